Context: an optimization exercise on an open-source flow, tuned for small area. The choices shown serve that exercise and are no tape-out recipe.
In this exercise RTL edits were held to simulation tests only and were not proved equivalent to the original.
The runs stand in the order in which they began. Some may have run side by side, so a run need not build on the results above it, and the first need not be the original design.
Not every run is shown, and edits may drop behaviour that the tests do not exercise.
Power is estimated from default activity; no workload was simulated.

--- run.sh ---
#!/bin/bash
# synth_recipe.tcl (not shown) runs the flow's synth.tcl, then flattens the netlist and writes it again
# the make line also repeats each setting of config.mk as NAME=value (left out here)
make -C /OpenROAD-flow-scripts/flow DESIGN_CONFIG=/design/flow/config.mk WORK_HOME=/design/flow/orfs CLKGATE_MAP_FILE= SYNTH_SCRIPT=/design/flow/synth_recipe.tcl finish
--- config.mk ---
export PLATFORM = sky130hd
export DESIGN_NAME = rifl_link
export DESIGN_NICKNAME = rifl_link
export VERILOG_FILES = /design/flow/design.v
export SDC_FILE = /design/flow/constraint.sdc
export NUM_CORES = 8
export LEC_CHECK = 0
export CAP_MARGIN = 20
export CORE_MARGIN = 2
export CORE_UTILIZATION = 45
export SLEW_MARGIN = 20
export SYNTH_MEMORY_MAX_BITS = 16384
--- constraint.sdc ---
create_clock -name core_clock -period 8.0 [get_ports {clk}]
set_input_delay 1.6000 -clock core_clock [delete_from_list [all_inputs] [get_ports {clk}]]
set_output_delay 1.6000 -clock core_clock [all_outputs]
set_load 0.01 [all_outputs]
--- design.v ---
`timescale 1ns/1ps
module graycntr #
(
    parameter int SIZE = 4
)
(
    input logic rst,
    input logic clk,
    input logic inc,
    output logic [SIZE-1:0] gray
);
    logic [SIZE-1:0] bin;
    logic [SIZE-1:0] bin_reg;
    always_ff @(posedge clk) begin
        if (rst) begin
            bin_reg <= {SIZE{1'b0}};
            gray <= {SIZE{1'b0}};
        end
        else begin
            bin_reg <= bin;
            gray <= (bin>>1) ^ bin;
        end
    end
    assign bin = bin_reg + inc;
endmodule
module gray2bin #
(
    parameter int SIZE = 4
)
(
    input logic [SIZE-1:0] gray,
    output logic [SIZE-1:0] bin
);
    genvar i;
    for (i=0; i<SIZE; i=i+1) begin
        assign bin[i] = ^(gray>>i);
    end
endmodule
`timescale 1ns/1ps
module simple_dp_ram #
(
    parameter int DWIDTH = 64,
    parameter int DEPTH = 16
)
(
    input logic wr_clk,
    input logic [DWIDTH-1:0] wr_data,
    input logic [$clog2(DEPTH)-1:0] wr_addr,
    input logic wr_en,
    input logic [$clog2(DEPTH)-1:0] rd_addr,
    output logic [DWIDTH-1:0] rd_data
);
    logic [DWIDTH-1:0] mem_int[DEPTH-1:0];
    always_ff @(posedge wr_clk) begin
        if (wr_en) mem_int[wr_addr] <= wr_data;
    end
    assign rd_data = mem_int[rd_addr];
endmodule
`timescale 1ns/1ps
module sync_signle_bit #
(
    parameter int SIZE = 1,
    parameter int N_STAGE = 2,
    parameter int INPUT_REG = 0
)
(
    input logic clk_in,
    input logic clk_out,
    input logic rst,
    input logic [SIZE-1:0] din,
    output logic [SIZE-1:0] dout
);
    logic [SIZE-1:0] dint;
    (* ASYNC_REG = "TRUE" *) logic [SIZE*N_STAGE-1:0] d_meta;
    if (INPUT_REG) begin
        always_ff @(posedge clk_in) begin
            if (rst)
                dint <= {SIZE{1'b0}};
            else
                dint <= din;
        end
    end
    else begin
        assign dint = din;
    end
    always_ff @(posedge clk_out) begin
        if (rst)
            d_meta[SIZE-1:0] <= {SIZE{1'b0}};
        else
            d_meta[SIZE-1:0] <= dint;
    end
    if (N_STAGE > 1) begin
        always_ff @(posedge clk_out) begin
            if (rst)
                d_meta[SIZE*N_STAGE-1:SIZE] <= {(SIZE*(N_STAGE-1)){1'b0}};
            else
                d_meta[SIZE*N_STAGE-1:SIZE] <= d_meta[SIZE*(N_STAGE-1)-1:0];
        end
    end
    assign dout = d_meta[SIZE*N_STAGE-1-:SIZE];
endmodule
`timescale 1ns/1ps
module sync_reset # (
	parameter int N_STAGE = 4
)(
	input logic clk,
	input logic rst_in,
	output logic rst_out
);
	(* ASYNC_REG = "TRUE" *) logic [N_STAGE-1:0] rst_meta;
	always_ff @(posedge clk) begin
		if (rst_in)
			rst_meta <= {N_STAGE{1'b1}};
		else
			rst_meta <= {rst_meta[N_STAGE-2:0],1'b0};
	end
	assign rst_out = rst_meta[N_STAGE-1];
endmodule
`timescale 1ns/1ps
module async_rd_ctrl #
(
    parameter int DEPTH = 4
)
(
    input logic rst,
    input logic rd_clk,
    input logic rd_en,
    input logic [$clog2(DEPTH):0] wr_ptr_rsync,
    output logic [$clog2(DEPTH)-1:0] rd_addr,
    output logic [$clog2(DEPTH):0] rd_ptr,
    output logic rd_empty,
	output logic [$clog2(DEPTH):0] fifo_cnt_rd_synced
);
    localparam AWIDTH = $clog2(DEPTH);
    logic [AWIDTH:0] rd_ptr_bin;
    logic [AWIDTH:0] wr_ptr_rsync_bin;
    graycntr #(
        .SIZE (AWIDTH+1)
    ) u_graycntr (
    	.rst  (rst),
        .clk  (rd_clk),
        .inc  (rd_en&~rd_empty),
        .gray (rd_ptr)
    );
    gray2bin #(
        .SIZE (AWIDTH+1)
    ) u_gray2bin1 (
    	.gray (wr_ptr_rsync),
        .bin  (wr_ptr_rsync_bin)
    );
    gray2bin #(
        .SIZE (AWIDTH+1)
    ) u_gray2bin2 (
    	.gray (rd_ptr),
        .bin  (rd_ptr_bin)
    );
	always_ff @(posedge rd_clk) begin
		if (rst)
			fifo_cnt_rd_synced <= {($clog2(DEPTH)+1){1'b0}};
		else
			fifo_cnt_rd_synced <= wr_ptr_rsync_bin - rd_ptr_bin;
	end
    assign rd_empty = rd_ptr_bin == wr_ptr_rsync_bin;
    assign rd_addr = rd_ptr_bin[AWIDTH-1:0];
endmodule
`timescale 1ns/1ps
module async_wr_ctrl #
(
    parameter int DEPTH = 4
)
(
    input logic rst,
    input logic wr_clk,
    input logic wr_en,
    input logic [$clog2(DEPTH):0] rd_ptr_wsync,
    output logic [$clog2(DEPTH)-1:0] wr_addr,
    output logic [$clog2(DEPTH):0] wr_ptr,
    output logic wr_full,
	output logic [$clog2(DEPTH):0] fifo_cnt_wr_synced
);
    localparam AWIDTH = $clog2(DEPTH);
    logic [AWIDTH:0] wr_ptr_bin;
    logic [AWIDTH:0] rd_ptr_wsync_bin;
    graycntr #(
        .SIZE (AWIDTH+1)
    ) u_graycntr (
    	.rst  (rst),
        .clk  (wr_clk),
        .inc  (wr_en&~wr_full),
        .gray (wr_ptr)
    );
    gray2bin #(
        .SIZE (AWIDTH+1)
    ) u_gray2bin1 (
    	.gray (rd_ptr_wsync),
        .bin  (rd_ptr_wsync_bin)
    );
    gray2bin #(
        .SIZE (AWIDTH+1)
    ) u_gray2bin2 (
    	.gray (wr_ptr),
        .bin  (wr_ptr_bin)
    );
	always_ff @(posedge wr_clk) begin
		if (rst)
			fifo_cnt_wr_synced <= {($clog2(DEPTH)+1){1'b0}};
		else
			fifo_cnt_wr_synced <= wr_ptr_bin - rd_ptr_wsync_bin;
	end
    always_ff @(posedge wr_clk) begin
        if (rst) begin
            wr_full <= 1'b0;
        end
        else begin
            wr_full <= (wr_ptr_bin+(wr_en&~wr_full)) == {~rd_ptr_wsync_bin[AWIDTH],rd_ptr_wsync_bin[AWIDTH-1:0]};
        end
    end
    assign wr_addr = wr_ptr_bin[AWIDTH-1:0];
endmodule
`timescale 1ns/1ps
module async_fifo #
(
    parameter int DWIDTH = 64,
    parameter int DEPTH = 16
)
(
    input logic rst,
    input logic wr_rst,
    input logic rd_rst,
    input logic wr_clk,
    input logic rd_clk,
    input logic wr_en,
    input logic rd_en,
    input logic [DWIDTH-1:0] wr_data,
    output logic wr_full,
    output logic [DWIDTH-1:0] rd_data,
    output logic rd_empty,
	output logic [$clog2(DEPTH):0] fifo_cnt_wr_synced,
	output logic [$clog2(DEPTH):0] fifo_cnt_rd_synced
);
    logic [$clog2(DEPTH)-1:0] wr_addr, rd_addr;
    logic [$clog2(DEPTH):0] wr_ptr, rd_ptr, wr_ptr_rsync, rd_ptr_wsync;
    sync_signle_bit #(
        .SIZE      ($clog2(DEPTH)+1),
        .N_STAGE   (2),
        .INPUT_REG (0)
    ) u_sync_signle_bit1 (
    	.clk_in  (wr_clk),
        .clk_out (rd_clk),
        .rst     (rst),
        .din     (wr_ptr),
        .dout    (wr_ptr_rsync)
    );
    sync_signle_bit #(
        .SIZE      ($clog2(DEPTH)+1),
        .N_STAGE   (2),
        .INPUT_REG (0)
    ) u_sync_signle_bit2 (
    	.clk_in  (rd_clk),
        .clk_out (wr_clk),
        .rst     (rst),
        .din     (rd_ptr),
        .dout    (rd_ptr_wsync)
    );
    simple_dp_ram #(
        .DWIDTH (DWIDTH),
        .DEPTH  (DEPTH)
    ) u_simple_dp_ram (
        .*,
        .wr_en(wr_en&~wr_full)
    );
    async_rd_ctrl #(
        .DEPTH  (DEPTH)
    ) u_async_rd_ctrl (
        .*,
        .rst(rd_rst)
    );
    async_wr_ctrl #(
        .DEPTH  (DEPTH)
    ) u_async_wr_ctrl(
        .*,
        .rst(wr_rst)
    );
endmodule
`timescale 1ns/1ps
module rst_cntrl (
    input logic rst,
    input logic wr_clk,
    input logic rd_clk,
    output logic wr_rst,
    output logic rd_rst
);
    logic wr_rst_request, rd_rst_request;
    logic wr_rst_rd_synced, rd_rst_wr_synced;
    sync_reset # (
        .N_STAGE(4)
    ) u_sync_reset_wr (
    	.clk        (wr_clk),
        .rst_in     (rst),
        .rst_out    (wr_rst_request)
    );
    sync_reset # (
        .N_STAGE(4)
    ) u_sync_reset_rd (
    	.clk        (rd_clk),
        .rst_in     (rst),
        .rst_out    (rd_rst_request)
    );
    sync_reset # (
        .N_STAGE(6)
    ) u_sync_reset_rd2wr (
    	.clk        (wr_clk),
        .rst_in     (rd_rst),
        .rst_out    (rd_rst_wr_synced)
    );
    sync_reset # (
        .N_STAGE(6)
    ) u_sync_reset_wr2rd (
    	.clk        (rd_clk),
        .rst_in     (wr_rst),
        .rst_out    (wr_rst_rd_synced)
    );
    always_ff @(posedge wr_clk) begin
        if (wr_rst_request)
            wr_rst <= 1'b1;
        else if (rd_rst_wr_synced)
            wr_rst <= 1'b0;
    end
    always_ff @(posedge rd_clk) begin
        if (rd_rst_request)
            rd_rst <= 1'b1;
        else if (wr_rst_rd_synced)
            rd_rst <= 1'b0;
    end
endmodule
`timescale 1ns/1ps
module rifl_axis_async_fifo #
(
    parameter int DWIDTH = 32,
    parameter int DEPTH = 16
)
(
    input logic rst,
    input logic s_axis_aclk,
    input logic m_axis_aclk,
    input logic [DWIDTH-1:0] s_axis_tdata,
    input logic s_axis_tvalid,
    output logic s_axis_tready,
    output logic [DWIDTH-1:0] m_axis_tdata,
    output logic m_axis_tvalid,
    input logic m_axis_tready
);
    logic wr_rst, rd_rst;
    logic wr_clk, rd_clk;
    logic [DWIDTH-1:0] wr_data_int, rd_data_int;
    logic wr_en_int, rd_en_int;
    logic wr_full_int, rd_empty_int;
    logic [DWIDTH-1:0] rd_data_async;
    logic wr_full_async, rd_empty_async;
    assign wr_clk = s_axis_aclk;
    assign rd_clk = m_axis_aclk;
    assign wr_data_int = s_axis_tdata;
    assign wr_en_int = s_axis_tvalid;
    assign s_axis_tready = ~wr_full_int & ~wr_rst;
    assign m_axis_tdata = rd_data_int;
    assign m_axis_tvalid = ~rd_empty_int & ~rd_rst;
    assign rd_en_int = m_axis_tready;
    async_fifo #(
        .DWIDTH (DWIDTH),
        .DEPTH  (DEPTH)
    ) u_async_fifo (
        .*,
        .wr_en    (wr_en_int),
        .rd_en    (rd_en_int),
        .wr_data  (wr_data_int),
        .wr_full  (wr_full_int),
        .rd_data  (rd_data_int),
        .rd_empty (rd_empty_int),
        .fifo_cnt_wr_synced(),
        .fifo_cnt_rd_synced()
    );
    rst_cntrl u_rst_cntrl(.*);
endmodule
`timescale 1ns/1ps
module rifl_sync_fifo #
(
    parameter int DWIDTH = 32,
    parameter int DEPTH = 512
)
(
    input logic clk,
    input logic rst,
    input logic [DWIDTH-1:0] wr_data,
    input logic wr_en,
    input logic rd_en,
    output logic [DWIDTH-1:0] rd_data,
    output logic wr_full,
    output logic rd_empty,
    output logic [$clog2(DEPTH):0] fifo_cnt
);
    localparam int LUT_DEPTH = DEPTH < 16 ? DEPTH : 16;
    localparam int BRAM_DEPTH = 1 << $clog2(DEPTH-LUT_DEPTH);
    localparam RAM_STYLE = BRAM_DEPTH > 32 ? "block" : "distributed";
    logic [DWIDTH-1:0] fifo_lutram[LUT_DEPTH-1:0];
    logic [$clog2(LUT_DEPTH)-1:0] lutram_rd_addr;
    logic [$clog2(LUT_DEPTH)-1:0] lutram_wr_addr;
    logic [$clog2(LUT_DEPTH):0] lutram_rd_ptr;
    logic [$clog2(LUT_DEPTH):0] lutram_wr_ptr;
    logic [DWIDTH-1:0] data_from_fifo;
    logic lutram_empty;
    logic lutram_full;
    logic input_to_output;
    logic input_to_lutram;
    logic [$clog2(LUT_DEPTH):0] lutram_cnt;
    if (DEPTH > 16) begin
        (* ram_style = RAM_STYLE *) logic [DWIDTH-1:0] fifo_bram[BRAM_DEPTH-1:0];
        logic [$clog2(BRAM_DEPTH)-1:0] bram_rd_addr;
        logic [$clog2(BRAM_DEPTH)-1:0] bram_wr_addr;
        logic [$clog2(BRAM_DEPTH):0] bram_rd_ptr;
        logic [$clog2(BRAM_DEPTH):0] bram_wr_ptr;
        logic [DWIDTH-1:0] bram_reg_1, bram_reg_2;
        logic bram_valid_1, bram_valid_2;
        logic bram_to_lutram, bram_to_lutram_1, bram_to_lutram_2;
        logic input_to_bram;
        logic bram_full;
        logic bram_empty;
        logic [$clog2(BRAM_DEPTH):0] bram_cnt;
        always_ff @(posedge clk) begin
            bram_reg_1 <= fifo_bram[bram_rd_addr];
            bram_reg_2 <= bram_reg_1;
        end
        always_ff @(posedge clk) begin
            if (rst) begin
                lutram_rd_ptr <= {{$clog2(LUT_DEPTH)+1}{1'b0}};
                lutram_wr_ptr <= {{$clog2(LUT_DEPTH)+1}{1'b0}};
                bram_rd_ptr <= {{$clog2(BRAM_DEPTH)+1}{1'b0}};
                bram_wr_ptr <= {{$clog2(BRAM_DEPTH)+1}{1'b0}};
                bram_valid_1 <= 1'b0;
                bram_valid_2 <= 1'b0;
                bram_to_lutram <= 1'b0;
                bram_to_lutram_1 <= 1'b0;
                bram_to_lutram_2 <= 1'b0;
                fifo_cnt <= {($clog2(DEPTH)+1){1'b0}};
            end
            else begin
                fifo_cnt <= bram_cnt+lutram_cnt;
                if (~bram_full & input_to_bram) begin
                    fifo_bram[bram_wr_addr] <= wr_data;
                    bram_wr_ptr <= bram_wr_ptr + 1'b1;
                end
                if (input_to_lutram)
                    fifo_lutram[lutram_wr_addr] <= wr_data;
                else if (bram_to_lutram_2 & bram_valid_2)
                    fifo_lutram[lutram_wr_addr] <= bram_reg_2;
                if (input_to_lutram | (bram_to_lutram_2 & bram_valid_2))
                    lutram_wr_ptr <= lutram_wr_ptr + 1'b1;
                if (bram_rd_ptr != bram_wr_ptr && bram_to_lutram)
                    bram_rd_ptr <= bram_rd_ptr + 1'b1;
                bram_valid_1 <= bram_rd_ptr != bram_wr_ptr;
                bram_valid_2 <= bram_valid_1;
                bram_to_lutram_1 <= bram_to_lutram;
                bram_to_lutram_2 <= bram_to_lutram_1;
                if (lutram_wr_ptr-lutram_rd_ptr <= 5'd8)
                    bram_to_lutram <= 1'b1;
                else
                    bram_to_lutram <= 1'b0;
                if (rd_en && lutram_rd_ptr != lutram_wr_ptr)
                    lutram_rd_ptr <= lutram_rd_ptr + 1'b1;
            end
        end
        assign wr_full = bram_full;
        assign bram_full = bram_rd_ptr == {~bram_wr_ptr[$clog2(BRAM_DEPTH)], bram_wr_addr};
        assign bram_empty = bram_rd_ptr == bram_wr_ptr && ~bram_valid_1 && ~bram_valid_2;
        assign bram_wr_addr = bram_wr_ptr[$clog2(BRAM_DEPTH)-1:0];
        assign bram_rd_addr = bram_rd_ptr[$clog2(BRAM_DEPTH)-1:0];
        assign input_to_output = lutram_empty & bram_empty & rd_en;
        assign input_to_bram = wr_en && (~bram_empty || lutram_full);
        assign input_to_lutram = (~lutram_empty | ~rd_en) & bram_empty & wr_en & ~lutram_full;
        assign bram_cnt = bram_wr_ptr-bram_rd_ptr;
        assign rd_data = (lutram_empty & bram_empty) ? wr_data : data_from_fifo;
        assign rd_empty = lutram_empty & (~wr_en | ~bram_empty);
    end
    else begin
        always_ff @(posedge clk) begin
            if (rst) begin
                lutram_rd_ptr <= {($clog2(LUT_DEPTH)+1){1'b0}};
                lutram_wr_ptr <= {($clog2(LUT_DEPTH)+1){1'b0}};
                fifo_cnt <= {($clog2(DEPTH)+1){1'b0}};
            end
            else begin
                fifo_cnt <= lutram_cnt;
                if (input_to_lutram) begin
                    fifo_lutram[lutram_wr_addr] <= wr_data;
                    lutram_wr_ptr <= lutram_wr_ptr + 1'b1;
                end
                if (rd_en && lutram_rd_ptr != lutram_wr_ptr)
                    lutram_rd_ptr <= lutram_rd_ptr + 1'b1;
            end
        end
        assign wr_full = lutram_full;
        assign input_to_output = lutram_empty & rd_en;
        assign input_to_lutram = ~input_to_output & wr_en & ~lutram_full;
        assign rd_data = lutram_empty ? wr_data : data_from_fifo;
        assign rd_empty = lutram_empty & ~wr_en;
    end
    assign lutram_wr_addr = lutram_wr_ptr[$clog2(LUT_DEPTH)-1:0];
    assign lutram_rd_addr = lutram_rd_ptr[$clog2(LUT_DEPTH)-1:0];
    assign lutram_full = lutram_rd_ptr == {~lutram_wr_ptr[$clog2(LUT_DEPTH)],lutram_wr_addr};
    assign lutram_empty = lutram_rd_ptr == lutram_wr_ptr;
    assign data_from_fifo = fifo_lutram[lutram_rd_addr];
    assign lutram_cnt = lutram_wr_ptr - lutram_rd_ptr;
endmodule
`timescale 1ns/1ps
module rifl_axis_sync_fifo #
(
    parameter int DWIDTH = 32,
    parameter int DEPTH = 1,
    parameter bit OUTPUT_REG = 0
)
(
    input logic rst,
    input logic clk,
    input logic [DWIDTH-1:0] s_axis_tdata,
    input logic [DWIDTH/8-1:0] s_axis_tkeep,
    input logic s_axis_tlast,
    input logic s_axis_tvalid,
    output logic s_axis_tready,
    output logic [DWIDTH-1:0] m_axis_tdata,
    output logic [DWIDTH/8-1:0] m_axis_tkeep,
    output logic m_axis_tlast,
    output logic m_axis_tvalid,
    input logic m_axis_tready,
	output logic [$clog2(DEPTH):0] fifo_cnt
);
    logic [DWIDTH*9/8:0] wr_data_int, rd_data_int;
    logic wr_en_int, rd_en_int;
    logic wr_full_int, rd_empty_int;
    rifl_sync_fifo #(
        .DWIDTH   (DWIDTH*9/8+1),
        .DEPTH    (DEPTH)
    ) u_sync_fifo (
    	.clk      (clk),
        .rst      (rst),
        .wr_data  (wr_data_int),
        .wr_en    (wr_en_int),
        .rd_en    (rd_en_int),
        .rd_data  (rd_data_int),
        .wr_full  (wr_full_int),
        .rd_empty (rd_empty_int),
		.fifo_cnt (fifo_cnt)
    );
    if (OUTPUT_REG) begin
        always_ff @(posedge clk) begin
            if (rst) begin
                m_axis_tdata <= {DWIDTH{1'b0}};
                m_axis_tkeep <= {DWIDTH/8{1'b0}};
                m_axis_tlast <= 1'b0;
                m_axis_tvalid <= 1'b0;
            end
            else if (rd_en_int) begin
                m_axis_tdata <= rd_data_int[DWIDTH-1:0];
                m_axis_tkeep <= rd_data_int[DWIDTH*9/8-1-:DWIDTH/8];
                m_axis_tlast <= rd_data_int[DWIDTH*9/8];
                m_axis_tvalid <= ~rd_empty_int;            
            end
        end
        assign rd_en_int = m_axis_tready | ~m_axis_tvalid;
    end
    else begin
        assign m_axis_tdata = rd_data_int[DWIDTH-1:0];
        assign m_axis_tkeep = rd_data_int[DWIDTH*9/8-1-:DWIDTH/8];
        assign m_axis_tlast = rd_data_int[DWIDTH*9/8];
        assign m_axis_tvalid = ~rd_empty_int;
        assign rd_en_int = m_axis_tready;        
    end
    assign wr_data_int = {s_axis_tlast,s_axis_tkeep,s_axis_tdata};
    assign wr_en_int = s_axis_tvalid;
    assign s_axis_tready = ~wr_full_int;
endmodule
module scrambler # (
    parameter int DWIDTH = 64,
    parameter int N1 = 13,
    parameter int N2 = 33,
    parameter bit DIRECTION = 1'b0
)
(
    input logic [N2-1:0] scrambler_in,
    input logic [DWIDTH-1:0] data_in,
    output logic [DWIDTH-1:0] data_out,
    output logic [N2-1:0] scrambler_out
);
    logic [DWIDTH+N2-1:0] scrambler_wire;
    logic [DWIDTH-1:0] data_out_wire;
    assign scrambler_out = scrambler_wire[N2-1:0];
    assign data_out = data_in ^ scrambler_wire[DWIDTH-1+N2:N2] ^ scrambler_wire[DWIDTH-1+N1:N1];
    if (DIRECTION == 0)
        assign scrambler_wire = {scrambler_in,data_out};
    else
        assign scrambler_wire = {scrambler_in,data_in};
endmodule
module rifl_scramble_cntrl #
(
    parameter int FRAME_WIDTH = 256,
    parameter int DWIDTH = 64,
    parameter int CRC_WIDTH = 12,
    parameter bit DIRECTION = 1'b0,
    parameter int N1 = 13,
    parameter int N2 = 33
)
(
    input logic clk,
    input logic rst,
    input logic sof,
    input logic [DWIDTH-1:0] data_in,
    output logic sof_out,
    output logic [DWIDTH-1:0] data_out
);
    localparam PIP_CYCLES = FRAME_WIDTH/DWIDTH;
    localparam CNT_WIDTH = PIP_CYCLES > 1 ? $clog2(PIP_CYCLES) : 1;
    logic [N2-1:0] scrambler_in;
    logic [N2-1:0] scrambler_out_head, scrambler_out_tail, scrambler_out_body;
    logic [DWIDTH-3-CRC_WIDTH:0] data_out_head_narrow;
    logic [DWIDTH-3:0] data_out_head;
    logic [DWIDTH-CRC_WIDTH-1:0] data_out_tail;
    logic [DWIDTH-1:0] data_out_body;
    logic [CNT_WIDTH-1:0] cnt;
    always_ff @(posedge clk) begin
        sof_out <= sof;
    end
    if (PIP_CYCLES != 1) begin
        always_ff @(posedge clk) begin
            if (sof)
                cnt <= 'b1;
            else if (cnt != 'b0)
                cnt <= cnt + 1'b1;
        end
    end
    else
        assign cnt = 1'b0;
    if (PIP_CYCLES == 1) begin
        always_ff @(posedge clk) begin
            if (rst)
                scrambler_in <= {N2{1'b0}};
            else
                scrambler_in <= scrambler_out_head;
        end
        always_ff @(posedge clk) begin
            data_out <= {data_in[DWIDTH-1:DWIDTH-2],data_out_head_narrow,{CRC_WIDTH{1'b0}}};
        end
    end
    else if (PIP_CYCLES == 2) begin
        always_ff @(posedge clk) begin
            if (rst)
                scrambler_in <= {N2{1'b0}};
            else if (cnt == 'b0)
                scrambler_in <= scrambler_out_head;
            else
                scrambler_in <= scrambler_out_tail;
        end
        always_ff @(posedge clk) begin
            if (cnt == 'b0)
                data_out <= {data_in[DWIDTH-1:DWIDTH-2],data_out_head};
            else
                data_out <= {data_out_tail,{CRC_WIDTH{1'b0}}};
        end
    end
    else begin
        always_ff @(posedge clk) begin
            if (rst)
                scrambler_in <= {N2{1'b0}};
            else if (cnt == 'b0)
                scrambler_in <= scrambler_out_head;
            else if (cnt == PIP_CYCLES-1)
                scrambler_in <= scrambler_out_tail;
            else
                scrambler_in <= scrambler_out_body;
        end
        always_ff @(posedge clk) begin
            if (cnt == 'b0)
                data_out <= {data_in[DWIDTH-1:DWIDTH-2],data_out_head};
            else if (cnt == PIP_CYCLES-1)
                data_out <= {data_out_tail,{CRC_WIDTH{1'b0}}};
            else
                data_out <= data_out_body;
        end
    end
    if (PIP_CYCLES == 1) begin
        scrambler #(
            .DWIDTH(DWIDTH-2-CRC_WIDTH),
            .DIRECTION(DIRECTION),
            .N1(N1),
            .N2(N2)
        ) u_scrambler_head (
            .*,
            .data_in       (data_in[DWIDTH-3:CRC_WIDTH]),
            .data_out      (data_out_head_narrow),
            .scrambler_out (scrambler_out_head)
        );
    end
    else begin
        scrambler #(
            .DWIDTH(DWIDTH-2),
            .DIRECTION(DIRECTION),
            .N1(N1),
            .N2(N2)
        ) u_scrambler_head (
            .*,
            .data_in       (data_in[DWIDTH-3:0]),
            .data_out      (data_out_head),
            .scrambler_out (scrambler_out_head)
        );
    end
    if (PIP_CYCLES >= 2) begin
        scrambler #(
            .DWIDTH(DWIDTH-CRC_WIDTH),
            .DIRECTION(DIRECTION),
            .N1(N1),
            .N2(N2)
        ) u_scrambler_tail (
            .*,
            .data_in       (data_in[DWIDTH-1:CRC_WIDTH]),
            .data_out      (data_out_tail),
            .scrambler_out (scrambler_out_tail)
        );
    end
    if (PIP_CYCLES > 2) begin
        scrambler #(
            .DWIDTH(DWIDTH),
            .DIRECTION(DIRECTION),
            .N1(N1),
            .N2(N2)
        ) u_scrambler_body (
            .*,
            .data_in       (data_in),
            .data_out      (data_out_body),
            .scrambler_out (scrambler_out_body)
        );
    end
endmodule
`timescale 1ns/1ps
module rifl_encode #(
    parameter int PAYLOAD_WIDTH = 240
)
(
    input logic [PAYLOAD_WIDTH-1:0] tx_lane_tdata,
    input logic [PAYLOAD_WIDTH/8-1:0] tx_lane_tkeep,
    input logic tx_lane_tlast,
    input logic tx_lane_tvalid,
    output logic tx_lane_tready,
    output logic [PAYLOAD_WIDTH+1:0] rifl_tx_payload,
    input logic rifl_tx_ready
);
    logic [1:0] rifl_tx_meta;
    logic [7:0] tx_lane_byte_cnt;
    assign rifl_tx_meta[0] = tx_lane_tkeep[0] & tx_lane_tvalid;
    assign rifl_tx_meta[1] = tx_lane_tlast & tx_lane_tvalid;
    always_comb begin
        tx_lane_byte_cnt = 8'b0;
        for (int i = 0; i < PAYLOAD_WIDTH/8; i++)
            tx_lane_byte_cnt = tx_lane_byte_cnt + tx_lane_tkeep[i];
    end
    always_comb begin
        if (~tx_lane_tvalid)
            rifl_tx_payload = {{PAYLOAD_WIDTH+2}{1'b0}};
        else if (tx_lane_tkeep[0])
            rifl_tx_payload = {rifl_tx_meta,tx_lane_tdata};
        else
            rifl_tx_payload = {rifl_tx_meta,tx_lane_tdata[PAYLOAD_WIDTH-1:8],tx_lane_byte_cnt};
    end
    assign tx_lane_tready = rifl_tx_ready;
endmodule
`timescale 1ns/1ps
module tx_controller # (
    parameter int FRAME_WIDTH = 256,
    parameter int PAYLOAD_WIDTH = 240,
    parameter int CRC_WIDTH = 12,
    parameter int FRAME_ID_WIDTH = 8
)
(
    input logic clk,
    input logic rst,
    input logic rx_up,
    input logic rx_error,
    input logic pause_req,
    input logic retrans_req,
    input logic compensate,
    input logic local_fc,
    input logic remote_fc,
    input logic [PAYLOAD_WIDTH+1:0] rifl_tx_payload,
    output logic rifl_tx_ready,
    output logic [FRAME_WIDTH-1:0] rifl_tx_data,
    output logic [2:0] state
);
    localparam bit [15:0] IDLE_KEY = 16'h0001;
    localparam bit [15:0] PAUSE_KEY = 16'h0010;
    localparam bit [15:0] RETRANS_KEY = 16'h1000;
    localparam bit [PAYLOAD_WIDTH+3:0] IDLE_CODE = {2'b10,IDLE_KEY,{(PAYLOAD_WIDTH-14){1'b0}}};
    localparam bit [PAYLOAD_WIDTH+3:0] PAUSE_CODE = {2'b10,PAUSE_KEY,{(PAYLOAD_WIDTH-14){1'b0}}};
    localparam bit [PAYLOAD_WIDTH+3:0] RETRANS_CODE = {2'b10,RETRANS_KEY,{(PAYLOAD_WIDTH-14){1'b0}}};
    localparam bit [7:0] FC_ON_KEY = 8'h01;
    localparam bit [7:0] FC_OFF_KEY = 8'h02;
    localparam bit [PAYLOAD_WIDTH+3:0] FC_ON_CODE = {4'b0100,{{(PAYLOAD_WIDTH-8){1'b0}},FC_ON_KEY}};
    localparam bit [PAYLOAD_WIDTH+3:0] FC_OFF_CODE = {4'b0100,{{(PAYLOAD_WIDTH-8){1'b0}},FC_OFF_KEY}};
    localparam bit [2:0] INIT = 3'd0;
    localparam bit [2:0] SEND_PAUSE = 3'd1;
    localparam bit [2:0] PAUSE = 3'd2;
    localparam bit [2:0] RETRANS = 3'd3;
    localparam bit [2:0] SEND_RESTRANS = 3'd4;
    localparam bit [2:0] NORMAL = 3'd5;
    logic shiftreg_ready;
    logic retrans_data_in_vld;
    logic [PAYLOAD_WIDTH+1:0] retrans_data_in;
    logic [PAYLOAD_WIDTH+1:0] retrans_data_out;
    logic [FRAME_ID_WIDTH+1:0] retrans_counter;
    logic [FRAME_ID_WIDTH:0] rollback_counter;
    logic [FRAME_ID_WIDTH:0] resume_counter;
    logic local_fc_on;
    logic [PAYLOAD_WIDTH+3:0] rifl_tx_data_reg;
    rifl_shiftreg #(
        .PAYLOAD_WIDTH  (PAYLOAD_WIDTH),
        .FRAME_ID_WIDTH (FRAME_ID_WIDTH)
    ) u_rifl_shiftreg(
        .*,
        .enable         (retrans_data_in_vld),
        .data_in        (retrans_data_in),
        .data_out       (retrans_data_out),
        .shiftreg_ready (shiftreg_ready)
    );
    always_comb begin
        if (~shiftreg_ready)
            state = INIT;
        else if (~rx_up)
            state = SEND_PAUSE;
        else if (pause_req)
            state = PAUSE;
        else if (retrans_req | (|retrans_counter))
            state = RETRANS;
        else if (rx_error)
            state = SEND_RESTRANS;
        else
            state = NORMAL;
    end
    always_ff @(posedge clk) begin
        if (rst)
            rollback_counter <= {(FRAME_ID_WIDTH+1){1'b0}};
        else if (state == NORMAL && ~rollback_counter[FRAME_ID_WIDTH] && ~compensate && ~remote_fc && ~(local_fc ^ local_fc_on))
            rollback_counter <= rollback_counter + 1'b1;
    end
    always @(posedge clk) begin
        if (rst)
            retrans_counter <= {(FRAME_ID_WIDTH+2){1'b0}};
        else if (state == RETRANS) begin
            if (retrans_counter[FRAME_ID_WIDTH+1-:3] != 3'b101)
                retrans_counter <= retrans_counter + 1'd1;
            else
                retrans_counter <= {(FRAME_ID_WIDTH+2){1'b0}};
        end
    end
    always_comb begin
        if (state == RETRANS && ~retrans_counter[FRAME_ID_WIDTH+1] && ~retrans_counter[0]) begin
            retrans_data_in = retrans_data_out;
            retrans_data_in_vld = 1'b1;
        end
        else if (state == NORMAL && ~compensate) begin
            if (~local_fc_on & local_fc) begin
                retrans_data_in = FC_ON_CODE[PAYLOAD_WIDTH+1:0];
                retrans_data_in_vld = 1'b1;
            end
            else if (local_fc_on & ~local_fc) begin
                retrans_data_in = FC_OFF_CODE[PAYLOAD_WIDTH+1:0];
                retrans_data_in_vld = 1'b1;
            end
            else if (~remote_fc & resume_counter[FRAME_ID_WIDTH]) begin
                retrans_data_in = rifl_tx_payload;
                retrans_data_in_vld = 1'b1;
            end
            else begin
                retrans_data_in = {(PAYLOAD_WIDTH+2){1'b0}};
                retrans_data_in_vld = 1'b0;
            end
        end
        else begin
            retrans_data_in = {(PAYLOAD_WIDTH+2){1'b0}};
            retrans_data_in_vld = 1'b0;
        end
    end
    always_ff @(posedge clk) begin
        if (rst)
            resume_counter <= {1'b1,{FRAME_ID_WIDTH{1'b0}}};
        else if (rx_error)
            resume_counter <= {(FRAME_ID_WIDTH+1){1'b0}};
        else if (state == NORMAL && ~resume_counter[FRAME_ID_WIDTH])
            resume_counter <= resume_counter + 1'b1;
    end
    always_ff @(posedge clk) begin
        if (rst) begin
            rifl_tx_data_reg <= PAUSE_CODE;
            local_fc_on <= 1'b0;
        end
        else begin
            if (state == INIT)
                rifl_tx_data_reg <= PAUSE_CODE;
            else if (state == SEND_PAUSE)
                rifl_tx_data_reg <= PAUSE_CODE;
            else if (state == PAUSE)
                rifl_tx_data_reg <= IDLE_CODE;
            else if (state == RETRANS) begin
                if (retrans_counter[FRAME_ID_WIDTH+1])
                    rifl_tx_data_reg <= rx_error ? RETRANS_CODE : IDLE_CODE;
                else if (~retrans_counter[0])
                    rifl_tx_data_reg <= {2'b01,retrans_data_out};
                else
                    rifl_tx_data_reg <= rx_error ? RETRANS_CODE : IDLE_CODE;
            end
            else if (state == SEND_RESTRANS)
                rifl_tx_data_reg <= RETRANS_CODE;
            else if (state == NORMAL) begin
                if (compensate)
                    rifl_tx_data_reg <= IDLE_CODE;
                else if (~local_fc_on & local_fc) begin
                    rifl_tx_data_reg <= FC_ON_CODE;
                    local_fc_on <= 1'b1;
                end
                else if (local_fc_on & ~local_fc) begin
                    rifl_tx_data_reg <= FC_OFF_CODE;
                    local_fc_on <= 1'b0;
                end
                else if (remote_fc | ~resume_counter[FRAME_ID_WIDTH])
                    rifl_tx_data_reg <= IDLE_CODE;
                else
                    rifl_tx_data_reg <= {2'b01,rifl_tx_payload};
            end
            else
                rifl_tx_data_reg <= IDLE_CODE;
        end
    end
    assign rifl_tx_data = {rifl_tx_data_reg,{CRC_WIDTH{1'b0}}};
    assign rifl_tx_ready = state == NORMAL && 
                            ~(local_fc ^ local_fc_on) &&
                           rollback_counter[FRAME_ID_WIDTH] &&
                            ~compensate && ~remote_fc && resume_counter[FRAME_ID_WIDTH];
endmodule
module rifl_shiftreg #(
    parameter int PAYLOAD_WIDTH = 240,
    parameter int FRAME_ID_WIDTH = 8
)
(
    input logic clk,
    input logic rst,
    input logic enable,
    input logic [PAYLOAD_WIDTH+1:0] data_in,
    output logic [PAYLOAD_WIDTH+1:0] data_out,
    output logic shiftreg_ready
);
    localparam int DEPTH = 1 << FRAME_ID_WIDTH;
    logic [FRAME_ID_WIDTH:0] rdy_cnt;
    logic [PAYLOAD_WIDTH+1:0] shiftreg[DEPTH-1:0];
    always_ff @(posedge clk) begin
        if (rst)
            rdy_cnt <= {(FRAME_ID_WIDTH+1){1'b0}};
        else if (~shiftreg_ready)
            rdy_cnt <= rdy_cnt + 1'b1;
    end
    always_ff @(posedge clk) begin
        if (~shiftreg_ready)
            shiftreg[0] <= {2'b01,{(PAYLOAD_WIDTH+2){1'b0}}};
        else if (enable)
            shiftreg[0] <= data_in;
        if (~shiftreg_ready | enable)
            for (int i = 0; i < DEPTH-1; i++)
                shiftreg[i+1] <= shiftreg[i];
    end
    assign data_out = shiftreg[DEPTH-1];
    assign shiftreg_ready = rdy_cnt[FRAME_ID_WIDTH];
endmodule
`timescale 1ns / 1ps
module tx_dwidth_conv # (
   parameter int DWIDTH_IN = 256,
   parameter int DWIDTH_OUT = 64,
   parameter int CNT_WIDTH = 2
)
(
   input logic clk,
   input logic [CNT_WIDTH-1:0] clk_cnt,
   input logic [DWIDTH_IN-1:0] din,
   output logic [DWIDTH_OUT-1:0] dout,
   output logic sof_out
);
    if (DWIDTH_IN > DWIDTH_OUT) begin
        localparam int RATIO = DWIDTH_IN / DWIDTH_OUT;
        logic [DWIDTH_IN-1:0] din_reg;
        always_ff @(posedge clk) begin
            if (clk_cnt == 'b0) begin
                din_reg <= din;
                sof_out <= 1'b1;
            end
            else begin
                din_reg <= din_reg << DWIDTH_OUT;
                sof_out <= 1'b0;
            end
        end
        assign dout = din_reg[DWIDTH_IN-1-:DWIDTH_OUT];
    end
    else begin
        assign dout = din;
        always_comb begin
            sof_out = 1'b1;
        end
    end
endmodule
`timescale 1ns/1ps
module vcode_gen #
(
    parameter int FRAME_WIDTH = 256,
    parameter int DWIDTH = 64,
    parameter int CRC_WIDTH = 12,
    parameter int CRC_POLY = 12'h02f,
    parameter int FRAME_ID_WIDTH = 8
)
(
    input logic clk,
    input logic rst,
    input logic sof,
    input logic [DWIDTH-1:0] data_in,
    output logic [DWIDTH-1:0] data_out
);
    (* keep = "true" *) logic [FRAME_ID_WIDTH-1:0] frame_id;
    logic [CRC_WIDTH-1:0] crc_int_in, crc_int_out;
    (* keep = "true" *) logic [CRC_WIDTH-1:0] crc_previous;
    always_comb begin
        crc_int_in = crc_previous;
        for (int i = 0; i < DWIDTH; i++) begin
            crc_int_out[0] = crc_int_in[CRC_WIDTH-1] ^ data_in[DWIDTH-1-i];
            for (int j = 1; j < CRC_WIDTH; j++) begin
                crc_int_out[j] = crc_int_in[j-1];
                if (CRC_POLY[j])
                    crc_int_out[j] = crc_int_out[j] ^ crc_int_out[0];
            end
            crc_int_in = crc_int_out;
        end
    end
    if (FRAME_WIDTH == DWIDTH) begin
        assign crc_previous = {CRC_WIDTH{1'b0}};
        always_ff @(posedge clk) begin
            if (rst)
                frame_id <= {FRAME_ID_WIDTH{1'b0}};
            else if (sof && data_in[DWIDTH-1-:2] == 2'b01)
                frame_id <= frame_id + 1'b1;
        end
        always_ff @(posedge clk) begin
            data_out <= {data_in[DWIDTH-1:CRC_WIDTH],crc_int_out ^ frame_id};
        end
    end
    else begin
        localparam int CNT_WIDTH = $clog2(FRAME_WIDTH/DWIDTH) == 0 ? 1 : $clog2(FRAME_WIDTH/DWIDTH);
        localparam bit [CNT_WIDTH-1:0] TAIL_CNT = (1 << $clog2(FRAME_WIDTH/DWIDTH)) - 1;
        (* keep = "true" *) logic [CNT_WIDTH-1:0] cnt;
        logic isdata;
        always_ff @(posedge clk) begin
            if (sof)
                cnt <= 'b1;
            else if (cnt != 'b0)
                cnt <= cnt + 1'b1;
        end
        always_ff @(posedge clk) begin
            if (cnt == TAIL_CNT)
                isdata <= 1'b0;
            else if (sof)
                isdata <= data_in[DWIDTH-1-:2] == 2'b01 ? 1'b1 : 1'b0;
        end
        always_ff @(posedge clk) begin
            if (rst)
                frame_id <= {FRAME_ID_WIDTH{1'b0}};
            else if (cnt == TAIL_CNT && isdata)
                frame_id <= frame_id + 1'b1;
        end
        always_ff @(posedge clk) begin
            if (cnt == TAIL_CNT)
                crc_previous <= {CRC_WIDTH{1'b0}};
            else
                crc_previous <= crc_int_out;
        end
        always_ff @(posedge clk) begin
            if (cnt == TAIL_CNT)
                data_out <= {data_in[DWIDTH-1:CRC_WIDTH],crc_int_out ^ frame_id};
            else
                data_out <= data_in;
        end
    end
endmodule
`timescale 1ns / 1ps
module rifl_tx #
(
    parameter int FRAME_WIDTH = 256,
    parameter int PAYLOAD_WIDTH = 240,
    parameter int GT_WIDTH = 64,
    parameter int CNT_WIDTH = 2,
    parameter int CRC_WIDTH = 12,
    parameter int CRC_POLY = 12'h02f,
    parameter int FRAME_ID_WIDTH = 8,
    parameter int SCRAMBLER_N1 = 13,
    parameter int SCRAMBLER_N2 = 33
)
(
    input logic tx_frame_clk,
    input logic tx_gt_clk,
    input logic rst,
    input logic tx_frame_rst,
    output logic [GT_WIDTH-1:0] gt_tx_data,
    input logic [PAYLOAD_WIDTH-1:0] tx_lane_tdata,
    input logic [PAYLOAD_WIDTH/8-1:0] tx_lane_tkeep,
    input logic tx_lane_tlast,
    input logic tx_lane_tvalid,
    output logic tx_lane_tready,
    input logic [CNT_WIDTH-1:0] clk_cnt,
    input logic rx_up,
    input logic rx_error,
    input logic pause_req,
    input logic retrans_req,
    input logic compensate,
    input logic local_fc,
    input logic remote_fc,
    output logic [2:0] tx_state
);
    logic [PAYLOAD_WIDTH+1:0] rifl_tx_payload;
    logic rifl_tx_ready;
    logic [FRAME_WIDTH-1:0] rifl_tx_data;
    logic sof_dwith_conv;
    logic [GT_WIDTH-1:0] dwidth_conv_data;
    logic [GT_WIDTH-1:0] scrambled_data;
    logic sof_scrambler;
    rifl_encode #(
        .PAYLOAD_WIDTH (PAYLOAD_WIDTH )
    ) u_rifl_encode(
        .tx_lane_tdata   (tx_lane_tdata   ),
        .tx_lane_tkeep   (tx_lane_tkeep   ),
        .tx_lane_tlast   (tx_lane_tlast   ),
        .tx_lane_tvalid  (tx_lane_tvalid  ),
        .tx_lane_tready  (tx_lane_tready  ),
        .rifl_tx_payload (rifl_tx_payload ),
        .rifl_tx_ready   (rifl_tx_ready   )
    );
    tx_controller #(
        .FRAME_WIDTH    (FRAME_WIDTH),
        .PAYLOAD_WIDTH  (PAYLOAD_WIDTH),
        .CRC_WIDTH      (CRC_WIDTH),
        .FRAME_ID_WIDTH (FRAME_ID_WIDTH)
    ) u_tx_controller(
        .*,
        .clk(tx_frame_clk),
        .rst(tx_frame_rst),
        .state(tx_state)
    );
    tx_dwidth_conv #(
        .DWIDTH_IN  (FRAME_WIDTH),
        .DWIDTH_OUT (GT_WIDTH),
        .CNT_WIDTH  (CNT_WIDTH)
    ) u_tx_dwidth_conv(
        .clk      (tx_gt_clk),
        .clk_cnt  (clk_cnt),
        .din      (rifl_tx_data),
        .dout     (dwidth_conv_data),
        .sof_out  (sof_dwith_conv)
    );
    rifl_scramble_cntrl #(
        .FRAME_WIDTH (FRAME_WIDTH),
        .DWIDTH      (GT_WIDTH),
        .CRC_WIDTH   (CRC_WIDTH),
        .DIRECTION   (1'b0),
        .N1          (SCRAMBLER_N1),
        .N2          (SCRAMBLER_N2)
    ) u_rifl_scramble_cntrl(
        .clk      (tx_gt_clk),
        .rst      (rst),
        .sof      (sof_dwith_conv),
        .data_in  (dwidth_conv_data),
        .sof_out  (sof_scrambler),
        .data_out (scrambled_data)
    );
    vcode_gen #(
        .FRAME_WIDTH    (FRAME_WIDTH    ),
        .DWIDTH         (GT_WIDTH       ),
        .CRC_WIDTH      (CRC_WIDTH      ),
        .CRC_POLY       (CRC_POLY       ),
        .FRAME_ID_WIDTH (FRAME_ID_WIDTH )
    ) u_vcode_gen(
    	.clk      (tx_gt_clk),
        .rst      (tx_frame_rst),
        .sof      (sof_scrambler),
        .data_in  (scrambled_data),
        .data_out (gt_tx_data)
    );
endmodule
`timescale 1ns / 1ps
module rx_aligner # (
	parameter int DWIDTH = 64,
	parameter int FRAME_WIDTH = 256,
	parameter bit LITTLE_ENDIAN = 1
)
(
    input logic rst,
	input logic clk,
	input logic [DWIDTH-1:0] rxdata_unaligned_in,
	output logic [DWIDTH-1:0] rxdata_aligned_out,
	output logic sof,
	output logic rx_aligned,
	output logic rx_up
);
	localparam N_FRAME_CYCLE = FRAME_WIDTH / DWIDTH;
	localparam N_INPUT1 = 1 << ($clog2(DWIDTH)/2);
	localparam DWIDTH_IN1 = 2*DWIDTH-1; 
	localparam DWIDTH_OUT1 = 2*DWIDTH-N_INPUT1;
	localparam N_INPUT2 = 1 << ($clog2(DWIDTH) - $clog2(DWIDTH)/2);
	logic [DWIDTH-2:0] rxdata_unaligned_reg;
	logic [DWIDTH_IN1-1:0] rxdata_combined;
	logic [DWIDTH_OUT1-1:0] p1_out;
	logic p1_slide;
	logic p2_slide;
	logic [$clog2(N_INPUT1)-1:0] p1_selector;
	logic [$clog2(N_INPUT2)-1:0] p2_selector;
	rx_aligner_mux #(
		.N_INPUT    (N_INPUT1),
		.DWIDTH_IN  (DWIDTH_IN1),
		.DWIDTH_OUT (DWIDTH_OUT1)
	) phase1_selector (
		.rst      (rst),
		.clk      (clk),
		.data_in  (rxdata_combined),
		.slide_in (p1_slide),
		.data_out (p1_out),
		.selector_out (p1_selector)
	);
	rx_aligner_mux #(
		.N_INPUT    (N_INPUT2),
		.DWIDTH_IN  (DWIDTH_OUT1),
		.DWIDTH_OUT (DWIDTH)
	) phase2_selector (
		.rst      (rst),
		.clk      (clk),
		.data_in  (p1_out),
		.slide_in (p2_slide),
		.data_out (rxdata_aligned_out),
		.selector_out (p2_selector)
	);
	rx_align_detector #(
		.N_FRAME_CYCLE (N_FRAME_CYCLE),
		.DWIDTH     (DWIDTH),
		.P1_SEL_WIDTH  ($clog2(N_INPUT1)),
		.P2_SEL_WIDTH  ($clog2(N_INPUT2))
	) rx_align_detector_inst (
		.rst(rst),
		.clk(clk),
		.rxdata_aligned(rxdata_aligned_out),
		.p1_selector(p1_selector),
		.p2_selector(p2_selector),
		.p1_slide(p1_slide),
		.p2_slide(p2_slide),
		.sof(sof),
		.rx_aligned(rx_aligned)
	);
	rx_up_detector rx_up_detector_inst (
		.rst        (rst        ),
		.clk        (clk        ),
		.rx_aligned (rx_aligned ),
		.rx_up      (rx_up      )
	);
	genvar i;
	if (LITTLE_ENDIAN) begin
		always_ff @(posedge clk) begin
			rxdata_unaligned_reg <= rxdata_unaligned_in[DWIDTH-1:1];
			rxdata_combined <= {rxdata_unaligned_in,rxdata_unaligned_reg};
		end
	end
	else begin
		always_ff @(posedge clk) begin
			rxdata_unaligned_reg <= rxdata_unaligned_in[DWIDTH-2:0];
			rxdata_combined <= {rxdata_unaligned_reg,rxdata_unaligned_in};
		end
	end
endmodule
module rx_aligner_mux #
(
    parameter int N_INPUT = 8,
    parameter int DWIDTH_IN = 127,
    parameter int DWIDTH_OUT= 120
)
(
	input logic rst,
	input logic clk,
	input logic [DWIDTH_IN-1:0] data_in,
	input logic slide_in,
	output logic [DWIDTH_OUT-1:0] data_out,
	output logic [$clog2(N_INPUT)-1:0] selector_out
);
	localparam N_STRIDE = (DWIDTH_IN - DWIDTH_OUT)/(N_INPUT-1);
	logic [$clog2(N_INPUT)-1:0] selector;
	logic [DWIDTH_IN-1:0] data_tmp_w;
	always_ff @(posedge clk) begin
		if (rst)
			selector <= {$clog2(N_INPUT){1'b0}};
		else if (slide_in)
			selector <= selector + 1'b1;
	end
	always_ff @(posedge clk) begin
		data_out <= data_tmp_w[DWIDTH_IN-1:DWIDTH_IN-DWIDTH_OUT];
	end
	assign data_tmp_w = data_in << N_STRIDE*selector;
	assign selector_out = selector;
endmodule
module rx_up_detector (
	input logic rst,
	input logic clk,
	input logic rx_aligned,
	output logic rx_up
);
	logic [20:0] rx_up_counter;
		always_ff @(posedge clk) begin
			if (rst) begin
				rx_up_counter <= 21'd0;
				rx_up <= 1'b0;
			end
			else begin
				rx_up <= rx_up_counter[12];
				if (~rx_aligned) begin
					if (rx_up_counter != 0)
						rx_up_counter <= rx_up_counter - 21'd1;
					else
						rx_up_counter <= 21'd0;
				end
				else if (~rx_up_counter[12])
					rx_up_counter <= rx_up_counter + 21'd1;
			end
		end
endmodule
module rx_align_detector #
(
	parameter int N_FRAME_CYCLE = 1,
	parameter int DWIDTH = 64,
	parameter int P1_SEL_WIDTH = 1,
	parameter int P2_SEL_WIDTH = 1
)
(
	input logic rst,
	input logic clk,
	input logic [DWIDTH-1:0] rxdata_aligned,
	input logic [P1_SEL_WIDTH-1:0] p1_selector,
	input logic [P2_SEL_WIDTH-1:0] p2_selector,
	output logic p1_slide,
	output logic p2_slide,
	output logic sof,
	output logic rx_aligned
);
	localparam WIDTH_ALIGN_CHECK = $clog2(N_FRAME_CYCLE) == 0 ? 1 : $clog2(N_FRAME_CYCLE);
	logic [4:0] slide_cnt;
	logic [1:0] header_invalid_cnt;
	logic [4:0] header_valid_cnt;
	logic p1_slide_int;
	logic cycle_slide;
	logic [WIDTH_ALIGN_CHECK-1:0] do_align_check_cnt;
	logic do_align_check;
	logic [1:0] pause_align_check_cnt;
	always_ff @(posedge clk) begin
		if (rst)
			pause_align_check_cnt <= 2'b0;
		else if (p1_slide_int)
			pause_align_check_cnt <= 2'd2;
		else if (|pause_align_check_cnt)
			pause_align_check_cnt <= pause_align_check_cnt - 1'b1;
	end
	if (N_FRAME_CYCLE > 1) begin
		always_ff @(posedge clk) begin
			if (rst)
				do_align_check_cnt <= {WIDTH_ALIGN_CHECK{1'b0}};
			else if (~cycle_slide) begin
				do_align_check_cnt <= do_align_check_cnt + 1'b1;
			end
		end
		assign do_align_check = (do_align_check_cnt == {WIDTH_ALIGN_CHECK{1'b0}} && ~|pause_align_check_cnt) ? 1'b1 : 1'b0;
	end
	else begin
		assign do_align_check_cnt = {WIDTH_ALIGN_CHECK{1'b0}};
		assign do_align_check = ~|pause_align_check_cnt;
	end
	always_ff @(posedge clk) begin
		if (rst) begin
			slide_cnt <= 5'b0;
			header_invalid_cnt <= 2'b0;
			header_valid_cnt <= 5'b0;
			p1_slide_int <= 1'b0;
			rx_aligned <= 1'b0;
		end
		else if(do_align_check) begin
			if (slide_cnt[4]) begin
				slide_cnt <= 5'b0;
			end
			else begin
				slide_cnt <= slide_cnt + 1'b1;
			end
			if (slide_cnt[4] | header_invalid_cnt[1]) begin
				header_invalid_cnt <= 2'd0;
				header_valid_cnt <= 5'd0;
			end
			else if (rxdata_aligned[DWIDTH-1] ^ rxdata_aligned[DWIDTH-2]) begin
				header_valid_cnt <= header_valid_cnt + 1'b1;
			end
			else begin
				header_invalid_cnt <= header_invalid_cnt + 1'b1;
			end
			p1_slide_int <= header_invalid_cnt[1];
			if (header_invalid_cnt[1])
				rx_aligned <= 1'b0;
			else if (header_valid_cnt[4])
				rx_aligned <= 1'b1;
		end
		else begin
			p1_slide_int <= 1'b0;
		end
	end
	assign p1_slide = p1_slide_int;
	assign p2_slide = p1_slide_int && p1_selector == {P1_SEL_WIDTH{1'b0}};
	assign sof = do_align_check_cnt == {WIDTH_ALIGN_CHECK{1'b0}} ? 1'b1 : 1'b0;
	if (N_FRAME_CYCLE > 1)
		assign cycle_slide = p1_slide_int && p1_selector == {P1_SEL_WIDTH{1'b0}} && p2_selector == {P2_SEL_WIDTH{1'b0}};
	else
		assign cycle_slide = 1'b0;
endmodule
`timescale 1ns/1ps
module vcode_val #
(
    parameter int FRAME_WIDTH = 256,
    parameter int DWIDTH = 64,
    parameter int CRC_WIDTH = 12,
    parameter int CRC_POLY = 12'h02f,
    parameter int FRAME_ID_WIDTH = 8
)
(
    input logic clk,
    input logic rst,
    input logic sof,
    input logic rx_up,
    input logic [DWIDTH-1:0] data_in,
    (* keep = "true" *) output logic crc_good_out,
    (* keep = "true" *) output logic rx_error,
    (* keep = "true" *) output logic isdata
);
    localparam bit [FRAME_ID_WIDTH-1:0] ROLLBACK_CYCLES = 'd16;
    logic [DWIDTH-1:0] data_int;
    logic [CRC_WIDTH-1:0] crc_golden;
    (* keep = "true" *) logic [FRAME_ID_WIDTH-1:0] frame_id;
    (* keep = "true" *) logic [FRAME_ID_WIDTH-1:0] frame_id_threshold;
    logic [CRC_WIDTH-1:0] crc_int_in, crc_int_out;
    (* keep = "true" *) logic [CRC_WIDTH-1:0] crc_previous;
    logic crc_good;
    always_comb begin
        crc_int_in = crc_previous;
        for (int i = 0; i < DWIDTH; i++) begin
            crc_int_out[0] = crc_int_in[CRC_WIDTH-1] ^ data_int[DWIDTH-1-i];
            for (int j = 1; j < CRC_WIDTH; j++) begin
                crc_int_out[j] = crc_int_in[j-1];
                if (CRC_POLY[j])
                    crc_int_out[j] = crc_int_out[j] ^ crc_int_out[0];
            end
            crc_int_in = crc_int_out;
        end
    end
    if (FRAME_WIDTH == DWIDTH) begin
        always_ff @(posedge clk) begin
            if (rst) begin
                frame_id <= {FRAME_ID_WIDTH{1'b0}};
                frame_id_threshold <= ROLLBACK_CYCLES;
                rx_error <= 1'b0;
            end
            else if (rx_up) begin
                if (crc_good && data_in[DWIDTH-1-:2] == 2'b01)
                    frame_id <= frame_id + 1'b1;
                else if (~crc_good)
                    frame_id <= frame_id_threshold - ROLLBACK_CYCLES;
                if (~crc_good)
                    rx_error <= 1'b1;
                else if (frame_id_threshold === (frame_id + 1'b1) && crc_good)
                    rx_error <= 1'b0;
                if (frame_id_threshold == frame_id && crc_good && data_in[DWIDTH-1-:2] == 2'b01)
                    frame_id_threshold <= frame_id_threshold + 1'b1;
            end
        end
        always_ff @(posedge clk) begin
            if (rst)
                crc_good_out <= 1'b0;
            else
                crc_good_out <= frame_id_threshold == frame_id && crc_good && data_in[DWIDTH-1-:2] == 2'b01;
        end
        always_ff @(posedge clk) begin
            if (rst)
                isdata <= 1'b0;
            else if (~rx_up)
                isdata <= 1'b0;
            else
                isdata <= data_in[DWIDTH-1-:2] == 2'b01 ? 1'b1 : 1'b0;
        end
        assign crc_previous = {CRC_WIDTH{1'b0}};
        assign data_int = {data_in[DWIDTH-1:CRC_WIDTH],{CRC_WIDTH{1'b0}}};
        assign crc_good = ~(|(crc_golden ^ crc_int_out ^ frame_id));
        assign crc_golden = data_in[CRC_WIDTH-1:0];
    end
    else begin
        localparam int CNT_WIDTH = $clog2(FRAME_WIDTH/DWIDTH) == 0 ? 1 : $clog2(FRAME_WIDTH/DWIDTH);
        localparam bit [CNT_WIDTH-1:0] TAIL_CNT = (1 << $clog2(FRAME_WIDTH/DWIDTH)) - 1;
        (* keep = "true" *) logic [CNT_WIDTH-1:0] cnt;
        always_ff @(posedge clk) begin
            if (rst)
                cnt <= 'b0;
            else if (sof & rx_up)
                cnt <= 'b1;
            else if (|cnt)
                cnt <= cnt + 1'b1;
        end
        always_ff @(posedge clk) begin
            if (rst)
                isdata <= 1'b0;
            else if (sof & rx_up)
                isdata <= data_in[DWIDTH-1-:2] == 2'b01 ? 1'b1 : 1'b0;
            else if (cnt == 'b0)
                isdata <= 1'b0;
        end
        always_ff @(posedge clk) begin
            if (rst)
                crc_previous <= {CRC_WIDTH{1'b0}};
            else if (cnt == TAIL_CNT)
                crc_previous <= {CRC_WIDTH{1'b0}};
            else if ((|cnt) || (sof & rx_up))
                crc_previous <= crc_int_out;
        end
        always_ff @(posedge clk) begin
            if (rst) begin
                frame_id <= {FRAME_ID_WIDTH{1'b0}};
                frame_id_threshold <= ROLLBACK_CYCLES;
                rx_error <= 1'b0;
            end
            else if (cnt == TAIL_CNT) begin
                if (crc_good & isdata)
                    frame_id <= frame_id + 1'b1;
                else if (~crc_good)
                    frame_id <= frame_id_threshold - ROLLBACK_CYCLES;
                if (~crc_good)
                    rx_error <= 1'b1;
                else if ((frame_id_threshold == frame_id + 1'b1) && crc_good)
                    rx_error <= 1'b0;
                if (frame_id_threshold == frame_id && crc_good && isdata)
                    frame_id_threshold <= frame_id_threshold + 1'b1;
            end
        end
        always_ff @(posedge clk) begin
            if (rst)
                crc_good_out <= 1'b0;
            else if (cnt == TAIL_CNT)
                crc_good_out <= frame_id_threshold == frame_id && crc_good;
            else
                crc_good_out <= 1'b0;
        end
        assign data_int = (cnt == TAIL_CNT) ? {data_in[DWIDTH-1:CRC_WIDTH],{CRC_WIDTH{1'b0}}} : data_in;
        assign crc_golden = data_in[CRC_WIDTH-1:0];
        assign crc_good = ~(|(crc_golden ^ crc_int_out ^ frame_id));
    end
endmodule
`timescale 1ns/1ps
module rx_controller (
    input logic clk,
    input logic rst,
    input logic sof,
    input logic rx_aligned,
    input logic [17:0] code,
    output logic pause_req,
    output logic retrans_req
);
    localparam bit [15:0] IDLE_KEY = 16'h001;
    localparam bit [15:0] PAUSE_KEY = 16'h0010;
    localparam bit [15:0] RETRANS_KEY = 16'h1000;
    logic [3:0] pause_cnt;
    logic [3:0] retrans_cnt;
    logic [4:0] regular_cnt;
    always_ff @(posedge clk) begin
        if (rst) begin
            pause_cnt <= 4'b0;
            retrans_cnt <= 4'b0;
            regular_cnt <= 5'b0;
        end
        else if (~rx_aligned) begin
            pause_cnt <= 4'b0;
            retrans_cnt <= 4'b0;
            regular_cnt <= 5'b0;
        end
        else if (sof) begin
            if (code[17:16] == 2'b10) begin
                if (code[15:0] != PAUSE_KEY)
                    pause_cnt <= 4'b0;
                else if (~pause_cnt[3])
                    pause_cnt <= pause_cnt + 1'b1;
                if (code[15:0] != RETRANS_KEY)
                    retrans_cnt <= 4'b0;
                else if (~retrans_cnt[3])
                    retrans_cnt <= retrans_cnt + 1'b1;
            end
            else if (regular_cnt[4]) begin
                pause_cnt <= 4'b0;
                retrans_cnt <= 4'b0;
            end
            if (code[15:0] != IDLE_KEY && code[17:16] != 2'b01)
                regular_cnt <= 5'b0;
            else if (~regular_cnt[4])
                regular_cnt <= regular_cnt + 1'b1;
        end        
    end
    assign retrans_req = retrans_cnt[3];
    assign pause_req = pause_cnt[3];
endmodule
module rx_cdc (
    input logic tx_frame_clk,
    input logic rst,
    input logic pause_req_rx,
    input logic retrans_req_rx,
    input logic rx_aligned_rx,
    input logic rx_up_rx,
    input logic rx_error_rx,
    output logic pause_req_tx,
    output logic retrans_req_tx,
    output logic rx_aligned_tx,
    output logic rx_up_tx,
    output logic rx_error_tx   
);
    sync_signle_bit sync_pause(
        .clk_in  (1'b0),
    	.clk_out (tx_frame_clk),
        .rst     (rst),
        .din     (pause_req_rx),
        .dout    (pause_req_tx)
    );
    sync_signle_bit sync_retrans(
        .clk_in  (1'b0),
    	.clk_out (tx_frame_clk),
        .rst     (rst),
        .din     (retrans_req_rx),
        .dout    (retrans_req_tx)
    );
    sync_signle_bit sync_rx_up(
        .clk_in  (1'b0),
    	.clk_out (tx_frame_clk),
        .rst     (rst),
        .din     (rx_up_rx),
        .dout    (rx_up_tx)
    );
    sync_signle_bit sync_rx_aligned(
        .clk_in  (1'b0),
    	.clk_out (tx_frame_clk),
        .rst     (rst),
        .din     (rx_aligned_rx),
        .dout    (rx_aligned_tx)
    );
    sync_signle_bit sync_rx_error(
        .clk_in  (1'b0),
    	.clk_out (tx_frame_clk),
        .rst     (rst),
        .din     (rx_error_rx),
        .dout    (rx_error_tx)
    );    
endmodule
`timescale 1ns / 1ps
module remote_fc_detector # 
(
   parameter int DWIDTH = 64,
   parameter int FRAME_WIDTH = 256,
   parameter int CRC_WIDTH = 12
)
(
    input logic tx_gt_clk,
    input logic tx_frame_clk,
    input logic rst,
    input logic [DWIDTH-1:0] din,
    input logic data_sof,
    input logic crc_good,
    input logic din_valid,
    output logic remote_fc
);
    localparam bit [7:0] FC_ON_KEY = 8'h01;
    localparam bit [7:0] FC_OFF_KEY = 8'h02;
    if (DWIDTH == FRAME_WIDTH) begin
        logic [1:0] rifl_rx_meta;
        always_ff @(posedge tx_gt_clk) begin
            if (rst)
                remote_fc <= 1'b0;
            else if (din_valid && rifl_rx_meta == 2'b00 && crc_good && din[CRC_WIDTH+7-:8] == FC_ON_KEY)
                remote_fc <= 1'b1;
            else if (din_valid && rifl_rx_meta == 2'b00 && crc_good && din[CRC_WIDTH+7-:8] == FC_OFF_KEY)
                remote_fc <= 1'b0;
        end
        assign rifl_rx_meta = din[DWIDTH-3-:2];
    end
    else begin
        localparam int RATIO = FRAME_WIDTH / DWIDTH;
        localparam bit [$clog2(RATIO)-1:0] EOF_CNT = RATIO-1;
        logic [1:0] rifl_rx_meta;
        logic remote_fc_int;
        logic [$clog2(RATIO)-1:0] cnt;
        always_ff @(posedge tx_gt_clk) begin
            if (din_valid) begin
                if (data_sof)
                    cnt <= {{($clog2(RATIO)-1){1'b0}},1'b1};
                else
                    cnt <= cnt + 1'b1;
            end
        end
        always_ff @(posedge tx_gt_clk) begin
            if (rst)
                remote_fc_int <= 1'b0;
            else if (din_valid) begin
                if (data_sof)
                    rifl_rx_meta <= din[DWIDTH-3-:2];
                if (cnt == EOF_CNT) begin
                    if (rifl_rx_meta == 2'b00 && crc_good && din[CRC_WIDTH+7-:8] == FC_ON_KEY)
                        remote_fc_int <= 1'b1;
                    else if (rifl_rx_meta == 2'b00 && crc_good && din[CRC_WIDTH+7-:8] == FC_OFF_KEY)
                        remote_fc_int <= 1'b0;
                end
            end
        end
        always_ff @(posedge tx_frame_clk) begin
            remote_fc <= remote_fc_int;
        end
    end
endmodule
`timescale 1ns / 1ps
module rx_dwidth_conv # 
(
   parameter int DWIDTH = 64,
   parameter int FRAME_WIDTH = 256,
   parameter int PAYLOAD_WIDTH = 240,
   parameter int CNT_WIDTH = 1
)
(
    input logic clk,
    input logic rst,
    input logic [CNT_WIDTH-1:0] clk_cnt,
    input logic [DWIDTH-1:0] din,
    input logic data_sof,
    input logic crc_good,
    input logic din_valid,
    output logic [PAYLOAD_WIDTH-1:0] dwidth_conv_out_tdata,
    output logic [PAYLOAD_WIDTH/8-1:0] dwidth_conv_out_tkeep,
    output logic dwidth_conv_out_tlast,
    output logic dwidth_conv_out_tvalid
);
    logic [1:0] rifl_rx_meta;
    if (DWIDTH == FRAME_WIDTH) begin
        genvar i;
        assign dwidth_conv_out_tdata = din[DWIDTH-5-:PAYLOAD_WIDTH];
        for (i = 0; i < PAYLOAD_WIDTH/8; i++)
            assign dwidth_conv_out_tkeep[PAYLOAD_WIDTH/8-1-i] = (din[DWIDTH+3-PAYLOAD_WIDTH-:8] > i && |rifl_rx_meta) || rifl_rx_meta[0];
        assign dwidth_conv_out_tlast = rifl_rx_meta[1];
        always_comb begin
            rifl_rx_meta = din[DWIDTH-3-:2];
            dwidth_conv_out_tvalid = (|rifl_rx_meta) & crc_good & din_valid;
        end
    end
    else begin
        localparam int RATIO = FRAME_WIDTH / DWIDTH;
        localparam bit [$clog2(RATIO)-1:0] EOF_CNT = RATIO-1;
        localparam int DWIDTH_INT = FRAME_WIDTH - DWIDTH;
        localparam bit [CNT_WIDTH-1:0] SAMPLE_EDGE_IDX = (1 << CNT_WIDTH) - 1;
        logic [PAYLOAD_WIDTH-1:0] int_tdata;
        logic [PAYLOAD_WIDTH/8-1:0] int_tkeep;
        logic int_tlast;
        logic int_tvalid;
        logic [$clog2(RATIO)-1:0] cnt;
        logic [DWIDTH_INT-1:0] int_reg;
        logic buffer_wr_flag;
        logic buffer_rd_flag;
        if (2*DWIDTH == FRAME_WIDTH) begin
            always_ff @(posedge clk) begin
                if (din_valid) begin
                    if (data_sof)
                        cnt <= 1'b1;
                    else
                        cnt <= ~cnt;
                end
            end
            always_ff @(posedge clk) begin
                if (rst) begin
                    buffer_wr_flag <= 1'b0;
                end
                else if (din_valid) begin
                    if (data_sof) begin
                        int_reg <= din;
                        rifl_rx_meta <= din[DWIDTH-3-:2];
                    end
                    if (cnt & ~clk_cnt) begin
                        int_tdata <= {int_reg[DWIDTH-5:0],din[DWIDTH-1:FRAME_WIDTH-4-PAYLOAD_WIDTH]};
                        for (int i = 0; i < PAYLOAD_WIDTH/8; i++)
                            int_tkeep[PAYLOAD_WIDTH/8-1-i] <= rifl_rx_meta[0] || (din[FRAME_WIDTH+3-PAYLOAD_WIDTH-:8] > i && |rifl_rx_meta);
                        int_tlast <= rifl_rx_meta[1];
                        int_tvalid <= (|rifl_rx_meta) & crc_good;
                        buffer_wr_flag <= ~buffer_wr_flag;
                    end
                end
            end
        end
        else begin
            always_ff @(posedge clk) begin
                if (din_valid) begin
                    if (data_sof)
                        cnt <= {{($clog2(RATIO)-1){1'b0}},1'b1};
                    else
                        cnt <= cnt + 1'b1;
                end
            end
            always_ff @(posedge clk) begin
                if (rst) begin
                    buffer_wr_flag <= 1'b0;
                end
                else if (din_valid) begin
                    if (data_sof) begin
                        int_reg <= {{(DWIDTH_INT-DWIDTH){1'b0}},din};
                        rifl_rx_meta <= din[DWIDTH-3-:2];
                    end
                    else
                        int_reg <= {int_reg[DWIDTH_INT-DWIDTH-1:0],din};
                    if (cnt == EOF_CNT && clk_cnt != SAMPLE_EDGE_IDX) begin
                        int_tdata <= {int_reg[DWIDTH_INT-5:0],din[DWIDTH-1:FRAME_WIDTH-4-PAYLOAD_WIDTH]};
                        for (int i = 0; i < PAYLOAD_WIDTH/8; i++)
                            int_tkeep[PAYLOAD_WIDTH/8-1-i] <= rifl_rx_meta[0] || (din[FRAME_WIDTH+3-PAYLOAD_WIDTH-:8] > i && |rifl_rx_meta);
                        int_tlast <= rifl_rx_meta[1];
                        int_tvalid <= (|rifl_rx_meta) && crc_good;
                        buffer_wr_flag <= ~buffer_wr_flag;
                    end
                end
            end
        end
        always_ff @(posedge clk) begin
            if (rst) begin
                buffer_rd_flag <= 1'b0;
                dwidth_conv_out_tvalid <= 1'b0;
            end
            else if (clk_cnt == SAMPLE_EDGE_IDX) begin
                if (buffer_wr_flag ^ buffer_rd_flag) begin
                    dwidth_conv_out_tdata <= int_tdata;
                    dwidth_conv_out_tkeep <= int_tkeep;
                    dwidth_conv_out_tlast <= int_tlast;
                    dwidth_conv_out_tvalid <= int_tvalid;
                    buffer_rd_flag <= ~buffer_rd_flag;
                end
                else if (cnt == EOF_CNT) begin
                    dwidth_conv_out_tdata <= {int_reg[DWIDTH_INT-5:0],din[DWIDTH-1:FRAME_WIDTH-4-PAYLOAD_WIDTH]};
                    for (int i = 0; i < PAYLOAD_WIDTH/8; i++)
                        dwidth_conv_out_tkeep[PAYLOAD_WIDTH/8-1-i] <= rifl_rx_meta[0] || (din[FRAME_WIDTH+3-PAYLOAD_WIDTH-:8] > i && |rifl_rx_meta);
                    dwidth_conv_out_tlast <= rifl_rx_meta[1];
                    dwidth_conv_out_tvalid <= (|rifl_rx_meta) && crc_good && din_valid;
                end
                else begin
                    dwidth_conv_out_tvalid <= 1'b0;
                end
            end
        end        
    end
endmodule
`timescale 1ns/1ps
module rifl_rx # 
(
    parameter int FRAME_WIDTH = 256,
    parameter int PAYLOAD_WIDTH = 240,
    parameter int GT_WIDTH = 64,
    parameter int CNT_WIDTH = 2,
    parameter int CRC_WIDTH = 12,
    parameter int CRC_POLY = 12'h02f,
    parameter int FRAME_ID_WIDTH = 8,
    parameter int SCRAMBLER_N1 = 13,
    parameter int SCRAMBLER_N2 = 33,
    parameter int FRAME_FREQ = 100
)
(
    input logic tx_frame_clk,
    input logic tx_gt_clk,
    input logic rx_gt_clk,
    input logic rst,
    input logic tx_frame_rst,
    input logic rx_frame_rst,
    input logic [CNT_WIDTH-1:0] clk_cnt,
    input logic [GT_WIDTH-1:0] gt_rx_data,
    output logic [PAYLOAD_WIDTH-1:0] rx_lane_tdata,
    output logic [PAYLOAD_WIDTH/8-1:0] rx_lane_tkeep,
    output logic rx_lane_tlast,
    output logic rx_lane_tvalid,
    input logic rx_lane_tready,
    output logic rx_aligned_tx,
    output logic rx_aligned_rx,
    output logic rx_up,
    output logic rx_error,
    output logic pause_req,
    output logic retrans_req,
    output logic local_fc,
    output logic remote_fc
);
    localparam int BUFFER_DEPTH = 1 << (FRAME_ID_WIDTH+1);
    localparam int PAUSE_ON_VAL = 2*BUFFER_DEPTH/3;
    localparam int PAUSE_OFF_VAL = BUFFER_DEPTH/3;
    localparam bit RX_BUFFER_REG = FRAME_FREQ >= 200 ? 1'b1 : 1'b0;
    logic rx_up_rx, rx_up_tx;
    logic rx_error_tx, rx_error_rx;
    logic pause_req_tx, pause_req_rx;
    logic retrans_req_tx, retrans_req_rx;
    logic [GT_WIDTH-1:0] gt_rx_data_aligned;
    logic sof_aligner;
    logic crc_good, isdata;
    logic sof_descrambler;
    logic [GT_WIDTH-1:0] descrambled_data;
    logic [GT_WIDTH+1:0] dwidth_conv_in;
    logic dwidth_conv_in_vld;
    logic [PAYLOAD_WIDTH-1:0] dwidth_conv_out_tdata;
    logic [PAYLOAD_WIDTH/8-1:0] dwidth_conv_out_tkeep;
    logic dwidth_conv_out_tlast;
    logic dwidth_conv_out_tvalid;
    logic [$clog2(BUFFER_DEPTH):0] rxbuffer_cnt;
    logic s_ready;
    rx_aligner #(
        .DWIDTH        (GT_WIDTH),
        .FRAME_WIDTH   (FRAME_WIDTH)
    ) u_rx_aligner(
        .rst                 (rx_frame_rst),
        .clk                 (rx_gt_clk),
        .rxdata_unaligned_in (gt_rx_data),
        .rxdata_aligned_out  (gt_rx_data_aligned),
        .sof                 (sof_aligner),
	    .rx_up               (rx_up_rx),
        .rx_aligned          (rx_aligned_rx)
    );
    vcode_val #(
        .FRAME_WIDTH     (FRAME_WIDTH),
        .DWIDTH          (GT_WIDTH),
        .CRC_WIDTH       (CRC_WIDTH),
        .CRC_POLY        (CRC_POLY),
        .FRAME_ID_WIDTH  (FRAME_ID_WIDTH)
    ) u_vcode_val(
        .clk          (rx_gt_clk),
        .rst          (rx_frame_rst),
        .sof          (sof_aligner),
        .rx_up        (rx_up_rx),
        .data_in      (gt_rx_data_aligned),
        .crc_good_out (crc_good),
        .rx_error     (rx_error_rx),
        .isdata       (isdata)
    );
    rifl_scramble_cntrl #(
        .FRAME_WIDTH (FRAME_WIDTH),
        .DWIDTH      (GT_WIDTH),
        .CRC_WIDTH   (CRC_WIDTH),
        .DIRECTION   (1'b1),
        .N1          (SCRAMBLER_N1),
        .N2          (SCRAMBLER_N2)
    ) u_rifl_scramble_cntrl(
        .clk      (rx_gt_clk),
        .rst      (rst),
        .sof      (sof_aligner),
        .data_in  (gt_rx_data_aligned),
        .sof_out  (sof_descrambler),
        .data_out (descrambled_data)
    );
    rx_controller u_rx_controller(
        .clk         (rx_gt_clk),
        .rst         (rx_frame_rst),
        .sof         (sof_descrambler),
        .rx_aligned  (rx_aligned_rx),
        .code        (descrambled_data[GT_WIDTH-1-:18]),
        .pause_req   (pause_req_rx),
        .retrans_req (retrans_req_rx)
    );
    rifl_axis_async_fifo #(
        .DWIDTH (GT_WIDTH+2),
        .DEPTH  (32)
    ) u_rifl_axis_async_fifo(
        .rst           (rst),
        .s_axis_aclk   (rx_gt_clk),
        .m_axis_aclk   (tx_gt_clk),
        .s_axis_tdata  ({crc_good,sof_descrambler,descrambled_data}),
        .s_axis_tvalid (isdata),
        .s_axis_tready (),
        .m_axis_tdata  (dwidth_conv_in),
        .m_axis_tvalid (dwidth_conv_in_vld),
        .m_axis_tready (1'b1)
    );
    remote_fc_detector #(
        .DWIDTH      (GT_WIDTH),
        .FRAME_WIDTH (FRAME_WIDTH),
        .CRC_WIDTH   (CRC_WIDTH)
    ) u_remote_fc_detector(
    	.tx_gt_clk    (tx_gt_clk),
        .tx_frame_clk (tx_frame_clk),
        .rst          (tx_frame_rst),
        .din          (dwidth_conv_in[GT_WIDTH-1:0]),
        .data_sof     (dwidth_conv_in[GT_WIDTH]),
        .crc_good     (dwidth_conv_in[GT_WIDTH+1]),
        .din_valid    (dwidth_conv_in_vld),
        .remote_fc    (remote_fc)
    );
    rx_dwidth_conv #(
        .DWIDTH (GT_WIDTH),
        .FRAME_WIDTH (FRAME_WIDTH),
        .PAYLOAD_WIDTH (PAYLOAD_WIDTH),
        .CNT_WIDTH(CNT_WIDTH)
    ) u_rx_dwidth_conv(
        .*,
        .clk      (tx_gt_clk),
        .rst      (tx_frame_rst),
        .din      (dwidth_conv_in[GT_WIDTH-1:0]),
        .data_sof (dwidth_conv_in[GT_WIDTH]),
        .crc_good (dwidth_conv_in[GT_WIDTH+1]),
        .din_valid(dwidth_conv_in_vld)
    );
    rifl_axis_sync_fifo #(
        .DWIDTH (PAYLOAD_WIDTH),
        .DEPTH  (BUFFER_DEPTH),
        .OUTPUT_REG (RX_BUFFER_REG)
    ) u_rifl_axis_sync_fifo(
    	.rst           (tx_frame_rst),
        .clk           (tx_frame_clk),
        .s_axis_tdata  (dwidth_conv_out_tdata),
        .s_axis_tkeep  (dwidth_conv_out_tkeep),
        .s_axis_tlast  (dwidth_conv_out_tlast),
        .s_axis_tvalid (dwidth_conv_out_tvalid),
        .s_axis_tready (s_ready),
        .m_axis_tdata  (rx_lane_tdata),
        .m_axis_tkeep  (rx_lane_tkeep),
        .m_axis_tlast  (rx_lane_tlast),
        .m_axis_tvalid (rx_lane_tvalid),
        .m_axis_tready (rx_lane_tready),
        .fifo_cnt      (rxbuffer_cnt)
    );
    rx_cdc u_rx_cdc(.*);
    always_ff @(posedge tx_frame_clk) begin
        if (tx_frame_rst)
            local_fc <= 1'b0;
        else if (rxbuffer_cnt > PAUSE_ON_VAL)
            local_fc <= 1'b1;
        else if (rxbuffer_cnt < PAUSE_OFF_VAL)
            local_fc <= 1'b0;
    end
    assign rx_up = rx_up_tx;
    assign rx_error = rx_error_tx;
    assign pause_req = pause_req_tx;
    assign retrans_req = retrans_req_tx;
endmodule
`timescale 1ns/1ps
module tx_spatial_cb #
(
    parameter int DWIDTH_IN = 240,
    parameter int DWIDTH_OUT = 240,
    parameter int N_CHANNEL = 1
)
(
    input logic clk,
    input logic rst,
    input logic [DWIDTH_IN-1:0] s_axis_tdata,
    input logic [DWIDTH_IN/8-1:0] s_axis_tkeep,
    input logic s_axis_tlast,
    input logic s_axis_tvalid,
    output logic s_axis_tready,
    output logic [N_CHANNEL*DWIDTH_OUT-1:0] m_axis_tdata,
    output logic [N_CHANNEL*DWIDTH_OUT/8-1:0] m_axis_tkeep,
    output logic [N_CHANNEL-1:0] m_axis_tlast,
    output logic [N_CHANNEL-1:0] m_axis_tvalid,
    input logic [N_CHANNEL-1:0] m_axis_tready
);
    logic [N_CHANNEL-1:0] lane_mask;
    logic [N_CHANNEL-1:0] m_axis_tvalid_int;
    always_comb begin
        lane_mask = {N_CHANNEL{1'b1}};
        for (int i = N_CHANNEL-2; i >= 0; i--)
            for (int j = N_CHANNEL-1; j > i; j--)
                lane_mask[i] = lane_mask[i] & ~(m_axis_tlast[j]&m_axis_tvalid_int[j]);
    end
    genvar i;
    for (i = 0; i < N_CHANNEL; i++) begin
        assign m_axis_tdata[(i+1)*DWIDTH_OUT-1-:DWIDTH_OUT] = s_axis_tdata[(i+1)*DWIDTH_OUT-1-:DWIDTH_OUT];
        assign m_axis_tkeep[(i+1)*DWIDTH_OUT/8-1-:DWIDTH_OUT/8] = s_axis_tkeep[(i+1)*DWIDTH_OUT/8-1-:DWIDTH_OUT/8];
        assign m_axis_tvalid_int[i] = s_axis_tvalid & s_axis_tkeep[(i+1)*DWIDTH_OUT/8-1];
    end
    assign m_axis_tlast[0] = s_axis_tvalid & s_axis_tlast & s_axis_tkeep[DWIDTH_OUT/8-1];
    for (i = 1; i < N_CHANNEL; i++) begin
       assign m_axis_tlast[i] = s_axis_tvalid & s_axis_tlast & s_axis_tkeep[(i+1)*DWIDTH_OUT/8-1] & ~s_axis_tkeep[i*DWIDTH_OUT/8-1];
    end 
    assign m_axis_tvalid = m_axis_tvalid_int & {N_CHANNEL{s_axis_tready}};
    assign s_axis_tready = &(m_axis_tready | ~lane_mask);
endmodule
`timescale 1ns/1ps
module rx_spatial_cb #
(
    parameter int DWIDTH_IN = 240,
    parameter int DWIDTH_OUT = 240,
    parameter int N_CHANNEL = 1
)
(
    input logic clk,
    input logic rst,
    input logic [N_CHANNEL*DWIDTH_IN-1:0] s_axis_tdata,
    input logic [N_CHANNEL*DWIDTH_IN/8-1:0] s_axis_tkeep,
    input logic [N_CHANNEL-1:0] s_axis_tlast,
    input logic [N_CHANNEL-1:0] s_axis_tvalid,
    output logic [N_CHANNEL-1:0] s_axis_tready,
    output logic [DWIDTH_OUT-1:0] m_axis_tdata,
    output logic [DWIDTH_OUT/8-1:0] m_axis_tkeep,
    output logic m_axis_tlast,
    output logic m_axis_tvalid,
    input logic m_axis_tready
);
    logic [N_CHANNEL-1:0] lane_mask;
    always_comb begin
        lane_mask = {N_CHANNEL{1'b1}};
        for (int i = N_CHANNEL-2; i >= 0; i--)
            for (int j = N_CHANNEL-1; j > i; j--)
                lane_mask[i] = lane_mask[i] & ~(s_axis_tlast[j]&s_axis_tvalid[j]);
    end
    assign s_axis_tready = {N_CHANNEL{m_axis_tready}} & lane_mask & {N_CHANNEL{m_axis_tvalid}};
    genvar i;
    for (i = 0; i < N_CHANNEL; i++) begin
        assign m_axis_tdata[(i+1)*DWIDTH_IN-1-:DWIDTH_IN] = s_axis_tdata[(i+1)*DWIDTH_IN-1-:DWIDTH_IN];
        assign m_axis_tkeep[(i+1)*DWIDTH_IN/8-1-:DWIDTH_IN/8] = s_axis_tkeep[(i+1)*DWIDTH_IN/8-1-:DWIDTH_IN/8] & {DWIDTH_IN/8{lane_mask[i]}};
    end
    assign m_axis_tlast = |(s_axis_tvalid & s_axis_tlast);
    assign m_axis_tvalid = &(s_axis_tvalid | ~lane_mask);
endmodule
`timescale 1ns / 1ps
module rifl_core #
(
    parameter int N_CHANNEL = 1,
    parameter int GT_WIDTH = 64,
    parameter int FRAME_WIDTH = 256,
    parameter int PAYLOAD_WIDTH = 240,
    parameter int CRC_WIDTH = 12,
    parameter int CRC_POLY = 12'h02f,
    parameter int FRAME_ID_WIDTH = 8,
    parameter int SCRAMBLER_N1 = 13,
    parameter int SCRAMBLER_N2 = 33,
    parameter int CNT_WIDTH = 2,
    parameter int FRAME_FREQ = 100
)
(
    input logic tx_frame_clk,
    input logic rst,
    input logic tx_frame_rst,
    input logic rx_frame_rst,
    input logic [N_CHANNEL*PAYLOAD_WIDTH-1:0] rifl_core_tx_tdata,
    input logic [N_CHANNEL*PAYLOAD_WIDTH/8-1:0] rifl_core_tx_tkeep,
    input logic rifl_core_tx_tlast,
    input logic rifl_core_tx_tvalid,
    output logic rifl_core_tx_tready,
    output logic [N_CHANNEL*PAYLOAD_WIDTH-1:0] rifl_core_rx_tdata,
    output logic [N_CHANNEL*PAYLOAD_WIDTH/8-1:0] rifl_core_rx_tkeep,
    output logic rifl_core_rx_tlast,
    output logic rifl_core_rx_tvalid,
    input logic rifl_core_rx_tready,
    input logic tx_gt_clk,
    input logic rx_gt_clk,
    input logic [N_CHANNEL*GT_WIDTH-1:0] gt_rx_data,
    output logic [N_CHANNEL*GT_WIDTH-1:0] gt_tx_data,
    input logic [CNT_WIDTH-1:0] clk_cnt,
    input logic compensate,
    output logic [3*N_CHANNEL-1:0] tx_state,
    output logic [N_CHANNEL-1:0] rx_up,
    output logic [N_CHANNEL-1:0] rx_aligned_tx,
    output logic [N_CHANNEL-1:0] rx_aligned_rx,
    output logic [N_CHANNEL-1:0] rx_error,
    output logic [N_CHANNEL-1:0] rx_pause_request,
    output logic [N_CHANNEL-1:0] rx_retrans_request,
    output logic [N_CHANNEL-1:0] local_fc,
    output logic [N_CHANNEL-1:0] remote_fc
);
    logic [N_CHANNEL*PAYLOAD_WIDTH-1:0] tx_lane_tdata;
    logic [N_CHANNEL*PAYLOAD_WIDTH/8-1:0] tx_lane_tkeep;
    logic [N_CHANNEL-1:0] tx_lane_tlast;
    logic [N_CHANNEL-1:0] tx_lane_tvalid;
    logic [N_CHANNEL-1:0] tx_lane_tready;
    logic [N_CHANNEL*PAYLOAD_WIDTH-1:0] rx_lane_tdata;
    logic [N_CHANNEL*PAYLOAD_WIDTH/8-1:0] rx_lane_tkeep;
    logic [N_CHANNEL-1:0] rx_lane_tlast;
    logic [N_CHANNEL-1:0] rx_lane_tvalid;
    logic [N_CHANNEL-1:0] rx_lane_tready;
    tx_spatial_cb #(
        .DWIDTH_IN  (N_CHANNEL*PAYLOAD_WIDTH),
        .DWIDTH_OUT (PAYLOAD_WIDTH),
        .N_CHANNEL  (N_CHANNEL)
    ) u_tx_spatial_cb(
    	.clk             (tx_frame_clk),
        .rst             (tx_frame_rst),
        .s_axis_tdata    (rifl_core_tx_tdata),
        .s_axis_tkeep    (rifl_core_tx_tkeep),
        .s_axis_tlast    (rifl_core_tx_tlast),
        .s_axis_tvalid   (rifl_core_tx_tvalid),
        .s_axis_tready   (rifl_core_tx_tready),
        .m_axis_tdata    (tx_lane_tdata),
        .m_axis_tkeep    (tx_lane_tkeep),
        .m_axis_tlast    (tx_lane_tlast),
        .m_axis_tvalid   (tx_lane_tvalid),
        .m_axis_tready   (tx_lane_tready)
    );
    genvar i;
    for (i = 0; i < N_CHANNEL; i++) begin
        rifl_tx #(
            .FRAME_WIDTH    (FRAME_WIDTH),
            .PAYLOAD_WIDTH  (PAYLOAD_WIDTH),
            .GT_WIDTH       (GT_WIDTH),
            .CNT_WIDTH      (CNT_WIDTH),
            .CRC_WIDTH      (CRC_WIDTH),
            .CRC_POLY       (CRC_POLY),
            .FRAME_ID_WIDTH (FRAME_ID_WIDTH),
            .SCRAMBLER_N1   (SCRAMBLER_N1),
            .SCRAMBLER_N2   (SCRAMBLER_N2)
        ) u_rifl_tx(
        	.tx_frame_clk     (tx_frame_clk),
            .tx_gt_clk        (tx_gt_clk),
            .rst              (rst),
            .tx_frame_rst     (tx_frame_rst),
            .gt_tx_data       (gt_tx_data[(i+1)*GT_WIDTH-1-:GT_WIDTH]),
            .tx_lane_tdata    (tx_lane_tdata[(i+1)*PAYLOAD_WIDTH-1-:PAYLOAD_WIDTH]),
            .tx_lane_tkeep    (tx_lane_tkeep[(i+1)*PAYLOAD_WIDTH/8-1-:PAYLOAD_WIDTH/8]),
            .tx_lane_tlast    (tx_lane_tlast[i]),
            .tx_lane_tvalid   (tx_lane_tvalid[i]),
            .tx_lane_tready   (tx_lane_tready[i]),
            .clk_cnt          (clk_cnt),
            .rx_up            (&rx_up),
            .rx_error         (rx_error[i]),
            .pause_req        (rx_pause_request[i]),
            .retrans_req      (rx_retrans_request[i]),
            .compensate       (compensate),
            .tx_state         (tx_state[3*i+2-:3]),
            .local_fc         (local_fc[i]),
            .remote_fc        (remote_fc[i])
        );
        rifl_rx #(
            .FRAME_WIDTH    (FRAME_WIDTH),
            .PAYLOAD_WIDTH  (PAYLOAD_WIDTH),
            .GT_WIDTH       (GT_WIDTH),
            .CNT_WIDTH      (CNT_WIDTH),
            .CRC_WIDTH      (CRC_WIDTH),
            .CRC_POLY       (CRC_POLY),
            .FRAME_ID_WIDTH (FRAME_ID_WIDTH ),
            .SCRAMBLER_N1   (SCRAMBLER_N1),
            .SCRAMBLER_N2   (SCRAMBLER_N2),
            .FRAME_FREQ     (FRAME_FREQ)
        ) u_rifl_rx(
        	.tx_frame_clk   (tx_frame_clk),
            .tx_gt_clk      (tx_gt_clk),
            .rx_gt_clk      (rx_gt_clk),
            .rst            (rst),
            .tx_frame_rst   (tx_frame_rst),
            .rx_frame_rst   (rx_frame_rst),
            .clk_cnt        (clk_cnt),
            .gt_rx_data     (gt_rx_data[(i+1)*GT_WIDTH-1-:GT_WIDTH]),
            .rx_lane_tdata  (rx_lane_tdata[(i+1)*PAYLOAD_WIDTH-1-:PAYLOAD_WIDTH]),
            .rx_lane_tkeep  (rx_lane_tkeep[(i+1)*PAYLOAD_WIDTH/8-1-:PAYLOAD_WIDTH/8]),
            .rx_lane_tlast  (rx_lane_tlast[i]),
            .rx_lane_tvalid (rx_lane_tvalid[i]),
            .rx_lane_tready (rx_lane_tready[i]),
            .rx_aligned_tx  (rx_aligned_tx[i]),
            .rx_aligned_rx  (rx_aligned_rx[i]),
            .rx_up          (rx_up[i]),
            .rx_error       (rx_error[i]),
            .pause_req      (rx_pause_request[i]),
            .retrans_req    (rx_retrans_request[i]),
            .local_fc       (local_fc[i]),
            .remote_fc      (remote_fc[i])
        );
    end
    rx_spatial_cb #(
        .DWIDTH_IN  (PAYLOAD_WIDTH),
        .DWIDTH_OUT (N_CHANNEL*PAYLOAD_WIDTH),
        .N_CHANNEL  (N_CHANNEL)
    ) u_rx_spatial_cb(
    	.clk           (tx_frame_clk),
        .rst           (tx_frame_rst),
        .s_axis_tdata  (rx_lane_tdata),
        .s_axis_tkeep  (rx_lane_tkeep),
        .s_axis_tlast  (rx_lane_tlast),
        .s_axis_tvalid (rx_lane_tvalid),
        .s_axis_tready (rx_lane_tready),
        .m_axis_tdata  (rifl_core_rx_tdata),
        .m_axis_tkeep  (rifl_core_rx_tkeep),
        .m_axis_tlast  (rifl_core_rx_tlast),
        .m_axis_tvalid (rifl_core_rx_tvalid),
        .m_axis_tready (rifl_core_rx_tready)
    );
endmodule
module rifl_rst_gen (
    input logic init_clk,
    input logic tx_frame_clk,
    input logic rx_frame_clk,
    input logic rst,
    input logic gt_rst,
    output logic tx_frame_rst,
    output logic rx_frame_rst,
    output logic gt_init_rst
);
    sync_reset u_sync_gt_init(
    	.clk     (init_clk),
        .rst_in  (gt_rst),
        .rst_out (gt_init_rst)
    );
    sync_reset u_sync_tx_frame(
    	.clk     (tx_frame_clk),
        .rst_in  (rst),
        .rst_out (tx_frame_rst)
    );
    sync_reset u_sync_rx_frame(
        .clk     (rx_frame_clk),
        .rst_in  (rst),
        .rst_out (rx_frame_rst)
    );
endmodule
module tx_axis_conv #(
    parameter int DWIDTH_IN = 256,
    parameter int DWIDTH_OUT = 240
)
(
    input logic clk,
    input logic rst,
    input logic [DWIDTH_IN-1:0] s_axis_tdata,
    input logic [DWIDTH_IN/8-1:0] s_axis_tkeep,
    input logic s_axis_tlast,
    input logic s_axis_tvalid,
    output logic s_axis_tready,
    output logic [DWIDTH_OUT-1:0] m_axis_tdata,
    output logic [DWIDTH_OUT/8-1:0] m_axis_tkeep,
    output logic m_axis_tlast,
    output logic m_axis_tvalid,
    input logic m_axis_tready
);
    localparam int DWIDTH_UNIT = DWIDTH_IN-DWIDTH_OUT;
    localparam int KEEP_UNIT = DWIDTH_UNIT/8;
    localparam bit [$clog2(DWIDTH_IN/DWIDTH_UNIT):0] N = DWIDTH_IN/DWIDTH_UNIT;
    localparam bit [$clog2(DWIDTH_IN/DWIDTH_UNIT):0] M = N - 1;
    logic [DWIDTH_OUT*2-1:0] data_vector;
    logic [DWIDTH_OUT/4-1:0] keep_vector;
    logic [$clog2(N)-1:0] cnt;
    logic [DWIDTH_OUT-1:0] data_tail_reg;
    logic [DWIDTH_OUT/8-1:0] keep_tail_reg;
    logic tail_eop;
    logic core_pause;
    assign s_axis_tready = m_axis_tready && ~core_pause;  
    always_ff @(posedge clk) begin
        if (rst)
            core_pause <= 1'b0;
        else if (m_axis_tready) begin
            if (core_pause)
                core_pause <= 1'b0;
            else if (s_axis_tvalid && s_axis_tkeep[KEEP_UNIT*(cnt+1)-1] && (s_axis_tlast || (cnt+1'b1) == M[$clog2(N)-1:0]))
                core_pause <= 1'b1;
        end
    end
    always_ff @(posedge clk) begin
        if (rst)
            cnt <= {$clog2(N){1'b0}};
        else if (m_axis_tready) begin
            if (core_pause)
                cnt <= {$clog2(N){1'b0}};
            else if (s_axis_tvalid && s_axis_tlast && ~s_axis_tkeep[KEEP_UNIT*(cnt+1)-1])
                cnt <= {$clog2(N){1'b0}};
            else if (s_axis_tvalid)
                cnt <= cnt + 1'b1;
        end
    end
    always_ff @(posedge clk) begin
        if (rst)
            tail_eop <= 1'b0;
        else if (m_axis_tready) begin
            tail_eop <= ~tail_eop && s_axis_tvalid && s_axis_tlast && s_axis_tkeep[KEEP_UNIT*(cnt+1)-1] && ~core_pause;
        end
    end
    always_ff @(posedge clk) begin
        if (rst) begin
            data_tail_reg <= {DWIDTH_OUT{1'b0}};
            keep_tail_reg <= {DWIDTH_OUT/8{1'b0}};
        end
        else if (m_axis_tready && s_axis_tvalid) begin
            data_tail_reg <= s_axis_tdata[DWIDTH_OUT-1:0];
            keep_tail_reg <= s_axis_tkeep[DWIDTH_OUT/8-1:0];
        end
    end
    assign data_vector = {data_tail_reg,s_axis_tdata[DWIDTH_IN-1:DWIDTH_UNIT]};
    assign keep_vector = {keep_tail_reg,({DWIDTH_OUT/8{~tail_eop}}&s_axis_tkeep[DWIDTH_IN/8-1:KEEP_UNIT])};
    assign m_axis_tdata = data_vector[DWIDTH_OUT-1+DWIDTH_UNIT*cnt-:DWIDTH_OUT];
    assign m_axis_tkeep = keep_vector[DWIDTH_OUT/8-1+KEEP_UNIT*cnt-:DWIDTH_OUT/8];
    assign m_axis_tlast = (tail_eop || (s_axis_tlast && ~s_axis_tkeep[KEEP_UNIT*(cnt+1)-1])) && (s_axis_tvalid | core_pause);
    assign m_axis_tvalid = s_axis_tvalid | core_pause;
endmodule
`timescale 1ns/1ps
module rx_axis_conv #(
    parameter int DWIDTH_IN = 240,
    parameter int DWIDTH_OUT = 256
)
(
    input logic clk,
    input logic rst,
    input logic [DWIDTH_IN-1:0] s_axis_tdata,
    input logic [DWIDTH_IN/8-1:0] s_axis_tkeep,
    input logic s_axis_tlast,
    input logic s_axis_tvalid,
    output logic s_axis_tready,
    output logic [DWIDTH_OUT-1:0] m_axis_tdata,
    output logic [DWIDTH_OUT/8-1:0] m_axis_tkeep,
    output logic m_axis_tlast,
    output logic m_axis_tvalid,
    input logic m_axis_tready
);
    localparam int DWIDTH_UNIT = DWIDTH_OUT-DWIDTH_IN;
    localparam int KEEP_UNIT = DWIDTH_UNIT/8;
    localparam bit [$clog2(DWIDTH_OUT/DWIDTH_UNIT):0] N = DWIDTH_OUT/DWIDTH_UNIT;
    localparam bit [$clog2(DWIDTH_OUT/DWIDTH_UNIT):0] M = N - 1;
    logic [DWIDTH_IN*2-1:0] data_vector;
    logic [DWIDTH_IN/4-1:0] keep_vector;
    logic [DWIDTH_IN-1:0] tdata_reg;
    logic [DWIDTH_IN/8-1:0] tkeep_reg;
    logic tlast_reg;
    logic tvalid_reg;
    logic [$clog2(N)-1:0] cnt;
    logic buffer_loaded;
    logic pass_through;
    logic buffer_store, buffer_consume;
    always_ff @(posedge clk) begin
        if (rst) begin
            tdata_reg <= {DWIDTH_IN{1'b0}};
            tkeep_reg <= {DWIDTH_IN/8{1'b0}};
            tlast_reg <= 1'b0;
            tvalid_reg <= 1'b0;
        end
        else if (s_axis_tready) begin
            if (buffer_store) begin
                tdata_reg <= s_axis_tdata;
                tkeep_reg <= s_axis_tkeep;
                tlast_reg <= s_axis_tlast && (cnt == M || tlast_reg || s_axis_tkeep[DWIDTH_IN/8-1-cnt*KEEP_UNIT]);
                tvalid_reg <= 1'b1;
            end
            else if (buffer_consume) begin
                tdata_reg <= {DWIDTH_IN{1'b0}};
                tkeep_reg <= {DWIDTH_IN/8{1'b0}};
                tlast_reg <= 1'b0;
                tvalid_reg <= 1'b0;
            end
        end
    end
    always_ff @(posedge clk) begin
        if (rst)
            cnt <= 'b0;
        else if (s_axis_tready) begin
            if (buffer_store) begin
                if (buffer_loaded & tlast_reg)
                    cnt <= 'b1;
                else
                    cnt <= cnt + 1'b1;
            end
            else if (buffer_consume)
                cnt <= 'b0;
        end
    end
    always_ff @(posedge clk) begin
        if (rst)
            buffer_loaded <= 1'b0;
        else if (s_axis_tready) begin
            if (buffer_store)
                buffer_loaded <= 1'b1;
            else if (buffer_consume)
                buffer_loaded <= 1'b0;
        end
    end
    assign data_vector = {tdata_reg,s_axis_tdata};
    assign keep_vector = {tkeep_reg,{(DWIDTH_IN/8){~tlast_reg}}&s_axis_tkeep};
    always_ff @(posedge clk) begin
        if (rst) begin
            m_axis_tdata <= {DWIDTH_OUT{1'b0}};
            m_axis_tkeep <= {(DWIDTH_OUT/8){1'b0}};
            m_axis_tlast <= 1'b0;
            m_axis_tvalid <= 1'b0;
        end
        else if (m_axis_tready | ~m_axis_tvalid) begin
            if (pass_through) begin
                m_axis_tdata <= {s_axis_tdata,{DWIDTH_UNIT{1'b0}}};
                m_axis_tkeep <= {s_axis_tkeep,{KEEP_UNIT{1'b0}}};
                m_axis_tlast <= 1'b1;
                m_axis_tvalid <= 1'b1;
            end
            else if (~buffer_loaded) begin
                m_axis_tdata <= {DWIDTH_OUT{1'b0}};
                m_axis_tkeep <= {(DWIDTH_OUT/8){1'b0}};
                m_axis_tlast <= 1'b0;
                m_axis_tvalid <= 1'b0;
            end
            else begin
                m_axis_tdata <= data_vector[DWIDTH_IN*2-1-(cnt-1'b1)*DWIDTH_UNIT-:DWIDTH_OUT];
                m_axis_tkeep <= keep_vector[DWIDTH_IN/4-1-(cnt-1'b1)*KEEP_UNIT-:DWIDTH_OUT/8];
                m_axis_tlast <= tlast_reg | (s_axis_tlast&~buffer_store);
                m_axis_tvalid <= tlast_reg | s_axis_tvalid;
            end
        end
    end
    assign pass_through = ~buffer_loaded && s_axis_tvalid && s_axis_tlast;
    assign buffer_store = s_axis_tvalid && (tlast_reg || (cnt != M &&
                        (cnt == 'b0 ? ~pass_through : s_axis_tkeep[DWIDTH_IN/8-1-cnt*KEEP_UNIT])));
    assign buffer_consume = buffer_loaded & (tlast_reg | s_axis_tvalid);
    assign s_axis_tready = m_axis_tready | (~buffer_loaded & ~pass_through) | ~m_axis_tvalid;
endmodule
`timescale 1ns / 1ps
module rifl_link #
(
    parameter int GT_WIDTH = 64,
    parameter int USER_WIDTH = 64,
    parameter int FRAME_WIDTH = 64,
    parameter int FRAME_ID_WIDTH = 6,
    parameter int FRAME_FREQ = 161
)
(
    input logic clk,
    input logic rst,
    input logic [GT_WIDTH-1:0] gt_rx_data,
    output logic [GT_WIDTH-1:0] gt_tx_data,
    input logic [USER_WIDTH-1:0] s_axis_tdata,
    input logic [USER_WIDTH/8-1:0] s_axis_tkeep,
    input logic s_axis_tlast,
    input logic s_axis_tvalid,
    output logic s_axis_tready,
    output logic [USER_WIDTH-1:0] m_axis_tdata,
    output logic [USER_WIDTH/8-1:0] m_axis_tkeep,
    output logic m_axis_tlast,
    output logic m_axis_tvalid,
    input logic m_axis_tready,
    input logic compensate,
    output logic tx_state_init,
    output logic tx_state_send_pause,
    output logic tx_state_pause,
    output logic tx_state_send_retrans,
    output logic tx_state_retrans,
    output logic tx_state_normal,
    output logic rx_up,
    output logic rx_aligned,
    output logic rx_error,
    output logic rx_pause_request,
    output logic rx_retrans_request,
    output logic local_fc,
    output logic remote_fc
);
    localparam int CRC_WIDTH = 12;
    localparam int CRC_POLY = 12'h02f;
    localparam int SCRAMBLER_N1 = 13;
    localparam int SCRAMBLER_N2 = 33;
    localparam int PAYLOAD_WIDTH = FRAME_WIDTH-4-CRC_WIDTH;
    logic tx_frame_rst;
    logic rx_frame_rst;
    logic gt_init_rst;
    logic tx_poweron_rst;
    logic core_tx_rst;
    logic [2:0] tx_state;
    logic rx_aligned_tx;
    logic rx_aligned_rx;
    logic [PAYLOAD_WIDTH-1:0] tx_narrow_tdata;
    logic [PAYLOAD_WIDTH/8-1:0] tx_narrow_tkeep;
    logic tx_narrow_tlast;
    logic tx_narrow_tvalid;
    logic tx_narrow_tready;
    logic [PAYLOAD_WIDTH-1:0] rx_narrow_tdata;
    logic [PAYLOAD_WIDTH/8-1:0] rx_narrow_tkeep;
    logic rx_narrow_tlast;
    logic rx_narrow_tvalid;
    logic rx_narrow_tready;
    rifl_rst_gen u_rifl_rst_gen(
        .init_clk     (clk),
        .tx_frame_clk (clk),
        .rx_frame_clk (clk),
        .rst          (rst),
        .gt_rst       (rst),
        .tx_frame_rst (tx_frame_rst),
        .rx_frame_rst (rx_frame_rst),
        .gt_init_rst  (gt_init_rst)
    );
    assign core_tx_rst = tx_frame_rst | tx_poweron_rst;
    tx_axis_conv #(
        .DWIDTH_IN   (USER_WIDTH),
        .DWIDTH_OUT  (PAYLOAD_WIDTH)
    ) u_tx_axis_conv(
        .clk           (clk),
        .rst           (core_tx_rst),
        .s_axis_tdata  (s_axis_tdata),
        .s_axis_tkeep  (s_axis_tkeep),
        .s_axis_tlast  (s_axis_tlast),
        .s_axis_tvalid (s_axis_tvalid),
        .s_axis_tready (s_axis_tready),
        .m_axis_tdata  (tx_narrow_tdata),
        .m_axis_tkeep  (tx_narrow_tkeep),
        .m_axis_tlast  (tx_narrow_tlast),
        .m_axis_tvalid (tx_narrow_tvalid),
        .m_axis_tready (tx_narrow_tready)
    );
    rifl_core #(
        .N_CHANNEL      (1),
        .GT_WIDTH       (GT_WIDTH),
        .FRAME_WIDTH    (FRAME_WIDTH),
        .PAYLOAD_WIDTH  (PAYLOAD_WIDTH),
        .CRC_WIDTH      (CRC_WIDTH),
        .CRC_POLY       (CRC_POLY),
        .FRAME_ID_WIDTH (FRAME_ID_WIDTH),
        .SCRAMBLER_N1   (SCRAMBLER_N1),
        .SCRAMBLER_N2   (SCRAMBLER_N2),
        .CNT_WIDTH      (1),
        .FRAME_FREQ     (FRAME_FREQ)
    ) u_rifl_core(
        .tx_frame_clk          (clk),
        .rst                   (rst),
        .tx_frame_rst          (core_tx_rst),
        .rx_frame_rst          (rx_frame_rst),
        .rifl_core_tx_tdata    (tx_narrow_tdata),
        .rifl_core_tx_tkeep    (tx_narrow_tkeep),
        .rifl_core_tx_tlast    (tx_narrow_tlast),
        .rifl_core_tx_tvalid   (tx_narrow_tvalid),
        .rifl_core_tx_tready   (tx_narrow_tready),
        .rifl_core_rx_tdata    (rx_narrow_tdata),
        .rifl_core_rx_tkeep    (rx_narrow_tkeep),
        .rifl_core_rx_tlast    (rx_narrow_tlast),
        .rifl_core_rx_tvalid   (rx_narrow_tvalid),
        .rifl_core_rx_tready   (rx_narrow_tready),
        .tx_gt_clk             (clk),
        .rx_gt_clk             (clk),
        .gt_rx_data            (gt_rx_data),
        .gt_tx_data            (gt_tx_data),
        .clk_cnt               (1'b0),
        .compensate            (compensate),
        .tx_state              (tx_state),
        .rx_up                 (rx_up),
        .rx_aligned_tx         (rx_aligned_tx),
        .rx_aligned_rx         (rx_aligned_rx),
        .rx_error              (rx_error),
        .rx_pause_request      (rx_pause_request),
        .rx_retrans_request    (rx_retrans_request),
        .local_fc              (local_fc),
        .remote_fc             (remote_fc)
    );
    rx_axis_conv #(
        .DWIDTH_IN   (PAYLOAD_WIDTH),
        .DWIDTH_OUT  (USER_WIDTH)
    ) u_rx_axis_conv(
        .clk           (clk),
        .rst           (core_tx_rst),
        .s_axis_tdata  (rx_narrow_tdata),
        .s_axis_tkeep  (rx_narrow_tkeep),
        .s_axis_tlast  (rx_narrow_tlast),
        .s_axis_tvalid (rx_narrow_tvalid),
        .s_axis_tready (rx_narrow_tready),
        .m_axis_tdata  (m_axis_tdata),
        .m_axis_tkeep  (m_axis_tkeep),
        .m_axis_tlast  (m_axis_tlast),
        .m_axis_tvalid (m_axis_tvalid),
        .m_axis_tready (m_axis_tready)
    );
    always_ff @(posedge clk) begin
        if (tx_frame_rst)
            tx_poweron_rst <= 1'b1;
        else if (rx_aligned_tx)
            tx_poweron_rst <= 1'b0;
    end
    assign rx_aligned = rx_aligned_tx;
    assign tx_state_init = tx_state == 3'd0;
    assign tx_state_send_pause = tx_state == 3'd1;
    assign tx_state_pause = tx_state == 3'd2;
    assign tx_state_retrans = tx_state == 3'd3;
    assign tx_state_send_retrans = tx_state == 3'd4;
    assign tx_state_normal = tx_state == 3'd5;
endmodule
==> flow_summary.json, run 1 <==
{
  "cp_top_family": "XOR/XNOR gates",
  "max-vdd-ir-drop_uv": 2930,
  "end_kind": "register",
  "wl_met1_um": 528000,
  "antenna_found_initial": 97,
  "viasPerCell": 5.82,
  "portBuffers": 293,
  "overflow": 0,
  "r2r_slack_ns": 0.47,
  "status": "complete, no violations",
  "critPathLaunchType": "register",
  "cts_resized": 0,
  "postLayoutCoreUtil_pct": 51.5,
  "cts_max_level": 7,
  "cts_buffers": 1471,
  "syn_area_um2": 510000,
  "rows": 391,
  "multi_input_area_um2": 102000,
  "clock_latency_ns": 1.31,
  "area_growth_syn_to_layout_pct": 14.3,
  "cts_sinks": 13900,
  "ant_nets": 0,
  "num_vias": 234000,
  "skew_ns": 0.166,
  "layout.nets": 24000,
  "synth_area_per_cell_um2": 22.7,
  "syn_inst": 22500,
  "dr_wl_met2_um": 574000,
  "coreArea_um2": 1130000,
  "rsz0062_at_grt": "false",
  "setup_viol": 0,
  "drc": 0,
  "tightest_slew_ns": 1.35,
  "power.density_nw_per_um2": 357,
  "met3_length_um": 91200,
  "io_pins": 294,
  "crit_buf_inv": 1,
  "dieArea_um2": 1140000,
  "worstHoldPathType": "register to register",
  "p_leak_uw": 0.186,
  "setup_tns_ns": 0,
  "cpMostUsedCell": "xnor3_1",
  "worstPathCellList": "inv_1, ha_1, xnor2_4, xnor2_2, xnor3_2, xnor2_1, xor3_1, xnor2_1, xnor3_1, xnor2_1, xnor3_1, xnor3_1, xnor3_1, nand2b_1, o22ai_1, o2111ai_4, or2_1, or3_1, a31oi_1",
  "drt_iter0_markers": 28800,
  "chipWidth_um": 1070,
  "max_stage_delay_ns": 0.62,
  "crit_type": "register to register",
  "grt_pass1_wl_um": 1740000,
  "clockBufferDepth": 6,
  "grt_max_degree": 223,
  "layout-drive-gt1-share_pct": 25.9,
  "top_layer": "met5",
  "max_cap_violations": 0,
  "max_freq_ghz": 0.133,
  "wl_um": 1230000,
  "clkTransAtPathRegs_ns": 0.06,
  "cp_slowest_cell": "xnor3_1",
  "cp.required_ns": 9.14,
  "dr.pass1.iters": 6,
  "dieHeight_um": 1070,
  "relSlewSlack_pct": 9.83,
  "initial_core_util_pct": 45.1,
  "syn_nets": 22700,
  "final-seq-area_um2": 405000,
  "gp_congestion": 0.833,
  "finalCritPeriodShare_pct": 94.2,
  "post_drt_wl_per_cell_um": 30.7,
  "fin_crit_ns": 7.53,
  "whs_path_depth": 0,
  "r2r_cells": 19,
  "grt_pass1_vias": 231000,
  "report.final.slew_viol_count": 0,
  "yosys_warnings": 34,
  "cp.arrival_ns": 8.67,
  "tritoncts": "yes",
  "cts_hold_buffers": 0,
  "grt_usage_pct": 21.1,
  "nFillCells": 87200,
  "post_cts_buffers": 0,
  "cp_max_fo": 13,
  "root_buffer": "clkbuf_16",
  "hpwlAfterDp_um": 725000,
  "hold_viol": 0
}
==> how the worst max path moves through the flow <==
stage,from,endpoint,slack (ns),depth (start not counted)
floorplan,compensate,register,-42.22,6
global placement,register,register,0.41,19
detailed placement,register,register,0.45,19
CTS,register,register,0.41,19
global route,register,register,0.06,19
finish,register,register,0.47,19
==> through the flow <==
stage,hold WS (ns),cell area [um^2],setup WS (ns),instances,total power [uW]
global placement,0.311,536000,0.407,37400,145000
global route,0.308,583000,0.0554,40100,212000
detailed placement,0.312,537000,0.450,37500,144000
floorplan,0.310,510000,-42.22,22500,144000
finish,0.312,583000,0.466,40100,208000
CTS,0.303,583000,0.413,40100,210000
==> cell type report <==
| type | instances | area share, % |
|---|---|---|
| inverter | 132 | 0.0948 |
| clock buffer | 1852 | 6.70 |
| clock inverter | 738 | 1.15 |
| timing repair buffer | 962 | 1.77 |
| tap | 15100 | 3.25 |
| sequential | 13900 | 69.5 |
| multi-input combinational | 7373 | 17.6 |
| antenna | 39 | 0.0167 |
==> placed cells by master (no fill, tap or decap), types with 318 or more instances in the layout <==
cell           n
dfxtp_1     1139
buf_4        485
clkbuf_1     318
clkbuf_16   1490
nand2_1      933
edfxtp_1   12700
nor2_1       492
xnor2_1      467
mux4_2      3252
==> power by group <==
group	internal, uW	switching (uW)	leakage (uW)
logic	30200	32700	0.0328
clock network	38100	27100	0.0224
registers	79300	786	0.131
total	148000	60600	0.186
==> layer usage <==
metal	track usage, %	vias to the layer above
met5	0	-
met4	5.96	18
met3	3.47	1877
met2	32.6	9484
met1	31.4	127000
li1	-	95400
==> inputs of run 2 (changes only) <==
--- a/design.v
+++ b/design.v
@@ -1,62 +1,4 @@
 `timescale 1ns/1ps
-module graycntr #
-(
-    parameter int SIZE = 4
-)
-(
-    input logic rst,
-    input logic clk,
-    input logic inc,
-    output logic [SIZE-1:0] gray
-);
-    logic [SIZE-1:0] bin;
-    logic [SIZE-1:0] bin_reg;
-    always_ff @(posedge clk) begin
-        if (rst) begin
-            bin_reg <= {SIZE{1'b0}};
-            gray <= {SIZE{1'b0}};
-        end
-        else begin
-            bin_reg <= bin;
-            gray <= (bin>>1) ^ bin;
-        end
-    end
-    assign bin = bin_reg + inc;
-endmodule
-module gray2bin #
-(
-    parameter int SIZE = 4
-)
-(
-    input logic [SIZE-1:0] gray,
-    output logic [SIZE-1:0] bin
-);
-    genvar i;
-    for (i=0; i<SIZE; i=i+1) begin
-        assign bin[i] = ^(gray>>i);
-    end
-endmodule
-`timescale 1ns/1ps
-module simple_dp_ram #
-(
-    parameter int DWIDTH = 64,
-    parameter int DEPTH = 16
-)
-(
-    input logic wr_clk,
-    input logic [DWIDTH-1:0] wr_data,
-    input logic [$clog2(DEPTH)-1:0] wr_addr,
-    input logic wr_en,
-    input logic [$clog2(DEPTH)-1:0] rd_addr,
-    output logic [DWIDTH-1:0] rd_data
-);
-    logic [DWIDTH-1:0] mem_int[DEPTH-1:0];
-    always_ff @(posedge wr_clk) begin
-        if (wr_en) mem_int[wr_addr] <= wr_data;
-    end
-    assign rd_data = mem_int[rd_addr];
-endmodule
-`timescale 1ns/1ps
 module sync_signle_bit #
 (
     parameter int SIZE = 1,
@@ -117,275 +59,10 @@
 	assign rst_out = rst_meta[N_STAGE-1];
 endmodule
 `timescale 1ns/1ps
-module async_rd_ctrl #
-(
-    parameter int DEPTH = 4
-)
-(
-    input logic rst,
-    input logic rd_clk,
-    input logic rd_en,
-    input logic [$clog2(DEPTH):0] wr_ptr_rsync,
-    output logic [$clog2(DEPTH)-1:0] rd_addr,
-    output logic [$clog2(DEPTH):0] rd_ptr,
-    output logic rd_empty,
-	output logic [$clog2(DEPTH):0] fifo_cnt_rd_synced
-);
-    localparam AWIDTH = $clog2(DEPTH);
-    logic [AWIDTH:0] rd_ptr_bin;
-    logic [AWIDTH:0] wr_ptr_rsync_bin;
-    graycntr #(
-        .SIZE (AWIDTH+1)
-    ) u_graycntr (
-    	.rst  (rst),
-        .clk  (rd_clk),
-        .inc  (rd_en&~rd_empty),
-        .gray (rd_ptr)
-    );
-    gray2bin #(
-        .SIZE (AWIDTH+1)
-    ) u_gray2bin1 (
-    	.gray (wr_ptr_rsync),
-        .bin  (wr_ptr_rsync_bin)
-    );
-    gray2bin #(
-        .SIZE (AWIDTH+1)
-    ) u_gray2bin2 (
-    	.gray (rd_ptr),
-        .bin  (rd_ptr_bin)
-    );
-	always_ff @(posedge rd_clk) begin
-		if (rst)
-			fifo_cnt_rd_synced <= {($clog2(DEPTH)+1){1'b0}};
-		else
-			fifo_cnt_rd_synced <= wr_ptr_rsync_bin - rd_ptr_bin;
-	end
-    assign rd_empty = rd_ptr_bin == wr_ptr_rsync_bin;
-    assign rd_addr = rd_ptr_bin[AWIDTH-1:0];
-endmodule
-`timescale 1ns/1ps
-module async_wr_ctrl #
-(
-    parameter int DEPTH = 4
-)
-(
-    input logic rst,
-    input logic wr_clk,
-    input logic wr_en,
-    input logic [$clog2(DEPTH):0] rd_ptr_wsync,
-    output logic [$clog2(DEPTH)-1:0] wr_addr,
-    output logic [$clog2(DEPTH):0] wr_ptr,
-    output logic wr_full,
-	output logic [$clog2(DEPTH):0] fifo_cnt_wr_synced
-);
-    localparam AWIDTH = $clog2(DEPTH);
-    logic [AWIDTH:0] wr_ptr_bin;
-    logic [AWIDTH:0] rd_ptr_wsync_bin;
-    graycntr #(
-        .SIZE (AWIDTH+1)
-    ) u_graycntr (
-    	.rst  (rst),
-        .clk  (wr_clk),
-        .inc  (wr_en&~wr_full),
-        .gray (wr_ptr)
-    );
-    gray2bin #(
-        .SIZE (AWIDTH+1)
-    ) u_gray2bin1 (
-    	.gray (rd_ptr_wsync),
-        .bin  (rd_ptr_wsync_bin)
-    );
-    gray2bin #(
-        .SIZE (AWIDTH+1)
-    ) u_gray2bin2 (
-    	.gray (wr_ptr),
-        .bin  (wr_ptr_bin)
-    );
-	always_ff @(posedge wr_clk) begin
-		if (rst)
-			fifo_cnt_wr_synced <= {($clog2(DEPTH)+1){1'b0}};
-		else
-			fifo_cnt_wr_synced <= wr_ptr_bin - rd_ptr_wsync_bin;
-	end
-    always_ff @(posedge wr_clk) begin
-        if (rst) begin
-            wr_full <= 1'b0;
-        end
-        else begin
-            wr_full <= (wr_ptr_bin+(wr_en&~wr_full)) == {~rd_ptr_wsync_bin[AWIDTH],rd_ptr_wsync_bin[AWIDTH-1:0]};
-        end
-    end
-    assign wr_addr = wr_ptr_bin[AWIDTH-1:0];
-endmodule
-`timescale 1ns/1ps
-module async_fifo #
-(
-    parameter int DWIDTH = 64,
-    parameter int DEPTH = 16
-)
-(
-    input logic rst,
-    input logic wr_rst,
-    input logic rd_rst,
-    input logic wr_clk,
-    input logic rd_clk,
-    input logic wr_en,
-    input logic rd_en,
-    input logic [DWIDTH-1:0] wr_data,
-    output logic wr_full,
-    output logic [DWIDTH-1:0] rd_data,
-    output logic rd_empty,
-	output logic [$clog2(DEPTH):0] fifo_cnt_wr_synced,
-	output logic [$clog2(DEPTH):0] fifo_cnt_rd_synced
-);
-    logic [$clog2(DEPTH)-1:0] wr_addr, rd_addr;
-    logic [$clog2(DEPTH):0] wr_ptr, rd_ptr, wr_ptr_rsync, rd_ptr_wsync;
-    sync_signle_bit #(
-        .SIZE      ($clog2(DEPTH)+1),
-        .N_STAGE   (2),
-        .INPUT_REG (0)
-    ) u_sync_signle_bit1 (
-    	.clk_in  (wr_clk),
-        .clk_out (rd_clk),
-        .rst     (rst),
-        .din     (wr_ptr),
-        .dout    (wr_ptr_rsync)
-    );
-    sync_signle_bit #(
-        .SIZE      ($clog2(DEPTH)+1),
-        .N_STAGE   (2),
-        .INPUT_REG (0)
-    ) u_sync_signle_bit2 (
-    	.clk_in  (rd_clk),
-        .clk_out (wr_clk),
-        .rst     (rst),
-        .din     (rd_ptr),
-        .dout    (rd_ptr_wsync)
-    );
-    simple_dp_ram #(
-        .DWIDTH (DWIDTH),
-        .DEPTH  (DEPTH)
-    ) u_simple_dp_ram (
-        .*,
-        .wr_en(wr_en&~wr_full)
-    );
-    async_rd_ctrl #(
-        .DEPTH  (DEPTH)
-    ) u_async_rd_ctrl (
-        .*,
-        .rst(rd_rst)
-    );
-    async_wr_ctrl #(
-        .DEPTH  (DEPTH)
-    ) u_async_wr_ctrl(
-        .*,
-        .rst(wr_rst)
-    );
-endmodule
-`timescale 1ns/1ps
-module rst_cntrl (
-    input logic rst,
-    input logic wr_clk,
-    input logic rd_clk,
-    output logic wr_rst,
-    output logic rd_rst
-);
-    logic wr_rst_request, rd_rst_request;
-    logic wr_rst_rd_synced, rd_rst_wr_synced;
-    sync_reset # (
-        .N_STAGE(4)
-    ) u_sync_reset_wr (
-    	.clk        (wr_clk),
-        .rst_in     (rst),
-        .rst_out    (wr_rst_request)
-    );
-    sync_reset # (
-        .N_STAGE(4)
-    ) u_sync_reset_rd (
-    	.clk        (rd_clk),
-        .rst_in     (rst),
-        .rst_out    (rd_rst_request)
-    );
-    sync_reset # (
-        .N_STAGE(6)
-    ) u_sync_reset_rd2wr (
-    	.clk        (wr_clk),
-        .rst_in     (rd_rst),
-        .rst_out    (rd_rst_wr_synced)
-    );
-    sync_reset # (
-        .N_STAGE(6)
-    ) u_sync_reset_wr2rd (
-    	.clk        (rd_clk),
-        .rst_in     (wr_rst),
-        .rst_out    (wr_rst_rd_synced)
-    );
-    always_ff @(posedge wr_clk) begin
-        if (wr_rst_request)
-            wr_rst <= 1'b1;
-        else if (rd_rst_wr_synced)
-            wr_rst <= 1'b0;
-    end
-    always_ff @(posedge rd_clk) begin
-        if (rd_rst_request)
-            rd_rst <= 1'b1;
-        else if (wr_rst_rd_synced)
-            rd_rst <= 1'b0;
-    end
-endmodule
-`timescale 1ns/1ps
-module rifl_axis_async_fifo #
-(
-    parameter int DWIDTH = 32,
-    parameter int DEPTH = 16
-)
-(
-    input logic rst,
-    input logic s_axis_aclk,
-    input logic m_axis_aclk,
-    input logic [DWIDTH-1:0] s_axis_tdata,
-    input logic s_axis_tvalid,
-    output logic s_axis_tready,
-    output logic [DWIDTH-1:0] m_axis_tdata,
-    output logic m_axis_tvalid,
-    input logic m_axis_tready
-);
-    logic wr_rst, rd_rst;
-    logic wr_clk, rd_clk;
-    logic [DWIDTH-1:0] wr_data_int, rd_data_int;
-    logic wr_en_int, rd_en_int;
-    logic wr_full_int, rd_empty_int;
-    logic [DWIDTH-1:0] rd_data_async;
-    logic wr_full_async, rd_empty_async;
-    assign wr_clk = s_axis_aclk;
-    assign rd_clk = m_axis_aclk;
-    assign wr_data_int = s_axis_tdata;
-    assign wr_en_int = s_axis_tvalid;
-    assign s_axis_tready = ~wr_full_int & ~wr_rst;
-    assign m_axis_tdata = rd_data_int;
-    assign m_axis_tvalid = ~rd_empty_int & ~rd_rst;
-    assign rd_en_int = m_axis_tready;
-    async_fifo #(
-        .DWIDTH (DWIDTH),
-        .DEPTH  (DEPTH)
-    ) u_async_fifo (
-        .*,
-        .wr_en    (wr_en_int),
-        .rd_en    (rd_en_int),
-        .wr_data  (wr_data_int),
-        .wr_full  (wr_full_int),
-        .rd_data  (rd_data_int),
-        .rd_empty (rd_empty_int),
-        .fifo_cnt_wr_synced(),
-        .fifo_cnt_rd_synced()
-    );
-    rst_cntrl u_rst_cntrl(.*);
-endmodule
-`timescale 1ns/1ps
 module rifl_sync_fifo #
 (
-    parameter int DWIDTH = 32,
-    parameter int DEPTH = 512
+    parameter int DWIDTH = 50,
+    parameter int NSLOT = 144
 )
 (
     input logic clk,
@@ -394,188 +71,76 @@
     input logic wr_en,
     input logic rd_en,
     output logic [DWIDTH-1:0] rd_data,
-    output logic wr_full,
     output logic rd_empty,
-    output logic [$clog2(DEPTH):0] fifo_cnt
+    output logic [7:0] fifo_cnt
 );
-    localparam int LUT_DEPTH = DEPTH < 16 ? DEPTH : 16;
-    localparam int BRAM_DEPTH = 1 << $clog2(DEPTH-LUT_DEPTH);
-    localparam RAM_STYLE = BRAM_DEPTH > 32 ? "block" : "distributed";
-    logic [DWIDTH-1:0] fifo_lutram[LUT_DEPTH-1:0];
-    logic [$clog2(LUT_DEPTH)-1:0] lutram_rd_addr;
-    logic [$clog2(LUT_DEPTH)-1:0] lutram_wr_addr;
-    logic [$clog2(LUT_DEPTH):0] lutram_rd_ptr;
-    logic [$clog2(LUT_DEPTH):0] lutram_wr_ptr;
-    logic [DWIDTH-1:0] data_from_fifo;
-    logic lutram_empty;
-    logic lutram_full;
-    logic input_to_output;
-    logic input_to_lutram;
-    logic [$clog2(LUT_DEPTH):0] lutram_cnt;
-    if (DEPTH > 16) begin
-        (* ram_style = RAM_STYLE *) logic [DWIDTH-1:0] fifo_bram[BRAM_DEPTH-1:0];
-        logic [$clog2(BRAM_DEPTH)-1:0] bram_rd_addr;
-        logic [$clog2(BRAM_DEPTH)-1:0] bram_wr_addr;
-        logic [$clog2(BRAM_DEPTH):0] bram_rd_ptr;
-        logic [$clog2(BRAM_DEPTH):0] bram_wr_ptr;
-        logic [DWIDTH-1:0] bram_reg_1, bram_reg_2;
-        logic bram_valid_1, bram_valid_2;
-        logic bram_to_lutram, bram_to_lutram_1, bram_to_lutram_2;
-        logic input_to_bram;
-        logic bram_full;
-        logic bram_empty;
-        logic [$clog2(BRAM_DEPTH):0] bram_cnt;
-        always_ff @(posedge clk) begin
-            bram_reg_1 <= fifo_bram[bram_rd_addr];
-            bram_reg_2 <= bram_reg_1;
-        end
-        always_ff @(posedge clk) begin
-            if (rst) begin
-                lutram_rd_ptr <= {{$clog2(LUT_DEPTH)+1}{1'b0}};
-                lutram_wr_ptr <= {{$clog2(LUT_DEPTH)+1}{1'b0}};
-                bram_rd_ptr <= {{$clog2(BRAM_DEPTH)+1}{1'b0}};
-                bram_wr_ptr <= {{$clog2(BRAM_DEPTH)+1}{1'b0}};
-                bram_valid_1 <= 1'b0;
-                bram_valid_2 <= 1'b0;
-                bram_to_lutram <= 1'b0;
-                bram_to_lutram_1 <= 1'b0;
-                bram_to_lutram_2 <= 1'b0;
-                fifo_cnt <= {($clog2(DEPTH)+1){1'b0}};
-            end
-            else begin
-                fifo_cnt <= bram_cnt+lutram_cnt;
-                if (~bram_full & input_to_bram) begin
-                    fifo_bram[bram_wr_addr] <= wr_data;
-                    bram_wr_ptr <= bram_wr_ptr + 1'b1;
-                end
-                if (input_to_lutram)
-                    fifo_lutram[lutram_wr_addr] <= wr_data;
-                else if (bram_to_lutram_2 & bram_valid_2)
-                    fifo_lutram[lutram_wr_addr] <= bram_reg_2;
-                if (input_to_lutram | (bram_to_lutram_2 & bram_valid_2))
-                    lutram_wr_ptr <= lutram_wr_ptr + 1'b1;
-                if (bram_rd_ptr != bram_wr_ptr && bram_to_lutram)
-                    bram_rd_ptr <= bram_rd_ptr + 1'b1;
-                bram_valid_1 <= bram_rd_ptr != bram_wr_ptr;
-                bram_valid_2 <= bram_valid_1;
-                bram_to_lutram_1 <= bram_to_lutram;
-                bram_to_lutram_2 <= bram_to_lutram_1;
-                if (lutram_wr_ptr-lutram_rd_ptr <= 5'd8)
-                    bram_to_lutram <= 1'b1;
-                else
-                    bram_to_lutram <= 1'b0;
-                if (rd_en && lutram_rd_ptr != lutram_wr_ptr)
-                    lutram_rd_ptr <= lutram_rd_ptr + 1'b1;
-            end
-        end
-        assign wr_full = bram_full;
-        assign bram_full = bram_rd_ptr == {~bram_wr_ptr[$clog2(BRAM_DEPTH)], bram_wr_addr};
-        assign bram_empty = bram_rd_ptr == bram_wr_ptr && ~bram_valid_1 && ~bram_valid_2;
-        assign bram_wr_addr = bram_wr_ptr[$clog2(BRAM_DEPTH)-1:0];
-        assign bram_rd_addr = bram_rd_ptr[$clog2(BRAM_DEPTH)-1:0];
-        assign input_to_output = lutram_empty & bram_empty & rd_en;
-        assign input_to_bram = wr_en && (~bram_empty || lutram_full);
-        assign input_to_lutram = (~lutram_empty | ~rd_en) & bram_empty & wr_en & ~lutram_full;
-        assign bram_cnt = bram_wr_ptr-bram_rd_ptr;
-        assign rd_data = (lutram_empty & bram_empty) ? wr_data : data_from_fifo;
-        assign rd_empty = lutram_empty & (~wr_en | ~bram_empty);
-    end
-    else begin
-        always_ff @(posedge clk) begin
-            if (rst) begin
-                lutram_rd_ptr <= {($clog2(LUT_DEPTH)+1){1'b0}};
-                lutram_wr_ptr <= {($clog2(LUT_DEPTH)+1){1'b0}};
-                fifo_cnt <= {($clog2(DEPTH)+1){1'b0}};
-            end
-            else begin
-                fifo_cnt <= lutram_cnt;
-                if (input_to_lutram) begin
-                    fifo_lutram[lutram_wr_addr] <= wr_data;
-                    lutram_wr_ptr <= lutram_wr_ptr + 1'b1;
-                end
-                if (rd_en && lutram_rd_ptr != lutram_wr_ptr)
-                    lutram_rd_ptr <= lutram_rd_ptr + 1'b1;
-            end
-        end
-        assign wr_full = lutram_full;
-        assign input_to_output = lutram_empty & rd_en;
-        assign input_to_lutram = ~input_to_output & wr_en & ~lutram_full;
-        assign rd_data = lutram_empty ? wr_data : data_from_fifo;
-        assign rd_empty = lutram_empty & ~wr_en;
-    end
-    assign lutram_wr_addr = lutram_wr_ptr[$clog2(LUT_DEPTH)-1:0];
-    assign lutram_rd_addr = lutram_rd_ptr[$clog2(LUT_DEPTH)-1:0];
-    assign lutram_full = lutram_rd_ptr == {~lutram_wr_ptr[$clog2(LUT_DEPTH)],lutram_wr_addr};
+    localparam int AW = $clog2(NSLOT);
+    logic [4:0] lutram_rd_ptr, lutram_wr_ptr;
+    logic [7:0] bram_rd_ptr, bram_wr_ptr;
+    logic bram_valid_1, bram_valid_2;
+    logic bram_to_lutram, bram_to_lutram_1, bram_to_lutram_2;
+    logic lutram_empty, lutram_full, bram_empty, bram_full;
+    logic input_to_bram, input_to_lutram, store;
+    logic [4:0] lutram_cnt;
+    logic [7:0] bram_cnt;
+    logic [AW:0] last;       
+    logic [NSLOT-1:0][DWIDTH-1:0] mem;
+    logic [DWIDTH-1:0] head_data;
     assign lutram_empty = lutram_rd_ptr == lutram_wr_ptr;
-    assign data_from_fifo = fifo_lutram[lutram_rd_addr];
+    assign lutram_full = lutram_rd_ptr == {~lutram_wr_ptr[4], lutram_wr_ptr[3:0]};
+    assign bram_full = bram_rd_ptr == {~bram_wr_ptr[7], bram_wr_ptr[6:0]};
+    assign bram_empty = bram_rd_ptr == bram_wr_ptr && ~bram_valid_1 && ~bram_valid_2;
+    assign input_to_bram = wr_en && (~bram_empty || lutram_full);
+    assign input_to_lutram = (~lutram_empty | ~rd_en) & bram_empty & wr_en & ~lutram_full;
+    assign store = input_to_lutram | (input_to_bram & ~bram_full);
     assign lutram_cnt = lutram_wr_ptr - lutram_rd_ptr;
-endmodule
-`timescale 1ns/1ps
-module rifl_axis_sync_fifo #
-(
-    parameter int DWIDTH = 32,
-    parameter int DEPTH = 1,
-    parameter bit OUTPUT_REG = 0
-)
-(
-    input logic rst,
-    input logic clk,
-    input logic [DWIDTH-1:0] s_axis_tdata,
-    input logic [DWIDTH/8-1:0] s_axis_tkeep,
-    input logic s_axis_tlast,
-    input logic s_axis_tvalid,
-    output logic s_axis_tready,
-    output logic [DWIDTH-1:0] m_axis_tdata,
-    output logic [DWIDTH/8-1:0] m_axis_tkeep,
-    output logic m_axis_tlast,
-    output logic m_axis_tvalid,
-    input logic m_axis_tready,
-	output logic [$clog2(DEPTH):0] fifo_cnt
-);
-    logic [DWIDTH*9/8:0] wr_data_int, rd_data_int;
-    logic wr_en_int, rd_en_int;
-    logic wr_full_int, rd_empty_int;
-    rifl_sync_fifo #(
-        .DWIDTH   (DWIDTH*9/8+1),
-        .DEPTH    (DEPTH)
-    ) u_sync_fifo (
-    	.clk      (clk),
-        .rst      (rst),
-        .wr_data  (wr_data_int),
-        .wr_en    (wr_en_int),
-        .rd_en    (rd_en_int),
-        .rd_data  (rd_data_int),
-        .wr_full  (wr_full_int),
-        .rd_empty (rd_empty_int),
-		.fifo_cnt (fifo_cnt)
-    );
-    if (OUTPUT_REG) begin
-        always_ff @(posedge clk) begin
-            if (rst) begin
-                m_axis_tdata <= {DWIDTH{1'b0}};
-                m_axis_tkeep <= {DWIDTH/8{1'b0}};
-                m_axis_tlast <= 1'b0;
-                m_axis_tvalid <= 1'b0;
-            end
-            else if (rd_en_int) begin
-                m_axis_tdata <= rd_data_int[DWIDTH-1:0];
-                m_axis_tkeep <= rd_data_int[DWIDTH*9/8-1-:DWIDTH/8];
-                m_axis_tlast <= rd_data_int[DWIDTH*9/8];
-                m_axis_tvalid <= ~rd_empty_int;            
-            end
+    assign bram_cnt = bram_wr_ptr - bram_rd_ptr;
+    always_ff @(posedge clk) begin
+        if (rst) begin
+            lutram_rd_ptr <= 5'd0;
+            lutram_wr_ptr <= 5'd0;
+            bram_rd_ptr <= 8'd0;
+            bram_wr_ptr <= 8'd0;
+            bram_valid_1 <= 1'b0;
+            bram_valid_2 <= 1'b0;
+            bram_to_lutram <= 1'b0;
+            bram_to_lutram_1 <= 1'b0;
+            bram_to_lutram_2 <= 1'b0;
+            fifo_cnt <= 8'd0;
+            last <= {(AW+1){1'b1}};
+        end
+        else begin
+            fifo_cnt <= bram_cnt + lutram_cnt;
+            if (~bram_full & input_to_bram)
+                bram_wr_ptr <= bram_wr_ptr + 1'b1;
+            if (input_to_lutram | (bram_to_lutram_2 & bram_valid_2))
+                lutram_wr_ptr <= lutram_wr_ptr + 1'b1;
+            if (bram_rd_ptr != bram_wr_ptr && bram_to_lutram)
+                bram_rd_ptr <= bram_rd_ptr + 1'b1;
+            bram_valid_1 <= bram_rd_ptr != bram_wr_ptr;
+            bram_valid_2 <= bram_valid_1;
+            bram_to_lutram_1 <= bram_to_lutram;
+            bram_to_lutram_2 <= bram_to_lutram_1;
+            bram_to_lutram <= lutram_cnt <= 5'd8;
+            if (rd_en && ~lutram_empty)
+                lutram_rd_ptr <= lutram_rd_ptr + 1'b1;
+            if (store & ~(rd_en & ~lutram_empty))
+                last <= last + 1'b1;
+            else if (~store & (rd_en & ~lutram_empty))
+                last <= last - 1'b1;
         end
-        assign rd_en_int = m_axis_tready | ~m_axis_tvalid;
     end
-    else begin
-        assign m_axis_tdata = rd_data_int[DWIDTH-1:0];
-        assign m_axis_tkeep = rd_data_int[DWIDTH*9/8-1-:DWIDTH/8];
-        assign m_axis_tlast = rd_data_int[DWIDTH*9/8];
-        assign m_axis_tvalid = ~rd_empty_int;
-        assign rd_en_int = m_axis_tready;        
-    end
-    assign wr_data_int = {s_axis_tlast,s_axis_tkeep,s_axis_tdata};
-    assign wr_en_int = s_axis_tvalid;
-    assign s_axis_tready = ~wr_full_int;
+    always_ff @(posedge clk) begin
+        if (store)
+            mem <= {mem[NSLOT-2:0], wr_data};
+    end
+    always_comb begin
+        head_data = {DWIDTH{1'b0}};
+        for (int i = 0; i < NSLOT; i++)
+            head_data = head_data | (mem[i] & {DWIDTH{last == i}});
+    end
+    assign rd_data = (lutram_empty & bram_empty) ? wr_data : head_data;
+    assign rd_empty = lutram_empty & (~wr_en | ~bram_empty);
 endmodule
 module scrambler # (
     parameter int DWIDTH = 64,
@@ -639,14 +204,18 @@
         assign cnt = 1'b0;
     if (PIP_CYCLES == 1) begin
         always_ff @(posedge clk) begin
-            if (rst)
-                scrambler_in <= {N2{1'b0}};
-            else
-                scrambler_in <= scrambler_out_head;
-        end
-        always_ff @(posedge clk) begin
             data_out <= {data_in[DWIDTH-1:DWIDTH-2],data_out_head_narrow,{CRC_WIDTH{1'b0}}};
         end
+        if (DIRECTION == 1'b0) begin
+            logic rst_q;
+            always_ff @(posedge clk)
+                rst_q <= rst;
+            assign scrambler_in = rst_q ? {N2{1'b0}} : data_out[CRC_WIDTH+N2-1:CRC_WIDTH];
+        end
+        else begin
+            always_ff @(posedge clk)
+                scrambler_in <= scrambler_out_head;
+        end
     end
     else if (PIP_CYCLES == 2) begin
         always_ff @(posedge clk) begin
@@ -816,6 +385,7 @@
     logic [FRAME_ID_WIDTH:0] resume_counter;
     logic local_fc_on;
     logic [PAYLOAD_WIDTH+3:0] rifl_tx_data_reg;
+    logic [PAYLOAD_WIDTH+1:0] sr_head;
     rifl_shiftreg #(
         .PAYLOAD_WIDTH  (PAYLOAD_WIDTH),
         .FRAME_ID_WIDTH (FRAME_ID_WIDTH)
@@ -824,7 +394,8 @@
         .enable         (retrans_data_in_vld),
         .data_in        (retrans_data_in),
         .data_out       (retrans_data_out),
-        .shiftreg_ready (shiftreg_ready)
+        .shiftreg_ready (shiftreg_ready),
+        .head           (sr_head)
     );
     always_comb begin
         if (~shiftreg_ready)
@@ -892,48 +463,36 @@
         else if (state == NORMAL && ~resume_counter[FRAME_ID_WIDTH])
             resume_counter <= resume_counter + 1'b1;
     end
+    localparam bit [1:0] C_PAUSE = 2'd0;
+    localparam bit [1:0] C_IDLE = 2'd1;
+    localparam bit [1:0] C_RETRANS = 2'd2;
+    logic tx_is_data;
+    logic [1:0] tx_code;
+    logic [15:0] tx_key;
     always_ff @(posedge clk) begin
         if (rst) begin
-            rifl_tx_data_reg <= PAUSE_CODE;
+            tx_is_data <= 1'b0;
+            tx_code <= C_PAUSE;
             local_fc_on <= 1'b0;
         end
         else begin
-            if (state == INIT)
-                rifl_tx_data_reg <= PAUSE_CODE;
-            else if (state == SEND_PAUSE)
-                rifl_tx_data_reg <= PAUSE_CODE;
-            else if (state == PAUSE)
-                rifl_tx_data_reg <= IDLE_CODE;
-            else if (state == RETRANS) begin
-                if (retrans_counter[FRAME_ID_WIDTH+1])
-                    rifl_tx_data_reg <= rx_error ? RETRANS_CODE : IDLE_CODE;
-                else if (~retrans_counter[0])
-                    rifl_tx_data_reg <= {2'b01,retrans_data_out};
-                else
-                    rifl_tx_data_reg <= rx_error ? RETRANS_CODE : IDLE_CODE;
-            end
-            else if (state == SEND_RESTRANS)
-                rifl_tx_data_reg <= RETRANS_CODE;
-            else if (state == NORMAL) begin
-                if (compensate)
-                    rifl_tx_data_reg <= IDLE_CODE;
-                else if (~local_fc_on & local_fc) begin
-                    rifl_tx_data_reg <= FC_ON_CODE;
+            tx_is_data <= retrans_data_in_vld;
+            if (state == INIT || state == SEND_PAUSE)
+                tx_code <= C_PAUSE;
+            else if (state == RETRANS || state == SEND_RESTRANS)
+                tx_code <= rx_error ? C_RETRANS : C_IDLE;
+            else
+                tx_code <= C_IDLE;
+            if (state == NORMAL && ~compensate) begin
+                if (~local_fc_on & local_fc)
                     local_fc_on <= 1'b1;
-                end
-                else if (local_fc_on & ~local_fc) begin
-                    rifl_tx_data_reg <= FC_OFF_CODE;
+                else if (local_fc_on & ~local_fc)
                     local_fc_on <= 1'b0;
-                end
-                else if (remote_fc | ~resume_counter[FRAME_ID_WIDTH])
-                    rifl_tx_data_reg <= IDLE_CODE;
-                else
-                    rifl_tx_data_reg <= {2'b01,rifl_tx_payload};
             end
-            else
-                rifl_tx_data_reg <= IDLE_CODE;
         end
     end
+    assign tx_key = tx_code == C_PAUSE ? PAUSE_KEY : tx_code == C_RETRANS ? RETRANS_KEY : IDLE_KEY;
+    assign rifl_tx_data_reg = tx_is_data ? {2'b01, sr_head} : {2'b10, tx_key, {(PAYLOAD_WIDTH-14){1'b0}}};
     assign rifl_tx_data = {rifl_tx_data_reg,{CRC_WIDTH{1'b0}}};
     assign rifl_tx_ready = state == NORMAL && 
                             ~(local_fc ^ local_fc_on) &&
@@ -950,7 +509,8 @@
     input logic enable,
     input logic [PAYLOAD_WIDTH+1:0] data_in,
     output logic [PAYLOAD_WIDTH+1:0] data_out,
-    output logic shiftreg_ready
+    output logic shiftreg_ready,
+    output logic [PAYLOAD_WIDTH+1:0] head
 );
     localparam int DEPTH = 1 << FRAME_ID_WIDTH;
     logic [FRAME_ID_WIDTH:0] rdy_cnt;
@@ -971,6 +531,7 @@
                 shiftreg[i+1] <= shiftreg[i];
     end
     assign data_out = shiftreg[DEPTH-1];
+    assign head = shiftreg[0];
     assign shiftreg_ready = rdy_cnt[FRAME_ID_WIDTH];
 endmodule
 `timescale 1ns / 1ps
@@ -1211,37 +772,31 @@
 	localparam DWIDTH_IN1 = 2*DWIDTH-1; 
 	localparam DWIDTH_OUT1 = 2*DWIDTH-N_INPUT1;
 	localparam N_INPUT2 = 1 << ($clog2(DWIDTH) - $clog2(DWIDTH)/2);
-	logic [DWIDTH-2:0] rxdata_unaligned_reg;
-	logic [DWIDTH_IN1-1:0] rxdata_combined;
-	logic [DWIDTH_OUT1-1:0] p1_out;
+	logic [DWIDTH-1:0] rx_data_d1;
+	logic [DWIDTH-2:0] rx_data_d2;
+	logic [DWIDTH-1:0] aligned_pre;
 	logic p1_slide;
 	logic p2_slide;
-	logic [$clog2(N_INPUT1)-1:0] p1_selector;
-	logic [$clog2(N_INPUT2)-1:0] p2_selector;
-	rx_aligner_mux #(
-		.N_INPUT    (N_INPUT1),
-		.DWIDTH_IN  (DWIDTH_IN1),
-		.DWIDTH_OUT (DWIDTH_OUT1)
-	) phase1_selector (
-		.rst      (rst),
-		.clk      (clk),
-		.data_in  (rxdata_combined),
-		.slide_in (p1_slide),
-		.data_out (p1_out),
-		.selector_out (p1_selector)
-	);
-	rx_aligner_mux #(
-		.N_INPUT    (N_INPUT2),
-		.DWIDTH_IN  (DWIDTH_OUT1),
-		.DWIDTH_OUT (DWIDTH)
-	) phase2_selector (
-		.rst      (rst),
-		.clk      (clk),
-		.data_in  (p1_out),
-		.slide_in (p2_slide),
-		.data_out (rxdata_aligned_out),
-		.selector_out (p2_selector)
-	);
+	logic [2:0] p1_selector, p2_selector, p2_selector_next;
+	logic [5:0] shift;
+	always_ff @(posedge clk) begin
+		rx_data_d1 <= rxdata_unaligned_in;
+		rx_data_d2 <= rx_data_d1[DWIDTH-1:1];
+	end
+	always_ff @(posedge clk) begin
+		if (rst)
+			p1_selector <= 3'd0;
+		else if (p1_slide)
+			p1_selector <= p1_selector + 1'b1;
+	end
+	assign p2_selector_next = rst ? 3'd0 : p2_selector + p2_slide;
+	always_ff @(posedge clk)
+		p2_selector <= p2_selector_next;
+	assign shift = {p2_selector_next, p1_selector};
+	always_ff @(posedge clk) begin
+		aligned_pre <= {rx_data_d1, rx_data_d2} >> (DWIDTH-1-shift);
+		rxdata_aligned_out <= aligned_pre;
+	end
 	rx_align_detector #(
 		.N_FRAME_CYCLE (N_FRAME_CYCLE),
 		.DWIDTH     (DWIDTH),
@@ -1264,48 +819,6 @@
 		.rx_aligned (rx_aligned ),
 		.rx_up      (rx_up      )
 	);
-	genvar i;
-	if (LITTLE_ENDIAN) begin
-		always_ff @(posedge clk) begin
-			rxdata_unaligned_reg <= rxdata_unaligned_in[DWIDTH-1:1];
-			rxdata_combined <= {rxdata_unaligned_in,rxdata_unaligned_reg};
-		end
-	end
-	else begin
-		always_ff @(posedge clk) begin
-			rxdata_unaligned_reg <= rxdata_unaligned_in[DWIDTH-2:0];
-			rxdata_combined <= {rxdata_unaligned_reg,rxdata_unaligned_in};
-		end
-	end
-endmodule
-module rx_aligner_mux #
-(
-    parameter int N_INPUT = 8,
-    parameter int DWIDTH_IN = 127,
-    parameter int DWIDTH_OUT= 120
-)
-(
-	input logic rst,
-	input logic clk,
-	input logic [DWIDTH_IN-1:0] data_in,
-	input logic slide_in,
-	output logic [DWIDTH_OUT-1:0] data_out,
-	output logic [$clog2(N_INPUT)-1:0] selector_out
-);
-	localparam N_STRIDE = (DWIDTH_IN - DWIDTH_OUT)/(N_INPUT-1);
-	logic [$clog2(N_INPUT)-1:0] selector;
-	logic [DWIDTH_IN-1:0] data_tmp_w;
-	always_ff @(posedge clk) begin
-		if (rst)
-			selector <= {$clog2(N_INPUT){1'b0}};
-		else if (slide_in)
-			selector <= selector + 1'b1;
-	end
-	always_ff @(posedge clk) begin
-		data_out <= data_tmp_w[DWIDTH_IN-1:DWIDTH_IN-DWIDTH_OUT];
-	end
-	assign data_tmp_w = data_in << N_STRIDE*selector;
-	assign selector_out = selector;
 endmodule
 module rx_up_detector (
 	input logic rst,
@@ -1313,22 +826,20 @@
 	input logic rx_aligned,
 	output logic rx_up
 );
-	logic [20:0] rx_up_counter;
+		logic [12:0] rx_up_counter;
 		always_ff @(posedge clk) begin
 			if (rst) begin
-				rx_up_counter <= 21'd0;
+				rx_up_counter <= 13'd0;
 				rx_up <= 1'b0;
 			end
 			else begin
 				rx_up <= rx_up_counter[12];
 				if (~rx_aligned) begin
 					if (rx_up_counter != 0)
-						rx_up_counter <= rx_up_counter - 21'd1;
-					else
-						rx_up_counter <= 21'd0;
+						rx_up_counter <= rx_up_counter - 13'd1;
 				end
 				else if (~rx_up_counter[12])
-					rx_up_counter <= rx_up_counter + 21'd1;
+					rx_up_counter <= rx_up_counter + 13'd1;
 			end
 		end
 endmodule
@@ -1664,201 +1175,33 @@
     );    
 endmodule
 `timescale 1ns / 1ps
-module remote_fc_detector # 
-(
-   parameter int DWIDTH = 64,
-   parameter int FRAME_WIDTH = 256,
-   parameter int CRC_WIDTH = 12
-)
+module remote_fc_detector
 (
-    input logic tx_gt_clk,
-    input logic tx_frame_clk,
+    input logic clk,
     input logic rst,
-    input logic [DWIDTH-1:0] din,
-    input logic data_sof,
-    input logic crc_good,
+    input logic [49:0] din,
     input logic din_valid,
     output logic remote_fc
 );
     localparam bit [7:0] FC_ON_KEY = 8'h01;
     localparam bit [7:0] FC_OFF_KEY = 8'h02;
-    if (DWIDTH == FRAME_WIDTH) begin
-        logic [1:0] rifl_rx_meta;
-        always_ff @(posedge tx_gt_clk) begin
-            if (rst)
-                remote_fc <= 1'b0;
-            else if (din_valid && rifl_rx_meta == 2'b00 && crc_good && din[CRC_WIDTH+7-:8] == FC_ON_KEY)
-                remote_fc <= 1'b1;
-            else if (din_valid && rifl_rx_meta == 2'b00 && crc_good && din[CRC_WIDTH+7-:8] == FC_OFF_KEY)
-                remote_fc <= 1'b0;
-        end
-        assign rifl_rx_meta = din[DWIDTH-3-:2];
-    end
-    else begin
-        localparam int RATIO = FRAME_WIDTH / DWIDTH;
-        localparam bit [$clog2(RATIO)-1:0] EOF_CNT = RATIO-1;
-        logic [1:0] rifl_rx_meta;
-        logic remote_fc_int;
-        logic [$clog2(RATIO)-1:0] cnt;
-        always_ff @(posedge tx_gt_clk) begin
-            if (din_valid) begin
-                if (data_sof)
-                    cnt <= {{($clog2(RATIO)-1){1'b0}},1'b1};
-                else
-                    cnt <= cnt + 1'b1;
-            end
-        end
-        always_ff @(posedge tx_gt_clk) begin
-            if (rst)
-                remote_fc_int <= 1'b0;
-            else if (din_valid) begin
-                if (data_sof)
-                    rifl_rx_meta <= din[DWIDTH-3-:2];
-                if (cnt == EOF_CNT) begin
-                    if (rifl_rx_meta == 2'b00 && crc_good && din[CRC_WIDTH+7-:8] == FC_ON_KEY)
-                        remote_fc_int <= 1'b1;
-                    else if (rifl_rx_meta == 2'b00 && crc_good && din[CRC_WIDTH+7-:8] == FC_OFF_KEY)
-                        remote_fc_int <= 1'b0;
-                end
-            end
-        end
-        always_ff @(posedge tx_frame_clk) begin
-            remote_fc <= remote_fc_int;
-        end
+    always_ff @(posedge clk) begin
+        if (rst)
+            remote_fc <= 1'b0;
+        else if (din_valid && din[49:48] == 2'b00 && din[7:0] == FC_ON_KEY)
+            remote_fc <= 1'b1;
+        else if (din_valid && din[49:48] == 2'b00 && din[7:0] == FC_OFF_KEY)
+            remote_fc <= 1'b0;
     end
 endmodule
 `timescale 1ns / 1ps
-module rx_dwidth_conv # 
-(
-   parameter int DWIDTH = 64,
-   parameter int FRAME_WIDTH = 256,
-   parameter int PAYLOAD_WIDTH = 240,
-   parameter int CNT_WIDTH = 1
-)
+module rx_dwidth_conv
 (
-    input logic clk,
-    input logic rst,
-    input logic [CNT_WIDTH-1:0] clk_cnt,
-    input logic [DWIDTH-1:0] din,
-    input logic data_sof,
-    input logic crc_good,
+    input logic [49:0] din,
     input logic din_valid,
-    output logic [PAYLOAD_WIDTH-1:0] dwidth_conv_out_tdata,
-    output logic [PAYLOAD_WIDTH/8-1:0] dwidth_conv_out_tkeep,
-    output logic dwidth_conv_out_tlast,
-    output logic dwidth_conv_out_tvalid
-);
-    logic [1:0] rifl_rx_meta;
-    if (DWIDTH == FRAME_WIDTH) begin
-        genvar i;
-        assign dwidth_conv_out_tdata = din[DWIDTH-5-:PAYLOAD_WIDTH];
-        for (i = 0; i < PAYLOAD_WIDTH/8; i++)
-            assign dwidth_conv_out_tkeep[PAYLOAD_WIDTH/8-1-i] = (din[DWIDTH+3-PAYLOAD_WIDTH-:8] > i && |rifl_rx_meta) || rifl_rx_meta[0];
-        assign dwidth_conv_out_tlast = rifl_rx_meta[1];
-        always_comb begin
-            rifl_rx_meta = din[DWIDTH-3-:2];
-            dwidth_conv_out_tvalid = (|rifl_rx_meta) & crc_good & din_valid;
-        end
-    end
-    else begin
-        localparam int RATIO = FRAME_WIDTH / DWIDTH;
-        localparam bit [$clog2(RATIO)-1:0] EOF_CNT = RATIO-1;
-        localparam int DWIDTH_INT = FRAME_WIDTH - DWIDTH;
-        localparam bit [CNT_WIDTH-1:0] SAMPLE_EDGE_IDX = (1 << CNT_WIDTH) - 1;
-        logic [PAYLOAD_WIDTH-1:0] int_tdata;
-        logic [PAYLOAD_WIDTH/8-1:0] int_tkeep;
-        logic int_tlast;
-        logic int_tvalid;
-        logic [$clog2(RATIO)-1:0] cnt;
-        logic [DWIDTH_INT-1:0] int_reg;
-        logic buffer_wr_flag;
-        logic buffer_rd_flag;
-        if (2*DWIDTH == FRAME_WIDTH) begin
-            always_ff @(posedge clk) begin
-                if (din_valid) begin
-                    if (data_sof)
-                        cnt <= 1'b1;
-                    else
-                        cnt <= ~cnt;
-                end
-            end
-            always_ff @(posedge clk) begin
-                if (rst) begin
-                    buffer_wr_flag <= 1'b0;
-                end
-                else if (din_valid) begin
-                    if (data_sof) begin
-                        int_reg <= din;
-                        rifl_rx_meta <= din[DWIDTH-3-:2];
-                    end
-                    if (cnt & ~clk_cnt) begin
-                        int_tdata <= {int_reg[DWIDTH-5:0],din[DWIDTH-1:FRAME_WIDTH-4-PAYLOAD_WIDTH]};
-                        for (int i = 0; i < PAYLOAD_WIDTH/8; i++)
-                            int_tkeep[PAYLOAD_WIDTH/8-1-i] <= rifl_rx_meta[0] || (din[FRAME_WIDTH+3-PAYLOAD_WIDTH-:8] > i && |rifl_rx_meta);
-                        int_tlast <= rifl_rx_meta[1];
-                        int_tvalid <= (|rifl_rx_meta) & crc_good;
-                        buffer_wr_flag <= ~buffer_wr_flag;
-                    end
-                end
-            end
-        end
-        else begin
-            always_ff @(posedge clk) begin
-                if (din_valid) begin
-                    if (data_sof)
-                        cnt <= {{($clog2(RATIO)-1){1'b0}},1'b1};
-                    else
-                        cnt <= cnt + 1'b1;
-                end
-            end
-            always_ff @(posedge clk) begin
-                if (rst) begin
-                    buffer_wr_flag <= 1'b0;
-                end
-                else if (din_valid) begin
-                    if (data_sof) begin
-                        int_reg <= {{(DWIDTH_INT-DWIDTH){1'b0}},din};
-                        rifl_rx_meta <= din[DWIDTH-3-:2];
-                    end
-                    else
-                        int_reg <= {int_reg[DWIDTH_INT-DWIDTH-1:0],din};
-                    if (cnt == EOF_CNT && clk_cnt != SAMPLE_EDGE_IDX) begin
-                        int_tdata <= {int_reg[DWIDTH_INT-5:0],din[DWIDTH-1:FRAME_WIDTH-4-PAYLOAD_WIDTH]};
-                        for (int i = 0; i < PAYLOAD_WIDTH/8; i++)
-                            int_tkeep[PAYLOAD_WIDTH/8-1-i] <= rifl_rx_meta[0] || (din[FRAME_WIDTH+3-PAYLOAD_WIDTH-:8] > i && |rifl_rx_meta);
-                        int_tlast <= rifl_rx_meta[1];
-                        int_tvalid <= (|rifl_rx_meta) && crc_good;
-                        buffer_wr_flag <= ~buffer_wr_flag;
-                    end
-                end
-            end
-        end
-        always_ff @(posedge clk) begin
-            if (rst) begin
-                buffer_rd_flag <= 1'b0;
-                dwidth_conv_out_tvalid <= 1'b0;
-            end
-            else if (clk_cnt == SAMPLE_EDGE_IDX) begin
-                if (buffer_wr_flag ^ buffer_rd_flag) begin
-                    dwidth_conv_out_tdata <= int_tdata;
-                    dwidth_conv_out_tkeep <= int_tkeep;
-                    dwidth_conv_out_tlast <= int_tlast;
-                    dwidth_conv_out_tvalid <= int_tvalid;
-                    buffer_rd_flag <= ~buffer_rd_flag;
-                end
-                else if (cnt == EOF_CNT) begin
-                    dwidth_conv_out_tdata <= {int_reg[DWIDTH_INT-5:0],din[DWIDTH-1:FRAME_WIDTH-4-PAYLOAD_WIDTH]};
-                    for (int i = 0; i < PAYLOAD_WIDTH/8; i++)
-                        dwidth_conv_out_tkeep[PAYLOAD_WIDTH/8-1-i] <= rifl_rx_meta[0] || (din[FRAME_WIDTH+3-PAYLOAD_WIDTH-:8] > i && |rifl_rx_meta);
-                    dwidth_conv_out_tlast <= rifl_rx_meta[1];
-                    dwidth_conv_out_tvalid <= (|rifl_rx_meta) && crc_good && din_valid;
-                end
-                else begin
-                    dwidth_conv_out_tvalid <= 1'b0;
-                end
-            end
-        end        
-    end
+    output logic wr_en
+);
+    assign wr_en = (|din[49:48]) & din_valid;
 endmodule
 `timescale 1ns/1ps
 module rifl_rx # 
@@ -1910,13 +1253,12 @@
     logic crc_good, isdata;
     logic sof_descrambler;
     logic [GT_WIDTH-1:0] descrambled_data;
-    logic [GT_WIDTH+1:0] dwidth_conv_in;
+    logic [PAYLOAD_WIDTH+1:0] dwidth_conv_in;
     logic dwidth_conv_in_vld;
-    logic [PAYLOAD_WIDTH-1:0] dwidth_conv_out_tdata;
-    logic [PAYLOAD_WIDTH/8-1:0] dwidth_conv_out_tkeep;
-    logic dwidth_conv_out_tlast;
-    logic dwidth_conv_out_tvalid;
-    logic [$clog2(BUFFER_DEPTH):0] rxbuffer_cnt;
+    logic buf_wr_en;
+    logic [PAYLOAD_WIDTH+1:0] buf_rd_data;
+    logic buf_rd_empty;
+    logic [7:0] rxbuffer_cnt;
     logic s_ready;
     rx_aligner #(
         .DWIDTH        (GT_WIDTH),
@@ -1970,67 +1312,46 @@
         .pause_req   (pause_req_rx),
         .retrans_req (retrans_req_rx)
     );
-    rifl_axis_async_fifo #(
-        .DWIDTH (GT_WIDTH+2),
-        .DEPTH  (32)
-    ) u_rifl_axis_async_fifo(
-        .rst           (rst),
-        .s_axis_aclk   (rx_gt_clk),
-        .m_axis_aclk   (tx_gt_clk),
-        .s_axis_tdata  ({crc_good,sof_descrambler,descrambled_data}),
-        .s_axis_tvalid (isdata),
-        .s_axis_tready (),
-        .m_axis_tdata  (dwidth_conv_in),
-        .m_axis_tvalid (dwidth_conv_in_vld),
-        .m_axis_tready (1'b1)
-    );
-    remote_fc_detector #(
-        .DWIDTH      (GT_WIDTH),
-        .FRAME_WIDTH (FRAME_WIDTH),
-        .CRC_WIDTH   (CRC_WIDTH)
-    ) u_remote_fc_detector(
-    	.tx_gt_clk    (tx_gt_clk),
-        .tx_frame_clk (tx_frame_clk),
+    logic [2:0] dly_vld;
+    logic [49:0] dly_data [2:0];
+    always_ff @(posedge tx_gt_clk) begin
+        dly_vld <= {dly_vld[1:0], isdata & crc_good};
+        dly_data[0] <= descrambled_data[GT_WIDTH-3:CRC_WIDTH];
+        dly_data[1] <= dly_data[0];
+        dly_data[2] <= dly_data[1];
+    end
+    assign dwidth_conv_in_vld = dly_vld[2];
+    assign dwidth_conv_in = dly_data[2];
+    remote_fc_detector u_remote_fc_detector(
+        .clk          (tx_frame_clk),
         .rst          (tx_frame_rst),
-        .din          (dwidth_conv_in[GT_WIDTH-1:0]),
-        .data_sof     (dwidth_conv_in[GT_WIDTH]),
-        .crc_good     (dwidth_conv_in[GT_WIDTH+1]),
+        .din          (dwidth_conv_in),
         .din_valid    (dwidth_conv_in_vld),
         .remote_fc    (remote_fc)
     );
-    rx_dwidth_conv #(
-        .DWIDTH (GT_WIDTH),
-        .FRAME_WIDTH (FRAME_WIDTH),
-        .PAYLOAD_WIDTH (PAYLOAD_WIDTH),
-        .CNT_WIDTH(CNT_WIDTH)
-    ) u_rx_dwidth_conv(
-        .*,
-        .clk      (tx_gt_clk),
-        .rst      (tx_frame_rst),
-        .din      (dwidth_conv_in[GT_WIDTH-1:0]),
-        .data_sof (dwidth_conv_in[GT_WIDTH]),
-        .crc_good (dwidth_conv_in[GT_WIDTH+1]),
-        .din_valid(dwidth_conv_in_vld)
-    );
-    rifl_axis_sync_fifo #(
-        .DWIDTH (PAYLOAD_WIDTH),
-        .DEPTH  (BUFFER_DEPTH),
-        .OUTPUT_REG (RX_BUFFER_REG)
-    ) u_rifl_axis_sync_fifo(
-    	.rst           (tx_frame_rst),
-        .clk           (tx_frame_clk),
-        .s_axis_tdata  (dwidth_conv_out_tdata),
-        .s_axis_tkeep  (dwidth_conv_out_tkeep),
-        .s_axis_tlast  (dwidth_conv_out_tlast),
-        .s_axis_tvalid (dwidth_conv_out_tvalid),
-        .s_axis_tready (s_ready),
-        .m_axis_tdata  (rx_lane_tdata),
-        .m_axis_tkeep  (rx_lane_tkeep),
-        .m_axis_tlast  (rx_lane_tlast),
-        .m_axis_tvalid (rx_lane_tvalid),
-        .m_axis_tready (rx_lane_tready),
-        .fifo_cnt      (rxbuffer_cnt)
+    rx_dwidth_conv u_rx_dwidth_conv(
+        .din      (dwidth_conv_in),
+        .din_valid(dwidth_conv_in_vld),
+        .wr_en    (buf_wr_en)
     );
+    rifl_sync_fifo #(
+        .DWIDTH (PAYLOAD_WIDTH+2),
+        .NSLOT  (144)
+    ) u_rx_buffer(
+        .clk      (tx_frame_clk),
+        .rst      (tx_frame_rst),
+        .wr_data  (dwidth_conv_in),
+        .wr_en    (buf_wr_en),
+        .rd_en    (rx_lane_tready),
+        .rd_data  (buf_rd_data),
+        .rd_empty (buf_rd_empty),
+        .fifo_cnt (rxbuffer_cnt)
+    );
+    assign rx_lane_tvalid = ~buf_rd_empty;
+    assign rx_lane_tlast = buf_rd_data[PAYLOAD_WIDTH+1];
+    assign rx_lane_tdata = buf_rd_data[PAYLOAD_WIDTH-1:0];
+    for (genvar i = 0; i < PAYLOAD_WIDTH/8; i++)
+        assign rx_lane_tkeep[PAYLOAD_WIDTH/8-1-i] = buf_rd_data[PAYLOAD_WIDTH] || buf_rd_data[7:0] > i;
     rx_cdc u_rx_cdc(.*);
     always_ff @(posedge tx_frame_clk) begin
         if (tx_frame_rst)
@@ -2371,11 +1692,7 @@
         end
     end
     always_ff @(posedge clk) begin
-        if (rst) begin
-            data_tail_reg <= {DWIDTH_OUT{1'b0}};
-            keep_tail_reg <= {DWIDTH_OUT/8{1'b0}};
-        end
-        else if (m_axis_tready && s_axis_tvalid) begin
+        if (m_axis_tready && s_axis_tvalid) begin
             data_tail_reg <= s_axis_tdata[DWIDTH_OUT-1:0];
             keep_tail_reg <= s_axis_tkeep[DWIDTH_OUT/8-1:0];
         end
@@ -2415,31 +1732,24 @@
     logic [DWIDTH_IN-1:0] tdata_reg;
     logic [DWIDTH_IN/8-1:0] tkeep_reg;
     logic tlast_reg;
-    logic tvalid_reg;
     logic [$clog2(N)-1:0] cnt;
     logic buffer_loaded;
     logic pass_through;
     logic buffer_store, buffer_consume;
     always_ff @(posedge clk) begin
-        if (rst) begin
-            tdata_reg <= {DWIDTH_IN{1'b0}};
-            tkeep_reg <= {DWIDTH_IN/8{1'b0}};
-            tlast_reg <= 1'b0;
-            tvalid_reg <= 1'b0;
+        if (s_axis_tready && buffer_store) begin
+            tdata_reg <= s_axis_tdata;
+            tkeep_reg <= s_axis_tkeep;
         end
+    end
+    always_ff @(posedge clk) begin
+        if (rst)
+            tlast_reg <= 1'b0;
         else if (s_axis_tready) begin
-            if (buffer_store) begin
-                tdata_reg <= s_axis_tdata;
-                tkeep_reg <= s_axis_tkeep;
+            if (buffer_store)
                 tlast_reg <= s_axis_tlast && (cnt == M || tlast_reg || s_axis_tkeep[DWIDTH_IN/8-1-cnt*KEEP_UNIT]);
-                tvalid_reg <= 1'b1;
-            end
-            else if (buffer_consume) begin
-                tdata_reg <= {DWIDTH_IN{1'b0}};
-                tkeep_reg <= {DWIDTH_IN/8{1'b0}};
+            else if (buffer_consume)
                 tlast_reg <= 1'b0;
-                tvalid_reg <= 1'b0;
-            end
         end
     end
     always_ff @(posedge clk) begin
@@ -2469,30 +1779,22 @@
     assign data_vector = {tdata_reg,s_axis_tdata};
     assign keep_vector = {tkeep_reg,{(DWIDTH_IN/8){~tlast_reg}}&s_axis_tkeep};
     always_ff @(posedge clk) begin
-        if (rst) begin
-            m_axis_tdata <= {DWIDTH_OUT{1'b0}};
-            m_axis_tkeep <= {(DWIDTH_OUT/8){1'b0}};
-            m_axis_tlast <= 1'b0;
+        if (rst)
             m_axis_tvalid <= 1'b0;
-        end
-        else if (m_axis_tready | ~m_axis_tvalid) begin
+        else if (m_axis_tready | ~m_axis_tvalid)
+            m_axis_tvalid <= pass_through | (buffer_loaded & (tlast_reg | s_axis_tvalid));
+    end
+    always_ff @(posedge clk) begin
+        if (m_axis_tready | ~m_axis_tvalid) begin
             if (pass_through) begin
                 m_axis_tdata <= {s_axis_tdata,{DWIDTH_UNIT{1'b0}}};
                 m_axis_tkeep <= {s_axis_tkeep,{KEEP_UNIT{1'b0}}};
                 m_axis_tlast <= 1'b1;
-                m_axis_tvalid <= 1'b1;
-            end
-            else if (~buffer_loaded) begin
-                m_axis_tdata <= {DWIDTH_OUT{1'b0}};
-                m_axis_tkeep <= {(DWIDTH_OUT/8){1'b0}};
-                m_axis_tlast <= 1'b0;
-                m_axis_tvalid <= 1'b0;
             end
             else begin
                 m_axis_tdata <= data_vector[DWIDTH_IN*2-1-(cnt-1'b1)*DWIDTH_UNIT-:DWIDTH_OUT];
                 m_axis_tkeep <= keep_vector[DWIDTH_IN/4-1-(cnt-1'b1)*KEEP_UNIT-:DWIDTH_OUT/8];
                 m_axis_tlast <= tlast_reg | (s_axis_tlast&~buffer_store);
-                m_axis_tvalid <= tlast_reg | s_axis_tvalid;
             end
         end
     end
--- a/config.mk
+++ b/config.mk
@@ -8,5 +8,7 @@
 export CAP_MARGIN = 20
 export CORE_MARGIN = 2
 export CORE_UTILIZATION = 45
+export CTS_CLUSTER_DIAMETER = 100
+export CTS_CLUSTER_SIZE = 24
 export SLEW_MARGIN = 20
 export SYNTH_MEMORY_MAX_BITS = 16384
==> flow_summary.json, run 2 <==
{
  "syn_inst": 21500,
  "tightest_slew_ns": 1.36,
  "grt_pass1_vias": 213000,
  "end_kind": "register",
  "p_leak_uw": 0.133,
  "layout.nets": 22300,
  "cp.arrival_ns": 8.13,
  "final_common_cell": "edfxtp_1",
  "status": "finished with violations",
  "viasPerCell": 7.09,
  "power.density_nw_per_um2": 346,
  "portBuffers": 293,
  "crit_type": "register to register",
  "nFillCells": 72200,
  "worstHoldStart": "u_rifl_core.genblk1[0].u_rifl_rx.dly_data[1][10]",
  "antenna_found_initial": 267,
  "setup_viol": 0,
  "cp_top_family": "simple AND/OR/NAND/NOR gates",
  "synth_area_per_cell_um2": 18.6,
  "dr.pass1.iters": 13,
  "worstPathCellList": "inv_2, ha_1, or4b_2, buf_4, nor2_4, buf_4, a21oi_1, nand4_1, nor4_1, a21oi_1, buf_4, nand2_1, a211oi_1, a2bb2oi_1, o22ai_1, mux2_2, o21ai_0, nand3_1, inv_2, buf_12",
  "rows": 346,
  "yosys_warnings": 24,
  "fin_hold_ws_ns": 0.286,
  "grt_pass1_wl_um": 1980000,
  "cp_max_fo": 29,
  "cp.required_ns": 8.83,
  "worstHoldPathType": "register to register",
  "dieHeight_um": 947,
  "relSlewSlack_pct": 8.93,
  "mostFrequentLayoutCells": "10.5k x edfxtp_1, 2859 x a22oi_1, 1333 x nand2_1",
  "cts_hold_buffers": 0,
  "clkTransAtPathRegs_ns": 0.10,
  "skew_ns": 0.130,
  "initial_core_util_pct": 45.1,
  "cpMostUsedCell": "buf_4",
  "max_stage_delay_ns": 1.11,
  "hpwlAfterDp_um": 929000,
  "root_buffer": "clkbuf_16",
  "overflow": 0,
  "dieArea_um2": 897000,
  "max_freq_ghz": 0.137,
  "io_pins": 294,
  "crit_buf_inv": 6,
  "finalCritPeriodShare_pct": 91.3,
  "drc": 0,
  "cts_buffers": 553,
  "critPathLaunchType": "register",
  "dpl.cell_count": 33400,
  "syn_area_um2": 400000,
  "hold_viol": 0,
  "clockBufferDepth": 4,
  "gp_congestion": 1.01,
  "fin_crit_ns": 7.31,
  "max-vdd-ir-drop_uv": 4220,
  "cp_slowest_cell": "or4b_2",
  "report.final.slew_viol_count": 0,
  "chipWidth_um": 947,
  "coreArea_um2": 887000,
  "drt_iter0_markers": 58900,
  "grt_usage_pct": 32.8,
  "post_cts_buffers": 0,
  "layout-drive-gt1-share_pct": 8.73,
  "wl_um": 1540000,
  "tritoncts": "yes",
  "max_cap_violations": 0,
  "num_vias": 247000,
  "grt_max_degree": 209,
  "clock_latency_ns": 1.26,
  "ant_nets": 11,
  "setup_tns_ns": 0,
  "fin_cells": 34800,
  "rsz0062_at_grt": "false",
  "syn_nets": 21700,
  "cts_max_level": 6,
  "area_growth_syn_to_layout_pct": 10.3,
  "cts_sinks": 11400,
  "post_drt_wl_per_cell_um": 44.1,
  "violatedChecks": "antenna violations",
  "cts_resized": 0
}
==> run 2: stage by stage <==
step | utilization [%] | area, um^2 | power, uW | worst slack [ns]
5_1_grt | 49.6 | 440000 | 155000 | 0.560
2_1_floorplan | - | 401000 | 120000 | -51.72
3_3_place_gp | 47.8 | 424000 | 122000 | 0.578
4_1_cts | 49.6 | 440000 | 153000 | 0.992
3_5_place_dp | 47.8 | 424000 | 122000 | 1.00
6_report | 49.8 | 442000 | 153000 | 0.695
==> run 2: final cells by class <==
class	count	area (um^2)	share of cell area (%)
well taps	11800	14800	3.35
flip-flops and latches	11400	333000	75.4
inverters	80	307	0.0694
clock inverters	84	1470	0.334
repair buffers	1079	10900	2.47
clock buffers	747	14700	3.32
multi-input cells	8996	65100	14.7
diodes	634	1590	0.359
==> run 2: final timing paths <==
path / endpoint / slack, ns / cells past startpoint
setup / recovery: u_rx_axis_conv.tkeep_reg[5] / 0.69 / 20
hold / removal: u_rifl_core.genblk1[0].u_rifl_rx.dly_data[2][10] / 0.29 / 0
setup reg to reg: u_rx_axis_conv.tkeep_reg[5] / 0.69 / 20
hold reg to reg: u_rifl_core.genblk1[0].u_rifl_rx.dly_data[2][10] / 0.29 / 0
==> run 2: report_power, final <==
part           total, uW  switching, uW  internal [uW]
logic              54900          29200          25700
clock network      32500          19100          13400
registers          65500            748          64800
==> run 2: routing by layer <==
metal	share of wire (%)	GRT usage (%)	vias to the layer above
met4	6.9	18.7	84
met5	0.056	0.175	-
met2	40	44.0	28600
met1	35	43.9	123000
li1	-	-	88300
met3	18	15.2	6337
==> inputs of run 3 (changes only) <==
--- a/design.v
+++ b/design.v
@@ -357,8 +357,12 @@
     input logic remote_fc,
     input logic [PAYLOAD_WIDTH+1:0] rifl_tx_payload,
     output logic rifl_tx_ready,
-    output logic [FRAME_WIDTH-1:0] rifl_tx_data,
-    output logic [2:0] state
+    output logic [2:0] state,
+    output logic tx_is_data,
+    output logic [1:0] tx_code,
+    output logic [PAYLOAD_WIDTH+1:0] sr_head,
+    output logic [PAYLOAD_WIDTH+1:0] sr_next,
+    output logic sr_shift
 );
     localparam bit [15:0] IDLE_KEY = 16'h0001;
     localparam bit [15:0] PAUSE_KEY = 16'h0010;
@@ -384,8 +388,6 @@
     logic [FRAME_ID_WIDTH:0] rollback_counter;
     logic [FRAME_ID_WIDTH:0] resume_counter;
     logic local_fc_on;
-    logic [PAYLOAD_WIDTH+3:0] rifl_tx_data_reg;
-    logic [PAYLOAD_WIDTH+1:0] sr_head;
     rifl_shiftreg #(
         .PAYLOAD_WIDTH  (PAYLOAD_WIDTH),
         .FRAME_ID_WIDTH (FRAME_ID_WIDTH)
@@ -395,8 +397,10 @@
         .data_in        (retrans_data_in),
         .data_out       (retrans_data_out),
         .shiftreg_ready (shiftreg_ready),
-        .head           (sr_head)
+        .head           (sr_head),
+        .next           (sr_next)
     );
+    assign sr_shift = ~shiftreg_ready | retrans_data_in_vld;
     always_comb begin
         if (~shiftreg_ready)
             state = INIT;
@@ -466,9 +470,6 @@
     localparam bit [1:0] C_PAUSE = 2'd0;
     localparam bit [1:0] C_IDLE = 2'd1;
     localparam bit [1:0] C_RETRANS = 2'd2;
-    logic tx_is_data;
-    logic [1:0] tx_code;
-    logic [15:0] tx_key;
     always_ff @(posedge clk) begin
         if (rst) begin
             tx_is_data <= 1'b0;
@@ -491,9 +492,6 @@
             end
         end
     end
-    assign tx_key = tx_code == C_PAUSE ? PAUSE_KEY : tx_code == C_RETRANS ? RETRANS_KEY : IDLE_KEY;
-    assign rifl_tx_data_reg = tx_is_data ? {2'b01, sr_head} : {2'b10, tx_key, {(PAYLOAD_WIDTH-14){1'b0}}};
-    assign rifl_tx_data = {rifl_tx_data_reg,{CRC_WIDTH{1'b0}}};
     assign rifl_tx_ready = state == NORMAL && 
                             ~(local_fc ^ local_fc_on) &&
                            rollback_counter[FRAME_ID_WIDTH] &&
@@ -510,7 +508,8 @@
     input logic [PAYLOAD_WIDTH+1:0] data_in,
     output logic [PAYLOAD_WIDTH+1:0] data_out,
     output logic shiftreg_ready,
-    output logic [PAYLOAD_WIDTH+1:0] head
+    output logic [PAYLOAD_WIDTH+1:0] head,
+    output logic [PAYLOAD_WIDTH+1:0] next
 );
     localparam int DEPTH = 1 << FRAME_ID_WIDTH;
     logic [FRAME_ID_WIDTH:0] rdy_cnt;
@@ -532,6 +531,7 @@
     end
     assign data_out = shiftreg[DEPTH-1];
     assign head = shiftreg[0];
+    assign next = shiftreg[1];
     assign shiftreg_ready = rdy_cnt[FRAME_ID_WIDTH];
 endmodule
 `timescale 1ns / 1ps
@@ -683,13 +683,16 @@
     input logic remote_fc,
     output logic [2:0] tx_state
 );
+    localparam bit [15:0] IDLE_KEY = 16'h0001;
+    localparam bit [15:0] PAUSE_KEY = 16'h0010;
+    localparam bit [15:0] RETRANS_KEY = 16'h1000;
+    localparam int NARROW = FRAME_WIDTH-2-CRC_WIDTH;
     logic [PAYLOAD_WIDTH+1:0] rifl_tx_payload;
     logic rifl_tx_ready;
-    logic [FRAME_WIDTH-1:0] rifl_tx_data;
-    logic sof_dwith_conv;
-    logic [GT_WIDTH-1:0] dwidth_conv_data;
-    logic [GT_WIDTH-1:0] scrambled_data;
-    logic sof_scrambler;
+    logic tx_is_data;
+    logic [1:0] tx_code;
+    logic [PAYLOAD_WIDTH+1:0] sr_head, sr_next;
+    logic sr_shift;
     rifl_encode #(
         .PAYLOAD_WIDTH (PAYLOAD_WIDTH )
     ) u_rifl_encode(
@@ -712,31 +715,36 @@
         .rst(tx_frame_rst),
         .state(tx_state)
     );
-    tx_dwidth_conv #(
-        .DWIDTH_IN  (FRAME_WIDTH),
-        .DWIDTH_OUT (GT_WIDTH),
-        .CNT_WIDTH  (CNT_WIDTH)
-    ) u_tx_dwidth_conv(
-        .clk      (tx_gt_clk),
-        .clk_cnt  (clk_cnt),
-        .din      (rifl_tx_data),
-        .dout     (dwidth_conv_data),
-        .sof_out  (sof_dwith_conv)
-    );
-    rifl_scramble_cntrl #(
-        .FRAME_WIDTH (FRAME_WIDTH),
-        .DWIDTH      (GT_WIDTH),
-        .CRC_WIDTH   (CRC_WIDTH),
-        .DIRECTION   (1'b0),
-        .N1          (SCRAMBLER_N1),
-        .N2          (SCRAMBLER_N2)
-    ) u_rifl_scramble_cntrl(
-        .clk      (tx_gt_clk),
-        .rst      (rst),
-        .sof      (sof_dwith_conv),
-        .data_in  (dwidth_conv_data),
-        .sof_out  (sof_scrambler),
-        .data_out (scrambled_data)
+    logic is_data_d;
+    logic [1:0] code_d;
+    logic shift_d;
+    logic rst_d1, rst_d2;
+    logic [15:0] key_d;
+    logic [1:0] frame_hdr;
+    logic [NARROW-1:0] frame_narrow;
+    logic [NARROW-1:0] scrambled;
+    logic [SCRAMBLER_N2-1:0] scrambler_state;
+    always_ff @(posedge tx_gt_clk) begin
+        is_data_d <= tx_is_data;
+        code_d <= tx_code;
+        shift_d <= sr_shift;
+        rst_d1 <= rst;
+        rst_d2 <= rst_d1;
+    end
+    assign key_d = code_d == 2'd0 ? PAUSE_KEY : code_d == 2'd2 ? RETRANS_KEY : IDLE_KEY;
+    assign frame_hdr = is_data_d ? 2'b01 : 2'b10;
+    assign frame_narrow = is_data_d ? (shift_d ? sr_next : sr_head) : {key_d, {(NARROW-16){1'b0}}};
+    assign scrambler_state = rst_d2 ? {SCRAMBLER_N2{1'b0}} : gt_tx_data[CRC_WIDTH+SCRAMBLER_N2-1:CRC_WIDTH];
+    scrambler #(
+        .DWIDTH(NARROW),
+        .DIRECTION(1'b0),
+        .N1(SCRAMBLER_N1),
+        .N2(SCRAMBLER_N2)
+    ) u_scrambler (
+        .scrambler_in  (scrambler_state),
+        .data_in       (frame_narrow),
+        .data_out      (scrambled),
+        .scrambler_out ()
     );
     vcode_gen #(
         .FRAME_WIDTH    (FRAME_WIDTH    ),
@@ -747,8 +755,8 @@
     ) u_vcode_gen(
     	.clk      (tx_gt_clk),
         .rst      (tx_frame_rst),
-        .sof      (sof_scrambler),
-        .data_in  (scrambled_data),
+        .sof      (1'b1),
+        .data_in  ({frame_hdr, scrambled, {CRC_WIDTH{1'b0}}}),
         .data_out (gt_tx_data)
     );
 endmodule
@@ -763,6 +771,7 @@
 	input logic clk,
 	input logic [DWIDTH-1:0] rxdata_unaligned_in,
 	output logic [DWIDTH-1:0] rxdata_aligned_out,
+	output logic [DWIDTH-1:0] rxdata_aligned_next,   
 	output logic sof,
 	output logic rx_aligned,
 	output logic rx_up
@@ -793,10 +802,25 @@
 	always_ff @(posedge clk)
 		p2_selector <= p2_selector_next;
 	assign shift = {p2_selector_next, p1_selector};
+	logic [DWIDTH+30:0] sh5;
+	logic [DWIDTH+14:0] sh4;
+	logic [DWIDTH+6:0] sh3;
+	logic [DWIDTH+2:0] sh2;
+	logic [DWIDTH:0] sh1;
+	logic [DWIDTH-1:0] sh0;
+	logic [2*DWIDTH-2:0] window;
+	assign window = {rx_data_d1, rx_data_d2};
+	assign sh5 = shift[5] ? window[DWIDTH+30:0] : window[DWIDTH+62:32];
+	assign sh4 = shift[4] ? sh5[DWIDTH+14:0] : sh5[DWIDTH+30:16];
+	assign sh3 = shift[3] ? sh4[DWIDTH+6:0] : sh4[DWIDTH+14:8];
+	assign sh2 = shift[2] ? sh3[DWIDTH+2:0] : sh3[DWIDTH+6:4];
+	assign sh1 = shift[1] ? sh2[DWIDTH:0] : sh2[DWIDTH+2:2];
+	assign sh0 = shift[0] ? sh1[DWIDTH-1:0] : sh1[DWIDTH:1];
 	always_ff @(posedge clk) begin
-		aligned_pre <= {rx_data_d1, rx_data_d2} >> (DWIDTH-1-shift);
+		aligned_pre <= sh0[DWIDTH-1:0];
 		rxdata_aligned_out <= aligned_pre;
 	end
+	assign rxdata_aligned_next = aligned_pre;
 	rx_align_detector #(
 		.N_FRAME_CYCLE (N_FRAME_CYCLE),
 		.DWIDTH     (DWIDTH),
@@ -950,6 +974,7 @@
     input logic sof,
     input logic rx_up,
     input logic [DWIDTH-1:0] data_in,
+    input logic [DWIDTH-1:0] data_next,      
     (* keep = "true" *) output logic crc_good_out,
     (* keep = "true" *) output logic rx_error,
     (* keep = "true" *) output logic isdata
@@ -1008,10 +1033,13 @@
             else
                 isdata <= data_in[DWIDTH-1-:2] == 2'b01 ? 1'b1 : 1'b0;
         end
+        logic [CRC_WIDTH-1:0] crc_syndrome;
+        always_ff @(posedge clk)
+            crc_syndrome <= crc_golden ^ crc_int_out;
         assign crc_previous = {CRC_WIDTH{1'b0}};
-        assign data_int = {data_in[DWIDTH-1:CRC_WIDTH],{CRC_WIDTH{1'b0}}};
-        assign crc_good = ~(|(crc_golden ^ crc_int_out ^ frame_id));
-        assign crc_golden = data_in[CRC_WIDTH-1:0];
+        assign data_int = {data_next[DWIDTH-1:CRC_WIDTH],{CRC_WIDTH{1'b0}}};
+        assign crc_good = ~(|(crc_syndrome ^ frame_id));
+        assign crc_golden = data_next[CRC_WIDTH-1:0];
     end
     else begin
         localparam int CNT_WIDTH = $clog2(FRAME_WIDTH/DWIDTH) == 0 ? 1 : $clog2(FRAME_WIDTH/DWIDTH);
@@ -1248,7 +1276,7 @@
     logic rx_error_tx, rx_error_rx;
     logic pause_req_tx, pause_req_rx;
     logic retrans_req_tx, retrans_req_rx;
-    logic [GT_WIDTH-1:0] gt_rx_data_aligned;
+    logic [GT_WIDTH-1:0] gt_rx_data_aligned, gt_rx_data_aligned_next;
     logic sof_aligner;
     logic crc_good, isdata;
     logic sof_descrambler;
@@ -1268,6 +1296,7 @@
         .clk                 (rx_gt_clk),
         .rxdata_unaligned_in (gt_rx_data),
         .rxdata_aligned_out  (gt_rx_data_aligned),
+        .rxdata_aligned_next (gt_rx_data_aligned_next),
         .sof                 (sof_aligner),
 	    .rx_up               (rx_up_rx),
         .rx_aligned          (rx_aligned_rx)
@@ -1284,6 +1313,7 @@
         .sof          (sof_aligner),
         .rx_up        (rx_up_rx),
         .data_in      (gt_rx_data_aligned),
+        .data_next    (gt_rx_data_aligned_next),
         .crc_good_out (crc_good),
         .rx_error     (rx_error_rx),
         .isdata       (isdata)
==> flow/run.sh (new file) <==
#!/bin/bash
# Layout flow: the standard layout (standard.sh) with three changes.
#  1. Synthesis maps the logic with an area-oriented ABC script
#     (flow/abc_area.script) in place of ORFS's delay-oriented one; everything
#     else in synth_recipe.tcl is unchanged, so the registers are the same.
#  2. Clock tree synthesis clusters up to 28 sinks within 90 um per leaf
#     buffer and inserts no dummy loads.
#  3. After global routing, antennas are repaired once more with a margin
#     (flow/grt_antenna.tcl), so that detailed routing leaves fewer of them.
# make's output, with every tool's log, goes to flow_make.log; ORFS keeps each
# step's log under orfs/logs/.
set -euo pipefail
W=$(pwd)
cat > "$W/flow_synth.tcl" <<EOT
proc abc {args} {
  set i [lsearch -exact \$args -script]
  if {\$i >= 0} { lset args [expr {\$i + 1}] {$W/flow/abc_area.script} }
  yosys abc {*}\$args
}
source {$W/synth_recipe.tcl}
EOT
sed "s#SYNTH_SCRIPT=[^ ]*#SYNTH_SCRIPT=$W/flow_synth.tcl#" standard.sh > flow_standard.sh
grep -q "SYNTH_SCRIPT=$W/flow_synth.tcl" flow_standard.sh
export CTS_ARGS="-sink_clustering_enable -repair_clock_nets -sink_clustering_size 28 -sink_clustering_max_diameter 90 -dont_use_dummy_load"
export POST_GLOBAL_ROUTE_TCL="$W/flow/grt_antenna.tcl"
bash flow_standard.sh > flow_make.log 2>&1
==> flow/abc_area.script (new file) <==
&get -n
&st
&dc2
&dch
&nf -R 1000
&put
==> flow/grt_antenna.tcl (new file) <==
repair_antennas -ratio_margin 60 -iterations 5
check_placement -verbose
==> standard.sh (new file) <==
#!/bin/bash
# synth_recipe.tcl (not shown) runs the flow's synth.tcl, then flattens the netlist and writes it again
# the make line also repeats each setting of config.mk as NAME=value (left out here)
make -C /OpenROAD-flow-scripts/flow DESIGN_CONFIG=/design/flow/config.mk WORK_HOME=/design/flow/orfs CLKGATE_MAP_FILE= SYNTH_SCRIPT=/design/flow/synth_recipe.tcl "${@:-finish}"
--- a/config.mk
+++ b/config.mk
@@ -7,8 +7,6 @@
 export LEC_CHECK = 0
 export CAP_MARGIN = 20
 export CORE_MARGIN = 2
-export CORE_UTILIZATION = 45
-export CTS_CLUSTER_DIAMETER = 100
-export CTS_CLUSTER_SIZE = 24
+export CORE_UTILIZATION = 30
 export SLEW_MARGIN = 20
 export SYNTH_MEMORY_MAX_BITS = 16384
removed: run.sh
==> flow_summary.json, run 3 <==
{
  "tightest_slew_ns": 1.51,
  "p_total_uw": 175000,
  "postLayoutCoreUtil_pct": 33.8,
  "pwr-share-seq_pct": 37.4,
  "grt_max_degree": 202,
  "syn_area_um2": 386000,
  "final_common_cell": "edfxtp_1",
  "cts_sinks": 11300,
  "grt_pass1_vias": 198000,
  "dr.pass1.iters": 14,
  "area_growth_syn_to_layout_pct": 12.4,
  "power_frac_comb_pct": 46.6,
  "layout.nets": 20700,
  "gp_congestion": 0.953,
  "cts_resized": 0,
  "cts_buffers": 475,
  "cp.required_ns": 8.60,
  "clock_latency_ns": 1.24,
  "cp.arrival_ns": 8.24,
  "power.density_nw_per_um2": 404,
  "cp.depth": 19,
  "syn_nets": 19000,
  "dieHeight_um": 1140,
  "critPathLaunchType": "register",
  "drt_iter0_markers": 65800,
  "wl_um": 1370000,
  "hold_viol": 0,
  "dieArea_um2": 1300000,
  "overflow": 0,
  "fin_crit_ns": 7.65,
  "drc": 0,
  "initial_core_util_pct": 30.1,
  "antenna_found_initial": 221,
  "finalCritPeriodShare_pct": 95.6,
  "root_buffer": "clkbuf_16",
  "max_cap_violations": 0,
  "chipWidth_um": 1140,
  "relSlewSlack_pct": -0.811,
  "cp_top_family": "simple AND/OR/NAND/NOR gates",
  "hpwlAfterDp_um": 858000,
  "worstHoldPathType": "register to register",
  "num_vias": 224000,
  "crit_type": "register to register",
  "viasPerCell": 5.80,
  "netSwitchingFraction_pct": 35.3,
  "p_leak_uw": 0.123,
  "max_stage_delay_ns": 1.21,
  "nFillCells": 120000,
  "synth_area_per_cell_um2": 20.5,
  "yosys_warnings": 23,
  "place_area_um2": 419000,
  "coreArea_um2": 1280000,
  "clkTransAtPathRegs_ns": 0.11,
  "cts_max_level": 5,
  "whs_path_depth": 0,
  "rows": 416,
  "p_switching_uw": 61700,
  "post_cts_buffers": 0,
  "clockBufferDepth": 5,
  "max_freq_ghz": 0.131,
  "r2r_cells": 19,
  "post_drt_wl_per_cell_um": 35.4,
  "cpMostUsedCell": "buf_12",
  "mostFrequentLayoutCells": "10.5k x edfxtp_1, 1286 x a222oi_1, 958 x a22oi_1",
  "cp_slowest_cell": "nor2_4",
  "grt_usage_pct": 20.1,
  "cp_max_fo": 187,
  "io_pins": 294,
  "p_int_uw": 113000,
  "status": "finished with violations",
  "end_kind": "register",
  "tritoncts": "yes",
  "worstPathCellList": "clkinv_1, ha_1, nor2b_1, nand2_1, nor2_4, a22oi_1, nand2_1, nor4_1, nand3_1, nor4_2, buf_4, nor2_1, o21bai_1, buf_4, a211oi_1, or2_4, buf_12, buf_12, buf_12",
  "crit_buf_inv": 6,
  "report.final.slew_viol_count": 8,
  "skew_ns": 0.238,
  "cts_hold_buffers": 0,
  "syn_inst": 18800,
  "grt_pass1_wl_um": 1790000,
  "setup_tns_ns": 0,
  "p_clk_share_pct": 16.0,
  "setup_viol": 0,
  "max-vdd-ir-drop_uv": 3500,
  "ant_nets": 0,
  "portBuffers": 293,
  "final_area_um2": 434000,
  "layout-drive-gt1-share_pct": 7.60,
  "violatedChecks": "max-slew violations"
}
==> run 3: cell count changes in the layout (fill, tap and decap cells not counted), sizes merged, moves of 108 or more <==
cell,change
a22oi,-1903
a222oi,+1105
diode,+484
nand2,-441
clkbuf,-272
nor2,-176
nor3,-119
inv,-114
a221oi,+108
clkinv,+108
nand4,+108
==> run 3: power by group through the flow <==
stage          Sequential [uW]  Clock, uW  Combinational (uW)
2_1_floorplan            66600          0               65000
3_3_place_gp             66800          0               79900
6_report                 65500      28100               81500
4_1_cts                  65400      28400               81400
3_5_place_dp             66800          0               82200
==> run 3: metrics by stage <==
step                      std cells  setup WS (ns)  hold WS [ns]
after floorplan               18800         -78.29         0.310
after global placement        37100          0.358         0.310
after detailed placement      37100          0.735         0.312
after CTS                     37600          0.573         0.263
final                         38700          0.353         0.244
==> run 3: final cells by class <==
class / instances / area [um^2] / area share, %
tap: 17100 / 21400 / 4.94
timing repair buffer: 1127 / 10400 / 2.41
antenna: 1118 / 2800 / 0.645
multi-input combinational: 7380 / 54500 / 12.6
inverter: 145 / 546 / 0.126
clock buffer: 475 / 11900 / 2.74
sequential: 11300 / 332000 / 76.6
==> run 3: metal layers <==
metal	up-vias	global-route usage, %	routed length (um)	share of wire (%)
li1	84000	-	-	-
met1	114000	27.6	490000	36
met2	23000	28.0	561000	41
met3	3447	8.12	250000	18
met4	86	8.65	67100	4.9
met5	-	0.187	778	0.057
==> run 3: final timing paths <==
check	startpoint	slack [ns]	to
setup / recovery	register	0.35	register
hold / removal	register	0.24	register
setup reg to reg	register	0.35	register
hold reg to reg	register	0.24	register
==> inputs of run 4 (changes only) <==
--- a/flow/run.sh
+++ b/flow/run.sh
@@ -6,7 +6,8 @@
 #  2. Clock tree synthesis clusters up to 28 sinks within 90 um per leaf
 #     buffer and inserts no dummy loads.
 #  3. After global routing, antennas are repaired once more with a margin
-#     (flow/grt_antenna.tcl), so that detailed routing leaves fewer of them.
+#     (flow/grt_antenna.tcl), so that detailed routing leaves fewer of them,
+#     and max slew and capacitance are repaired again after it.
 # make's output, with every tool's log, goes to flow_make.log; ORFS keeps each
 # step's log under orfs/logs/.
 set -euo pipefail
==> flow/grt_antenna.tcl (replaced) <==
repair_antennas -ratio_margin 40 -iterations 5
check_placement -verbose
estimate_parasitics -placement
repair_design_helper
global_route -start_incremental
detailed_placement
global_route -end_incremental -congestion_report_file $::env(REPORTS_DIR)/congestion_post_antenna_margin.rpt
check_placement -verbose
--- a/config.mk
+++ b/config.mk
@@ -7,6 +7,6 @@
 export LEC_CHECK = 0
 export CAP_MARGIN = 20
 export CORE_MARGIN = 2
-export CORE_UTILIZATION = 30
+export CORE_UTILIZATION = 35
 export SLEW_MARGIN = 20
 export SYNTH_MEMORY_MAX_BITS = 16384
==> flow_summary.json, run 4 <==
{
  "status": "did not finish",
  "lastStage": "5_2_route",
  "tool.error": "Error: detail_route.tcl, 8 Global routing failed, run `make gui_grt` and load /design/flow/orfs/reports/sky130hd/rifl_link/base/congestion.rpt  in DRC viewer to view c...",
  "cts_hold_buffers": 0,
  "overflow": 0,
  "io_pins": 294,
  "synth_area_per_cell_um2": 20.5,
  "antenna_found_initial": 155,
  "initial_core_util_pct": 35.1,
  "syn_area_um2": 386000,
  "syn_inst": 18800,
  "rows": 385,
  "root_buffer": "clkbuf_16",
  "cts_max_level": 5,
  "dieHeight_um": 1050,
  "place_area_um2": 417000,
  "grt_usage_pct": 23.3,
  "grt_pass1_vias": 201000,
  "dpl.cell_count": 34800,
  "worstEndpointType": "sequential cell input",
  "cts_sinks": 11300,
  "chipWidth_um": 1050,
  "cts_resized": 1,
  "hpwlAfterDp_um": 867000,
  "cts_buffers": 490,
  "portBuffers": 293,
  "post_cts_buffers": 0,
  "yosys_warnings": 23,
  "syn_nets": 19000,
  "grt_pass1_wl_um": 1780000,
  "gp_congestion": 0.964,
  "clockBufferDepth": 5,
  "grt_max_degree": 205,
  "repair-timing-grt-worst-ep": "u_rifl_core.genblk1[0].u_rifl_tx.u_vcode_gen.data_out[5]$_DFF_P_/D"
}
[run 4: per-layer routing]
metal	GRT usage (%)
met1	30.8
met2	33.1
met3	8.68
met4	13.0
met5	0.425
[run 4: worst max-delay path by stage]
stage / from / end / slack (ns)
2_1_floorplan: compensate / register / -78.29
3_3_place_gp: register / u_rx_axis_conv.tdata_reg[42] / -0.36
3_5_place_dp: register / u_rx_axis_conv.tdata_reg[26] / -0.20
4_1_cts: register / u_rx_axis_conv.tdata_reg[14] / 0.23
[run 4: through the flow]
step,util [%],worst slack (ns)
floorplan,-,-78.29
global placement,37.9,-0.362
CTS,39.0,0.232
detailed placement,37.9,-0.203
[run 4: power by group through the flow]
stage	Combinational [uW]	Clock [uW]	Sequential, uW
after detailed placement	79800	0	66800
after CTS	78900	28900	65400
after floorplan	65000	0	66600
after global placement	77900	0	66700
==> inputs of run 5 (changes only) <==
--- a/config.mk
+++ b/config.mk
@@ -7,6 +7,7 @@
 export LEC_CHECK = 0
 export CAP_MARGIN = 20
 export CORE_MARGIN = 2
-export CORE_UTILIZATION = 35
+export CORE_UTILIZATION = 30
+export SETUP_SLACK_MARGIN = 0.3
 export SLEW_MARGIN = 20
 export SYNTH_MEMORY_MAX_BITS = 16384
==> flow_summary.json, run 5 <==
{
  "cts_resized": 0,
  "gp_congestion": 0.953,
  "overflow": 0,
  "antenna_found_initial": 221,
  "repair-timing-grt-worst-ep": "u_rifl_core.genblk1[0].u_rifl_tx.u_vcode_gen.data_out[3]$_DFF_P_/D",
  "grt_usage_pct": 20.1,
  "synth_area_per_cell_um2": 20.5,
  "grt_max_degree": 202,
  "yosys_warnings": 23,
  "io_pins": 294,
  "worstEndpointType": "sequential cell input",
  "grt_pass1_wl_um": 1790000,
  "dieHeight_um": 1140,
  "cts_hold_buffers": 0,
  "syn_area_um2": 386000,
  "root_buffer": "clkbuf_16",
  "hpwlAfterDp_um": 858000,
  "grt_pass1_vias": 198000,
  "clockBufferDepth": 5,
  "cts_max_level": 5,
  "initial_core_util_pct": 30.1,
  "rows": 416,
  "cts_sinks": 11300,
  "portBuffers": 293,
  "status": "did not finish",
  "lastStage": "5_2_route",
  "dp_slack_ns": 0.735,
  "cts_buffers": 475,
  "syn_nets": 19000,
  "post_cts_buffers": 0,
  "syn_inst": 18800,
  "tool.error": "Error: detail_route.tcl, 8 Global routing failed, run `make gui_grt` and load /design/flow/orfs/reports/sky130hd/rifl_link/base/congestion.rpt  in DRC viewer to view c...",
  "chipWidth_um": 1140
}
## run 5: power by group through the flow
stage               clock network (uW)  registers [uW]  logic [uW]
global placement                     0           66800       79900
detailed placement                   0           66800       82200
floorplan                            0           66600       65000
CTS                              28400           65400       81400
## run 5: worst max-delay path by stage
stage / to / slack [ns] / cells past startpoint
after global placement: register / 0.36 / 24
after CTS: register / 0.57 / 24
after detailed placement: register / 0.73 / 24
after floorplan: register / -78.29 / 4
## run 5: per-stage QoR
| stage | util (%) | cells | total power (uW) | hold slack [ns] | area (um^2) |
|---|---|---|---|---|---|
| after detailed placement | 32.7 | 37100 | 149000 | 0.312 | 419000 |
| after floorplan | - | 18800 | 132000 | 0.310 | 386000 |
| after CTS | 33.6 | 37600 | 175000 | 0.263 | 431000 |
| after global placement | 32.7 | 37100 | 147000 | 0.310 | 419000 |
## run 5: per-layer routing
metal  track usage, %
met5            0.187
met3             8.12
met4             8.65
met2             28.0
met1             27.6
==> inputs of run 6 (changes only) <==
--- a/design.v
+++ b/design.v
@@ -84,6 +84,10 @@
     logic [4:0] lutram_cnt;
     logic [7:0] bram_cnt;
     logic [AW:0] last;       
+    logic [AW:0] last_next;
+    logic consume;
+    logic [(NSLOT+15)/16-1:0] last_hi;
+    logic [15:0] last_lo;
     logic [NSLOT-1:0][DWIDTH-1:0] mem;
     logic [DWIDTH-1:0] head_data;
     assign lutram_empty = lutram_rd_ptr == lutram_wr_ptr;
@@ -124,12 +128,17 @@
             bram_to_lutram <= lutram_cnt <= 5'd8;
             if (rd_en && ~lutram_empty)
                 lutram_rd_ptr <= lutram_rd_ptr + 1'b1;
-            if (store & ~(rd_en & ~lutram_empty))
-                last <= last + 1'b1;
-            else if (~store & (rd_en & ~lutram_empty))
-                last <= last - 1'b1;
+            last <= last_next;
         end
     end
+    assign consume = rd_en & ~lutram_empty;
+    assign last_next = store & ~consume ? last + 1'b1 : ~store & consume ? last - 1'b1 : last;
+    always_ff @(posedge clk) begin
+        for (int h = 0; h < (NSLOT+15)/16; h++)
+            last_hi[h] <= ~rst && last_next[AW:4] == h;
+        for (int l = 0; l < 16; l++)
+            last_lo[l] <= last_next[3:0] == l;
+    end
     always_ff @(posedge clk) begin
         if (store)
             mem <= {mem[NSLOT-2:0], wr_data};
@@ -137,7 +146,7 @@
     always_comb begin
         head_data = {DWIDTH{1'b0}};
         for (int i = 0; i < NSLOT; i++)
-            head_data = head_data | (mem[i] & {DWIDTH{last == i}});
+            head_data = head_data | (mem[i] & {DWIDTH{last_hi[i/16] & last_lo[i%16]}});
     end
     assign rd_data = (lutram_empty & bram_empty) ? wr_data : head_data;
     assign rd_empty = lutram_empty & (~wr_en | ~bram_empty);
==> flow/run.sh (replaced) <==
#!/bin/bash
# Layout flow: the standard layout (standard.sh) with three changes.
#  1. Synthesis maps the logic with an area-oriented ABC script
#     (flow/abc_area.script) in place of ORFS's delay-oriented one; everything
#     else in synth_recipe.tcl is unchanged, so the registers are the same.
#  2. Clock tree synthesis clusters up to 24 sinks within 80 um per leaf
#     buffer and inserts no dummy loads.
#  3. After global routing, antennas are repaired once more with a margin
#     (flow/grt_antenna.tcl), so that detailed routing leaves fewer of them.
# make's output, with every tool's log, goes to flow_make.log; ORFS keeps each
# step's log under orfs/logs/.
set -euo pipefail
W=$(pwd)
cat > "$W/flow_synth.tcl" <<EOT
proc abc {args} {
  set i [lsearch -exact \$args -script]
  if {\$i >= 0} { lset args [expr {\$i + 1}] {$W/flow/abc_area.script} }
  yosys abc {*}\$args
}
source {$W/synth_recipe.tcl}
EOT
sed "s#SYNTH_SCRIPT=[^ ]*#SYNTH_SCRIPT=$W/flow_synth.tcl#" standard.sh > flow_standard.sh
grep -q "SYNTH_SCRIPT=$W/flow_synth.tcl" flow_standard.sh
export CTS_ARGS="-sink_clustering_enable -repair_clock_nets -sink_clustering_size 24 -sink_clustering_max_diameter 80 -dont_use_dummy_load"
export POST_GLOBAL_ROUTE_TCL="$W/flow/grt_antenna.tcl"
bash flow_standard.sh > flow_make.log 2>&1
==> flow/grt_antenna.tcl (replaced) <==
repair_antennas -ratio_margin 40 -iterations 5
check_placement -verbose
--- a/config.mk
+++ b/config.mk
@@ -7,7 +7,7 @@
 export LEC_CHECK = 0
 export CAP_MARGIN = 20
 export CORE_MARGIN = 2
-export CORE_UTILIZATION = 30
-export SETUP_SLACK_MARGIN = 0.3
+export CORE_UTILIZATION = 35
+export SETUP_SLACK_MARGIN = 0.2
 export SLEW_MARGIN = 20
 export SYNTH_MEMORY_MAX_BITS = 16384
==> flow_summary.json, run 6 <==
{
  "r2r_start": "u_rifl_core.genblk1[0].u_rifl_tx.shift_d",
  "fin_crit_ns": 7.24,
  "finalWorstSetupSlack_ns": 0.756,
  "end_kind": "register",
  "cts_resized": 0,
  "cp_max_fo": 36,
  "cp_slowest_cell": "dfxtp_4",
  "antenna_found_initial": 198,
  "whs_path_depth": 0,
  "dp_slack_ns": 0.468,
  "rows": 386,
  "portBuffers": 293,
  "syn_nets": 19100,
  "yosys_warnings": 23,
  "multi_input_area_um2": 54600,
  "power.density_nw_per_um2": 432,
  "fin_hold_ws_ns": 0.297,
  "layout-drive-gt1-share_pct": 7.80,
  "viasPerCell": 6.32,
  "drt_iter0_markers": 64900,
  "grt_pass1_vias": 201000,
  "grt_usage_pct": 23.2,
  "nFillCells": 98600,
  "cts_hold_buffers": 0,
  "dieArea_um2": 1110000,
  "p_int_uw": 120000,
  "status": "finished with violations",
  "clock_latency_ns": 1.14,
  "synth_area_per_cell_um2": 20.5,
  "overflow": 0,
  "coreArea_um2": 1100000,
  "area_growth_syn_to_layout_pct": 11.5,
  "drc": 0,
  "dieHeight_um": 1060,
  "netSwitchingFraction_pct": 35.4,
  "p_leak_uw": 0.139,
  "clkTransAtPathRegs_ns": 0.09,
  "r2r_cells": 28,
  "worstHoldStart": "u_rifl_core.genblk1[0].u_rifl_rx.dly_data[1][1]",
  "cts_max_level": 6,
  "cts_sinks": 11300,
  "io_pins": 294,
  "hold_viol": 0,
  "grt_pass1_wl_um": 1770000,
  "cp-startpoint": "u_rifl_core.genblk1[0].u_rifl_tx.shift_d",
  "final_common_cell": "edfxtp_1",
  "critPathLaunchType": "register",
  "dr.pass1.iters": 14,
  "report.final.slew_viol_count": 57,
  "wl_um": 1350000,
  "max_stage_delay_ns": 0.58,
  "chipWidth_um": 1060,
  "gp_congestion": 0.960,
  "p_clk_share_pct": 16.7,
  "cp.required_ns": 8.96,
  "mostFrequentLayoutCells": "10.5k x edfxtp_1, 1316 x a222oi_1, 803 x dfxtp_1",
  "p_switching_uw": 65900,
  "initial_core_util_pct": 35.1,
  "hpwlAfterDp_um": 836000,
  "skew_ns": 0.159,
  "r2r_slack_ns": 0.76,
  "final-seq-area_um2": 333000,
  "grt_max_degree": 197,
  "clockBufferDepth": 5,
  "violatedChecks": "antenna violations, max-capacitance violations, max-slew violations",
  "num_vias": 226000,
  "layout.nets": 20700,
  "finalCritPeriodShare_pct": 90.6,
  "power_frac_comb_pct": 48.0,
  "tritoncts": "yes",
  "syn_area_um2": 387000,
  "pwr-share-seq_pct": 35.2,
  "cp.arrival_ns": 8.20,
  "tightest_slew_ns": 1.90,
  "syn_inst": 18900,
  "setup_viol": 0,
  "max_cap_violations": 1,
  "max_freq_ghz": 0.138,
  "setup_tns_ns": 0,
  "whs_endpoint": "u_rifl_core.genblk1[0].u_rifl_rx.dly_data[2][1]",
  "ant_nets": 1,
  "root_buffer": "clkbuf_16",
  "worstHoldPathType": "register to register",
  "max-vdd-ir-drop_uv": 4520,
  "post_drt_wl_per_cell_um": 37.9,
  "post_cts_buffers": 0,
  "crit_type": "register to register",
  "cpMostUsedCell": "xnor2_1",
  "relSlewSlack_pct": -26.6,
  "cts_buffers": 581
}
## run 6: final cells by class
class,instances,area share (%)
multi-input cells,7396,12.7
clock buffers,581,3.37
diodes,479,0.278
well taps,14700,4.28
repair buffers,1027,2.17
flip-flops and latches,11300,77.1
inverters,145,0.133
## run 6: power by group through the flow
stage / logic (uW) / registers (uW) / clock network (uW)
floorplan: 65600 / 66800 / 0
global placement: 89000 / 66900 / 0
detailed placement: 90300 / 67000 / 0
CTS: 89000 / 65600 / 31500
finish: 89500 / 65600 / 31200
## run 6: how the worst max path moves through the flow
stage / slack, ns / cells past startpoint / endpoint
floorplan: -52.35 / 16 / register
global placement: 0.15 / 30 / register
detailed placement: 0.47 / 27 / register
CTS: 0.37 / 27 / register
finish: 0.76 / 28 / register
## run 6: worst max-delay path, delay by kind of cell (launching register included)
| kind | cells | cell delay (ns) |
|---|---|---|
| compound gates | 2 | 0.44 |
| xor+xnor | 22 | 5.35 |
| buf+inv | 4 | 0.77 |
| flops | 1 | 0.58 |
## run 6: per-layer routing
layer	part of all wire, %	vias up	wire, um	global-route usage (%)
met5	0.057	-	773	0.777
met4	6.4	97	87100	13.1
met3	18	4598	243000	9.45
met2	41	23900	553000	31.8
met1	35	114000	470000	30.9
li1	-	83300	-	-
## run 6: stage by stage
step	util, %	power [uW]	cell area [um^2]	std cells
floorplan	-	132000	387000	18900
global placement	37.7	156000	415000	34700
detailed placement	37.7	157000	415000	34700
CTS	39.0	186000	430000	35200
finish	39.1	186000	431000	35700
==> inputs of run 7 (changes only) <==
--- a/flow/run.sh
+++ b/flow/run.sh
@@ -3,7 +3,7 @@
 #  1. Synthesis maps the logic with an area-oriented ABC script
 #     (flow/abc_area.script) in place of ORFS's delay-oriented one; everything
 #     else in synth_recipe.tcl is unchanged, so the registers are the same.
-#  2. Clock tree synthesis clusters up to 24 sinks within 80 um per leaf
+#  2. Clock tree synthesis clusters up to 22 sinks within 80 um per leaf
 #     buffer and inserts no dummy loads.
 #  3. After global routing, antennas are repaired once more with a margin
 #     (flow/grt_antenna.tcl), so that detailed routing leaves fewer of them.
@@ -21,6 +21,6 @@
 EOT
 sed "s#SYNTH_SCRIPT=[^ ]*#SYNTH_SCRIPT=$W/flow_synth.tcl#" standard.sh > flow_standard.sh
 grep -q "SYNTH_SCRIPT=$W/flow_synth.tcl" flow_standard.sh
-export CTS_ARGS="-sink_clustering_enable -repair_clock_nets -sink_clustering_size 24 -sink_clustering_max_diameter 80 -dont_use_dummy_load"
+export CTS_ARGS="-sink_clustering_enable -repair_clock_nets -sink_clustering_size 22 -sink_clustering_max_diameter 80 -dont_use_dummy_load"
 export POST_GLOBAL_ROUTE_TCL="$W/flow/grt_antenna.tcl"
 bash flow_standard.sh > flow_make.log 2>&1
--- a/config.mk
+++ b/config.mk
@@ -7,7 +7,7 @@
 export LEC_CHECK = 0
 export CAP_MARGIN = 20
 export CORE_MARGIN = 2
-export CORE_UTILIZATION = 35
+export CORE_UTILIZATION = 30
 export SETUP_SLACK_MARGIN = 0.2
 export SLEW_MARGIN = 20
 export SYNTH_MEMORY_MAX_BITS = 16384
==> flow_summary.json, run 7 <==
{
  "status": "finished with violations",
  "violatedChecks": "max-capacitance violations, max-slew violations",
  "chipWidth_um": 1140,
  "rows": 417,
  "yosys_warnings": 23,
  "initial_core_util_pct": 30.1,
  "p_switching_uw": 61800,
  "wl_um": 1370000,
  "pwr-share-seq_pct": 37.0,
  "fin_crit_ns": 7.48,
  "finalWorstSetupSlack_ns": 0.520,
  "tritoncts": "yes",
  "final_common_cell": "edfxtp_1",
  "cp_max_fo": 51,
  "final_area_um2": 435000,
  "max-vdd-ir-drop_uv": 3760,
  "grt_max_degree": 201,
  "finalCritPeriodShare_pct": 93.5,
  "skew_ns": 0.196,
  "max_cap_violations": 1,
  "gp_congestion": 0.941,
  "syn_area_um2": 387000,
  "end_kind": "register",
  "num_vias": 224000,
  "cts_hold_buffers": 0,
  "max_freq_ghz": 0.134,
  "dr.pass1.iters": 17,
  "p_leak_uw": 0.139,
  "portBuffers": 293,
  "p_total_uw": 178000,
  "layout.nets": 20700,
  "tightest_slew_ns": 1.50,
  "clock_latency_ns": 1.16,
  "post_drt_wl_per_cell_um": 35.7,
  "report.final.slew_viol_count": 24,
  "cts_max_level": 6,
  "power.density_nw_per_um2": 408,
  "cts_resized": 0,
  "coreArea_um2": 1290000,
  "p_clk_share_pct": 18.1,
  "grt_pass1_vias": 201000,
  "io_pins": 294,
  "hold_viol": 0,
  "dieHeight_um": 1140,
  "p_int_uw": 116000,
  "layout-drive-gt1-share_pct": 7.93,
  "power_frac_comb_pct": 44.9,
  "viasPerCell": 5.87,
  "netSwitchingFraction_pct": 34.8,
  "cts_sinks": 11300,
  "antenna_found_initial": 213,
  "overflow": 0,
  "grt_pass1_wl_um": 1790000,
  "area_growth_syn_to_layout_pct": 12.5,
  "worstHoldPathType": "register to register",
  "syn_nets": 19100,
  "dp_slack_ns": 0.435,
  "dieArea_um2": 1300000,
  "drt_iter0_markers": 65800,
  "hpwlAfterDp_um": 834000,
  "clockBufferDepth": 5,
  "crit_type": "register to register",
  "grt_usage_pct": 19.9,
  "syn_inst": 18900,
  "critPathLaunchType": "register",
  "post_cts_buffers": 0,
  "cp.arrival_ns": 8.20,
  "root_buffer": "clkbuf_16",
  "ant_nets": 0,
  "place_area_um2": 418000,
  "mostFrequentLayoutCells": "10.5k x edfxtp_1, 1316 x a222oi_1, 803 x dfxtp_1",
  "drc": 0,
  "synth_area_per_cell_um2": 20.5,
  "cp.required_ns": 8.72,
  "setup_viol": 0,
  "clkTransAtPathRegs_ns": 0.09,
  "relSlewSlack_pct": -0.134,
  "cts_buffers": 620
}
[run 7: power by group through the flow]
stage | combinational, uW | clock [uW] | sequential, uW
final | 79700 | 32200 | 65600
after floorplan | 65600 | 0 | 66800
after detailed placement | 79400 | 0 | 67000
after CTS | 78900 | 32600 | 65600
after global placement | 77300 | 0 | 66900
[run 7: critical path: stages, from the launching register on]
cell and delay, ns:
dfxtp_1 0.78, and2_4 1.01, buf_4 0.70, a22oi_1 0.14
nand4_1 0.16, nor4_1 0.07, nand3_1 0.06, nor4_1 0.10
a21oi_1 0.96, or2_0 0.38, clkinv_1 0.22, nand2_1 0.16
clkinv_1 0.11, a2111oi_0 0.67, o21ai_0 0.17, a21boi_0 0.30
nand2_1 0.18, inv_2 0.15, buf_4 0.61
[run 7: layer usage]
metal / global-route usage, % / routed length [um]
met5: 0.584 / 1370
met4: 10.1 / 81100
met3: 8.40 / 246000
met2: 27.5 / 554000
met1: 26.5 / 482000
[run 7: layout make-up]
cell class | count | area (um^2)
tap | 17200 | 21500
sequential | 11300 | 333000
fill | 120000 | 852000
clock buffer | 620 | 15500
multi-input combinational | 7396 | 54600
inverter | 145 | 571
antenna | 561 | 1400
timing repair buffer | 1010 | 9100
[run 7: metrics by stage]
step                TNS, ns  utilization, %  cells  hold WS [ns]
floorplan                 -               -  18900         0.310
global placement     -0.591            32.5  37100         0.312
detailed placement        0            32.5  37100         0.312
CTS                       0            33.7  37700         0.300
finish                    0            33.8  38300         0.298
[run 7: final timing paths]
check,start,to,slack [ns],cells past startpoint
worst max register to register,register,u_rx_axis_conv.tdata_reg[45],0.52,18
worst min-delay path,u_rifl_core.genblk1[0].u_rifl_rx.dly_data[0][7],u_rifl_core.genblk1[0].u_rifl_rx.dly_data[1][7],0.30,0
worst max-delay path,register,u_rx_axis_conv.tdata_reg[45],0.52,18
worst min register to register,u_rifl_core.genblk1[0].u_rifl_rx.dly_data[0][7],u_rifl_core.genblk1[0].u_rifl_rx.dly_data[1][7],0.30,0
==> inputs of run 8 (changes only) <==
==> flow/run.sh (replaced) <==
#!/bin/bash
# Layout flow: the standard layout (standard.sh) with three changes.
#  1. Synthesis maps the logic with an area-oriented ABC script
#     (flow/abc_area.script) in place of ORFS's delay-oriented one; everything
#     else in synth_recipe.tcl is unchanged, so the registers are the same.
#  2. Clock tree synthesis clusters up to 24 sinks within 80 um per leaf
#     buffer and inserts no dummy loads.
#  3. After global routing, antennas are repaired once more with a margin
#     (flow/grt_antenna.tcl), so that detailed routing leaves fewer of them,
#     and the repair after detailed routing may take up to 8 rounds.
# make's output, with every tool's log, goes to flow_make.log; ORFS keeps each
# step's log under orfs/logs/.
set -euo pipefail
W=$(pwd)
cat > "$W/flow_synth.tcl" <<EOT
proc abc {args} {
  set i [lsearch -exact \$args -script]
  if {\$i >= 0} { lset args [expr {\$i + 1}] {$W/flow/abc_area.script} }
  yosys abc {*}\$args
}
source {$W/synth_recipe.tcl}
EOT
sed "s#SYNTH_SCRIPT=[^ ]*#SYNTH_SCRIPT=$W/flow_synth.tcl#" standard.sh > flow_standard.sh
grep -q "SYNTH_SCRIPT=$W/flow_synth.tcl" flow_standard.sh
export CTS_ARGS="-sink_clustering_enable -repair_clock_nets -sink_clustering_size 24 -sink_clustering_max_diameter 80 -dont_use_dummy_load"
export POST_GLOBAL_ROUTE_TCL="$W/flow/grt_antenna.tcl"
export MAX_REPAIR_ANTENNAS_ITER_DRT=8
bash flow_standard.sh > flow_make.log 2>&1
==> flow/grt_antenna.tcl (replaced) <==
repair_antennas -ratio_margin 60 -iterations 5
check_placement -verbose
--- a/config.mk
+++ b/config.mk
@@ -5,9 +5,9 @@
 export SDC_FILE = /design/flow/constraint.sdc
 export NUM_CORES = 8
 export LEC_CHECK = 0
-export CAP_MARGIN = 20
+export CAP_MARGIN = 40
 export CORE_MARGIN = 2
-export CORE_UTILIZATION = 30
+export CORE_UTILIZATION = 35
 export SETUP_SLACK_MARGIN = 0.2
-export SLEW_MARGIN = 20
+export SLEW_MARGIN = 40
 export SYNTH_MEMORY_MAX_BITS = 16384
==> flow_summary.json, run 8 <==
{
  "portBuffers": 293,
  "drc": 0,
  "crit_type": "register to register",
  "max_stage_delay_ns": 0.59,
  "cp_slowest_cell": "dfxtp_4",
  "hold_viol": 0,
  "grt_usage_pct": 23.2,
  "cts_max_level": 6,
  "cp.required_ns": 8.95,
  "syn_area_um2": 387000,
  "finalWorstSetupSlack_ns": 0.805,
  "ant_nets": 0,
  "setup_viol": 0,
  "worstHoldPathType": "register to register",
  "tritoncts": "yes",
  "gp_congestion": 0.960,
  "cp.arrival_ns": 8.14,
  "p_int_uw": 121000,
  "power.density_nw_per_um2": 431,
  "grt_pass1_vias": 201000,
  "clock_latency_ns": 1.15,
  "setup_tns_ns": 0,
  "dieArea_um2": 1110000,
  "dieHeight_um": 1060,
  "area_growth_syn_to_layout_pct": 12.3,
  "cts_buffers": 583,
  "layout-drive-gt1-share_pct": 8.14,
  "fin_crit_ns": 7.19,
  "relSlewSlack_pct": 26.7,
  "max_cap_violations": 0,
  "syn_nets": 19100,
  "antenna_found_initial": 206,
  "cp_max_fo": 36,
  "status": "complete, no violations",
  "grt_max_degree": 177,
  "power_frac_comb_pct": 48.2,
  "r2r_slack_ns": 0.81,
  "final_common_cell": "edfxtp_1",
  "syn_inst": 18900,
  "grt_pass1_wl_um": 1780000,
  "coreArea_um2": 1100000,
  "yosys_warnings": 23,
  "tightest_slew_ns": 1.10,
  "viasPerCell": 6.18,
  "p_switching_uw": 66200,
  "end_kind": "register",
  "overflow": 0,
  "skew_ns": 0.163,
  "wl_um": 1350000,
  "drt_iter0_markers": 67300,
  "mostFrequentLayoutCells": "10.5k x edfxtp_1, 1316 x a222oi_1, 797 x nand2_1, 797 x dfxtp_1, 743 x a22oi_1",
  "cpMostUsedCell": "xnor2_1",
  "hpwlAfterDp_um": 839000,
  "clockBufferDepth": 5,
  "report.final.slew_viol_count": 0,
  "cts_hold_buffers": 0,
  "clkTransAtPathRegs_ns": 0.10,
  "p_clk_share_pct": 16.7,
  "pwr-share-seq_pct": 35.1,
  "max-vdd-ir-drop_uv": 4450,
  "io_pins": 294,
  "num_vias": 225000,
  "dp_slack_ns": 0.508,
  "rows": 386,
  "chipWidth_um": 1060,
  "initial_core_util_pct": 35.1,
  "cts_sinks": 11300,
  "synth_area_per_cell_um2": 20.5,
  "dr.pass1.iters": 14,
  "post_drt_wl_per_cell_um": 37.1,
  "root_buffer": "clkbuf_16",
  "critPathLaunchType": "register",
  "finalCritPeriodShare_pct": 89.9,
  "netSwitchingFraction_pct": 35.4,
  "p_leak_uw": 0.139,
  "layout.nets": 20700,
  "cts_resized": 0,
  "post_cts_buffers": 0,
  "max_freq_ghz": 0.139
}
-- run 8: cell types whose count changed in the layout (fill, tap and decap cells not counted), moves of 6 or more --
cell       before   now
a21oi_1       366   360
a21oi_4         7    14
buf_12         56    89
buf_16          4    20
buf_4         656   646
buf_6           1    17
clkbuf_16     620   583
dfxtp_1       803   797
diode_2       561  1163
nor4_1        194   184
nor4_4          2    10
-- run 8: final cells by class --
cell class              count  area, um^2
diodes                   1163        2910
well taps               14700       18400
fillers                 98500      669000
clock buffers             583       14600
repair buffers           1066       10300
inverters                 145         573
flip-flops and latches  11300      333000
multi-input cells        7396       54800
-- run 8: worst paths after layout --
path	depth (start not counted)	to	startpoint
worst max-delay path	27	register	u_rifl_core.genblk1[0].u_rifl_tx.shift_d
worst min-delay path	0	u_rifl_core.genblk1[0].u_rifl_rx.dly_data[2][46]	u_rifl_core.genblk1[0].u_rifl_rx.dly_data[1][46]
worst min register to register	0	u_rifl_core.genblk1[0].u_rifl_rx.dly_data[2][46]	u_rifl_core.genblk1[0].u_rifl_rx.dly_data[1][46]
worst max register to register	27	register	u_rifl_core.genblk1[0].u_rifl_tx.shift_d
-- run 8: power groups by stage --
stage          combinational [uW]  sequential (uW)  clock [uW]
3_3_place_gp                89000            66900           0
2_1_floorplan               65600            66800           0
6_report                    90200            65700       31200
3_5_place_dp                90000            66900           0
4_1_cts                     89000            65600       31600
-- run 8: per-layer routing --
metal,GRT usage [%],up-vias,part of all wire [%]
met5,0.0382,-,0.049
met4,11.4,68,5.9
met3,9.48,4086,18
met2,32.7,23500,41
met1,30.9,113000,35
li1,-,84400,-
-- run 8: through the flow --
step | hold slack (ns) | utilization [%] | total power, uW | instances | area [um^2]
final | 0.286 | 39.4 | 187000 | 36400 | 434000
after CTS | 0.292 | 39.0 | 186000 | 35300 | 431000
after detailed placement | 0.312 | 37.7 | 157000 | 34700 | 416000
after global placement | 0.311 | 37.7 | 156000 | 34700 | 415000
after floorplan | 0.310 | - | 132000 | 18900 | 387000
-- run 8: worst max-delay path: cells and delay by family (launching register included) --
family | cells | cell delay, ns
AOI/OAI and AO/OA | 2 | 0.44
xor gates and xnor gates | 23 | 5.61
buffers and inverters | 2 | 0.43
DFF | 1 | 0.59
==> inputs of run 9 (changes only) <==
==> flow/grt_antenna.tcl (replaced) <==
repair_antennas -ratio_margin 50 -iterations 5
check_placement -verbose
--- a/config.mk
+++ b/config.mk
@@ -7,7 +7,7 @@
 export LEC_CHECK = 0
 export CAP_MARGIN = 40
 export CORE_MARGIN = 2
-export CORE_UTILIZATION = 35
+export CORE_UTILIZATION = 40
 export SETUP_SLACK_MARGIN = 0.2
 export SLEW_MARGIN = 40
 export SYNTH_MEMORY_MAX_BITS = 16384
==> flow_summary.json, run 9 <==
{
  "status": "complete, no violations",
  "fin_crit_ns": 7.31,
  "setup_tns_ns": 0,
  "coreArea_um2": 965000,
  "syn_inst": 18900,
  "viasPerCell": 6.60,
  "dieArea_um2": 975000,
  "power.density_nw_per_um2": 427,
  "chipWidth_um": 987,
  "cts_max_level": 6,
  "gp_congestion": 0.952,
  "area_growth_syn_to_layout_pct": 11.5,
  "place_area_um2": 414000,
  "io_pins": 294,
  "setup_viol": 0,
  "netSwitchingFraction_pct": 34.5,
  "portBuffers": 293,
  "clockBufferDepth": 5,
  "pwr-share-seq_pct": 35.7,
  "initial_core_util_pct": 40.1,
  "cts_sinks": 11300,
  "report.final.slew_viol_count": 0,
  "worstHoldPathType": "register to register",
  "cp_slowest_cell": "dfxtp_2",
  "cts_buffers": 595,
  "grt_usage_pct": 26.5,
  "syn_nets": 19100,
  "cpMostUsedCell": "xnor2_1",
  "p_switching_uw": 63600,
  "cp.arrival_ns": 8.30,
  "cp_max_fo": 22,
  "post_drt_wl_per_cell_um": 39.7,
  "cp.required_ns": 9.00,
  "mostFrequentLayoutCells": "10.5k x edfxtp_1, 1316 x a222oi_1, 801 x dfxtp_1",
  "root_buffer": "clkbuf_16",
  "grt_max_degree": 172,
  "syn_area_um2": 387000,
  "drc": 0,
  "max_stage_delay_ns": 0.64,
  "layout.nets": 20800,
  "rows": 361,
  "cts_hold_buffers": 0,
  "layout-drive-gt1-share_pct": 8.29,
  "max-vdd-ir-drop_uv": 4390,
  "clkTransAtPathRegs_ns": 0.09,
  "power_frac_comb_pct": 47.3,
  "max_cap_violations": 0,
  "post_cts_buffers": 0,
  "finalWorstSetupSlack_ns": 0.693,
  "overflow": 0,
  "relSlewSlack_pct": 29.1,
  "p_int_uw": 121000,
  "grt_pass1_vias": 201000,
  "p_leak_uw": 0.140,
  "max_freq_ghz": 0.137,
  "cts_resized": 0,
  "tritoncts": "yes",
  "ant_nets": 0,
  "dp_slack_ns": 0.495,
  "skew_ns": 0.144,
  "num_vias": 225000,
  "hpwlAfterDp_um": 848000,
  "crit_type": "register to register",
  "drt_iter0_markers": 66500,
  "grt_pass1_wl_um": 1770000,
  "finalCritPeriodShare_pct": 91.3,
  "end_kind": "register",
  "hold_viol": 0,
  "critPathLaunchType": "register",
  "dieHeight_um": 987,
  "p_clk_share_pct": 17.1,
  "final_area_um2": 431000,
  "tightest_slew_ns": 1.06,
  "wl_um": 1350000,
  "final_common_cell": "edfxtp_1",
  "dr.pass1.iters": 13,
  "clock_latency_ns": 1.14,
  "yosys_warnings": 23,
  "synth_area_per_cell_um2": 20.5,
  "antenna_found_initial": 212
}
[run 9: layer usage]
| metal | GRT usage, % | up-vias | wire [um] |
|---|---|---|---|
| met5 | 0 | - | 806 |
| met4 | 13.0 | 96 | 77700 |
| met3 | 10.7 | 4139 | 245000 |
| met2 | 36.7 | 23500 | 557000 |
| met1 | 36.3 | 113000 | 471000 |
| li1 | - | 83700 | - |
[run 9: final timing paths]
check | startpoint | endpoint | slack, ns | cells past startpoint
setup / recovery | u_rifl_core.genblk1[0].u_rifl_tx.shift_d | register | 0.69 | 30
hold / removal | register | register | 0.32 | 0
setup reg to reg | u_rifl_core.genblk1[0].u_rifl_tx.shift_d | register | 0.69 | 30
hold reg to reg | register | register | 0.32 | 0
[run 9: area by class of cell]
cell class              count  area [um^2]
fillers                 81600       534000
flip-flops and latches  11300       333000
multi-input cells        7396        54700
well taps               12900        16100
clock buffers             595        14900
repair buffers           1109        11000
diodes                    592         1480
inverters                 145          569
[run 9: worst max-delay path: cells and delay by family, from the launching register on]
kind | cells | cell delay, ns
xor gates and xnor gates | 22 | 5.00
buffers and inverters | 5 | 1.00
DFF | 1 | 0.64
AOI/OAI and AO/OA | 3 | 0.58
[run 9: power groups by stage]
| stage | registers [uW] | logic (uW) | clock network [uW] |
|---|---|---|---|
| after global placement | 67000 | 85400 | 0 |
| final | 65700 | 87100 | 31400 |
| after detailed placement | 67000 | 87300 | 0 |
| after floorplan | 66800 | 65600 | 0 |
| after CTS | 65600 | 86800 | 31800 |
[run 9: per-stage QoR]
step	util, %	total power (uW)	hold slack, ns	instances
detailed placement	42.9	154000	0.312	32900
global placement	42.8	152000	0.311	32800
finish	44.7	184000	0.320	34100
floorplan	-	132000	0.310	18900
CTS	44.5	184000	0.324	33500
==> inputs of run 10 (changes only) <==
--- a/flow/run.sh
+++ b/flow/run.sh
@@ -3,7 +3,7 @@
 #  1. Synthesis maps the logic with an area-oriented ABC script
 #     (flow/abc_area.script) in place of ORFS's delay-oriented one; everything
 #     else in synth_recipe.tcl is unchanged, so the registers are the same.
-#  2. Clock tree synthesis clusters up to 24 sinks within 80 um per leaf
+#  2. Clock tree synthesis clusters up to 22 sinks within 80 um per leaf
 #     buffer and inserts no dummy loads.
 #  3. After global routing, antennas are repaired once more with a margin
 #     (flow/grt_antenna.tcl), so that detailed routing leaves fewer of them,
@@ -22,7 +22,7 @@
 EOT
 sed "s#SYNTH_SCRIPT=[^ ]*#SYNTH_SCRIPT=$W/flow_synth.tcl#" standard.sh > flow_standard.sh
 grep -q "SYNTH_SCRIPT=$W/flow_synth.tcl" flow_standard.sh
-export CTS_ARGS="-sink_clustering_enable -repair_clock_nets -sink_clustering_size 24 -sink_clustering_max_diameter 80 -dont_use_dummy_load"
+export CTS_ARGS="-sink_clustering_enable -repair_clock_nets -sink_clustering_size 22 -sink_clustering_max_diameter 80 -dont_use_dummy_load"
 export POST_GLOBAL_ROUTE_TCL="$W/flow/grt_antenna.tcl"
 export MAX_REPAIR_ANTENNAS_ITER_DRT=8
 bash flow_standard.sh > flow_make.log 2>&1
==> flow/grt_antenna.tcl (replaced) <==
repair_antennas -ratio_margin 80 -iterations 5
check_placement -verbose
--- a/config.mk
+++ b/config.mk
@@ -7,7 +7,7 @@
 export LEC_CHECK = 0
 export CAP_MARGIN = 40
 export CORE_MARGIN = 2
-export CORE_UTILIZATION = 40
+export CORE_UTILIZATION = 30
 export SETUP_SLACK_MARGIN = 0.2
 export SLEW_MARGIN = 40
 export SYNTH_MEMORY_MAX_BITS = 16384
==> flow_summary.json, run 10 <==
{
  "status": "complete, no violations",
  "post_drt_wl_per_cell_um": 31.6,
  "syn_inst": 18900,
  "cts_buffers": 622,
  "cp.depth": 21,
  "p_total_uw": 179000,
  "fin_cells": 43900,
  "pwr-share-seq_pct": 36.7,
  "grt_pass1_vias": 201000,
  "yosys_warnings": 23,
  "end_kind": "register",
  "final_common_cell": "edfxtp_1",
  "p_switching_uw": 62600,
  "postLayoutCoreUtil_pct": 35.0,
  "cts_resized": 0,
  "coreArea_um2": 1290000,
  "fin_crit_ns": 7.45,
  "hpwlAfterDp_um": 847000,
  "viasPerCell": 5.38,
  "syn_nets": 19100,
  "area_growth_syn_to_layout_pct": 16.6,
  "final_area_um2": 451000,
  "cp_slowest_cell": "dfxtp_1",
  "dieHeight_um": 1140,
  "gp_congestion": 0.941,
  "relSlewSlack_pct": 6.67,
  "mostFrequentLayoutCells": "10.5k x edfxtp_1, 1316 x a222oi_1, 796 x nand2_1",
  "overflow": 0,
  "cpMostUsedCell": "buf_12",
  "p_int_uw": 116000,
  "skew_ns": 0.220,
  "netSwitchingFraction_pct": 35.1,
  "max-vdd-ir-drop_uv": 3910,
  "critPathLaunchType": "register",
  "io_pins": 294,
  "cts_sinks": 11300,
  "power.density_nw_per_um2": 396,
  "grt_usage_pct": 19.9,
  "worstPathCellList": "and2_4, buf_4, a221oi_1, nand3_1, nor2_1, nand4_1, nor4_1, buf_4, a21oi_1, a31oi_2, buf_4, clkinv_1, o21ai_2, a21oi_2, or2_4, buf_12, buf_12, buf_12, buf_16, buf_12, buf_16",
  "cp_top_family": "buffers and inverters",
  "root_buffer": "clkbuf_16",
  "syn_area_um2": 387000,
  "setup_viol": 0,
  "report.final.slew_viol_count": 0,
  "max_stage_delay_ns": 0.79,
  "dieArea_um2": 1300000,
  "grt_max_degree": 181,
  "max_cap_violations": 0,
  "cp.arrival_ns": 8.17,
  "crit_buf_inv": 10,
  "dpl.cell_count": 37100,
  "antenna_found_initial": 209,
  "grt_pass1_wl_um": 1790000,
  "clock_latency_ns": 1.19,
  "r2r_cells": 21,
  "portBuffers": 293,
  "ant_nets": 0,
  "power_frac_comb_pct": 45.1,
  "initial_core_util_pct": 30.1,
  "nFillCells": 120000,
  "layout-drive-gt1-share_pct": 8.50,
  "fin_hold_ws_ns": 0.308,
  "max_freq_ghz": 0.134,
  "num_vias": 236000,
  "r2r_slack_ns": 0.55,
  "clkTransAtPathRegs_ns": 0.08,
  "layout.nets": 20800,
  "cts_max_level": 6,
  "post_cts_buffers": 0,
  "drt_iter0_markers": 69500,
  "p_clk_share_pct": 18.1,
  "worstHoldPathType": "register to register",
  "hold_viol": 0,
  "place_area_um2": 419000,
  "cp_max_fo": 115,
  "tritoncts": "yes",
  "rows": 417,
  "dr.pass1.iters": 14,
  "clockBufferDepth": 5,
  "finalCritPeriodShare_pct": 93.1,
  "crit_type": "register to register",
  "tightest_slew_ns": 1.40,
  "cts_hold_buffers": 0,
  "synth_area_per_cell_um2": 20.5,
  "chipWidth_um": 1140,
  "p_leak_uw": 0.140,
  "cp.required_ns": 8.72,
  "drc": 0,
  "wl_um": 1380000
}
[run 10: how the worst min path moves through the flow]
stage	startpoint	to	cells past startpoint
2_1_floorplan	register	u_rifl_core.genblk1[0].u_rifl_rx.dly_data[0][0]	0
3_3_place_gp	u_rifl_core.genblk1[0].u_rifl_rx.dly_data[1][1]	u_rifl_core.genblk1[0].u_rifl_rx.dly_data[2][1]	0
3_5_place_dp	u_rifl_core.genblk1[0].u_rifl_rx.dly_data[1][15]	u_rifl_core.genblk1[0].u_rifl_rx.dly_data[2][15]	0
4_1_cts	u_rifl_core.genblk1[0].u_rifl_rx.dly_data[1][39]	u_rifl_core.genblk1[0].u_rifl_rx.dly_data[2][39]	0
6_report	u_rifl_core.genblk1[0].u_rifl_rx.dly_data[1][44]	u_rifl_core.genblk1[0].u_rifl_rx.dly_data[2][44]	0
[run 10: area by class of cell]
cell class | count | area, um^2 | share of cell area, %
tap | 17200 | 21500 | 4.77
multi-input combinational | 7396 | 54800 | 12.2
inverter | 145 | 573 | 0.127
timing repair buffer | 1085 | 10800 | 2.39
clock buffer | 622 | 15600 | 3.45
sequential | 11300 | 333000 | 73.7
antenna | 6089 | 15200 | 3.38
[run 10: stage by stage]
step | TNS, ns | setup slack (ns)
3_3_place_gp | -0.591 | -0.195
2_1_floorplan | - | -52.35
4_1_cts | 0 | 0.276
6_report | 0 | 0.553
3_5_place_dp | 0 | 0.409
[run 10: power by group through the flow]
| stage | Combinational, uW | Sequential, uW | Clock [uW] |
|---|---|---|---|
| 2_1_floorplan | 65600 | 66800 | 0 |
| 3_3_place_gp | 77300 | 66900 | 0 |
| 3_5_place_dp | 79200 | 66900 | 0 |
| 4_1_cts | 78700 | 65600 | 32600 |
| 6_report | 80700 | 65600 | 32400 |
[run 10: layer usage]
layer | vias up | wire length, um | track usage, % | part of all wire, %
li1 | 91100 | - | - | -
met1 | 117000 | 481000 | 26.6 | 35
met2 | 23900 | 565000 | 27.4 | 41
met3 | 4036 | 256000 | 8.41 | 18
met4 | 124 | 81200 | 10.0 | 5.9
met5 | - | 1420 | 0.214 | 0.10

[separate check: timing with driven ports]
Ports are ideal in the flow. The routed layouts listed here were re-timed in OpenROAD. Step 1, drivers: a clkbuf_16 drives clk and a buf_2 each remaining input, both assumed. Step 2, shift: input delay + t, output delay - t, t = (earliest + latest rising clock arrival at the registers) / 2. This alone moves slack from input paths to output paths. Slacks: ideal ports / drivers / drivers and shift; pairs: ideal ports / drivers.
| run | shift t [ns] | setup WS [ns] | worst data-port slew with drivers (ns) | pins driven straight from the clock port |
|---|---|---|---|---|
| run 1 | 1.385 | 0.466 / 0.466 / 0.466 | 0.15 | 1 |
| run 2 | 1.349 | 0.695 / 0.695 / 0.695 | 0.17 | 1 |
| run 3 | 1.253 | 0.353 / 0.353 / 0.353 | 0.19 | 1 |
| run 6 | 1.185 | 0.756 / 0.756 / 0.756 | 0.23 | 1 |
| run 7 | 1.173 | 0.520 / 0.520 / 0.520 | 0.18 | 1 |
| run 8 | 1.196 | 0.805 / 0.805 / 0.805 | 0.22 | 1 |
| run 9 | 1.229 | 0.693 / 0.693 / 0.693 | 0.21 | 1 |
| run 10 | 1.214 | 0.553 / 0.553 / 0.553 | 0.16 | 1 |
